What follows belongs to an exercise in optimizing a design on an open flow for small area; a production flow would make more cautious choices. RTL that was checked went through simulation tests only; none was proved equivalent to the original. Order is by start time. A run may have started before the one above it ended, and the first run may already hold edits. Some runs may be left out. An edit can pass the tests and still lose a function that they never use. Only the layout flow was run in runs 3 to 6, 13 and 14; the RTL was not checked for function there. Power figures rest on the tool's default switching activity, not on a simulated workload.

==> flow/run.sh <==
#!/bin/bash
# synth_recipe.tcl (not shown) runs the flow's synth.tcl, then flattens the netlist and writes it again
# the make line also repeats each setting of config.mk as NAME=value (left out here)
make -C /OpenROAD-flow-scripts/flow DESIGN_CONFIG=/design/flow/config.mk WORK_HOME=/design/flow/orfs CLKGATE_MAP_FILE= SYNTH_SCRIPT=/design/flow/synth_recipe.tcl finish
==> flow/config.mk <==
export PLATFORM = sky130hd
export DESIGN_NAME = cpu
export DESIGN_NICKNAME = cpu
export VERILOG_FILES = /design/flow/design.v
export SDC_FILE = /design/flow/constraint.sdc
export NUM_CORES = 4
export LEC_CHECK = 0
export CAP_MARGIN = 20
export CORE_MARGIN = 2
export CORE_UTILIZATION = 40
export SLEW_MARGIN = 20
==> flow/constraint.sdc <==
create_clock -name core_clock -period 10.0 [get_ports {clk}]
set_input_delay 2.0000 -clock core_clock [delete_from_list [all_inputs] [get_ports {clk}]]
set_output_delay 2.0000 -clock core_clock [all_outputs]
set_load 0.01 [all_outputs]
==> flow/design.v <==
module register #(parameter WIDTH=8) (
  input clk, rst,
  input load,
  input [WIDTH-1:0] in,
  output reg [WIDTH-1:0] out
);
  always @(posedge clk or negedge rst) begin
    if (!rst) out <= {WIDTH{1'b0}};  
    else if (load) out <= in;        
  end
endmodule
module register_reset #(parameter WIDTH=8, parameter RSTVAL=8'b0) (
  input clk, rst,
  input load,
  input [WIDTH-1:0] in,
  output reg [WIDTH-1:0] out
);
  always @(posedge clk or negedge rst) begin
    if (!rst) out <= RSTVAL;   
    else if (load) out <= in;  
  end
endmodule
module stage_reg #(parameter WIDTH=8) (
  input clk, rst,
  input keep,
  input [WIDTH-1:0] in,
  output wire [WIDTH-1:0] out
);
  register #(.WIDTH(WIDTH)) stage_regi (.clk(clk), .rst(rst),
                                        .load(!keep),
                                        .in(in),
                                        .out(out));
endmodule
module flags_reg (
  input clk, rst,
  input enable,
  input sc,
  input zi, ni, ci,
  output wire z, n, c
);
  wire [2:0] flags_out;
  assign {z, n, c} = flags_out;  
  wire [2:0] flags_in;
  assign flags_in = {zi, ni, sc || ci};  
  register #(.WIDTH(3)) flags_regi (.clk(clk), .rst(rst),
                                    .load(enable),
                                    .in(flags_in),
                                    .out(flags_out));
endmodule
module in_reg (
  input clk, rst,
  input [15:0] in_port,
  output wire [15:0] in
);
  register #(.WIDTH(16)) in_regi (.clk(clk), .rst(rst),
                                  .load(1'b1),
                                  .in(in_port),
                                  .out(in));
endmodule
module out_reg (
  input clk, rst,
  input enable,
  input [15:0] out,
  output wire [15:0] out_port
);
  register #(.WIDTH(16)) out_regi (.clk(clk), .rst(rst),
                                   .load(enable),
                                   .in(out),
                                   .out(out_port));
endmodule
module pc_reg (
  input clk, rst,
  input enable,
  input load,
  input [31:0] in,
  output wire [31:0] pc
);
  reg [31:0] pc_in;
  always @(*) begin
    if (load)
      pc_in = in;
    else
      pc_in = pc + 32'd4;
  end
  register #(.WIDTH(32)) pc_regi (.clk(clk), .rst(rst),
                                  .load(enable),
                                  .in(pc_in),
                                  .out(pc));
endmodule
module sp_reg (
  input clk, rst,
  input enable,
  input push, pop,
  output wire [31:0] sp
);
  wire [31:0] sp_out;
  assign sp = pop ? sp_out + 32'd2 : sp_out;  
  wire [31:0] sp_in;
  assign sp_in = push ? sp_out - 32'd2 : sp_out + 32'd2;  
  register_reset #(.WIDTH(32), .RSTVAL({32'hFFFFFFFE})) sp_regi (.clk(clk), .rst(rst),
                                                                 .load(enable && (push || pop)),
                                                                 .in(sp_in),
                                                                 .out(sp_out));
endmodule
module register_file (
  input clk, rst,
  input write,
  input [2:0] wreg, rreg1, rreg2,
  input [15:0] wd,
  output wire [15:0] rd1, rd2
);
  integer i;
  reg [15:0] regfile[0:7];
  assign rd1 = (write && rreg1 == wreg) ? wd : regfile[rreg1];
  assign rd2 = (write && rreg2 == wreg) ? wd : regfile[rreg2];
  always @(posedge clk or negedge rst) begin
    if (!rst) begin
      for (i = 0; i < 8; i = i + 1)
        regfile[i] <= 16'b0;
    end else if (write) begin
      regfile[wreg] <= wd;
    end
  end
endmodule
module rd_wr_unit (
  input clk, rst,
  input dirty, skip,
  input [2:0] wreg, rreg1, rreg2,
  input [15:0] wd,
  output wire [15:0] rd1, rd2
);
  wire write;
  assign write = !dirty && !skip;
  register_file regi_file (.clk(clk), .rst(rst),
                           .write(write),
                           .wreg(wreg), .rreg1(rreg1), .rreg2(rreg2),
                           .wd(wd),
                           .rd1(rd1), .rd2(rd2));
endmodule
module alu (
  input [2:0] func,
  input [15:0] a, b,
  output reg [15:0] r,
  output reg z, n, c
);
  parameter ADD = 3'b000;
  parameter SUB = 3'b001;
  parameter INC = 3'b010;
  parameter SHL = 3'b011;
  parameter SHR = 3'b100;
  parameter AND = 3'b101;
  parameter ORR = 3'b110;
  parameter NOT = 3'b111;
  always @(*) begin
    case (func)
      ADD: {c, r} = a + b;
      SUB: {c, r} = a - b;
      INC: {c, r} = a + 1'b1;
      SHL: {c, r} = {a[15], a << 1'b1};
      SHR: {c, r} = {a[0], a >> 1'b1};
      AND: {c, r} = {1'b0, a & b};
      ORR: {c, r} = {1'b0, a | b};
      NOT: {c, r} = {1'b0, ~a};
    endcase
    z = (r == 16'b0);
    n = r[15];
  end
endmodule
module exec_unit (
  input skip,
  input [2:0] func,
  input [15:0] a, b,
  output wire [15:0] r,
  output wire z, n, c
);
  wire zo, no, co;
  assign z = !skip ? zo : 1'b0;
  assign n = !skip ? no : 1'b0;
  assign c = !skip ? co : 1'b0;
  alu alu (.func(func),
           .a(a), .b(b),
           .r(r),
           .z(zo), .n(no), .c(co));
endmodule
module decode_unit (
  input [31:0] instr,
  output wire [6:0] opcode,
  output wire [2:0] rdst, rsrc1, rsrc2,
  output wire [15:0] imm
);
  assign {opcode, rdst, rsrc1, rsrc2, imm} = instr;
endmodule
module pipe_unit (
  input clk, rst,
  input [4:0] stall,
  input [4:0] flush,
  input [4:0] extend,
  output reg [4:0] keep,
  output reg [4:0] throw,
  output reg [4:0] dirtyNow,
  output wire [4:0] dirty
);
  reg [4:0] bubble;
  reg [4:0] nextBubble;
  always @(posedge clk or negedge rst) begin
    if (!rst) bubble <= 5'b11111;   
    else bubble <= nextBubble;      
  end
  always @(*) begin 
    casez (flush)
      5'b????1: nextBubble = 5'b11111;
      5'b???10: nextBubble = {4'b1111, bubble[0]};
      5'b??100: nextBubble = {3'b111, bubble[1:0]};
      5'b?1000: nextBubble = {2'b11, bubble[2:0]};
      5'b10000: nextBubble = {1'b1, bubble[3:0]};
      5'b00000: nextBubble = bubble[4:0];
      default: nextBubble = bubble[4:0];
    endcase
    casez (stall | extend)
      5'b????1: nextBubble = nextBubble;
      5'b???10: nextBubble = {nextBubble[4:1], 1'b1};
      5'b??100: nextBubble = {nextBubble[4:2], 1'b1, nextBubble[1]};
      5'b?1000: nextBubble = {nextBubble[4:3], 1'b1, nextBubble[2:1]};
      5'b10000: nextBubble = {nextBubble[4], 1'b1, nextBubble[3:1]};
      5'b00000: nextBubble = {1'b0, nextBubble[4:1]};
      default: nextBubble = {1'b0, nextBubble[4:1]};
    endcase
  end
  always @(*) begin
    keep[0] = stall[0] || extend[0];
    keep[1] = |stall[1:0] || |extend[1:0];
    keep[2] = |stall[2:0] || |extend[2:0];
    keep[3] = |stall[3:0] || |extend[3:0];
    keep[4] = |stall[4:0] || |extend[4:0];
  end
  always @(*) begin
    throw[0] = flush[0];
    throw[1] = |flush[1:0];
    throw[2] = |flush[2:0];
    throw[3] = |flush[3:0];
    throw[4] = |flush[4:0];
  end
  always @(*) begin
    dirtyNow[0] = bubble[0] || stall[0];
    dirtyNow[1] = bubble[1] || |stall[1:0] || extend[0];
    dirtyNow[2] = bubble[2] || |stall[2:0] || |extend[1:0];
    dirtyNow[3] = bubble[3] || |stall[3:0] || |extend[2:0];
    dirtyNow[4] = bubble[4] || |stall[4:0] || |extend[3:0];
  end
  assign dirty = dirtyNow | throw;
endmodule
module fetch_control (
  input clk, rst,
  input valid, flush,
  input intr, expt1, expt2,
  output reg extend,
  output reg fetch,
  output reg [1:0] fetchSrc
);
  parameter RSTSRC   = 2'b00;
  parameter EXPT1SRC = 2'b01;
  parameter EXPT2SRC = 2'b10;
  parameter INTSRC   = 2'b11;
  parameter STRT  = 3'b000;
  parameter NORM  = 3'b001;
  parameter RST   = 3'b010;
  parameter INT   = 3'b011;
  parameter EXPT1 = 3'b100;
  parameter EXPT2 = 3'b101;
  reg [2:0] state, nextState;
  always @(posedge clk or negedge rst) begin
    if (!rst) state <= STRT;  
    else state <= nextState;  
  end
  always @(*) begin
    extend = 1'b0;
    fetch = 1'b0;
    fetchSrc = 2'b00;
    if (valid) begin
      case (state)
        RST: begin
          extend = 1'b1;
          fetch = 1'b1;
          fetchSrc = RSTSRC;
        end
        EXPT1: begin
          extend = 1'b1;
          fetch = 1'b1;
          fetchSrc = EXPT1SRC;
        end
        EXPT2: begin
          extend = 1'b1;
          fetch = 1'b1;
          fetchSrc = EXPT2SRC;
        end
        INT: begin
          extend = 1'b1;
          fetch = 1'b1;
          fetchSrc = INTSRC;
        end
      endcase
    end
  end
  always @(*) begin
    if (expt1) nextState = EXPT1;
    else if (expt2) nextState = EXPT2;
    else if (intr) nextState = INT;
    else if (state == STRT) nextState = RST;
    else if (flush) nextState = NORM;
    else if (valid) nextState = NORM;
    else nextState = state;
  end
endmodule
module mem_control (
  input clk, rst,
  input valid, flush,
  input cont,
  output reg extend,
  output reg offset
);
  parameter NORM = 2'b0;
  parameter CONT = 2'b1;
  reg state, nextState;
  always @(posedge clk or negedge rst) begin
    if (!rst) state <= NORM;  
    else state <= nextState;  
  end
  always @(*) begin
    extend = 1'b0;
    offset = 1'b0;
    if (valid) begin
      case (state)
        NORM: begin
          extend = cont;
          offset = 1'b0;
        end
        CONT: begin
          extend = 1'b0;
          offset = 1'b1;
        end
      endcase
    end
  end
  always @(*) begin
    if (flush) nextState = NORM;
    else if (valid) begin
      if (cont && state == NORM) nextState = CONT;
      else nextState = NORM;
    end else nextState = state;
  end
endmodule
module branch_logic (
  input valid,
  input z, n, c,
  input [2:0] branch,
  output reg jump
);
  parameter JMP = 3'b100;
  parameter  JZ = 3'b101;
  parameter  JN = 3'b110;
  parameter  JC = 3'b111;
  always @(*) begin
    jump = 1'b0;
    if (valid) begin
      case (branch)
        JMP: jump = 1'b1;
        JZ: jump = z;
        JN: jump = n;
        JC: jump = c;
      endcase
    end
  end
endmodule
module control_logic (
  input [6:0] opcode,
  output wire hlt,
  output wire call, intr, ret,
  output wire [2:0] branch,
  output wire setC, load,
  output wire in, out,
  output wire imm1, imm2,
  output wire skipE,
  output wire [2:0] func,
  output wire skipM, push, pop, wr,
  output wire skipW
);
  reg [21:0] code;
  assign {hlt,
          call, intr, ret,
          branch, setC, load, in, out,
          imm1, imm2,
          skipE, func,
          skipM, push, pop, wr,
          skipW} = code;
  always @(*) begin
    casez (opcode)
      7'b00000??: code = 22'b0000000000000100010001;  
      7'b00001??: code = 22'b1000000000000100010001;  
      7'b00010??: code = 22'b0000000100000100010001;  
      7'b00011??: code = 22'b0000000001000100010000;  
      7'b00100??: code = 22'b0000000000100100010001;  
      7'b0100101: code = 22'b0000000000000010110000;  
      7'b0100110: code = 22'b0000000000000011010000;  
      7'b0100111: code = 22'b0000000000000011110000;  
      7'b0100000: code = 22'b0000000000000000010000;  
      7'b0101000: code = 22'b0000000000001000010000;  
      7'b0100001: code = 22'b0000000000000000110000;  
      7'b0100010: code = 22'b0000000000000001010000;  
      7'b0100011: code = 22'b0000000000000001110000;  
      7'b0100100: code = 22'b0000000000000010010000;  
      7'b0110???: code = 22'b0000000000000100010000;  
      7'b0111???: code = 22'b0000000000010100010000;  
      7'b1000???: code = 22'b0000000000000100001011;  
      7'b1001???: code = 22'b0000000000000100000100;  
      7'b1010???: code = 22'b0000000010001000000000;  
      7'b1011???: code = 22'b0000000000001000000011;  
      7'b11000??: code = 22'b0000101000000100010001;  
      7'b11001??: code = 22'b0000110000000100010001;  
      7'b11010??: code = 22'b0000111000000100010001;  
      7'b11011??: code = 22'b0000100000000100010001;  
      7'b11100??: code = 22'b0100000000000100001011;  
      7'b11101??: code = 22'b0001000000000100000101;  
      7'b11110??: code = 22'b0010000000010100001011;  
      7'b11111??: code = 22'b0001000000000100000101;  
      default: code = 22'b0000000000000100010001;
    endcase
  end
endmodule
module forward_logic (
  input me_valid, wb_valid,
  input [2:0] rsrc1, rsrc2,
  input [2:0] me_rdst, wb_rdst,
  output reg [1:0] fwd1, fwd2
);
  parameter NOF = 2'b00;
  parameter MEF = 2'b10;
  parameter WBF = 2'b11;
  always @(*) begin
    fwd1 = NOF;
    fwd2 = NOF;
    if (me_valid && rsrc1 == me_rdst)
      fwd1 = MEF;
    else if (wb_valid && rsrc1 == wb_rdst)
      fwd1 = WBF;
    if (me_valid && rsrc2 == me_rdst)
      fwd2 = MEF;
    else if (wb_valid && rsrc2 == wb_rdst)
      fwd2 = WBF;
  end
endmodule
module hazard_logic (
  input ex_valid,
  input ex_load,
  input [6:0] opcode,
  input [2:0] rsrc1, rsrc2,
  input [2:0] ex_rdst,
  output reg stallD
);
  always @(*) begin
    stallD = 1'b0;
    if (ex_valid && ex_load) begin
      if (rsrc1 == ex_rdst && rsrc2 == ex_rdst) begin
        casez (opcode)
          7'b0100101: stallD = 1'b1;  
          7'b0100110: stallD = 1'b1;  
          7'b0100000: stallD = 1'b1;  
          7'b0100001: stallD = 1'b1;  
          7'b1011???: stallD = 1'b1;  
        endcase
      end else if (rsrc1 == ex_rdst) begin
        casez (opcode)
          7'b00100??: stallD = 1'b1;  
          7'b0100111: stallD = 1'b1;  
          7'b0100010: stallD = 1'b1;  
          7'b0100011: stallD = 1'b1;  
          7'b0100100: stallD = 1'b1;  
          7'b0110???: stallD = 1'b1;  
          7'b0101000: stallD = 1'b1;  
          7'b1010???: stallD = 1'b1;  
        endcase
      end else if (rsrc2 == ex_rdst) begin
        casez (opcode)
          7'b1000???: stallD = 1'b1;  
        endcase
      end
    end
  end
endmodule
module cpu (
  input clk, rst, 
  input [15:0] in_port,
  output wire [15:0] out_port,
  output wire [17:0] imem_addr,
  input  [31:0] imem_data,
  output wire [18:0] dmem_addr,
  output wire dmem_we,
  output wire [15:0] dmem_wdata,
  input  [15:0] dmem_rdata
);
  parameter RSTSRC   = 2'b00;
  parameter EXPT1SRC = 2'b01;
  parameter EXPT2SRC = 2'b10;
  parameter INTSRC   = 2'b11;
  parameter MEF = 2'b10;
  parameter WBF = 2'b11;
  wire keepF, keepD, keepE, keepM, keepW;
  wire throwF, throwD, throwE, throwM, throwW;
  wire dirtyNowF, dirtyNowD, dirtyNowE, dirtyNowM, dirtyNowW;
  wire dirtyF, dirtyD, dirtyE, dirtyM, dirtyW;
  wire [31:0] pc;
  wire extendF;
  wire fetch;
  wire [1:0] fetchSrc;
  wire [31:0] instr;
  wire [31:0] id_pc, id_instr;
  wire [15:0] inputData;
  wire [6:0] opcode;
  wire [2:0] rdst, rsrc1, rsrc2;
  wire [15:0] imm;
  wire [15:0] rd1, rd2;
  wire hlt;
  wire call, intr, ret;
  wire [2:0] branch;
  wire setC, load;
  wire in, out;
  wire imm1, imm2;
  wire skipE;
  wire [2:0] func;
  wire skipM, push, pop, wr;
  wire skipW;
  wire stallD;
  wire [31:0] ex_pc;
  wire [2:0] ex_rdst, ex_rsrc1, ex_rsrc2;
  wire [15:0] ex_rd1, ex_rd2, ex_imm, ex_input;
  wire ex_hlt;
  wire ex_call, ex_int, ex_ret;
  wire [2:0] ex_branch;
  wire ex_setC, ex_load;
  wire ex_in, ex_out;
  wire ex_imm1, ex_imm2;
  wire ex_skipE;
  wire [2:0] ex_func;
  wire ex_skipM, ex_push, ex_pop, ex_wr;
  wire ex_skipW;
  wire halted;
  wire stallE;
  wire z, n, c;
  wire [1:0] fwd1, fwd2;
  reg [15:0] s1, s2;
  wire [15:0] r;
  wire zo, no, co;
  wire flushD;
  wire jump;
  wire [31:0] target;
  wire [31:0] me_pc;
  wire [2:0] me_rdst;
  wire [15:0] me_s1, me_r, me_s2;
  wire [31:0] me_target;
  wire me_call, me_int, me_ret;
  wire me_out;
  wire me_skipE;
  wire me_skipM, me_push, me_pop, me_wr;
  wire me_skipW;
  wire extendM;
  wire offset;
  wire [31:0] sp;
  wire [15:0] r_s1;
  wire [15:0] dout;
  wire [31:0] epc;
  wire flushM;
  wire memExpt, memExpt1, memExpt2;
  wire flushE;
  wire memJump, memInt;
  wire [31:0] memTarget;
  wire [31:0] wb_pc;
  wire [2:0] wb_rdst;
  wire [15:0] wb_r_s1, wb_do;
  wire wb_out;
  wire wb_skipM;
  wire wb_skipW;
  wire [15:0] wd;
  reg [31:0] pc_in;
  always @(*) begin
    if (jump) pc_in = target;
    else if (memJump) pc_in = memTarget;
    else if (fetch) pc_in = instr;
    else pc_in = 32'b0;
  end
  pc_reg pc_reg (.clk(clk), .rst(rst),
                 .enable(!keepF || fetch),
                 .load(fetch || jump || memJump),
                 .in(pc_in),
                 .pc(pc));
  reg [31:0] instrAddr;
  always @(*) begin
    if (fetch) begin
      case (fetchSrc)
        RSTSRC:   instrAddr = 32'd0;
        EXPT1SRC: instrAddr = 32'd4;
        EXPT2SRC: instrAddr = 32'd8;
        INTSRC:   instrAddr = 32'd12 + ({16'b0, wb_r_s1} << 2);
      endcase
    end else instrAddr = pc;
  end
  assign imem_addr = instrAddr[19:2];
  assign instr = imem_data;
  fetch_control fetch_control (.clk(clk), .rst(rst),
                               .valid(!dirtyF), .flush(throwF),
                               .intr(memInt), .expt1(memExpt1), .expt2(memExpt2),
                               .extend(extendF),
                               .fetch(fetch),
                               .fetchSrc(fetchSrc));
  wire [63:0] if_id_in, if_id_out;
  assign if_id_in = {instr, pc};
  assign {id_instr, id_pc} = if_id_out;
  stage_reg #(.WIDTH(64)) if_id_reg (.clk(clk), .rst(rst),
                                     .keep(keepD),
                                     .in(if_id_in),
                                     .out(if_id_out));
  decode_unit decode_unit (.instr(id_instr),
                           .opcode(opcode),
                           .rdst(rdst), .rsrc1(rsrc1), .rsrc2(rsrc2),
                           .imm(imm));
  rd_wr_unit rd_wr_unit (.clk(clk), .rst(rst),
                         .dirty(dirtyW), .skip(wb_skipW),
                         .wreg(wb_rdst), .rreg1(rsrc1), .rreg2(rsrc2),
                         .wd(wd),
                         .rd1(rd1), .rd2(rd2));
  in_reg in_reg (.clk(clk), .rst(rst),
                 .in_port(in_port),
                 .in(inputData));
  out_reg out_reg (.clk(clk), .rst(rst),
                   .enable(wb_out && !dirtyW),
                   .out(wd),
                   .out_port(out_port));
  control_logic control_logic (.opcode(opcode),
                               .hlt(hlt),
                               .intr(intr), .call(call), .ret(ret),
                               .branch(branch),
                               .setC(setC), .load(load),
                               .in(in), .out(out),
                               .imm1(imm1), .imm2(imm2),
                               .skipE(skipE),
                               .func(func),
                               .skipM(skipM), .push(push), .pop(pop), .wr(wr),
                               .skipW(skipW));
  hazard_logic hazard_logic (.ex_valid(!dirtyE),
                             .ex_load(ex_load),
                             .opcode(opcode),
                             .rsrc1(rsrc1), .rsrc2(rsrc2),
                             .ex_rdst(ex_rdst),
                             .stallD(stallD));
  wire [126:0] id_ex_in, id_ex_out;
  assign id_ex_in = {hlt, call, intr, ret, branch, setC, load, in, out,
                     imm1, imm2, rsrc1, rsrc2,
                     skipE, func, skipM, push, pop, wr, skipW,
                     inputData, imm, rd2, rd1, rdst, id_pc};
  assign {ex_hlt, ex_call, ex_int, ex_ret, ex_branch, ex_setC, ex_load, ex_in, ex_out,
          ex_imm1, ex_imm2, ex_rsrc1, ex_rsrc2,
          ex_skipE, ex_func, ex_skipM, ex_push, ex_pop, ex_wr, ex_skipW,
          ex_input, ex_imm, ex_rd2, ex_rd1, ex_rdst, ex_pc} = id_ex_out;
  stage_reg #(.WIDTH(127)) id_ex_reg (.clk(clk), .rst(rst),
                                      .keep(keepE),
                                      .in(id_ex_in),
                                      .out(id_ex_out));
  forward_logic forward_logic (.me_valid(!(dirtyM || me_skipW)), .wb_valid(!(dirtyW || wb_skipW)),
                               .rsrc1(ex_rsrc1), .rsrc2(ex_rsrc2),
                               .me_rdst(me_rdst), .wb_rdst(wb_rdst),
                               .fwd1(fwd1), .fwd2(fwd2));
  always @(*) begin
    if (ex_in) s1 = ex_input;
    else if (ex_imm1) s1 = ex_imm;
    else begin
      case (fwd1)
        MEF: s1 = r_s1;
        WBF: s1 = wd;
        default: s1 = ex_rd1;
      endcase
    end
    case (fwd2)
      MEF: s2 = r_s1;
      WBF: s2 = wd;
      default: s2 = ex_rd2;
    endcase
  end
  wire [15:0] a, b;
  assign a = s1;
  assign b = ex_imm2 ? ex_imm : s2;
  exec_unit exec_unit (.skip(ex_skipE),
                       .func(ex_func),
                       .a(a), .b(b),
                       .r(r),
                       .z(zo), .n(no), .c(co));
  register #(.WIDTH(1)) halt_reg (.clk(clk), .rst(rst),
                                  .load(!dirtyE),
                                  .in(ex_hlt),
                                  .out(halted));
  assign stallE = halted;
  flags_reg flags_reg (.clk(clk), .rst(rst),
                       .enable(!dirtyE),
                       .sc(ex_setC),
                       .zi(zo), .ni(no), .ci(co),
                       .z(z), .n(n), .c(c));
  assign target = ex_pc + ({{16{ex_imm[15]}}, ex_imm} << 2);
  branch_logic branch_logic (.valid(!dirtyE),
                             .z(z), .n(n), .c(c),
                             .branch(ex_branch),
                             .jump(jump));
  assign flushD = jump;
  wire [124:0] ex_me_in, ex_me_out;
  assign ex_me_in = {ex_call, ex_int, ex_ret, ex_out,
                     ex_skipE, ex_skipM, ex_push, ex_pop, ex_wr, ex_skipW,
                     target, s2, r, s1, ex_rdst, ex_pc};
  assign {me_call, me_int, me_ret, me_out,
          me_skipE, me_skipM, me_push, me_pop, me_wr, me_skipW,
          me_target, me_s2, me_r, me_s1, me_rdst, me_pc} = ex_me_out;
  stage_reg #(.WIDTH(125)) ex_me_reg (.clk(clk), .rst(rst),
                                     .keep(keepM),
                                     .in(ex_me_in),
                                     .out(ex_me_out));
  wire badPop, badAddr;
  assign badPop = sp == 32'hFFFFFFFE || (me_ret && sp == 32'hFFFFFFFC);
  assign badAddr = me_r >= 16'hFF00;
  assign memExpt1 = !(dirtyNowM || me_skipM) && me_pop && badPop;
  assign memExpt2 = !(dirtyNowM || me_skipM) && !(me_push || me_pop) && badAddr;
  assign memExpt = memExpt1 || memExpt2;
  assign flushM = memExpt;
  register #(.WIDTH(32)) epc_reg (.clk(clk), .rst(rst),
                                  .load(memExpt),
                                  .in(me_pc),
                                  .out(epc));
  sp_reg sp_reg (.clk(clk), .rst(rst),
                 .enable(!(dirtyM || me_skipM)),
                 .push(me_push), .pop(me_pop),
                 .sp(sp));
  wire [31:0] pc_save;
  assign pc_save = me_pc + 32'd4;
  wire [31:0] memAddr;
  wire [15:0] memInput;
  assign memAddr  = (me_push || me_pop) ? sp : {16'b0, me_r};
  assign memInput = (me_call || me_int) ? (offset ? pc_save[31:16] : pc_save[15:0]) : me_s2;
  assign dmem_we = !dirtyM && !me_skipM && me_wr;
  assign dmem_addr = memAddr[19:1];
  assign dmem_wdata = memInput;
  assign dout = dmem_rdata;
  assign r_s1 = me_skipE ? me_s1 : me_r;
  mem_control mem_control (.clk(clk), .rst(rst),
                           .valid(!dirtyM), .flush(throwM),
                           .cont(me_call || me_int || me_ret),
                           .extend(extendM),
                           .offset(offset));
  wire [31:0] pc_load;
  assign pc_load = {wb_do, dout};
  assign memTarget = me_ret ? pc_load : me_target;
  assign memJump = (me_call || me_ret) && offset;
  assign memInt = me_int && offset;
  assign flushE = memJump || memInt || halted;
  wire [69:0] me_wb_in, me_wb_out;
  assign me_wb_in = {me_out, me_skipM, me_skipW,
                     dout, r_s1, me_rdst, me_pc};
  assign {wb_out, wb_skipM, wb_skipW,
          wb_do, wb_r_s1, wb_rdst, wb_pc} = me_wb_out;
  stage_reg #(.WIDTH(70)) me_wb_reg (.clk(clk), .rst(rst),
                                     .keep(keepW),
                                     .in(me_wb_in),
                                     .out(me_wb_out));
  assign wd = wb_skipM ? wb_r_s1 : wb_do;
  pipe_unit pipe_unit (.clk(clk), .rst(rst),
                       .stall({1'b0, stallD, stallE, 1'b0, 1'b0}),
                       .flush({1'b0, flushD, flushE, flushM, 1'b0}),
                       .extend({extendF, 1'b0, 1'b0, extendM, 1'b0}),
                       .keep({keepF, keepD, keepE, keepM, keepW}),
                       .throw({throwF, throwD, throwE, throwM, throwW}),
                       .dirtyNow({dirtyNowF, dirtyNowD, dirtyNowE, dirtyNowM, dirtyNowW}),
                       .dirty({dirtyF, dirtyD, dirtyE, dirtyM, dirtyW}));
endmodule
==> results by group, run 1 <==
Run status
  – Status: finished clean

Synth
  – Cell accounting for the most synthesized area: dfrtp_1
  – Post-synth EDFFs: 0
  – Area contributors post-synth: dfrtp_1 (41%), nand2_1 (11%), o21ai_0 (5.5%), nor2_1 (3.1%), a21oi_1 (2.9%)
  – Number of nets in the synthesized netlist: 4093
  – Async set-reset flop share out of synthesis: 1.00
  – Syn Area/Cell: 8.50 sq um
  – Prevailing post-synth register cell: dfrtp_1
  – Synth top area share: 0.409
  – Share of synthesized area occupied by flip-flops and latches: 0.437
  – Synthesized flop and latch total: 588
  – Gate count of the mapped netlist: 3974
  – Post-synth cell types: 106
  – Mapped cell area: 33800 sq um
  – Yosys warning total: 21

Floorplan
  – Effective utilization at floorplan: 0.404
  – Die Outline Area: 86800 sq um
  – Number of placement rows: 106
  – Number of top-level pins: 136
  – Std-Cell Core Area: 83700 sq um
  – Die X-Extent: 295 microns
  – Height of the die: 295 microns

Power and ir drop
  – Sequential power share: 0.292
  – Share of power burned in the clock network: 0.168
  – Fraction of power spent switching nets: 0.472
  – Peak ir drop on the vdd network: 0.203 mV
  – Standby leakage power: 16.8 nW
  – Proportion of power drawn by combinational gates: 0.540
  – Internal power contribution: 8.54 mW
  – Net Sw Power: 7.65 mW
  – Ratio of total power to cell area: 420 nW/um^2
  – Power consumption: 16.2 mW

STA
  – Post-layout worst setup margin: 1.39 ns
  – Fin crit share: 0.861
  – Tmin final: 8.61 ns
  – Unrepaired setup endpoints after global routing: no
  – Highest clock rate: 116 MHz
  – Hold Violations, Final: 0
  – Max Slew Vio Count: 0
  – Setup total negative slack: 0 ns
  – Worst Max-Slew Pin Slew: 1.22 ns
  – Relative slew slack: 0.164
  – Final setup vio count: 0
  – Final setup skew: 0.0265 ns

Critical path
  – Type of element launching the critical path: register
  – Type of element capturing the critical path: output port
  – Critical Setup Path Class: register to output port
  – Worst endpoint required time: 8.00 ns
  – Crit-path max FO: 15
  – Arrival time of the worst setup path: 6.61 ns

Cells and area
  – Number of flip-flops under the largest register name: 128
  – Non-filler cells in the finished layout: 5152
  – Area delta synth->final: 14.0%
  – Number of nets in the finished design: 4086
  – Leading cell types in the layout, fill and taps excluded: nand2_1 (963), dfrtp_1 (549), o21ai_0 (373), nor2_1 (274), a21oi_1 (192)
  – Most frequent standard cell in the layout excluding fill and tap cells: nand2_1
  – Layout cells sized above 1: 0.0881

Placed design
  – Port Buffer Count: 135
  – Weighted congestion reported at the end of routability-driven placement: 0.979
  – Total placed cells including tap cells: 5030
  – Worst setup slack after placement: 2.23 ns
  – Estimated wirelength of the detail-placed design: 85.4 mm

Clocking
  – Buffers inserted during post-CTS setup optimization: 0
  – Insertion delay of the later-clocked pin in the worst-skew pair: 0.64 ns
  – Clk pin slew, worst setup/hold paths: 0.06 ns
  – Maximum level of the CTS H-tree: 3
  – Number of clock buffers inserted by TritonCTS: 69
  – Num Clock Sinks: 588
  – Maximum root-to-sink buffer count: 3
  – Hold buffer count at CTS: 0
  – Clock tree from TritonCTS: done
  – Resize count post-CTS: 0
  – Root Buffer: clkbuf_16

Flow run
  – Number of max-cap violations: 0

Routing
  – Sum of met3 wire segment lengths after detailed routing: 9.66 mm
  – Detail Route Antenna Nets: 0
  – Highest layer used for signal routing: met4
  – Detail-routed via count per cell: 5.84
  – Iteration count of the initial detailed-routing pass: 5
  – Starting DRT DRC Count: 3375
  – Vias: 30100
  – Remaining design rule violation count: 0
  – Length of routed wiring on met1: 53.7 mm
  – Wire length on met2: 53.0 mm
  – Average routed wire per standard cell: 23.5 microns
  – Routed WL: 121 mm

Global route
  – Wire length of the first global-routing pass: 184 mm
  – All-layer global routing usage: 0.279
  – Via count of the first global-routing pass: 28500
  – Sum of overflow across all layers after global routing: 0
  – Pin count of the biggest net entering global routing: 159
  – Initial antenna violation count: 3

Worst hold path
  – Hold/Removal Path Class: register to register
-- cells in the mapped netlist, types with 25 or more instances --
cell and number:
dfstp_2 36, and3_1 52, mux2i_1 80, nand2_1 965, nor2_1 277, mux2_2 60
nand2b_1 31, inv_1 75, clkbuf_1 243, o22ai_1 33, o21ai_0 373, a21oi_1 193
a31oi_1 32, ha_1 51, o211ai_1 72, nand3_1 82, o21a_1 51, a21o_1 26
nand4_1 25, xnor2_1 105, nor2b_1 25, nor3_1 54, xor2_1 61, dfrtp_1 552
-- critical path, cell delays in order, from the launching register on --
cell and delay, ns:
dfstp_2 0.64, ha_1 0.36, nand3_2 0.24, nor4_1 0.70, a2111oi_0 0.23, o21ai_0 0.33, a211o_1 0.26, o22ai_4 0.16
a21oi_2 0.47, nand2_1 0.29, nor3_2 0.32, nand3_1 0.16, or2_2 0.49, o21ai_0 0.66, clkdlybuf4s50_1 0.67
-- cells by family (layout without fill, tap and decap cells) --
kind of cell    after synthesis  after routing  share of synthesized area
xor+xnor                    166            166                     0.0430
compound gates             1020           1020                      0.192
flops                       588            588                      0.437
other cells                   0              1                          0
fa+ha+maj                    53             53                     0.0201
mux                         163            163                     0.0587
buf+inv                     360            403                     0.0407
simple gates               1624           1624                      0.209
-- routing by layer --
metal | vias up | GRT usage
met2 | 1227 | 0.419
met1 | 14800 | 0.402
met5 | - | 0
li1 | 13900 | -
met4 | 0 | 0.107
met3 | 216 | 0.0456
-- power by group through the flow --
| stage | sequential (mW) | clock, mW | combinational, mW |
|---|---|---|---|
| floorplan | 4.13 | 0 | 6.05 |
| global placement | 4.71 | 0 | 8.51 |
| detailed placement | 4.73 | 0 | 8.58 |
| CTS | 4.70 | 2.75 | 8.63 |
| global route | 4.86 | 2.85 | 9.59 |
| finish | 4.73 | 2.71 | 8.75 |
-- through the flow --
step | area (sq um) | hold WS, ns | util
finish | 38500 | 0.375 | 0.460
global placement | 36100 | 0.359 | 0.431
global route | 38500 | 0.381 | 0.460
detailed placement | 36100 | 0.365 | 0.431
floorplan | 33800 | 0.354 | -
CTS | 38500 | 0.375 | 0.460
-- final timing paths --
check / cells after the start / to / startpoint / slack [ns]
min in group asynchronous: 1 / in_reg.in_regi.out[6]$_DFF_PN0_ / rst / 1.42
hold / removal: 0 / me_wb_reg.stage_regi.out[69]$_DFF_PN0_ / ex_me_reg.stage_regi.out[121]$_DFFE_PN0N_ / 0.38
hold reg to reg: 0 / me_wb_reg.stage_regi.out[69]$_DFF_PN0_ / ex_me_reg.stage_regi.out[121]$_DFFE_PN0N_ / 0.38
max in group asynchronous: 3 / if_id_reg.stage_regi.out[50]$_DFFE_PN0N_ / rst / 6.60
setup reg to reg: 27 / flags_reg.flags_regi.out[2]$_DFFE_PN0N_ / ex_me_reg.stage_regi.out[122]$_DFFE_PN0N_ / 2.33
setup / recovery: 14 / imem_addr[2] / sp_reg.sp_regi.out[2]$_DFFE_PN1P_ / 1.39
-- layout make-up --
class | count | area (sq um)
antenna | 1 | 2.50
clock buffer | 96 | 1970
clock inverter | 25 | 437
fill | 8267 | 45200
inverter | 80 | 300
multi-input combinational | 3026 | 17700
sequential | 588 | 14800
tap | 1134 | 1420
timing repair buffer | 202 | 1900
==> inputs of run 2 (changes only) <==
==> flow/design.v (replaced) <==
module cpu (
  input clk, rst,
  input [15:0] in_port,
  output wire [15:0] out_port,
  output wire [17:0] imem_addr,
  input  [31:0] imem_data,
  output wire [18:0] dmem_addr,
  output wire dmem_we,
  output wire [15:0] dmem_wdata,
  input  [15:0] dmem_rdata
);
  reg [31:0] pc;
  reg [31:1] sp_out;
  reg [15:0] regfile [0:7];
  reg [15:0] out_r;
  reg fz, fn, fc;
  reg halted;
  reg [4:0] bubble;           
  reg [2:0] fstate;
  reg mstate;
  reg [31:0] id_instr;
  reg [31:0] ex_instr;
  reg me_call, me_int, me_ret, me_out, me_skipM, me_push, me_pop, me_wr, me_skipW;
  reg [2:0] me_rdst;
  reg [15:0] me_rs, me_s2;
  reg wb_out, wb_skipW;
  reg [2:0] wb_rdst;
  reg [15:0] wb_wd;
  wire bF = bubble[4], bD = bubble[3], bE = bubble[2], bM = bubble[1], bW = bubble[0];
  wire stallD, stallE, extendM, extendF, flushD, flushE, flushM;
  assign stallE = halted;
  wire dirtyW = bW;
  wire dirtyM = bM | flushM;
  wire dirtyE = bE | stallE | extendM | flushM | flushE;
  wire dirtyF = bF | stallD | stallE | extendM | flushM | flushE | flushD;
  wire keepF  = stallD | stallE | extendM | extendF;
  reg [4:0] nb, nextBubble;
  always @(*) begin
    if (flushM) nb = {4'b1111, bW};
    else if (flushE) nb = {3'b111, bM, bW};
    else if (flushD) nb = {2'b11, bE, bM, bW};
    else nb = bubble;
    if (extendM) nextBubble = {nb[4:1], 1'b1};
    else if (stallE) nextBubble = {nb[4:2], 1'b1, nb[1]};
    else if (stallD) nextBubble = {nb[4:3], 1'b1, nb[2:1]};
    else if (extendF) nextBubble = {nb[4], 1'b1, nb[3:1]};
    else nextBubble = {1'b0, nb[4:1]};
  end
  always @(posedge clk or negedge rst)
    if (!rst) bubble <= 5'b11111;
    else bubble <= nextBubble;
  wire [6:0] id_op = id_instr[31:25];
  wire [2:0] id_rs1 = id_instr[21:19], id_rs2 = id_instr[18:16];
  wire [6:0] ex_op = ex_instr[31:25];
  wire [2:0] ex_rdst = ex_instr[24:22], ex_rs1 = ex_instr[21:19], ex_rs2 = ex_instr[18:16];
  wire [15:0] ex_imm = ex_instr[15:0];
  reg [21:0] code;
  always @(*) begin
    casez (ex_op)
      7'b00000??: code = 22'b0000000000000100010001;  
      7'b00001??: code = 22'b1000000000000100010001;  
      7'b00010??: code = 22'b0000000100000100010001;  
      7'b00011??: code = 22'b0000000001000100010000;  
      7'b00100??: code = 22'b0000000000100100010001;  
      7'b0100101: code = 22'b0000000000000010110000;  
      7'b0100110: code = 22'b0000000000000011010000;  
      7'b0100111: code = 22'b0000000000000011110000;  
      7'b0100000: code = 22'b0000000000000000010000;  
      7'b0101000: code = 22'b0000000000001000010000;  
      7'b0100001: code = 22'b0000000000000000110000;  
      7'b0100010: code = 22'b0000000000000001010000;  
      7'b0100011: code = 22'b0000000000000001110000;  
      7'b0100100: code = 22'b0000000000000010010000;  
      7'b0110???: code = 22'b0000000000000100010000;  
      7'b0111???: code = 22'b0000000000010100010000;  
      7'b1000???: code = 22'b0000000000000100001011;  
      7'b1001???: code = 22'b0000000000000100000100;  
      7'b1010???: code = 22'b0000000010001000000000;  
      7'b1011???: code = 22'b0000000000001000000011;  
      7'b11000??: code = 22'b0000101000000100010001;  
      7'b11001??: code = 22'b0000110000000100010001;  
      7'b11010??: code = 22'b0000111000000100010001;  
      7'b11011??: code = 22'b0000100000000100010001;  
      7'b11100??: code = 22'b0100000000000100001011;  
      7'b11101??: code = 22'b0001000000000100000101;  
      7'b11110??: code = 22'b0010000000010100001011;  
      7'b11111??: code = 22'b0001000000000100000101;  
      default: code = 22'b0000000000000100010001;
    endcase
  end
  wire ex_hlt, ex_call, ex_int, ex_ret, ex_setC, ex_load, ex_in, ex_out, ex_imm1, ex_imm2;
  wire ex_skipE, ex_skipM, ex_push, ex_pop, ex_wr, ex_skipW;
  wire [2:0] ex_branch, ex_func;
  assign {ex_hlt, ex_call, ex_int, ex_ret, ex_branch, ex_setC, ex_load, ex_in, ex_out,
          ex_imm1, ex_imm2, ex_skipE, ex_func, ex_skipM, ex_push, ex_pop, ex_wr, ex_skipW} = code;
  wire ex_valid = !dirtyE;
  wire [15:0] rf1 = regfile[ex_rs1];
  wire [15:0] rf2 = regfile[ex_rs2];
  wire me_fv = !(dirtyM || me_skipW);
  wire wb_fv = !(dirtyW || wb_skipW);
  reg [15:0] s1, s2;
  always @(*) begin
    if (ex_in || ex_imm1 || ex_call) s1 = ex_imm;
    else if (me_fv && ex_rs1 == me_rdst) s1 = me_rs;
    else if (wb_fv && ex_rs1 == wb_rdst) s1 = wb_wd;
    else s1 = rf1;
    if (me_fv && ex_rs2 == me_rdst) s2 = me_rs;
    else if (wb_fv && ex_rs2 == wb_rdst) s2 = wb_wd;
    else s2 = rf2;
  end
  wire [15:0] a = s1;
  wire [15:0] b = ex_imm2 ? ex_imm : s2;
  wire do_sub = (ex_func == 3'b001);
  wire do_inc = (ex_func == 3'b010);
  wire [15:0] addb = do_inc ? 16'd0 : (do_sub ? ~b : b);
  wire [16:0] sum = {1'b0, a} + {1'b0, addb} + {16'd0, do_sub | do_inc};
  reg [15:0] r;
  reg co;
  always @(*) begin
    case (ex_func)
      3'b000, 3'b010: {co, r} = sum;
      3'b001: {co, r} = {!sum[16], sum[15:0]};
      3'b011: {co, r} = {a[15], a[14:0], 1'b0};
      3'b100: {co, r} = {a[0], 1'b0, a[15:1]};
      3'b101: {co, r} = {1'b0, a & b};
      3'b110: {co, r} = {1'b0, a | b};
      default: {co, r} = {1'b0, ~a};
    endcase
  end
  wire zo = (r == 16'd0);
  wire no = r[15];
  always @(posedge clk or negedge rst)
    if (!rst) halted <= 1'b0;
    else if (ex_valid) halted <= ex_hlt;
  always @(posedge clk or negedge rst)
    if (!rst) {fz, fn, fc} <= 3'b000;
    else if (ex_valid) {fz, fn, fc} <= {!ex_skipE & zo, !ex_skipE & no, ex_setC | (!ex_skipE & co)};
  reg jump;
  always @(*) begin
    jump = 1'b0;
    if (ex_valid)
      case (ex_branch)
        3'b100: jump = 1'b1;
        3'b101: jump = fz;
        3'b110: jump = fn;
        3'b111: jump = fc;
        default: jump = 1'b0;
      endcase
  end
  assign flushD = jump;
  reg stallD_r;
  always @(*) begin
    stallD_r = 1'b0;
    if (ex_valid && ex_load) begin
      if (id_rs1 == ex_rdst && id_rs2 == ex_rdst) begin
        casez (id_op)
          7'b0100101, 7'b0100110, 7'b0100000, 7'b0100001, 7'b1011???: stallD_r = 1'b1;
          default: ;
        endcase
      end else if (id_rs1 == ex_rdst) begin
        casez (id_op)
          7'b00100??, 7'b0100111, 7'b0100010, 7'b0100011, 7'b0100100,
          7'b0110???, 7'b0101000, 7'b1010???: stallD_r = 1'b1;
          default: ;
        endcase
      end else if (id_rs2 == ex_rdst) begin
        casez (id_op)
          7'b1000???: stallD_r = 1'b1;
          default: ;
        endcase
      end
    end
  end
  assign stallD = stallD_r;
  wire me_validm = !(bM || me_skipM);
  wire me_stk = me_push || me_pop;
  wire [31:1] sp_ud = me_push ? sp_out - 31'd1 : sp_out + 31'd1;
  wire [31:1] spv = me_pop ? sp_ud : sp_out;
  wire badPop = (sp_out == 31'h7FFFFFFE) || (me_ret && sp_out == 31'h7FFFFFFD);
  wire badAddr = (me_rs[15:8] == 8'hFF);
  wire memExpt1 = me_validm && me_pop && badPop;
  wire memExpt2 = me_validm && !me_stk && badAddr;
  assign flushM = memExpt1 || memExpt2;
  always @(posedge clk or negedge rst)
    if (!rst) sp_out <= 31'h7FFFFFFF;
    else if (!(dirtyM || me_skipM) && me_stk) sp_out <= sp_ud;
  wire mvalid = !dirtyM;
  wire mcont = me_call || me_int || me_ret;
  assign extendM = mvalid && !mstate && mcont;
  wire offset = mvalid && mstate;
  always @(posedge clk or negedge rst)
    if (!rst) mstate <= 1'b0;
    else if (flushM) mstate <= 1'b0;
    else if (mvalid) mstate <= mcont && !mstate;
  wire memJump = (me_call || me_ret) && offset;
  wire memInt = me_int && offset;
  assign flushE = memJump || memInt || halted;
  wire callJ = memJump && me_call;
  wire [15:0] isel = jump ? ex_imm : (callJ ? me_rs : 16'd0);
  wire [16:0] kc = (jump || extendM) ? 17'h1FFFE : (callJ ? 17'h1FFFD : 17'h00001);
  wire [16:0] kt = {isel[15], isel} + kc;
  wire [29:0] pcA = pc[31:2] + {{13{kt[16]}}, kt};
  wire [15:0] pcm8_lo = {pcA[13:0], pc[1:0]};
  assign dmem_we = !dirtyM && !me_skipM && me_wr;
  assign dmem_addr = me_stk ? spv[19:1] : me_rs[15:1];
  assign dmem_wdata = ((me_call || me_int) && !offset) ? pcm8_lo : me_s2;
  reg fetch;
  reg [1:0] fetchSrc;
  reg [2:0] nfstate;
  wire fvalid = !dirtyF;
  wire throwF = flushM | flushE | flushD;
  always @(*) begin
    fetch = 1'b0;
    fetchSrc = 2'b00;
    if (fvalid)
      case (fstate)
        3'b010: begin fetch = 1'b1; fetchSrc = 2'b00; end
        3'b100: begin fetch = 1'b1; fetchSrc = 2'b01; end
        3'b101: begin fetch = 1'b1; fetchSrc = 2'b10; end
        3'b011: begin fetch = 1'b1; fetchSrc = 2'b11; end
        default: ;
      endcase
    if (memExpt1) nfstate = 3'b100;
    else if (memExpt2) nfstate = 3'b101;
    else if (memInt) nfstate = 3'b011;
    else if (fstate == 3'b000) nfstate = 3'b010;
    else if (throwF) nfstate = 3'b001;
    else if (fvalid) nfstate = 3'b001;
    else nfstate = fstate;
  end
  assign extendF = fetch;
  always @(posedge clk or negedge rst)
    if (!rst) fstate <= 3'b000;
    else fstate <= nfstate;
  reg [17:0] iaddr;
  always @(*) begin
    if (fetch)
      case (fetchSrc)
        2'b00: iaddr = 18'd0;
        2'b01: iaddr = 18'd1;
        2'b10: iaddr = 18'd2;
        default: iaddr = {2'b00, wb_wd} + 18'd3;
      endcase
    else iaddr = pc[19:2];
  end
  assign imem_addr = iaddr;
  always @(posedge clk or negedge rst)
    if (!rst) pc <= 32'd0;
    else if (!keepF || fetch)
      pc <= fetch ? imem_data : ((memJump && me_ret) ? {wb_wd, dmem_rdata} : {pcA, pc[1:0]});
  wire f_is_in = (imem_data[31:27] == 5'b00011);
  always @(posedge clk)
    if (!stallD) id_instr <= {imem_data[31:16], f_is_in ? in_port : imem_data[15:0]};
  always @(posedge clk)
    ex_instr <= id_instr;
  always @(posedge clk) begin
    if (!extendM) begin
      {me_call, me_int, me_ret, me_out, me_skipM, me_push, me_pop, me_wr, me_skipW} <=
        {ex_call, ex_int, ex_ret, ex_out, ex_skipM, ex_push, ex_pop, ex_wr, ex_skipW};
      me_rs <= ex_skipE ? s1 : r;
    end
    me_rdst <= ex_rdst;
    me_s2 <= extendM ? pcA[29:14] : s2;
  end
  always @(posedge clk) begin
    wb_out <= me_out;
    wb_skipW <= me_skipW;
    wb_rdst <= me_rdst;
    wb_wd <= (me_skipM || me_int) ? me_rs : dmem_rdata;
  end
  integer i;
  always @(posedge clk or negedge rst)
    if (!rst) begin
      for (i = 0; i < 8; i = i + 1) regfile[i] <= 16'd0;
    end else if (!dirtyW && !wb_skipW)
      regfile[wb_rdst] <= wb_wd;
  always @(posedge clk or negedge rst)
    if (!rst) out_r <= 16'd0;
    else if (wb_out && !dirtyW) out_r <= wb_wd;
  assign out_port = out_r;
endmodule
==> run 2 against run 1 <==
Net effect:
- die area is 31% lower
- largest power group unchanged
- via count down 34%
- maximum frequency fell by 9.2%
- critical path depth up 9
- sequential share of layout area fell by 5.5 points
- still clean
- area after synthesis shrank 32%
- cell count decreased by 36%
- clock power fell by 43%
==> results by group, run 2 <==
Run status
  – Status: finished clean (unchanged)

Worst hold path
  – Worst hold path startpoint: id_instr[22]$_DFFE_PN_ (was ex_me_reg.stage_regi.out[121]$_DFFE_PN0N_)
  – Worst Hold Endpoint: ex_instr[22]$_DFF_P_ (was me_wb_reg.stage_regi.out[69]$_DFF_PN0_)
  – Worst hold path stage count: 0 (unchanged)
  – Hold/Removal Path Class: register to register (unchanged)

Synth
  – Synthesized flop and latch total: 349 (was 588)
  – Synth top area share: 0.200 (was 0.409)
  – Prevailing post-synth register cell: dfrtp_1 (unchanged)
  – Share of synthesized area occupied by flip-flops and latches: 0.378 (was 0.437)
  – Commonest cells in the netlist: nand2_1 (237), mux2_2 (206), dfrtp_1 (184), o21ai_0 (162), nor2_1 (146) (was nand2_1 (965), dfrtp_1 (552), o21ai_0 (373), nor2_1 (277), clkbuf_1 (243))
  – Post-synth cell types: 91 (was 106)
  – Post-synth EDFFs: 57 (was 0)
  – Gate count of the mapped netlist: 2406 (was 3974)
  – Async set-reset flop share out of synthesis: 0.630 (was 1.00)
  – Yosys warning total: 2 (was 21)
  – Syn Area/Cell: 9.58 sq um (was 8.50 sq um)
  – Cell accounting for the most synthesized area: dfrtp_1 (unchanged)
  – Most frequent cell after synthesis: nand2_1 (unchanged)
  – Area contributors post-synth: dfrtp_1 (20%), mux2_2 (10%), edfxtp_1 (7.4%), dfxtp_1 (6.3%), ha_1 (5.0%) (was dfrtp_1 (41%), nand2_1 (11%), o21ai_0 (5.5%), nor2_1 (3.1%), a21oi_1 (2.9%))
  – Number of nets in the synthesized netlist: 2569 (was 4093)
  – Mapped cell area: 23000 sq um (was 33800 sq um)

Cells and area
  – Non-filler cells in the finished layout: 3273 (was 5152)
  – Area delta synth->final: 15.0% (was 14.0%)
  – Number of flip-flops under the largest register name: 128 (unchanged)
  – Leading cell types in the layout, fill and taps excluded: nand2_1 (236), mux2_2 (206), dfrtp_1 (184), o21ai_0 (162), nor2_1 (145) (was nand2_1 (963), dfrtp_1 (549), o21ai_0 (373), nor2_1 (274), a21oi_1 (192))
  – Most frequent standard cell in the layout excluding fill and tap cells: nand2_1 (unchanged)
  – Largest register by flop count: regfile
  – Layout cells sized above 1: 0.159 (was 0.0881)
  – Number of nets in the finished design: 2648 (was 4086)
  – Filler Cell Count: 5320 (was 8267)

Clocking
  – Number of clock buffers inserted by TritonCTS: 42 (was 69)
  – Maximum root-to-sink buffer count: 3 (unchanged)
  – Insertion delay of the later-clocked pin in the worst-skew pair: 0.59 ns (was 0.64 ns)
  – Hold buffer count at CTS: 0 (unchanged)
  – Num Clock Sinks: 349 (was 588)
  – Root Buffer: clkbuf_16 (unchanged)
  – Maximum level of the CTS H-tree: 2 (was 3)
  – Clock tree from TritonCTS: done (unchanged)
  – Clk pin slew, worst setup/hold paths: 0.06 ns (about the same)

Routing
  – Average routed wire per standard cell: 26.5 microns (was 23.5 microns)
  – Vias: 20000 (was 30100)
  – Starting DRT DRC Count: 1867 (was 3375)
  – Detail Route Antenna Nets: 0 (unchanged)
  – Detail-routed via count per cell: 6.11 (was 5.84)
  – Routed WL: 86.8 mm (was 121 mm)
  – Iteration count of the initial detailed-routing pass: 6 (was 5)
  – Remaining design rule violation count: 0 (unchanged)

Critical path
  – Top cell by count, worst path: nand4_1 (was o21ai_0)
  – Arrival time of the worst setup path: 7.48 ns (was 6.61 ns)
  – Crit-path max cell delay: 0.56 ns (was 0.70 ns)
  – Worst-case reg-to-reg path depth: 28 (was 27)
  – Type of element launching the critical path: register (unchanged)
  – R2r endpoint: pc[30]$_DFFE_PN0P_ (was flags_reg.flags_regi.out[2]$_DFFE_PN0N_)
  – R2r setup slk: 1.74 ns (was 2.33 ns)
  – Critical Setup Path Class: register to output port (unchanged)
  – Master of the slowest instance on the critical path: dfstp_2 (was nor4_1)
  – Worst endpoint required time: 8.00 ns (about the same)
  – Crit-path max FO: 17 (was 15)
  – Crit path cell chain: nand4_1 -> nor4_1 -> nand4_1 -> nand2_1 -> nor2_1 -> and3_1 -> nand2b_1 -> ha_1 -> a21oi_1 -> o21bai_1 -> a21oi_1 -> nor2b_1 -> o21a_1 -> o31a_1 -> o41ai_2 -> xnor2_1 -> ha_1 -> nand4_1 -> o32ai_1 -> nor2_1 -> xnor2_1 -> mux2_2 -> clkdlybuf4s50_1 (was ha_1 -> nand3_2 -> nor4_1 -> a2111oi_0 -> o21ai_0 -> a211o_1 -> o22ai_4 -> a21oi_2 -> nand2_1 -> nor3_2 -> nand3_1 -> or2_2 -> o21ai_0 -> clkdlybuf4s50_1)
  – Type of element capturing the critical path: output port (unchanged)
  – Source of the worst register-to-register timing path: sp_out[7]$_DFFE_PN1P_ (was ex_me_reg.stage_regi.out[122]$_DFFE_PN0N_)

STA
  – Final setup skew: 0.0294 ns (was 0.0265 ns)
  – Setup total negative slack: 0 ns (unchanged)
  – Unrepaired setup endpoints after global routing: no (unchanged)
  – Tmin final: 9.48 ns (was 8.61 ns)
  – Highest clock rate: 106 MHz (was 116 MHz)
  – Worst Max-Slew Pin Slew: 1.02 ns (was 1.22 ns)
  – Fin crit share: 0.948 (was 0.861)
  – Max Slew Vio Count: 0 (unchanged)
  – Relative slew slack: 0.317 (was 0.164)
  – Hold Violations, Final: 0 (unchanged)
  – Final setup vio count: 0 (unchanged)

Floorplan
  – Number of placement rows: 87 (was 106)
  – Effective utilization at floorplan: 0.406 (was 0.404)
  – Die X-Extent: 244 microns (was 295 microns)
  – Number of top-level pins: 136 (unchanged)
  – Die Outline Area: 59500 sq um (was 86800 sq um)
  – Std-Cell Core Area: 56700 sq um (was 83700 sq um)
  – Height of the die: 244 microns (was 295 microns)

Global route
  – Pin count of the biggest net entering global routing: 88 (was 159)
  – Initial antenna violation count: 6 (was 3)
  – Via count of the first global-routing pass: 19500 (was 28500)
  – Wire length of the first global-routing pass: 128 mm (was 184 mm)
  – All-layer global routing usage: 0.286 (was 0.279)
  – Sum of overflow across all layers after global routing: 0 (unchanged)

Placed design
  – Port Buffer Count: 135 (unchanged)
  – Estimated wirelength of the detail-placed design: 63.5 mm (was 85.4 mm)
  – Total placed cells including tap cells: 3195 (was 5030)
  – Weighted congestion reported at the end of routability-driven placement: 0.953 (was 0.979)

Power and ir drop
  – Peak ir drop on the vdd network: 0.148 mV (was 0.203 mV)
  – Standby leakage power: 11.5 nW (was 16.8 nW)
  – Ratio of total power to cell area: 294 nW/um^2 (was 420 nW/um^2)
  – Power consumption: 7.78 mW (was 16.2 mW)

Flow run
  – Number of max-cap violations: 0 (unchanged)
## run 2: cell count changes after synthesis, moves of 72 or more
cell,before,now
dfrtp_1,552,184
dfxtp_1,0,72
clkbuf_1,243,103
o21ai_0,373,162
nor2_1,277,146
nand2_1,965,237
mux2_2,60,206
## run 2: power by group
group | total, mW | leakage (nW) | internal, mW | switching [mW]
Combinational | 3.54 | 6.82 | 1.59 | 1.95
Sequential | 2.68 | 4.00 | 2.03 | 0.647
Clock | 1.55 | 0.673 | 0.906 | 0.648
## run 2: kinds of logic (layout without fill, tap and decap cells)
group / Yosys count / in the layout / share of synthesized area
fa+ha+maj: 97 / 97 / 0.0543
xor+xnor: 133 / 133 / 0.0506
mux: 325 / 325 / 0.156
other cells: 0 / 1 / 0
compound gates: 662 / 662 / 0.191
simple gates: 634 / 634 / 0.132
buf+inv: 206 / 316 / 0.0381
flops: 349 / 349 / 0.378
## run 2: metrics by stage
stage | cell area [sq um] | util | worst slack, ns | hold slack [ns]
5_1_grt | 26500 | 0.467 | 0.0645 | 0.344
3_3_place_gp | 25100 | 0.442 | 0.818 | 0.326
2_1_floorplan | 23000 | - | 1.94 | 0.323
6_report | 26500 | 0.467 | 0.524 | 0.340
3_5_place_dp | 25100 | 0.442 | 0.683 | 0.328
4_1_cts | 26500 | 0.466 | 0.0507 | 0.341
## run 2: how the worst max path moves through the flow
stage	slack (ns)	from	to
after floorplan	1.94	me_push$_DFFE_PN_	dmem_wdata[14]
after global placement	0.82	sp_out[9]$_DFFE_PN1P_	dmem_wdata[14]
after detailed placement	0.68	sp_out[7]$_DFFE_PN1P_	dmem_wdata[14]
after CTS	0.05	sp_out[7]$_DFFE_PN1P_	dmem_wdata[14]
after global routing	0.06	sp_out[9]$_DFFE_PN1P_	dmem_wdata[14]
final	0.52	sp_out[7]$_DFFE_PN1P_	dmem_wdata[14]
## run 2: routing by layer
layer / track usage / part of all wire / vias to the layer above
met5: 0 / 0.00025 / -
met4: 0.113 / 0.040 / 4
met3: 0.0452 / 0.074 / 192
met2: 0.460 / 0.46 / 852
met1: 0.384 / 0.43 / 9896
li1: - / - / 9057
## run 2: critical path: cells and delay by family (launching register included)
kind	cells	cell delay (ns)
fa+ha+maj	2	0.80
mux	1	0.18
buf+inv	1	0.55
flops	1	0.56
xor+xnor	2	0.37
compound gates	7	1.91
simple gates	10	2.53
## run 2: layout make-up
class	count	area, sq um	share of cell area
Antenna cell	1	2.50	0.0000945
Clock buffer	61	1220	0.0462
Clock inverter	14	146	0.00553
Inverter	57	214	0.00808
Multi-Input combinational cell	1851	13500	0.510
Sequential cell	349	8710	0.329
Tap cell	756	946	0.0357
Timing Repair Buffer	184	1730	0.0654
## run 2: what timing repair did
item	4_1_cts	5_1_grt
setup endpoints to repair	0	3
resized for setup	0	1
buffers inserted	0	2
==> inputs of run 3 (changes only) <==
--- a/flow/design.v
+++ b/flow/design.v
@@ -9,9 +9,24 @@
   output wire [15:0] dmem_wdata,
   input  [15:0] dmem_rdata
 );
+  function [32:0] radd;
+    input [31:0] x, y;
+    input cin;
+    integer k;
+    reg c;
+    begin
+      c = cin;
+      for (k = 0; k < 32; k = k + 1) begin
+        radd[k] = x[k] ^ y[k] ^ c;
+        c = (x[k] & y[k]) | (c & (x[k] ^ y[k]));
+      end
+      radd[32] = c;
+    end
+  endfunction
   reg [31:0] pc;
   reg [31:1] sp_out;
   reg [15:0] regfile [0:7];
+  reg [7:0] rvalid;
   reg [15:0] out_r;
   reg fz, fn, fc;
   reg halted;
@@ -19,6 +34,7 @@
   reg [2:0] fstate;
   reg mstate;
   reg [31:0] id_instr;
+  reg id_tx, ex_tx, me_tx;
   reg [31:0] ex_instr;
   reg me_call, me_int, me_ret, me_out, me_skipM, me_push, me_pop, me_wr, me_skipW;
   reg [2:0] me_rdst;
@@ -94,9 +110,17 @@
   assign {ex_hlt, ex_call, ex_int, ex_ret, ex_branch, ex_setC, ex_load, ex_in, ex_out,
           ex_imm1, ex_imm2, ex_skipE, ex_func, ex_skipM, ex_push, ex_pop, ex_wr, ex_skipW} = code;
   wire ex_valid = !dirtyE;
-  wire [15:0] rf1 = regfile[ex_rs1];
-  wire [15:0] rf2 = regfile[ex_rs2];
-  wire me_fv = !(dirtyM || me_skipW);
+  reg [15:0] rf1, rf2;
+  integer j;
+  always @(*) begin
+    rf1 = 16'd0;
+    rf2 = 16'd0;
+    for (j = 0; j < 8; j = j + 1) begin
+      rf1 = rf1 | (regfile[j] & {16{rvalid[j] && ex_rs1 == j}});
+      rf2 = rf2 | (regfile[j] & {16{rvalid[j] && ex_rs2 == j}});
+    end
+  end
+  wire me_fv = !(bM || me_skipW);
   wire wb_fv = !(dirtyW || wb_skipW);
   reg [15:0] s1, s2;
   always @(*) begin
@@ -148,6 +172,10 @@
       endcase
   end
   assign flushD = jump;
+  wire mcont = me_call || me_int || me_ret;
+  wire jumpF = !bE && !halted && (bM || !mcont) && (
+                 (ex_branch == 3'b100) || (ex_branch == 3'b101 && fz) ||
+                 (ex_branch == 3'b110 && fn) || (ex_branch == 3'b111 && fc));
   reg stallD_r;
   always @(*) begin
     stallD_r = 1'b0;
@@ -174,7 +202,7 @@
   assign stallD = stallD_r;
   wire me_validm = !(bM || me_skipM);
   wire me_stk = me_push || me_pop;
-  wire [31:1] sp_ud = me_push ? sp_out - 31'd1 : sp_out + 31'd1;
+  wire [31:1] sp_ud = sp_out + {{30{me_push}}, 1'b1};
   wire [31:1] spv = me_pop ? sp_ud : sp_out;
   wire badPop = (sp_out == 31'h7FFFFFFE) || (me_ret && sp_out == 31'h7FFFFFFD);
   wire badAddr = (me_rs[15:8] == 8'hFF);
@@ -185,7 +213,6 @@
     if (!rst) sp_out <= 31'h7FFFFFFF;
     else if (!(dirtyM || me_skipM) && me_stk) sp_out <= sp_ud;
   wire mvalid = !dirtyM;
-  wire mcont = me_call || me_int || me_ret;
   assign extendM = mvalid && !mstate && mcont;
   wire offset = mvalid && mstate;
   always @(posedge clk or negedge rst)
@@ -195,11 +222,12 @@
   wire memJump = (me_call || me_ret) && offset;
   wire memInt = me_int && offset;
   assign flushE = memJump || memInt || halted;
-  wire callJ = memJump && me_call;
-  wire [15:0] isel = jump ? ex_imm : (callJ ? me_rs : 16'd0);
-  wire [16:0] kc = (jump || extendM) ? 17'h1FFFE : (callJ ? 17'h1FFFD : 17'h00001);
-  wire [16:0] kt = {isel[15], isel} + kc;
-  wire [29:0] pcA = pc[31:2] + {{13{kt[16]}}, kt};
+  wire callJ = !bM && mstate && me_call;
+  wire extM = !bM && !mstate && mcont;
+  wire [16:0] isel = ({17{jumpF}} & {ex_tx, ex_imm}) | ({17{callJ}} & {me_tx, me_rs}) |
+                     ({17{extM}} & 17'h1FFFE);
+  wire pcin = !(jumpF || callJ || extM);
+  wire [29:0] pcA = pc[31:2] + {{13{isel[16]}}, isel} + {29'd0, pcin};
   wire [15:0] pcm8_lo = {pcA[13:0], pc[1:0]};
   assign dmem_we = !dirtyM && !me_skipM && me_wr;
   assign dmem_addr = me_stk ? spv[19:1] : me_rs[15:1];
@@ -232,6 +260,8 @@
   always @(posedge clk or negedge rst)
     if (!rst) fstate <= 3'b000;
     else fstate <= nfstate;
+  wire [32:0] iaddr_w = radd({16'd0, wb_wd}, 32'd3, 1'b0);
+  wire [17:0] iaddr_int = iaddr_w[17:0];
   reg [17:0] iaddr;
   always @(*) begin
     if (fetch)
@@ -239,25 +269,35 @@
         2'b00: iaddr = 18'd0;
         2'b01: iaddr = 18'd1;
         2'b10: iaddr = 18'd2;
-        default: iaddr = {2'b00, wb_wd} + 18'd3;
+        default: iaddr = iaddr_int;
       endcase
+    else if (fstate == 3'b000) iaddr = 18'd0;
     else iaddr = pc[19:2];
   end
   assign imem_addr = iaddr;
-  always @(posedge clk or negedge rst)
-    if (!rst) pc <= 32'd0;
-    else if (!keepF || fetch)
+  always @(posedge clk)
+    if (!keepF || fetch)
       pc <= fetch ? imem_data : ((memJump && me_ret) ? {wb_wd, dmem_rdata} : {pcA, pc[1:0]});
   wire f_is_in = (imem_data[31:27] == 5'b00011);
+  wire f_is_br = (imem_data[31:29] == 3'b110);    
+  wire f_is_call = (imem_data[31:27] == 5'b11100);
+  wire [16:0] f_t = {imem_data[15], imem_data[15:0]} + (f_is_call ? 17'h1FFFD : 17'h1FFFE);
   always @(posedge clk)
-    if (!stallD) id_instr <= {imem_data[31:16], f_is_in ? in_port : imem_data[15:0]};
-  always @(posedge clk)
+    if (!stallD) begin
+      id_instr <= {imem_data[31:16], f_is_in ? in_port :
+                                     ((f_is_br || f_is_call) ? f_t[15:0] : imem_data[15:0])};
+      id_tx <= f_t[16];
+    end
+  always @(posedge clk) begin
     ex_instr <= id_instr;
+    ex_tx <= id_tx;
+  end
   always @(posedge clk) begin
     if (!extendM) begin
       {me_call, me_int, me_ret, me_out, me_skipM, me_push, me_pop, me_wr, me_skipW} <=
         {ex_call, ex_int, ex_ret, ex_out, ex_skipM, ex_push, ex_pop, ex_wr, ex_skipW};
       me_rs <= ex_skipE ? s1 : r;
+      me_tx <= ex_tx;
     end
     me_rdst <= ex_rdst;
     me_s2 <= extendM ? pcA[29:14] : s2;
@@ -268,13 +308,14 @@
     wb_rdst <= me_rdst;
     wb_wd <= (me_skipM || me_int) ? me_rs : dmem_rdata;
   end
-  integer i;
-  always @(posedge clk or negedge rst)
-    if (!rst) begin
-      for (i = 0; i < 8; i = i + 1) regfile[i] <= 16'd0;
-    end else if (!dirtyW && !wb_skipW)
+  always @(posedge clk)
+    if (!dirtyW && !wb_skipW)
       regfile[wb_rdst] <= wb_wd;
   always @(posedge clk or negedge rst)
+    if (!rst) rvalid <= 8'd0;
+    else if (!dirtyW && !wb_skipW)
+      rvalid[wb_rdst] <= 1'b1;
+  always @(posedge clk or negedge rst)
     if (!rst) out_r <= 16'd0;
     else if (wb_out && !dirtyW) out_r <= wb_wd;
   assign out_port = out_r;
==> run 3 against run 2 <==
Net effect:
- die area is 5.3% lower
- clock power grew 8%
- cell area fell by 4.0%
- non-clock buffer count rose by 1
- worst setup slack better by 1.7 ns
- core utilization grew 0.53 points
- sequential share of layout area up 5.6 points
- synthesized cell count decreased by 7.7%
- largest power group unchanged
==> results by group, run 3 <==
Clocking
  – Clock tree from TritonCTS: done (unchanged)
  – Number of clock buffers inserted by TritonCTS: 43 (was 42)
  – Hold buffer count at CTS: 0 (unchanged)
  – Resize count post-CTS: 0 (unchanged)
  – Maximum root-to-sink buffer count: 3 (unchanged)
  – Num Clock Sinks: 360 (was 349)
  – Clk pin slew, worst setup/hold paths: 0.06 ns (about the same)
  – Buffers inserted during post-CTS setup optimization: 0 (unchanged)
  – Root Buffer: clkbuf_16 (unchanged)
  – Insertion delay of the later-clocked pin in the worst-skew pair: 0.60 ns (was 0.59 ns)
  – Maximum level of the CTS H-tree: 2 (unchanged)

Global route
  – Via count of the first global-routing pass: 18200 (was 19500)
  – All-layer global routing usage: 0.280 (was 0.286)
  – Wire length of the first global-routing pass: 118 mm (was 128 mm)
  – Pin count of the biggest net entering global routing: 69 (was 88)
  – Initial antenna violation count: 0 (was 6)
  – Sum of overflow across all layers after global routing: 0 (unchanged)

Critical path
  – Crit-path max FO: 28 (was 17)
  – Worst endpoint required time: 8.00 ns (about the same)
  – Type of element capturing the critical path: output port (unchanged)
  – Critical path buffer and inverter count: 2 (was 1)
  – Crit path cell chain: o21ai_0 -> o21ai_0 -> nand4b_1 -> nor2_2 -> nor3_1 -> fa_1 -> inv_1 -> fa_1 -> nor2b_1 -> o31a_1 -> o21ai_1 -> o221ai_1 -> or2_2 -> xor2_1 -> mux2_2 -> clkdlybuf4s50_1 (was nand4_1 -> nor4_1 -> nand4_1 -> nand2_1 -> nor2_1 -> and3_1 -> nand2b_1 -> ha_1 -> a21oi_1 -> o21bai_1 -> a21oi_1 -> nor2b_1 -> o21a_1 -> o31a_1 -> o41ai_2 -> xnor2_1 -> ha_1 -> nand4_1 -> o32ai_1 -> nor2_1 -> xnor2_1 -> mux2_2 -> clkdlybuf4s50_1)
  – Arrival time of the worst setup path: 5.82 ns (was 7.48 ns)
  – Crit-path max cell delay: 0.88 ns (was 0.56 ns)
  – Type of element launching the critical path: register (unchanged)
  – Master of the slowest instance on the critical path: dfxtp_1 (was dfstp_2)
  – Critical Setup Path Class: register to output port (unchanged)
  – Kind of cell adding the most delay to the critical path: simple AND/OR/NAND/NOR gates (unchanged)

Cells and area
  – Layout cells sized above 1: 0.121 (was 0.159)
  – Sequential standard cell area: 9780 sq um (was 8710 sq um)
  – Area occupied by multi-input gates: 11400 sq um (was 13500 sq um)
  – Area delta synth->final: 16.6% (was 15.0%)
  – Number of antenna cells inserted: 0 (was 1)
  – Number of flip-flops under the largest register name: 128 (unchanged)
  – Leading cell types in the layout, fill and taps excluded: nand2_1 (219), edfxtp_1 (219), nor2_1 (191), a21oi_1 (143), clkdlybuf4s50_1 (134) (was nand2_1 (236), mux2_2 (206), dfrtp_1 (184), o21ai_0 (162), nor2_1 (145))
  – Largest register by flop count: regfile (unchanged)
  – Number of nets in the finished design: 2477 (was 2648)
  – Filler Cell Count: 5066 (was 5320)
  – Non-filler cells in the finished layout: 3044 (was 3273)

Routing
  – Detail-routed via count per cell: 6.24 (was 6.11)
  – Remaining design rule violation count: 0 (unchanged)
  – Vias: 19000 (was 20000)
  – Detail Route Antenna Nets: 0 (unchanged)
  – Iteration count of the initial detailed-routing pass: 5 (was 6)
  – Routed WL: 79.9 mm (was 86.8 mm)
  – Average routed wire per standard cell: 26.2 microns (was 26.5 microns)
  – Starting DRT DRC Count: 2004 (was 1867)

STA
  – Max Slew Vio Count: 0 (unchanged)
  – Tmin final: 7.82 ns (was 9.48 ns)
  – Worst Max-Slew Pin Slew: 1.12 ns (was 1.02 ns)
  – Setup total negative slack: 0 ns (unchanged)
  – Final setup vio count: 0 (unchanged)
  – Hold Violations, Final: 0 (unchanged)
  – Highest clock rate: 128 MHz (was 106 MHz)
  – Unrepaired setup endpoints after global routing: no (unchanged)
  – Fin crit share: 0.782 (was 0.948)
  – Relative slew slack: 0.251 (was 0.317)
  – Final setup skew: 0.0190 ns (was 0.0294 ns)

Floorplan
  – Die X-Extent: 237 microns (was 244 microns)
  – Die Outline Area: 56400 sq um (was 59500 sq um)
  – Effective utilization at floorplan: 0.405 (was 0.406)
  – Number of top-level pins: 136 (unchanged)
  – Number of placement rows: 85 (was 87)
  – Height of the die: 237 microns (was 244 microns)
  – Std-Cell Core Area: 53800 sq um (was 56700 sq um)

Synth
  – Number of nets in the synthesized netlist: 2384 (was 2569)
  – Post-synth cell types: 93 (was 91)
  – Synthesized flop and latch total: 360 (was 349)
  – Share of synthesized area occupied by flip-flops and latches: 0.449 (was 0.378)
  – Async set-reset flop share out of synthesis: 0.189 (was 0.630)
  – Post-synth EDFFs: 219 (was 57)
  – Syn Area/Cell: 9.82 sq um (was 9.58 sq um)
  – Commonest cells in the netlist: edfxtp_1 (219), nand2_1 (219), nor2_1 (193), a21oi_1 (144), o21ai_0 (124) (was nand2_1 (237), mux2_2 (206), dfrtp_1 (184), o21ai_0 (162), nor2_1 (146))
  – Gate count of the mapped netlist: 2220 (was 2406)
  – Prevailing post-synth register cell: edfxtp_1 (was dfrtp_1)
  – Synth top area share: 0.302 (was 0.200)
  – Area contributors post-synth: edfxtp_1 (30%), dfxtp_1 (6.7%), ha_1 (5.3%), dfstp_2 (4.3%), nand2_1 (3.8%) (was dfrtp_1 (20%), mux2_2 (10%), edfxtp_1 (7.4%), dfxtp_1 (6.3%), ha_1 (5.0%))
  – Yosys warning total: 1 (was 2)
  – Cell accounting for the most synthesized area: edfxtp_1 (was dfrtp_1)
  – Mapped cell area: 21800 sq um (was 23000 sq um)

Run status
  – Status: finished clean (unchanged)

Worst hold path
  – Hold/Removal Path Class: register to register (unchanged)

Power and ir drop
  – Fraction of power spent switching nets: 0.401 (was 0.418)
  – Internal power contribution: 4.34 mW (was 4.53 mW)
  – Ratio of total power to cell area: 285 nW/um^2 (was 294 nW/um^2)
  – Standby leakage power: 9.76 nW (was 11.5 nW)
  – Share of power burned in the clock network: 0.231 (was 0.200)
  – Proportion of power drawn by combinational gates: 0.412 (was 0.455)
  – Net Sw Power: 2.91 mW (was 3.25 mW)
  – Peak ir drop on the vdd network: 0.172 mV (was 0.148 mV)
  – Sequential power share: 0.357 (was 0.345)

Placed design
  – Port Buffer Count: 135 (unchanged)
  – Estimated wirelength of the detail-placed design: 56.8 mm (was 63.5 mm)
  – Weighted congestion reported at the end of routability-driven placement: 0.962 (was 0.953)
  – Total placed cells including tap cells: 2964 (was 3195)

Flow run
  – Number of max-cap violations: 0 (unchanged)
[run 3: cell types whose count changed after synthesis, moves of 47 or more]
cell / delta
a22oi_1: +85
mux2_2: -142
mux2i_1: -92
nor2_1: +47
dfrtp_1: -152
edfxtp_1: +162
[run 3: path summary, 6_finish.rpt]
kind	startpoint	to	slack (ns)	cells after the start
setup / recovery	ex_instr[27]$_DFF_P_	dmem_wdata[14]	2.18	16
hold / removal	id_instr[7]$_DFFE_PN_	ex_instr[7]$_DFF_P_	0.34	0
setup reg to reg	ex_instr[26]$_DFF_P_	fz$_DFFE_PN0N_	3.75	20
hold reg to reg	id_instr[7]$_DFFE_PN_	ex_instr[7]$_DFF_P_	0.34	0
max in group asynchronous	rst	fstate[2]$_DFFE_PN0P_	7.75	1
min in group asynchronous	rst	rvalid[0]$_DFFE_PN0P_	1.53	1
[run 3: per-stage QoR]
stage | hold slack [ns] | setup WS, ns | cell area, sq um | util | power (mW)
2_1_floorplan | 0.323 | 3.95 | 21800 | - | 4.18
3_3_place_gp | 0.331 | 2.59 | 23900 | 0.444 | 5.49
3_5_place_dp | 0.327 | 2.88 | 23900 | 0.444 | 5.52
4_1_cts | 0.334 | 2.24 | 25400 | 0.472 | 7.22
5_1_grt | 0.341 | 1.81 | 25400 | 0.472 | 7.60
6_report | 0.340 | 2.18 | 25400 | 0.472 | 7.26
[run 3: area by class of cell]
| class | instances | share of cell area |
|---|---|---|
| clock buffers | 47 | 0.0442 |
| well taps | 696 | 0.0343 |
| flip-flops and latches | 360 | 0.385 |
| multi-input cells | 1681 | 0.447 |
| repair buffers | 185 | 0.0678 |
| clock inverters | 33 | 0.0156 |
| inverters | 42 | 0.00620 |
[run 3: cells by family after synthesis]
kind of cell,Yosys count,synth area share
AO/OA/AOI/OAI,660,0.210
buffers and inverters,179,0.0348
AND/OR/NAND/NOR,718,0.158
flip-flops,360,0.449
multiplexers,84,0.0422
XOR/XNOR,120,0.0482
adder cells (fa/ha/maj),99,0.0588
[run 3: metal layers]
| layer | vias to the layer above | share of wire | track usage |
|---|---|---|---|
| li1 | 8565 | - | - |
| met5 | - | 0 | 0 |
| met3 | 163 | 0.084 | 0.0417 |
| met1 | 9273 | 0.44 | 0.397 |
| met2 | 981 | 0.44 | 0.423 |
| met4 | 0 | 0.045 | 0.122 |
[run 3: power by group through the flow]
stage                     registers [mW]  logic (mW)  clock network, mW
final                               2.59        2.99               1.68
after global routing                2.61        3.23               1.76
after CTS                           2.57        2.95               1.70
after detailed placement            2.59        2.93                  0
after global placement              2.58        2.91                  0
after floorplan                     2.34        1.84                  0
==> inputs of run 4 (changes only) <==
--- a/flow/design.v
+++ b/flow/design.v
@@ -202,7 +202,17 @@
   assign stallD = stallD_r;
   wire me_validm = !(bM || me_skipM);
   wire me_stk = me_push || me_pop;
-  wire [31:1] sp_ud = sp_out + {{30{me_push}}, 1'b1};
+  wire sp_en = !(dirtyM || me_skipM) && me_stk;
+  reg [31:1] sp_ud;
+  reg spc;
+  integer q;
+  always @(*) begin
+    spc = sp_en;
+    for (q = 1; q < 32; q = q + 1) begin
+      sp_ud[q] = sp_out[q] ^ spc;
+      spc = spc & (sp_out[q] ^ me_push);
+    end
+  end
   wire [31:1] spv = me_pop ? sp_ud : sp_out;
   wire badPop = (sp_out == 31'h7FFFFFFE) || (me_ret && sp_out == 31'h7FFFFFFD);
   wire badAddr = (me_rs[15:8] == 8'hFF);
@@ -211,7 +221,7 @@
   assign flushM = memExpt1 || memExpt2;
   always @(posedge clk or negedge rst)
     if (!rst) sp_out <= 31'h7FFFFFFF;
-    else if (!(dirtyM || me_skipM) && me_stk) sp_out <= sp_ud;
+    else sp_out <= sp_ud;
   wire mvalid = !dirtyM;
   assign extendM = mvalid && !mstate && mcont;
   wire offset = mvalid && mstate;
--- a/flow/config.mk
+++ b/flow/config.mk
@@ -7,5 +7,7 @@
 export LEC_CHECK = 0
 export CAP_MARGIN = 20
 export CORE_MARGIN = 2
-export CORE_UTILIZATION = 40
+export CORE_UTILIZATION = 60
+export CTS_BUF_LIST = sky130_fd_sc_hd__clkbuf_4
+export GPL_TIMING_DRIVEN = 0
 export SLEW_MARGIN = 20
==> run 4 against run 3 <==
Net effect:
- hold slack worse by 0.0056 ns
- total power decreased by 15%
- area after synthesis shrank 4.0%
- maximum frequency is 7.5% lower
- die area decreased by 35%
- sequential share of layout area up 1.8 points
- worst setup slack got worse by 0.64 ns
- routed wire length down 2.9%
- combinational power down about 20%
- cell count shrank 6.0%
- critical path type unchanged
- clock power down 21%
- core utilization increased by 23 points
- largest cell class unchanged
==> results by group, run 4 <==
Floorplan
  – Number of placement rows: 68 (was 85)
  – Std-Cell Core Area: 34500 sq um (was 53800 sq um)
  – Height of the die: 191 microns (was 237 microns)
  – Die Outline Area: 36400 sq um (was 56400 sq um)
  – Number of top-level pins: 136 (unchanged)
  – Effective utilization at floorplan: 0.607 (was 0.405)
  – Die X-Extent: 191 microns (was 237 microns)

Synth
  – Syn Area/Cell: 10.0 sq um (was 9.82 sq um)
  – Prevailing post-synth register cell: edfxtp_1 (unchanged)
  – Gate count of the mapped netlist: 2085 (was 2220)
  – Yosys warning total: 1 (unchanged)
  – Share of synthesized area occupied by flip-flops and latches: 0.467 (was 0.449)
  – Post-synth cell types: 99 (was 93)
  – Area contributors post-synth: edfxtp_1 (31%), dfxtp_1 (7.0%), dfstp_2 (4.5%), dfrtp_1 (3.8%), ha_1 (3.8%) (was edfxtp_1 (30%), dfxtp_1 (6.7%), ha_1 (5.3%), dfstp_2 (4.3%), nand2_1 (3.8%))
  – Async set-reset flop share out of synthesis: 0.189 (unchanged)
  – Post-synth EDFFs: 219 (unchanged)
  – Synthesized flop and latch total: 360 (unchanged)
  – Commonest cells in the netlist: edfxtp_1 (219), nand2_1 (190), nor2_1 (189), o21ai_0 (114), clkbuf_1 (91) (was edfxtp_1 (219), nand2_1 (219), nor2_1 (193), a21oi_1 (144), o21ai_0 (124))
  – Number of nets in the synthesized netlist: 2219 (was 2384)
  – Cell accounting for the most synthesized area: edfxtp_1 (unchanged)
  – Most frequent cell after synthesis: edfxtp_1
  – Synth top area share: 0.314 (was 0.302)
  – Mapped cell area: 20900 sq um (was 21800 sq um)

Critical path
  – R2r endpoint: fz$_DFFE_PN0N_ (unchanged)
  – Worst endpoint required time: 8.00 ns (about the same)
  – Master of the slowest instance on the critical path: clkdlybuf4s50_1 (was dfxtp_1)
  – Crit-path max cell delay: 0.54 ns (was 0.88 ns)
  – Type of element capturing the critical path: output port (unchanged)
  – R2r setup slk: 3.27 ns (was 3.75 ns)
  – Arrival time of the worst setup path: 6.45 ns (was 5.82 ns)
  – Worst-case reg-to-reg path depth: 22 (was 20)
  – Crit-path max FO: 10 (was 28)
  – Top cell by count, worst path: clkbuf_1
  – Crit path cell chain: clkbuf_1 -> clkbuf_1 -> o21ai_0 -> nor4b_1 -> clkbuf_1 -> clkbuf_1 -> nor3_1 -> fa_1 -> a21o_1 -> a21oi_1 -> nor2b_1 -> o41a_1 -> o221ai_1 -> o21ai_0 -> xor2_1 -> mux2_2 -> clkdlybuf4s50_1 (was o21ai_0 -> o21ai_0 -> nand4b_1 -> nor2_2 -> nor3_1 -> fa_1 -> inv_1 -> fa_1 -> nor2b_1 -> o31a_1 -> o21ai_1 -> o221ai_1 -> or2_2 -> xor2_1 -> mux2_2 -> clkdlybuf4s50_1)
  – Type of element launching the critical path: register (unchanged)
  – Source of the worst register-to-register timing path: ex_instr[16]$_DFF_P_ (was ex_instr[26]$_DFF_P_)
  – Critical Setup Path Class: register to output port (unchanged)

Placed design
  – Weighted congestion reported at the end of routability-driven placement: 1.07 (was 0.962)
  – Port Buffer Count: 135 (unchanged)
  – Estimated wirelength of the detail-placed design: 57.0 mm (was 56.8 mm)
  – Worst setup slack after placement: 2.56 ns (was 2.88 ns)

Power and ir drop
  – Peak ir drop on the vdd network: 0.194 mV (was 0.172 mV)
  – Standby leakage power: 9.26 nW (was 9.76 nW)
  – Ratio of total power to cell area: 255 nW/um^2 (was 285 nW/um^2)

Clocking
  – Resize count post-CTS: 0 (unchanged)
  – Hold buffer count at CTS: 0 (unchanged)
  – Root Buffer: clkbuf_4 (was clkbuf_16)
  – Clock tree from TritonCTS: done (unchanged)
  – Number of clock buffers inserted by TritonCTS: 95 (was 43)
  – Maximum root-to-sink buffer count: 3 (unchanged)
  – Clk pin slew, worst setup/hold paths: 0.07 ns (was 0.06 ns)
  – Buffers inserted during post-CTS setup optimization: 0 (unchanged)
  – Maximum level of the CTS H-tree: 3 (was 2)
  – Insertion delay of the later-clocked pin in the worst-skew pair: 0.82 ns (was 0.60 ns)
  – Num Clock Sinks: 360 (unchanged)

Cells and area
  – Number of nets in the finished design: 2464 (was 2477)
  – Sequential standard cell area: 9780 sq um (unchanged)
  – Filler Cell Count: 2662 (was 5066)
  – Largest register by flop count: regfile (unchanged)
  – Leading cell types in the layout, fill and taps excluded: edfxtp_1 (219), nand2_1 (190), nor2_1 (186), clkbuf_4 (140), clkdlybuf4s50_1 (134) (was nand2_1 (219), edfxtp_1 (219), nor2_1 (191), a21oi_1 (143), clkdlybuf4s50_1 (134))
  – Layout cells sized above 1: 0.140 (was 0.121)
  – Area occupied by multi-input gates: 10400 sq um (was 11400 sq um)
  – Number of flip-flops under the largest register name: 128 (unchanged)
  – Most frequent standard cell in the layout excluding fill and tap cells: edfxtp_1
  – Area delta synth->final: 16.0% (was 16.6%)

Routing
  – Average routed wire per standard cell: 27.1 microns (was 26.2 microns)
  – Iteration count of the initial detailed-routing pass: 28 (was 5)
  – Starting DRT DRC Count: 3155 (was 2004)
  – Detail-routed via count per cell: 6.92 (was 6.24)
  – Remaining design rule violation count: 0 (unchanged)
  – Detail Route Antenna Nets: 0 (unchanged)
  – Vias: 19800 (was 19000)
  – Routed WL: 77.5 mm (was 79.9 mm)

Worst hold path
  – Worst hold path startpoint: id_instr[3]$_DFFE_PN_ (was id_instr[7]$_DFFE_PN_)
  – Worst hold path stage count: 0 (unchanged)
  – Hold/Removal Path Class: register to register (unchanged)
  – Worst Hold Endpoint: ex_instr[3]$_DFF_P_ (was ex_instr[7]$_DFF_P_)

STA
  – Relative slew slack: 0.193 (was 0.251)
  – Unrepaired setup endpoints after global routing: no (unchanged)
  – Worst Max-Slew Pin Slew: 1.21 ns (was 1.12 ns)
  – Tmin final: 8.45 ns (was 7.82 ns)
  – Highest clock rate: 118 MHz (was 128 MHz)
  – Final setup vio count: 0 (unchanged)
  – Post-layout worst setup margin: 1.55 ns (was 2.18 ns)
  – Hold Violations, Final: 0 (unchanged)
  – Final setup skew: 0.0650 ns (was 0.0190 ns)
  – Max Slew Vio Count: 0 (unchanged)
  – Setup total negative slack: 0 ns (unchanged)
  – Fin crit share: 0.845 (was 0.782)

Global route
  – GRT Max-Usage Layer: met2 (unchanged)
  – Met2 track utilization from global routing: 0.619 (was 0.423)
  – Initial antenna violation count: 3 (was 0)
  – Sum of overflow across all layers after global routing: 0 (unchanged)
  – Met3 GRT Util: 0.129 (was 0.0417)
  – Met1 track demand over resource in global routing: 0.554 (was 0.397)
  – Via count of the first global-routing pass: 18800 (was 18200)
  – Wire length of the first global-routing pass: 114 mm (was 118 mm)
  – All-layer global routing usage: 0.425 (was 0.280)
  – Pin count of the biggest net entering global routing: 47 (was 69)

Run status
  – Status: finished clean (unchanged)

Flow run
  – Number of max-cap violations: 0 (unchanged)
run 4: layer usage:
| metal | routed length (microns) | vias to the layer above | part of all wire |
|---|---|---|---|
| met5 | 23 | - | 0.00030 |
| met1 | 28500 | 9305 | 0.37 |
| li1 | - | 8459 | - |
| met3 | 11200 | 354 | 0.14 |
| met4 | 5250 | 2 | 0.068 |
| met2 | 32600 | 1676 | 0.42 |
run 4: logic make-up (layout without fill, tap and decap cells):
group / Yosys count / count (layout) / synth area share
and+or+nand+nor: 707 / 707 / 0.169
AOI/OAI and AO/OA: 568 / 568 / 0.192
DFF: 360 / 360 / 0.467
buffers and inverters: 178 / 496 / 0.0363
xor gates and xnor gates: 133 / 133 / 0.0563
muxes: 71 / 71 / 0.0368
adders and majority gates: 68 / 68 / 0.0424
other: 0 / 2 / 0
run 4: cell type report:
cell class,count,area share
Multi-Input combinational cell,1547,0.430
Clock buffer,140,0.0433
Tap cell,455,0.0235
Antenna cell,2,0.000206
Clock inverter,30,0.00691
Sequential cell,360,0.403
Inverter,38,0.00588
Buffer,140,0.0255
Timing Repair Buffer,148,0.0620
run 4: how the worst max path moves through the flow:
| stage | slack (ns) | end | from | cells after the start |
|---|---|---|---|---|
| finish | 1.55 | dmem_wdata[15] | ex_instr[28]$_DFF_P_ | 17 |
| global route | 1.27 | dmem_wdata[15] | ex_instr[28]$_DFF_P_ | 17 |
| CTS | 1.69 | dmem_wdata[15] | ex_instr[28]$_DFF_P_ | 17 |
| detailed placement | 2.56 | dmem_wdata[15] | ex_instr[28]$_DFF_P_ | 17 |
| global placement | 2.61 | dmem_wdata[15] | ex_instr[28]$_DFF_P_ | 17 |
| floorplan | 4.13 | dmem_wdata[15] | ex_instr[31]$_DFF_P_ | 16 |
run 4: metrics by stage:
stage,cell area [sq um],utilization,hold WS (ns),cells,power [mW]
2_1_floorplan,20900,-,0.323,2085,3.66
3_3_place_gp,22900,0.663,0.324,2675,4.70
3_5_place_dp,23000,0.668,0.327,2688,4.74
4_1_cts,24300,0.704,0.326,2858,6.06
5_1_grt,24300,0.704,0.341,2859,6.40
6_report,24300,0.704,0.335,2860,6.18
run 4: critical path, delay by kind of cell (launching register included):
family	cells	cell delay, ns
buf+inv	5	1.95
fa+ha+maj	1	0.44
flops	1	0.32
simple gates	3	0.63
xor+xnor	1	0.26
mux	1	0.22
compound gates	6	1.81
run 4: report_power, final:
| group | total, mW | internal [mW] | switching, mW |
|---|---|---|---|
| clock network | 1.32 | 0.670 | 0.650 |
| logic | 2.38 | 1.03 | 1.35 |
| registers | 2.47 | 2.00 | 0.475 |
| total | 6.18 | 3.70 | 2.48 |
==> inputs of run 5 (changes only) <==
--- a/flow/config.mk
+++ b/flow/config.mk
@@ -7,7 +7,6 @@
 export LEC_CHECK = 0
 export CAP_MARGIN = 20
 export CORE_MARGIN = 2
-export CORE_UTILIZATION = 60
+export CORE_UTILIZATION = 40
 export CTS_BUF_LIST = sky130_fd_sc_hd__clkbuf_4
-export GPL_TIMING_DRIVEN = 0
 export SLEW_MARGIN = 20
==> run 5 against run 4 <==
Net effect:
- total power grew 1.1%
- hold slack lost 0.0011 ns
- critical path depth shrank 5
- core utilization shrank 23 points
- global-route usage shrank 13 points
- sequential cell count is the same
- cell area grew 0.27%
- sequential power is essentially flat
- register-to-register slack gained 0.44 ns
- via count shrank 5.4%
- critical endpoint is now imem_addr[7]
- largest power group unchanged
- highest routed layer unchanged
==> results by group, run 5 <==
Power and ir drop
  – Proportion of power drawn by combinational gates: 0.386 (about the same)
  – Internal power contribution: 3.76 mW (was 3.70 mW)
  – Net Sw Power: 2.49 mW (was 2.48 mW)
  – Ratio of total power to cell area: 257 nW/um^2 (was 255 nW/um^2)
  – Standby leakage power: 9.23 nW (was 9.26 nW)
  – Power consumption: 6.25 mW (was 6.18 mW)
  – Sequential power share: 0.391 (was 0.401)
  – Fraction of power spent switching nets: 0.398 (was 0.401)
  – Peak ir drop on the vdd network: 0.152 mV (was 0.194 mV)
  – Share of power burned in the clock network: 0.223 (was 0.214)

STA
  – Setup total negative slack: 0 ns (unchanged)
  – Relative slew slack: 0.247 (was 0.193)
  – Final setup skew: 0.0710 ns (was 0.0650 ns)
  – Final setup vio count: 0 (unchanged)
  – Hold Violations, Final: 0 (unchanged)
  – Fin crit share: 0.775 (was 0.845)
  – Tmin final: 7.75 ns (was 8.45 ns)
  – Highest clock rate: 129 MHz (was 118 MHz)
  – Worst Max-Slew Pin Slew: 1.13 ns (was 1.21 ns)
  – Unrepaired setup endpoints after global routing: no (unchanged)
  – Worst hold slack across all endpoints: 0.334 ns (was 0.335 ns)
  – Max Slew Vio Count: 0 (unchanged)

Cells and area
  – Most frequent standard cell in the layout excluding fill and tap cells: edfxtp_1 (unchanged)
  – Largest register by flop count: regfile (unchanged)
  – Number of nets in the finished design: 2364 (was 2464)
  – Non-filler cells in the finished layout: 2991 (was 2860)
  – Filler Cell Count: 4895 (was 2662)
  – Number of flip-flops under the largest register name: 128 (unchanged)
  – Post-route core utilization: 0.472 (was 0.704)
  – Layout cells sized above 1: 0.152 (was 0.140)
  – Leading cell types in the layout, fill and taps excluded: edfxtp_1 (219), nand2_1 (190), nor2_1 (189), clkbuf_4 (147), clkdlybuf4s50_1 (134) (was edfxtp_1 (219), nand2_1 (190), nor2_1 (186), clkbuf_4 (140), clkdlybuf4s50_1 (134))
  – Area delta synth->final: 16.3% (was 16.0%)

Synth
  – Prevailing post-synth register cell: edfxtp_1 (unchanged)
  – Gate count of the mapped netlist: 2085 (unchanged)
  – Synth top area share: 0.314 (unchanged)
  – Yosys warning total: 1 (unchanged)
  – Mapped cell area: 20900 sq um (unchanged)
  – Commonest cells in the netlist: edfxtp_1 (219), nand2_1 (190), nor2_1 (189), o21ai_0 (114), clkbuf_1 (91) (unchanged)
  – Area contributors post-synth: edfxtp_1 (31%), dfxtp_1 (7.0%), dfstp_2 (4.5%), dfrtp_1 (3.8%), ha_1 (3.8%) (unchanged)
  – Most frequent cell after synthesis: edfxtp_1 (unchanged)
  – Syn Area/Cell: 10.0 sq um (unchanged)
  – Async set-reset flop share out of synthesis: 0.189 (unchanged)
  – Dominant combinational cell family by area after synthesis: compound AO/OA/AOI/OAI gates (unchanged)
  – Area fraction in compound gates after synthesis: 0.192 (unchanged)
  – Post-synth cell types: 99 (unchanged)
  – Cell accounting for the most synthesized area: edfxtp_1 (unchanged)
  – Adder-cell share of the synthesized area: 0.0424 (unchanged)
  – Share of synthesized area occupied by flip-flops and latches: 0.467 (unchanged)
  – Post-synthesis xor/xnor area fraction: 0.0563 (unchanged)
  – Synthesized flop and latch total: 360 (unchanged)
  – Number of nets in the synthesized netlist: 2219 (unchanged)
  – Post-synth EDFFs: 219 (unchanged)
  – Simple-gate share of the synthesized area: 0.169 (unchanged)
  – Fraction of synthesized area in multiplexers: 0.0368 (unchanged)

Critical path
  – R2r endpoint: fz$_DFFE_PN0N_ (unchanged)
  – Arrival time of the worst setup path: 5.75 ns (was 6.45 ns)
  – Type of element launching the critical path: register (unchanged)
  – Type of element capturing the critical path: output port (unchanged)
  – Worst-case reg-to-reg path depth: 20 (was 22)
  – Source of the worst register-to-register timing path: ex_instr[29]$_DFF_P_ (was ex_instr[16]$_DFF_P_)
  – Critical Setup Path Class: register to output port (unchanged)
  – Worst endpoint required time: 8.00 ns (about the same)
  – R2r setup slk: 3.71 ns (was 3.27 ns)
  – Crit-path max FO: 45 (was 10)

Routing
  – Detail Route Antenna Nets: 0 (unchanged)
  – Routed WL: 79.9 mm (was 77.5 mm)
  – Iteration count of the initial detailed-routing pass: 10 (was 28)
  – Vias: 18700 (was 19800)
  – Average routed wire per standard cell: 26.7 microns (was 27.1 microns)
  – Detail-routed via count per cell: 6.26 (was 6.92)
  – Starting DRT DRC Count: 2508 (was 3155)
  – Remaining design rule violation count: 0 (unchanged)

Clocking
  – Insertion delay of the later-clocked pin in the worst-skew pair: 0.89 ns (was 0.82 ns)
  – Maximum root-to-sink buffer count: 3 (unchanged)
  – Clk pin slew, worst setup/hold paths: 0.07 ns (about the same)
  – Root Buffer: clkbuf_4 (unchanged)
  – Clock tree from TritonCTS: done (unchanged)
  – Hold buffer count at CTS: 0 (unchanged)
  – Num Clock Sinks: 360 (unchanged)
  – Number of clock buffers inserted by TritonCTS: 96 (was 95)
  – Resize count post-CTS: 0 (unchanged)
  – Buffers inserted during post-CTS setup optimization: 0 (unchanged)
  – Maximum level of the CTS H-tree: 3 (unchanged)

Global route
  – Sum of overflow across all layers after global routing: 0 (unchanged)
  – Via count of the first global-routing pass: 18200 (was 18800)
  – Wire length of the first global-routing pass: 116 mm (was 114 mm)
  – Pin count of the biggest net entering global routing: 60 (was 47)
  – Initial antenna violation count: 3 (unchanged)
  – All-layer global routing usage: 0.291 (was 0.425)

Worst hold path
  – Worst hold path startpoint: id_instr[24]$_DFFE_PN_ (was id_instr[3]$_DFFE_PN_)
  – Hold/Removal Path Class: register to register (unchanged)
  – Worst hold path stage count: 0 (unchanged)
  – Worst Hold Endpoint: ex_instr[24]$_DFF_P_ (was ex_instr[3]$_DFF_P_)

Floorplan
  – Die Outline Area: 54200 sq um (was 36400 sq um)
  – Number of placement rows: 83 (was 68)
  – Number of top-level pins: 136 (unchanged)
  – Height of the die: 233 microns (was 191 microns)
  – Effective utilization at floorplan: 0.406 (was 0.607)
  – Std-Cell Core Area: 51500 sq um (was 34500 sq um)
  – Die X-Extent: 233 microns (was 191 microns)

Placed design
  – Port Buffer Count: 135 (unchanged)
  – Estimated wirelength of the detail-placed design: 56.1 mm (was 57.0 mm)
  – Total placed cells including tap cells: 2811 (was 2688)
  – Weighted congestion reported at the end of routability-driven placement: 0.960 (was 1.07)

Flow run
  – Number of max-cap violations: 0 (unchanged)

Run status
  – Status: finished clean (unchanged)
## run 5: changes by cell type in the layout (fill, tap and decap cells not counted), sizes merged
cell / delta
bufinv: +1
clkbuf: -85
clkinv: -2
buf: -9
inv: +2
diode: -1
## run 5: worst max-delay path by stage
stage / to / slack (ns) / startpoint
floorplan: dmem_wdata[15] / 4.13 / ex_instr[31]$_DFF_P_
global placement: imem_addr[17] / 3.38 / me_pop$_DFFE_PN_
detailed placement: imem_addr[17] / 3.28 / me_pop$_DFFE_PN_
CTS: imem_addr[7] / 2.26 / me_pop$_DFFE_PN_
global route: imem_addr[16] / 1.99 / me_pop$_DFFE_PN_
finish: imem_addr[7] / 2.25 / me_pop$_DFFE_PN_
## run 5: power by group through the flow
stage          clock network (mW)  registers (mW)  logic, mW
4_1_cts                      1.43            2.41       2.37
5_1_grt                      1.50            2.45       2.57
3_3_place_gp                    0            2.44       2.35
6_report                     1.39            2.44       2.41
2_1_floorplan                   0            2.21       1.45
3_5_place_dp                    0            2.44       2.35
## run 5: final cells by class
type | instances | area [sq um] | share of cell area
clock buffer | 147 | 1100 | 0.0453
inverter | 38 | 143 | 0.00586
tap | 680 | 851 | 0.0350
timing repair buffer | 187 | 1750 | 0.0721
multi-input combinational | 1547 | 10500 | 0.431
antenna | 1 | 2.50 | 0.000103
clock inverter | 31 | 204 | 0.00838
sequential | 360 | 9780 | 0.402
## run 5: logic make-up after synthesis
| kind of cell | count (synthesis) |
|---|---|
| mux | 71 |
| simple gates | 707 |
| compound gates | 568 |
| xor+xnor | 133 |
| fa+ha+maj | 68 |
| buf+inv | 178 |
| flops | 360 |
## run 5: layer usage
| metal | track usage | part of all wire | up-vias |
|---|---|---|---|
| met2 | 0.450 | 0.45 | 1209 |
| li1 | - | - | 8255 |
| met5 | 0 | 0.00016 | - |
| met1 | 0.371 | 0.39 | 9020 |
| met4 | 0.176 | 0.058 | 2 |
| met3 | 0.0663 | 0.11 | 232 |
## run 5: through the flow
step | setup WS (ns) | cell area [sq um]
2_1_floorplan | 4.13 | 20900
3_3_place_gp | 3.38 | 23000
3_5_place_dp | 3.28 | 23000
4_1_cts | 2.26 | 24300
5_1_grt | 1.99 | 24300
6_report | 2.25 | 24300
## run 5: critical path, cell delays in order, from the launching register on
cell             delay [ns]
edfxtp_1               0.46
buf_4                  0.35
nand4_1                0.19
nor4_1                 0.38
nand4_1                0.36
nand3b_1               0.39
a2111oi_0              0.16
or3_1                  0.50
or4_2                  0.97
buf_4                  0.39
nand3_1                0.15
nand2_1                0.08
clkdlybuf4s50_1        0.47
==> inputs of run 6 (changes only) <==
--- a/flow/design.v
+++ b/flow/design.v
@@ -136,7 +136,7 @@
   wire [15:0] b = ex_imm2 ? ex_imm : s2;
   wire do_sub = (ex_func == 3'b001);
   wire do_inc = (ex_func == 3'b010);
-  wire [15:0] addb = do_inc ? 16'd0 : (do_sub ? ~b : b);
+  wire [15:0] addb = (do_inc || ex_skipE) ? 16'd0 : (do_sub ? ~b : b);
   wire [16:0] sum = {1'b0, a} + {1'b0, addb} + {16'd0, do_sub | do_inc};
   reg [15:0] r;
   reg co;
@@ -306,7 +306,7 @@
     if (!extendM) begin
       {me_call, me_int, me_ret, me_out, me_skipM, me_push, me_pop, me_wr, me_skipW} <=
         {ex_call, ex_int, ex_ret, ex_out, ex_skipM, ex_push, ex_pop, ex_wr, ex_skipW};
-      me_rs <= ex_skipE ? s1 : r;
+      me_rs <= r;
       me_tx <= ex_tx;
     end
     me_rdst <= ex_rdst;
==> flow/flow/run.sh (new file) <==
#!/bin/bash
# The standard layout (standard.sh: standard synthesis, floorplan,
# placement, CTS, routing), with one change: the port buffers that
# buffer_ports inserts use the smallest buffer cell (buf_1) instead of the
# resizer's default pick (clkdlybuf4s50_1). Every port still gets its buffer;
# repair_design resizes any that need more drive.
export BUFFER_PORTS_ARGS="-buffer_cell sky130_fd_sc_hd__buf_1"
bash standard.sh > standard.log 2>&1
==> flow/standard.sh (new file) <==
#!/bin/bash
# synth_recipe.tcl (not shown) runs the flow's synth.tcl, then flattens the netlist and writes it again
# the make line also repeats each setting of config.mk as NAME=value (left out here)
make -C /OpenROAD-flow-scripts/flow DESIGN_CONFIG=/design/flow/config.mk WORK_HOME=/design/flow/orfs CLKGATE_MAP_FILE= SYNTH_SCRIPT=/design/flow/synth_recipe.tcl "${@:-finish}"
removed: flow/run.sh
==> run 6 against run 5 <==
Net effect:
- synthesized cell count increased by 0.34%
- clock skew increased by 0.011 ns
- cell area decreased by 3.1%
- clock power increased by 3%
- via count increased by 0.78%
- count of clock-buffer cells in the layout decreased by 9
- register-to-register slack got worse by 0.55 ns
- sequential power about the same
- first-iteration DRC count decreased by 5.3%
- routed wire length decreased by 1.0%
- total power decreased by 3.8%
- largest power group unchanged
==> results by group, run 6 <==
Clocking
  – Root Buffer: clkbuf_4 (unchanged)
  – Number of clock buffers inserted by TritonCTS: 98 (was 96)
  – Clock tree from TritonCTS: done (unchanged)
  – Resize count post-CTS: 0 (unchanged)
  – Maximum root-to-sink buffer count: 3 (unchanged)
  – Hold buffer count at CTS: 0 (unchanged)
  – Buffers inserted during post-CTS setup optimization: 0 (unchanged)
  – Insertion delay of the later-clocked pin in the worst-skew pair: 0.92 ns (was 0.89 ns)
  – Clk pin slew, worst setup/hold paths: 0.06 ns (was 0.07 ns)
  – Num Clock Sinks: 360 (unchanged)
  – Maximum level of the CTS H-tree: 3 (unchanged)

Global route
  – All-layer global routing usage: 0.288 (was 0.291)
  – Via count of the first global-routing pass: 17700 (was 18200)
  – Sum of overflow across all layers after global routing: 0 (unchanged)
  – Initial antenna violation count: 3 (unchanged)
  – Pin count of the biggest net entering global routing: 60 (unchanged)
  – Wire length of the first global-routing pass: 115 mm (was 116 mm)

Flow run
  – Number of max-cap violations: 0 (unchanged)

Routing
  – Routed WL: 79.1 mm (was 79.9 mm)
  – Vias: 18900 (was 18700)
  – Detail Route Antenna Nets: 0 (unchanged)
  – Starting DRT DRC Count: 2374 (was 2508)
  – Iteration count of the initial detailed-routing pass: 7 (was 10)
  – Detail-routed via count per cell: 6.25 (was 6.26)
  – Remaining design rule violation count: 0 (unchanged)
  – Average routed wire per standard cell: 26.2 microns (was 26.7 microns)

Synth
  – Async set-reset flop share out of synthesis: 0.189 (unchanged)
  – Share of synthesized area occupied by flip-flops and latches: 0.468 (was 0.467)
  – Area contributors post-synth: edfxtp_1 (31%), dfxtp_1 (7.0%), dfstp_2 (4.5%), nand2_1 (3.9%), dfrtp_1 (3.8%) (was edfxtp_1 (31%), dfxtp_1 (7.0%), dfstp_2 (4.5%), dfrtp_1 (3.8%), ha_1 (3.8%))
  – Number of nets in the synthesized netlist: 2226 (was 2219)
  – Cell accounting for the most synthesized area: edfxtp_1 (unchanged)
  – Post-synth EDFFs: 219 (unchanged)
  – Yosys warning total: 1 (unchanged)
  – Mapped cell area: 20900 sq um (about the same)
  – Post-synth cell types: 102 (was 99)
  – Synthesized flop and latch total: 360 (unchanged)
  – Syn Area/Cell: 9.99 sq um (was 10.0 sq um)
  – Commonest cells in the netlist: edfxtp_1 (219), nand2_1 (219), nor2_1 (175), a21oi_1 (103), clkbuf_1 (99) (was edfxtp_1 (219), nand2_1 (190), nor2_1 (189), o21ai_0 (114), clkbuf_1 (91))
  – Prevailing post-synth register cell: edfxtp_1 (unchanged)
  – Gate count of the mapped netlist: 2092 (was 2085)
  – Synth top area share: 0.315 (was 0.314)

STA
  – Relative slew slack: 0.222 (was 0.247)
  – Worst hold slack across all endpoints: 0.340 ns (was 0.334 ns)
  – Worst Max-Slew Pin Slew: 1.15 ns (was 1.13 ns)
  – Post-layout worst setup margin: 2.44 ns (was 2.25 ns)
  – Final setup skew: 0.0821 ns (was 0.0710 ns)
  – Highest clock rate: 132 MHz (was 129 MHz)
  – Hold Violations, Final: 0 (unchanged)
  – Tmin final: 7.56 ns (was 7.75 ns)
  – Max Slew Vio Count: 0 (unchanged)
  – Final setup vio count: 0 (unchanged)
  – Unrepaired setup endpoints after global routing: no (unchanged)
  – Fin crit share: 0.756 (was 0.775)
  – Setup total negative slack: 0 ns (unchanged)

Floorplan
  – Number of top-level pins: 136 (unchanged)
  – Effective utilization at floorplan: 0.406 (about the same)
  – Height of the die: 233 microns (about the same)
  – Die X-Extent: 233 microns (about the same)
  – Number of placement rows: 83 (unchanged)
  – Std-Cell Core Area: 51500 sq um (unchanged)
  – Die Outline Area: 54100 sq um (was 54200 sq um)

Critical path
  – Worst endpoint required time: 8.00 ns (about the same)
  – Type of element launching the critical path: register (unchanged)
  – Arrival time of the worst setup path: 5.56 ns (was 5.75 ns)
  – Crit-path max FO: 18 (was 45)
  – Type of element capturing the critical path: output port (unchanged)
  – Critical Setup Path Class: register to output port (unchanged)

Run status
  – Status: finished clean (unchanged)

Power and ir drop
  – Ratio of total power to cell area: 255 nW/um^2 (was 257 nW/um^2)
  – Peak ir drop on the vdd network: 0.150 mV (was 0.152 mV)
  – Standby leakage power: 8.94 nW (was 9.23 nW)

Placed design
  – Weighted congestion reported at the end of routability-driven placement: 0.983 (was 0.960)
  – Port Buffer Count: 135 (unchanged)
  – Estimated wirelength of the detail-placed design: 55.3 mm (was 56.1 mm)
  – Total placed cells including tap cells: 2826 (was 2811)
  – Worst setup slack after placement: 3.26 ns (was 3.28 ns)

Cells and area
  – Number of nets in the finished design: 2381 (was 2364)
  – Leading cell types in the layout, fill and taps excluded: nand2_1 (219), edfxtp_1 (219), nor2_1 (175), clkbuf_4 (139), buf_1 (134) (was edfxtp_1 (219), nand2_1 (190), nor2_1 (189), clkbuf_4 (147), clkdlybuf4s50_1 (134))
  – Number of flip-flops under the largest register name: 128 (unchanged)
  – Non-filler cells in the finished layout: 3016 (was 2991)
  – Largest register by flop count: regfile (unchanged)
  – Area delta synth->final: 12.9% (was 16.3%)
  – Layout cells sized above 1: 0.150 (was 0.152)

Worst hold path
  – Hold/Removal Path Class: register to register (unchanged)
-- run 6: changes by cell type after synthesis, moves of 11 or more --
cell      before  now
a222oi_1      32    0
nand2_1      190  219
nor2_1       189  175
nand4_1       18   31
and3_1        13   24
xnor2_1       83   65
a22o_1        12   36
nand3_1       78   55
a21oi_1       85  103
o21ai_0      114   97
a221oi_1       8   35
nor3_1        42   53
or3_1         24   13
-- run 6: cell type report --
type	count	area, sq um
Multi-Input combinational cell	1549	10500
Tap cell	680	851
Sequential cell	360	9780
Clock buffer	138	1040
Timing Repair Buffer	193	966
Fill cell	5025	27900
Antenna cell	3	7.51
Clock inverter	48	307
Inverter	45	169
-- run 6: kinds of logic (layout without fill, tap and decap cells) --
| kind of cell | after synthesis | after routing | synth area share |
|---|---|---|---|
| multiplexers | 70 | 70 | 0.0369 |
| other | 0 | 3 | 0 |
| buffers and inverters | 183 | 424 | 0.0362 |
| XOR/XNOR | 119 | 119 | 0.0520 |
| AND/OR/NAND/NOR | 703 | 703 | 0.164 |
| flip-flops | 360 | 360 | 0.468 |
| adder cells (fa/ha/maj) | 69 | 69 | 0.0430 |
| AO/OA/AOI/OAI | 588 | 588 | 0.200 |
-- run 6: worst paths after layout --
kind | start | to | slack, ns | depth (start not counted)
worst max-delay path | ex_instr[30]$_DFF_P_ | dmem_wdata[12] | 2.44 | 19
worst min register to register | id_instr[11]$_DFFE_PN_ | ex_instr[11]$_DFF_P_ | 0.34 | 0
worst min-delay path | id_instr[11]$_DFFE_PN_ | ex_instr[11]$_DFF_P_ | 0.34 | 0
worst max register to register | ex_instr[17]$_DFF_P_ | fz$_DFFE_PN0N_ | 3.16 | 21
min in group asynchronous | rst | rvalid[6]$_DFFE_PN0P_ | 1.05 | 1
max in group asynchronous | rst | bubble[3]$_DFF_PN1_ | 7.92 | 2
-- run 6: stage by stage --
step,total power [mW],util,area (sq um)
CTS,5.95,0.457,23600
floorplan,3.59,-,20900
global placement,4.48,0.431,22200
detailed placement,4.50,0.431,22200
finish,6.01,0.458,23600
global route,6.28,0.458,23600
-- run 6: layer usage --
metal | wire length [microns] | GRT usage
met1 | 32300 | 0.392
met2 | 33800 | 0.417
met3 | 8680 | 0.0737
met4 | 4330 | 0.153
met5 | 29 | 0
-- run 6: where the power goes --
| part | switching, mW | internal [mW] |
|---|---|---|
| Combinational | 1.32 | 0.801 |
| Sequential | 0.442 | 2.01 |
| Clock | 0.706 | 0.729 |
| Total | 2.47 | 3.54 |
-- run 6: critical path, stage by stage, from the launching register on --
cell	delay, ns
dfxtp_1	0.52
nor2b_1	0.49
nand3_1	0.21
nor4_2	0.28
buf_4	0.28
nor3_1	0.10
fa_1	0.46
inv_1	0.10
fa_1	0.21
nor2b_1	0.05
o21ai_0	0.23
a21boi_0	0.24
o31a_1	0.33
o21a_1	0.19
o21a_1	0.18
o21ai_0	0.14
nand2_1	0.08
xor2_1	0.15
mux2_2	0.29
buf_1	0.13
==> inputs of run 7 (changes only) <==
--- a/flow/design.v
+++ b/flow/design.v
@@ -1,3 +1,4 @@
+`default_nettype none
 module cpu (
   input clk, rst,
   input [15:0] in_port,
@@ -39,8 +40,7 @@
   reg me_call, me_int, me_ret, me_out, me_skipM, me_push, me_pop, me_wr, me_skipW;
   reg [2:0] me_rdst;
   reg [15:0] me_rs, me_s2;
-  reg wb_out, wb_skipW;
-  reg [2:0] wb_rdst;
+  reg wb_out;
   reg [15:0] wb_wd;
   wire bF = bubble[4], bD = bubble[3], bE = bubble[2], bM = bubble[1], bW = bubble[0];
   wire stallD, stallE, extendM, extendF, flushD, flushE, flushM;
@@ -121,15 +121,12 @@
     end
   end
   wire me_fv = !(bM || me_skipW);
-  wire wb_fv = !(dirtyW || wb_skipW);
   reg [15:0] s1, s2;
   always @(*) begin
     if (ex_in || ex_imm1 || ex_call) s1 = ex_imm;
     else if (me_fv && ex_rs1 == me_rdst) s1 = me_rs;
-    else if (wb_fv && ex_rs1 == wb_rdst) s1 = wb_wd;
     else s1 = rf1;
     if (me_fv && ex_rs2 == me_rdst) s2 = me_rs;
-    else if (wb_fv && ex_rs2 == wb_rdst) s2 = wb_wd;
     else s2 = rf2;
   end
   wire [15:0] a = s1;
@@ -146,8 +143,8 @@
       3'b001: {co, r} = {!sum[16], sum[15:0]};
       3'b011: {co, r} = {a[15], a[14:0], 1'b0};
       3'b100: {co, r} = {a[0], 1'b0, a[15:1]};
-      3'b101: {co, r} = {1'b0, a & b};
-      3'b110: {co, r} = {1'b0, a | b};
+      3'b101: {co, r} = {1'b0, a & addb};    
+      3'b110: {co, r} = {1'b0, a | addb};
       default: {co, r} = {1'b0, ~a};
     endcase
   end
@@ -238,6 +235,8 @@
                      ({17{extM}} & 17'h1FFFE);
   wire pcin = !(jumpF || callJ || extM);
   wire [29:0] pcA = pc[31:2] + {{13{isel[16]}}, isel} + {29'd0, pcin};
+  wire [15:0] me_wd = (me_skipM || me_int) ? me_rs : dmem_rdata;
+  wire rf_we = !dirtyM && !me_skipW;
   wire [15:0] pcm8_lo = {pcA[13:0], pc[1:0]};
   assign dmem_we = !dirtyM && !me_skipM && me_wr;
   assign dmem_addr = me_stk ? spv[19:1] : me_rs[15:1];
@@ -314,19 +313,18 @@
   end
   always @(posedge clk) begin
     wb_out <= me_out;
-    wb_skipW <= me_skipW;
-    wb_rdst <= me_rdst;
-    wb_wd <= (me_skipM || me_int) ? me_rs : dmem_rdata;
+    wb_wd <= me_wd;
   end
   always @(posedge clk)
-    if (!dirtyW && !wb_skipW)
-      regfile[wb_rdst] <= wb_wd;
+    if (rf_we)
+      regfile[me_rdst] <= me_wd;
   always @(posedge clk or negedge rst)
     if (!rst) rvalid <= 8'd0;
-    else if (!dirtyW && !wb_skipW)
-      rvalid[wb_rdst] <= 1'b1;
+    else if (rf_we)
+      rvalid[me_rdst] <= 1'b1;
   always @(posedge clk or negedge rst)
     if (!rst) out_r <= 16'd0;
     else if (wb_out && !dirtyW) out_r <= wb_wd;
   assign out_port = out_r;
 endmodule
+`default_nettype wire
==> run 7 against run 6 <==
Net effect:
- combinational power decreased by 5%
- clock power is 8% lower
- still clean on timing, DRC and antenna
- largest cell class unchanged
- cell count shrank 2.1%
- critical endpoint is now dmem_wdata[15]
- global-route usage up 0.33 points
- critical path depth shrank 7
- routed wire length fell by 0.80%
- synthesized cell count decreased by 2.6%
==> results by group, run 7 <==
Synth
  – Post-synth cell types: 89 (was 102)
  – Gate count of the mapped netlist: 2037 (was 2092)
  – Synthesized flop and latch total: 356 (was 360)
  – Yosys warning total: 1 (unchanged)
  – Commonest cells in the netlist: edfxtp_1 (219), nand2_1 (208), o21ai_0 (155), nor2_1 (141), a22oi_1 (87) (was edfxtp_1 (219), nand2_1 (219), nor2_1 (175), a21oi_1 (103), clkbuf_1 (99))
  – Async set-reset flop share out of synthesis: 0.191 (was 0.189)
  – Post-synth EDFFs: 219 (unchanged)
  – Area contributors post-synth: edfxtp_1 (32%), dfxtp_1 (6.7%), ha_1 (4.9%), dfstp_2 (4.6%), dfrtp_1 (3.9%) (was edfxtp_1 (31%), dfxtp_1 (7.0%), dfstp_2 (4.5%), nand2_1 (3.9%), dfrtp_1 (3.8%))
  – Cell accounting for the most synthesized area: edfxtp_1 (unchanged)
  – Prevailing post-synth register cell: edfxtp_1 (unchanged)
  – Syn Area/Cell: 10.1 sq um (was 9.99 sq um)
  – Mapped cell area: 20500 sq um (was 20900 sq um)
  – Synth top area share: 0.320 (was 0.315)
  – Most frequent cell after synthesis: edfxtp_1
  – Share of synthesized area occupied by flip-flops and latches: 0.472 (was 0.468)
  – Number of nets in the synthesized netlist: 2188 (was 2226)

Floorplan
  – Number of placement rows: 83 (unchanged)
  – Die X-Extent: 231 microns (was 233 microns)
  – Effective utilization at floorplan: 0.403 (was 0.406)
  – Height of the die: 231 microns (was 233 microns)
  – Number of top-level pins: 136 (unchanged)
  – Die Outline Area: 53200 sq um (was 54100 sq um)
  – Std-Cell Core Area: 51000 sq um (was 51500 sq um)

Global route
  – Initial antenna violation count: 3 (unchanged)
  – Via count of the first global-routing pass: 17200 (was 17700)
  – All-layer global routing usage: 0.291 (was 0.288)
  – Wire length of the first global-routing pass: 114 mm (was 115 mm)
  – Sum of overflow across all layers after global routing: 0 (unchanged)
  – Pin count of the biggest net entering global routing: 69 (was 60)

Placed design
  – Port Buffer Count: 135 (unchanged)
  – Estimated wirelength of the detail-placed design: 56.2 mm (was 55.3 mm)
  – Total placed cells including tap cells: 2780 (was 2826)
  – Weighted congestion reported at the end of routability-driven placement: 0.978 (was 0.983)

Routing
  – Vias: 18300 (was 18900)
  – Iteration count of the initial detailed-routing pass: 6 (was 7)
  – Detail-routed via count per cell: 6.19 (was 6.25)
  – Average routed wire per standard cell: 26.6 microns (was 26.2 microns)
  – Routed WL: 78.5 mm (was 79.1 mm)
  – Remaining design rule violation count: 0 (unchanged)
  – Starting DRT DRC Count: 2215 (was 2374)
  – Detail Route Antenna Nets: 0 (unchanged)

Clocking
  – Num Clock Sinks: 356 (was 360)
  – Buffers inserted during post-CTS setup optimization: 0 (unchanged)
  – Resize count post-CTS: 0 (unchanged)
  – Maximum root-to-sink buffer count: 3 (unchanged)
  – Hold buffer count at CTS: 0 (unchanged)
  – Maximum level of the CTS H-tree: 3 (unchanged)
  – Insertion delay of the later-clocked pin in the worst-skew pair: 0.88 ns (was 0.92 ns)
  – Number of clock buffers inserted by TritonCTS: 96 (was 98)
  – Clk pin slew, worst setup/hold paths: 0.09 ns (was 0.06 ns)
  – Root Buffer: clkbuf_4 (unchanged)
  – Clock tree from TritonCTS: done (unchanged)

Flow run
  – Number of max-cap violations: 0 (unchanged)

Cells and area
  – Largest register by flop count: regfile (unchanged)
  – Leading cell types in the layout, fill and taps excluded: edfxtp_1 (219), nand2_1 (208), o21ai_0 (154), nor2_1 (139), clkbuf_4 (139) (was nand2_1 (219), edfxtp_1 (219), nor2_1 (175), clkbuf_4 (139), buf_1 (134))
  – Post-route core utilization: 0.453 (was 0.458)
  – Layout cells sized above 1: 0.149 (was 0.150)
  – Non-filler cells in the finished layout: 2952 (was 3016)
  – Number of nets in the finished design: 2349 (was 2381)
  – Most frequent standard cell in the layout excluding fill and tap cells: edfxtp_1
  – Area delta synth->final: 12.5% (was 12.9%)
  – Number of flip-flops under the largest register name: 128 (unchanged)
  – Filler Cell Count: 4909 (was 5025)

Power and ir drop
  – Ratio of total power to cell area: 243 nW/um^2 (was 255 nW/um^2)
  – Peak ir drop on the vdd network: 0.180 mV (was 0.150 mV)
  – Standby leakage power: 8.82 nW (was 8.94 nW)

Critical path
  – Crit-path max FO: 19 (was 18)
  – Worst endpoint required time: 8.00 ns (about the same)
  – Type of element launching the critical path: register (unchanged)
  – Type of element capturing the critical path: output port (unchanged)
  – Arrival time of the worst setup path: 5.65 ns (was 5.56 ns)
  – Critical Setup Path Class: register to output port (unchanged)

STA
  – Unrepaired setup endpoints after global routing: no (unchanged)
  – Highest clock rate: 131 MHz (was 132 MHz)
  – Relative slew slack: 0.177 (was 0.222)
  – Worst Max-Slew Pin Slew: 1.22 ns (was 1.15 ns)
  – Final setup vio count: 0 (unchanged)
  – Setup total negative slack: 0 ns (unchanged)
  – Tmin final: 7.65 ns (was 7.56 ns)
  – Max Slew Vio Count: 0 (unchanged)
  – Final setup skew: 0.0859 ns (was 0.0821 ns)
  – Hold Violations, Final: 0 (unchanged)
  – Fin crit share: 0.765 (was 0.756)

Worst hold path
  – Hold/Removal Path Class: register to register (unchanged)

Run status
  – Status: finished clean (unchanged)
## run 7: per-stage QoR
step                hold WS (ns)  setup WS (ns)  total power, mW  area [sq um]
finish                     0.316           2.35             5.62         23100
global route               0.334           1.87             5.90         23100
CTS                        0.324           2.47             5.60         23100
detailed placement         0.328           3.41             4.27         21900
global placement           0.324           3.52             4.26         21900
floorplan                  0.323           3.95             3.39         20500
## run 7: area by class of cell
cell class	instances	area, sq um	area share
multi-input combinational	1497	10200	0.442
sequential	356	9700	0.420
clock buffer	138	1040	0.0448
timing repair buffer	184	876	0.0379
tap	680	851	0.0368
inverter	63	236	0.0102
clock inverter	33	183	0.00791
antenna	1	2.50	0.000108
## run 7: cell families after synthesis
kind of cell	synth area share
DFF	0.472
and+or+nand+nor	0.152
buffers and inverters	0.0358
xor gates and xnor gates	0.0490
muxes	0.0404
AOI/OAI and AO/OA	0.196
adders and majority gates	0.0541
## run 7: worst max-delay path: stages, from the launching register on
cell and delay [ns]:
edfxtp_1 0.44, nor3_1 0.40, nor2_1 0.19, nor4_4 0.93, nor3_1 0.19, fa_1 0.49
a211oi_1 0.36, o21ai_0 0.28, a311oi_1 0.53, o21ai_0 0.25, xor2_1 0.36, mux2_2 0.26
buf_1 0.16
## run 7: path summary, 6_finish.rpt
check	startpoint	endpoint	slack, ns	cells past startpoint
setup / recovery	me_ret$_DFFE_PN_	dmem_wdata[15]	2.35	12
hold / removal	id_instr[5]$_DFFE_PN_	ex_instr[5]$_DFF_P_	0.32	0
setup reg to reg	ex_instr[26]$_DFF_P_	fz$_DFFE_PN0N_	4.00	20
hold reg to reg	id_instr[5]$_DFFE_PN_	ex_instr[5]$_DFF_P_	0.32	0
max in group asynchronous	rst	rvalid[4]$_DFFE_PN0P_	7.90	2
min in group asynchronous	rst	out_r[3]$_DFFE_PN0P_	1.43	2
## run 7: layer usage
metal  GRT usage  vias up  share of wire
li1            -     8047              -
met1       0.392     8924           0.41
met2       0.445     1116           0.44
met3      0.0736      178           0.11
met4       0.123        0          0.041
met5           0        -              0
## run 7: where the power goes
| part | internal [mW] | total [mW] | switching, mW |
|---|---|---|---|
| registers | 1.97 | 2.30 | 0.328 |
| clock network | 0.664 | 1.32 | 0.653 |
| logic | 0.714 | 2.01 | 1.30 |
| total | 3.35 | 5.62 | 2.28 |
==> inputs of run 8 (changes only) <==
==> flow/flow/run.sh (replaced) <==
#!/bin/bash
# The standard layout (standard.sh: standard synthesis, floorplan,
# placement, CTS, routing), with two changes:
#  - the port buffers that buffer_ports inserts use the smallest buffer cell
#    (buf_1) instead of the resizer's default pick (clkdlybuf4s50_1); every
#    port still gets its buffer, and repair_design resizes any that need it;
#  - clock tree: clkbuf_8 buffers, sink clusters of up to 16 flip-flops within
#    80 um, no dummy loads.
export BUFFER_PORTS_ARGS="-buffer_cell sky130_fd_sc_hd__buf_1"
export CTS_ARGS="-sink_clustering_enable -repair_clock_nets -dont_use_dummy_load -buf_list sky130_fd_sc_hd__clkbuf_8 -sink_clustering_size 16 -sink_clustering_max_diameter 80"
bash standard.sh > standard.log 2>&1
--- a/flow/config.mk
+++ b/flow/config.mk
@@ -5,6 +5,7 @@
 export SDC_FILE = /design/flow/constraint.sdc
 export NUM_CORES = 4
 export LEC_CHECK = 0
+export ABC_AREA = 1
 export CAP_MARGIN = 20
 export CORE_MARGIN = 2
 export CORE_UTILIZATION = 40
==> run 8 against run 7 <==
Net effect:
- first-iteration DRC count shrank 2.8%
- core utilization is 1.1 points lower
- count of clock-buffer cells in the layout shrank 110
- total power is 6.6% lower
- cell count up 6.7%
- global-route usage shrank 1.7 points
- non-clock buffer count is 13 lower
- maximum frequency rose by 2.6%
- sequential share of layout area up 1.6 points
- area after synthesis down 0.41%
==> results by group, run 8 <==
Run status
  – Status: finished clean (unchanged)

Critical path
  – Kind of cell adding the most delay to the critical path: simple AND/OR/NAND/NOR gates (unchanged)
  – Master of the slowest instance on the critical path: inv_2 (was nor4_4)
  – Type of element launching the critical path: register (unchanged)
  – Type of element capturing the critical path: output port (unchanged)
  – Top cell by count, worst path: nand2_1
  – Crit-path max FO: 41 (was 19)
  – Crit path cell chain: nand2_1 -> nor3_1 -> nand3_1 -> nand2_1 -> nor2_1 -> inv_2 -> nand2_1 -> a21oi_4 -> buf_4 -> nand2_1 -> nor2_2 -> nand2_1 -> nand2_1 -> buf_1 (was nor3_1 -> nor2_1 -> nor4_4 -> nor3_1 -> fa_1 -> a211oi_1 -> o21ai_0 -> a311oi_1 -> o21ai_0 -> xor2_1 -> mux2_2 -> buf_1)
  – Source of the worst register-to-register timing path: ex_instr[30]$_DFF_P_ (was ex_instr[26]$_DFF_P_)
  – Critical Setup Path Class: register to output port (unchanged)
  – Worst-case reg-to-reg path depth: 37 (was 20)
  – Crit-path max cell delay: 0.82 ns (was 0.93 ns)
  – R2r setup slk: 3.26 ns (was 4.00 ns)
  – Critical path buffer and inverter count: 3 (was 1)
  – Arrival time of the worst setup path: 5.45 ns (was 5.65 ns)
  – R2r endpoint: fc$_DFFE_PN0N_ (was fz$_DFFE_PN0N_)
  – Worst endpoint required time: 8.00 ns (about the same)

Power and ir drop
  – Peak ir drop on the vdd network: 0.143 mV (was 0.180 mV)
  – Ratio of total power to cell area: 236 nW/um^2 (was 243 nW/um^2)
  – Standby leakage power: 9.38 nW (was 8.82 nW)

STA
  – Fin crit share: 0.745 (was 0.765)
  – Unrepaired setup endpoints after global routing: no (unchanged)
  – Post-layout worst setup margin: 2.55 ns (was 2.35 ns)
  – Setup total negative slack: 0 ns (unchanged)
  – Final setup vio count: 0 (unchanged)
  – Relative slew slack: 0.309 (was 0.177)
  – Highest clock rate: 134 MHz (was 131 MHz)
  – Tmin final: 7.45 ns (was 7.65 ns)
  – Hold Violations, Final: 0 (unchanged)
  – Max Slew Vio Count: 0 (unchanged)
  – Worst Max-Slew Pin Slew: 1.03 ns (was 1.22 ns)
  – Final setup skew: 0.0609 ns (was 0.0859 ns)

Placed design
  – Worst setup slack after placement: 2.96 ns (was 3.41 ns)
  – Weighted congestion reported at the end of routability-driven placement: 1.08 (was 0.978)
  – Total placed cells including tap cells: 3118 (was 2780)
  – Estimated wirelength of the detail-placed design: 56.0 mm (was 56.2 mm)
  – Post-detailed-placement cell area: 21800 sq um (was 21900 sq um)
  – Port Buffer Count: 135 (unchanged)

Synth
  – Mapped cell area: 20500 sq um (about the same)
  – Simple-gate share of the synthesized area: 0.182 (was 0.152)
  – Yosys warning total: 1 (unchanged)
  – Fraction of synthesized area in multiplexers: 0.0141 (was 0.0404)
  – Async set-reset flop share out of synthesis: 0.191 (unchanged)
  – Post-synth EDFFs: 219 (unchanged)
  – Post-synthesis xor/xnor area fraction: 0.0428 (was 0.0490)
  – Dominant combinational cell family by area after synthesis: simple AND/OR/NAND/NOR gates (was compound AO/OA/AOI/OAI gates)
  – Gate count of the mapped netlist: 2351 (was 2037)
  – Commonest cells in the netlist: nand2_1 (444), inv_1 (303), nor2_1 (234), edfxtp_1 (219), o21ai_0 (111) (was edfxtp_1 (219), nand2_1 (208), o21ai_0 (155), nor2_1 (141), a22oi_1 (87))
  – Syn Area/Cell: 8.70 sq um (was 10.1 sq um)
  – Adder-cell share of the synthesized area: 0.0538 (was 0.0541)
  – Synthesized flop and latch total: 356 (unchanged)
  – Number of nets in the synthesized netlist: 2502 (was 2188)
  – Area fraction in compound gates after synthesis: 0.157 (was 0.196)
  – Area contributors post-synth: edfxtp_1 (32%), nand2_1 (8.1%), dfxtp_1 (6.8%), inv_1 (5.6%), ha_1 (4.9%) (was edfxtp_1 (32%), dfxtp_1 (6.7%), ha_1 (4.9%), dfstp_2 (4.6%), dfrtp_1 (3.9%))
  – Cell accounting for the most synthesized area: edfxtp_1 (unchanged)
  – Most frequent cell after synthesis: nand2_1 (was edfxtp_1)
  – Synth top area share: 0.321 (was 0.320)
  – Prevailing post-synth register cell: edfxtp_1 (unchanged)
  – Share of synthesized area occupied by flip-flops and latches: 0.474 (was 0.472)
  – Post-synth cell types: 64 (was 89)

Routing
  – Starting DRT DRC Count: 2154 (was 2215)
  – Routed WL: 74.3 mm (was 78.5 mm)
  – Detail-routed via count per cell: 5.82 (was 6.19)
  – Iteration count of the initial detailed-routing pass: 6 (unchanged)
  – Detail Route Antenna Nets: 0 (unchanged)
  – Remaining design rule violation count: 0 (unchanged)
  – Vias: 18300 (about the same)
  – Average routed wire per standard cell: 23.6 microns (was 26.6 microns)

Clocking
  – Maximum root-to-sink buffer count: 3 (unchanged)
  – Num Clock Sinks: 356 (unchanged)
  – Insertion delay of the later-clocked pin in the worst-skew pair: 0.66 ns (was 0.88 ns)
  – Root Buffer: clkbuf_8 (was clkbuf_4)
  – Number of clock buffers inserted by TritonCTS: 28 (was 96)
  – Clock tree from TritonCTS: done (unchanged)
  – Hold buffer count at CTS: 0 (unchanged)
  – Clk pin slew, worst setup/hold paths: 0.12 ns (was 0.09 ns)
  – Maximum level of the CTS H-tree: 1 (was 3)
  – Buffers inserted during post-CTS setup optimization: 0 (unchanged)
  – Resize count post-CTS: 0 (unchanged)

Cells and area
  – Non-filler cells in the finished layout: 3149 (was 2952)
  – Leading cell types in the layout, fill and taps excluded: nand2_1 (444), inv_1 (303), nor2_1 (230), edfxtp_1 (219), buf_1 (134) (was edfxtp_1 (219), nand2_1 (208), o21ai_0 (154), nor2_1 (139), clkbuf_4 (139))
  – Area delta synth->final: 8.74% (was 12.5%)
  – Most frequent standard cell in the layout excluding fill and tap cells: nand2_1 (was edfxtp_1)
  – Largest register by flop count: regfile (unchanged)
  – Sequential standard cell area: 9700 sq um (unchanged)
  – Area occupied by multi-input gates: 9270 sq um (was 10200 sq um)
  – Number of flip-flops under the largest register name: 128 (unchanged)
  – Final instance area: 22200 sq um (was 23100 sq um)
  – Number of nets in the finished design: 2629 (was 2349)
  – Layout cells sized above 1: 0.0800 (was 0.149)
  – Filler Cell Count: 4947 (was 4909)

Floorplan
  – Height of the die: 230 microns (was 231 microns)
  – Number of placement rows: 82 (was 83)
  – Effective utilization at floorplan: 0.407 (was 0.403)
  – Std-Cell Core Area: 50300 sq um (was 51000 sq um)
  – Die Outline Area: 53000 sq um (was 53200 sq um)
  – Die X-Extent: 230 microns (was 231 microns)
  – Number of top-level pins: 136 (unchanged)

Worst hold path
  – Hold/Removal Path Class: register to register (unchanged)
  – Worst hold path startpoint: me_out$_DFFE_PN_ (was id_instr[5]$_DFFE_PN_)
  – Worst hold path stage count: 0 (unchanged)
  – Worst Hold Endpoint: wb_out$_DFF_P_ (was ex_instr[5]$_DFF_P_)

Global route
  – Initial antenna violation count: 4 (was 3)
  – Sum of overflow across all layers after global routing: 0 (unchanged)
  – All-layer global routing usage: 0.274 (was 0.291)
  – Pin count of the biggest net entering global routing: 69 (unchanged)
  – Wire length of the first global-routing pass: 109 mm (was 114 mm)
  – Via count of the first global-routing pass: 17300 (was 17200)

Flow run
  – Number of max-cap violations: 0 (unchanged)
run 8: report_power, final:
| group | switching [mW] | total, mW | internal [mW] |
|---|---|---|---|
| Clock | 0.480 | 0.729 | 0.250 |
| Combinational | 1.63 | 2.32 | 0.688 |
| Sequential | 0.246 | 2.21 | 1.96 |
run 8: how the worst max path moves through the flow:
stage	depth (start not counted)	to	startpoint	slack, ns
after floorplan	19	imem_addr[10]	sp_out[2]$_DFF_PN1_	4.40
after CTS	14	imem_addr[2]	me_pop$_DFFE_PN_	2.24
after global placement	17	imem_addr[4]	me_pop$_DFFE_PN_	3.19
after global routing	14	imem_addr[4]	me_pop$_DFFE_PN_	2.18
final	14	imem_addr[2]	me_pop$_DFFE_PN_	2.55
after detailed placement	14	imem_addr[2]	me_pop$_DFFE_PN_	2.96
run 8: cells by family (layout without fill, tap and decap cells):
family / after synthesis / count (layout)
AO/OA/AOI/OAI: 511 / 511
XOR/XNOR: 100 / 100
adder cells (fa/ha/maj): 85 / 85
buffers and inverters: 403 / 528
flip-flops: 356 / 356
multiplexers: 27 / 27
other: 0 / 1
AND/OR/NAND/NOR: 869 / 869
run 8: area by class of cell:
cell class | count | share of cell area
antenna | 1 | 0.000112
clock buffer | 28 | 0.0173
inverter | 329 | 0.0556
multi-input combinational | 1592 | 0.417
tap | 672 | 0.0378
sequential | 356 | 0.436
timing repair buffer | 171 | 0.0362
run 8: per-stage QoR:
| stage | hold slack (ns) | total power, mW | utilization |
|---|---|---|---|
| 3_3_place_gp | 0.326 | 4.46 | 0.434 |
| 3_5_place_dp | 0.327 | 4.48 | 0.434 |
| 6_report | 0.347 | 5.26 | 0.442 |
| 4_1_cts | 0.350 | 5.20 | 0.441 |
| 2_1_floorplan | 0.323 | 3.52 | - |
| 5_1_grt | 0.353 | 5.51 | 0.442 |
run 8: metal layers:
metal	GRT usage	up-vias	share of wire
met3	0.0511	201	0.095
met4	0.134	2	0.055
met5	0	-	0.00011
met2	0.430	1056	0.45
met1	0.363	8758	0.40
li1	-	8319	-
==> inputs of run 9 (changes only) <==
==> flow/flow/run.sh (replaced) <==
#!/bin/bash
# The standard layout (standard.sh: standard synthesis, floorplan,
# placement, CTS, routing), with two changes:
#  - the port buffers that buffer_ports inserts use the smallest buffer cell
#    (buf_1) instead of the resizer's default pick (clkdlybuf4s50_1); every
#    port still gets its buffer, and repair_design resizes any that need it;
#  - clock tree: clkbuf_16 buffers, sink clusters of up to 24 flip-flops within
#    100 um, no dummy loads.
export BUFFER_PORTS_ARGS="-buffer_cell sky130_fd_sc_hd__buf_1"
export CTS_ARGS="-sink_clustering_enable -repair_clock_nets -dont_use_dummy_load -buf_list sky130_fd_sc_hd__clkbuf_16 -sink_clustering_size 24 -sink_clustering_max_diameter 100"
bash standard.sh > standard.log 2>&1
==> run 9 against run 8 <==
Net effect:
- area after synthesis stayed put
- die area unchanged
- sequential share of layout area decreased by 0.15 points
- maximum frequency grew 1.5%
- cell count decreased by 0.32%
- count of clock-buffer cells in the layout shrank 9
- clock skew increased by 0.0066 ns
- global-route usage is 0.076 points lower
- critical path type unchanged
- largest power group unchanged
==> results by group, run 9 <==
Worst hold path
  – Worst hold path startpoint: id_instr[14]$_DFFE_PN_ (was me_out$_DFFE_PN_)
  – Worst Hold Endpoint: ex_instr[14]$_DFF_P_ (was wb_out$_DFF_P_)
  – Hold/Removal Path Class: register to register (unchanged)
  – Worst hold path stage count: 0 (unchanged)

Global route
  – Met1 track demand over resource in global routing: 0.363 (about the same)
  – Sum of overflow across all layers after global routing: 0 (unchanged)
  – Via count of the first global-routing pass: 17200 (was 17300)
  – Wire length of the first global-routing pass: 109 mm (about the same)
  – All-layer global routing usage: 0.273 (was 0.274)
  – Initial antenna violation count: 2 (was 4)
  – GRT Max-Usage Layer: met2 (unchanged)
  – Met3 GRT Util: 0.0491 (was 0.0511)
  – Pin count of the biggest net entering global routing: 69 (unchanged)
  – Met2 track utilization from global routing: 0.429 (was 0.430)

Synth
  – Most frequent cell after synthesis: nand2_1 (unchanged)
  – Syn Area/Cell: 8.70 sq um (unchanged)
  – Share of synthesized area occupied by flip-flops and latches: 0.474 (unchanged)
  – Async set-reset flop share out of synthesis: 0.191 (unchanged)
  – Synth top area share: 0.321 (unchanged)
  – Area contributors post-synth: edfxtp_1 (32%), nand2_1 (8.1%), dfxtp_1 (6.8%), inv_1 (5.6%), ha_1 (4.9%) (unchanged)
  – Synthesized flop and latch total: 356 (unchanged)
  – Mapped cell area: 20500 sq um (unchanged)
  – Number of nets in the synthesized netlist: 2502 (unchanged)
  – Post-synth EDFFs: 219 (unchanged)
  – Cell accounting for the most synthesized area: edfxtp_1 (unchanged)
  – Post-synth cell types: 64 (unchanged)
  – Yosys warning total: 1 (unchanged)
  – Commonest cells in the netlist: nand2_1 (444), inv_1 (303), nor2_1 (234), edfxtp_1 (219), o21ai_0 (111) (unchanged)
  – Gate count of the mapped netlist: 2351 (unchanged)
  – Prevailing post-synth register cell: edfxtp_1 (unchanged)

Cells and area
  – Number of flip-flops under the largest register name: 128 (unchanged)
  – Largest register by flop count: regfile (unchanged)
  – Non-filler cells in the finished layout: 3139 (was 3149)
  – Post-route core utilization: 0.444 (was 0.442)
  – Final instance area: 22300 sq um (was 22200 sq um)
  – Leading cell types in the layout, fill and taps excluded: nand2_1 (444), inv_1 (303), nor2_1 (230), edfxtp_1 (219), buf_1 (134) (unchanged)
  – Most frequent standard cell in the layout excluding fill and tap cells: nand2_1 (unchanged)
  – Number of antenna cells inserted: 0 (was 1)
  – Area delta synth->final: 9.11% (was 8.74%)
  – Number of nets in the finished design: 2620 (was 2629)
  – Layout cells sized above 1: 0.0766 (was 0.0800)

Routing
  – Average routed wire per standard cell: 23.6 microns (about the same)
  – Starting DRT DRC Count: 2177 (was 2154)
  – Remaining design rule violation count: 0 (unchanged)
  – Vias: 18200 (was 18300)
  – Detail Route Antenna Nets: 0 (unchanged)
  – Routed WL: 73.9 mm (was 74.3 mm)
  – Detail-routed via count per cell: 5.79 (was 5.82)
  – Iteration count of the initial detailed-routing pass: 6 (unchanged)

Critical path
  – R2r endpoint: fz$_DFFE_PN0N_ (was fc$_DFFE_PN0N_)
  – Arrival time of the worst setup path: 5.34 ns (was 5.45 ns)
  – Master of the slowest instance on the critical path: inv_2 (unchanged)
  – R2r setup slk: 3.30 ns (was 3.26 ns)
  – Crit-path max cell delay: 0.84 ns (was 0.82 ns)
  – Worst-case reg-to-reg path depth: 39 (was 37)
  – Top cell by count, worst path: nand2_1 (unchanged)
  – Type of element launching the critical path: register (unchanged)
  – Crit-path max FO: 41 (unchanged)
  – Crit path cell chain: nor2_1 -> a21oi_1 -> nand2_1 -> nor2_1 -> inv_2 -> nand2_1 -> a21oi_4 -> buf_4 -> nand2_1 -> nor2_2 -> nand2_1 -> nand2_1 -> buf_1 (was nand2_1 -> nor3_1 -> nand3_1 -> nand2_1 -> nor2_1 -> inv_2 -> nand2_1 -> a21oi_4 -> buf_4 -> nand2_1 -> nor2_2 -> nand2_1 -> nand2_1 -> buf_1)
  – Critical Setup Path Class: register to output port (unchanged)
  – Source of the worst register-to-register timing path: ex_instr[30]$_DFF_P_ (unchanged)
  – Start point of the critical path: me_int$_DFFE_PN_ (was me_pop$_DFFE_PN_)
  – Worst endpoint required time: 8.00 ns (about the same)
  – Type of element capturing the critical path: output port (unchanged)

Floorplan
  – Die Outline Area: 53000 sq um (unchanged)
  – Effective utilization at floorplan: 0.407 (unchanged)
  – Number of top-level pins: 136 (unchanged)
  – Height of the die: 230 microns (unchanged)
  – Std-Cell Core Area: 50300 sq um (unchanged)
  – Die X-Extent: 230 microns (unchanged)
  – Number of placement rows: 82 (unchanged)

Clocking
  – Clock tree from TritonCTS: done (unchanged)
  – Hold buffer count at CTS: 0 (unchanged)
  – Resize count post-CTS: 0 (unchanged)
  – Number of clock buffers inserted by TritonCTS: 19 (was 28)
  – Buffers inserted during post-CTS setup optimization: 0 (unchanged)
  – Clk pin slew, worst setup/hold paths: 0.09 ns (was 0.12 ns)
  – Maximum level of the CTS H-tree: 1 (unchanged)
  – Num Clock Sinks: 356 (unchanged)
  – Insertion delay of the later-clocked pin in the worst-skew pair: 0.57 ns (was 0.66 ns)
  – Root Buffer: clkbuf_16 (was clkbuf_8)
  – Maximum root-to-sink buffer count: 3 (unchanged)

STA
  – Worst Max-Slew Pin Slew: 1.13 ns (was 1.03 ns)
  – Hold Violations, Final: 0 (unchanged)
  – Post-layout worst setup margin: 2.66 ns (was 2.55 ns)
  – Setup total negative slack: 0 ns (unchanged)
  – Final setup skew: 0.0675 ns (was 0.0609 ns)
  – Max Slew Vio Count: 0 (unchanged)
  – Final setup vio count: 0 (unchanged)
  – Relative slew slack: 0.242 (was 0.309)
  – Fin crit share: 0.734 (was 0.745)
  – Unrepaired setup endpoints after global routing: no (unchanged)
  – Worst hold slack across all endpoints: 0.348 ns (was 0.347 ns)
  – Tmin final: 7.34 ns (was 7.45 ns)
  – Highest clock rate: 136 MHz (was 134 MHz)

Placed design
  – Worst setup slack after placement: 2.96 ns (unchanged)
  – Port Buffer Count: 135 (unchanged)
  – Total placed cells including tap cells: 3118 (unchanged)
  – Estimated wirelength of the detail-placed design: 56.0 mm (unchanged)
  – Post-detailed-placement cell area: 21800 sq um (unchanged)
  – Weighted congestion reported at the end of routability-driven placement: 1.08 (unchanged)

Power and ir drop
  – Peak ir drop on the vdd network: 0.145 mV (was 0.143 mV)
  – Ratio of total power to cell area: 239 nW/um^2 (was 236 nW/um^2)
  – Standby leakage power: 9.41 nW (was 9.38 nW)
  – Power consumption: 5.33 mW (was 5.26 mW)

Flow run
  – Number of max-cap violations: 0 (unchanged)

Run status
  – Status: finished clean (unchanged)
-- run 9: kinds of logic (layout without fill, tap and decap cells) --
group | after synthesis | count (layout) | synth area share
buffers and inverters | 403 | 519 | 0.0758
adders and majority gates | 85 | 85 | 0.0538
DFF | 356 | 356 | 0.474
and+or+nand+nor | 869 | 869 | 0.182
AOI/OAI and AO/OA | 511 | 511 | 0.157
muxes | 27 | 27 | 0.0141
xor gates and xnor gates | 100 | 100 | 0.0428
-- run 9: layout make-up --
cell class              instances  area (sq um)
clock buffers                  19           475
flip-flops and latches        356          9700
repair buffers                171           792
well taps                     672           841
inverters                     329          1240
fillers                      4949         28000
multi-input cells            1592          9270
-- run 9: power breakdown --
group | internal (mW) | switching [mW]
Sequential | 1.96 | 0.247
Combinational | 0.686 | 1.63
Clock | 0.341 | 0.470
-- run 9: how the worst max path moves through the flow --
stage | endpoint | slack (ns) | cells after the start
floorplan | imem_addr[10] | 4.40 | 19
global placement | imem_addr[4] | 3.19 | 17
detailed placement | imem_addr[2] | 2.96 | 14
CTS | imem_addr[2] | 2.36 | 14
global route | imem_addr[4] | 2.35 | 14
finish | imem_addr[2] | 2.66 | 13
-- run 9: critical path: cells and delay by family (launching register included) --
| family | cells | cell delay, ns |
|---|---|---|
| AOI/OAI and AO/OA | 2 | 0.32 |
| buffers and inverters | 3 | 1.46 |
| and+or+nand+nor | 8 | 2.55 |
| DFF | 1 | 0.47 |
-- run 9: routing by layer --
metal  routed length, microns  vias up  share of wire
li1                         -     8321              -
met1                    29500     8660           0.40
met2                    33100      998           0.45
met3                     7250      189          0.098
met4                     4120        2          0.056
met5                        8        -        0.00011
==> inputs of run 10 (changes only) <==
--- a/flow/design.v
+++ b/flow/design.v
@@ -35,7 +35,7 @@
   reg [2:0] fstate;
   reg mstate;
   reg [31:0] id_instr;
-  reg id_tx, ex_tx, me_tx;
+  reg id_tx, ex_tx, me_tx, wb_tx;
   reg [31:0] ex_instr;
   reg me_call, me_int, me_ret, me_out, me_skipM, me_push, me_pop, me_wr, me_skipW;
   reg [2:0] me_rdst;
@@ -133,7 +133,7 @@
   wire [15:0] b = ex_imm2 ? ex_imm : s2;
   wire do_sub = (ex_func == 3'b001);
   wire do_inc = (ex_func == 3'b010);
-  wire [15:0] addb = (do_inc || ex_skipE) ? 16'd0 : (do_sub ? ~b : b);
+  wire [15:0] addb = (do_inc || ex_skipE) ? {14'd0, ex_int, ex_int} : (do_sub ? ~b : b);
   wire [16:0] sum = {1'b0, a} + {1'b0, addb} + {16'd0, do_sub | do_inc};
   reg [15:0] r;
   reg co;
@@ -234,7 +234,23 @@
   wire [16:0] isel = ({17{jumpF}} & {ex_tx, ex_imm}) | ({17{callJ}} & {me_tx, me_rs}) |
                      ({17{extM}} & 17'h1FFFE);
   wire pcin = !(jumpF || callJ || extM);
-  wire [29:0] pcA = pc[31:2] + {{13{isel[16]}}, isel} + {29'd0, pcin};
+  wire [9:0] lo9 = {1'b0, pc[10:2]} + {1'b0, isel[8:0]} + {9'd0, pcin};
+  wire [8:0] up0 = {1'b0, pc[18:11]} + {1'b0, isel[16:9]};
+  wire [8:0] up1 = {1'b0, pc[18:11]} + {1'b0, isel[16:9]} + 9'd1;
+  wire [8:0] up = lo9[9] ? up1 : up0;
+  wire [17:0] pcLo = {up, lo9[8:0]};
+  wire hi_en = pcLo[17] ^ isel[16];
+  reg [12:0] pcHi;
+  reg hc;
+  integer h;
+  always @(*) begin
+    hc = hi_en;
+    for (h = 0; h < 13; h = h + 1) begin
+      pcHi[h] = pc[19 + h] ^ hc;
+      hc = hc & (pc[19 + h] ^ isel[16]);
+    end
+  end
+  wire [29:0] pcA = {pcHi, pcLo[16:0]};
   wire [15:0] me_wd = (me_skipM || me_int) ? me_rs : dmem_rdata;
   wire rf_we = !dirtyM && !me_skipW;
   wire [15:0] pcm8_lo = {pcA[13:0], pc[1:0]};
@@ -269,8 +285,7 @@
   always @(posedge clk or negedge rst)
     if (!rst) fstate <= 3'b000;
     else fstate <= nfstate;
-  wire [32:0] iaddr_w = radd({16'd0, wb_wd}, 32'd3, 1'b0);
-  wire [17:0] iaddr_int = iaddr_w[17:0];
+  wire [17:0] iaddr_int = {1'b0, wb_tx, wb_wd};    
   reg [17:0] iaddr;
   always @(*) begin
     if (fetch)
@@ -306,7 +321,7 @@
       {me_call, me_int, me_ret, me_out, me_skipM, me_push, me_pop, me_wr, me_skipW} <=
         {ex_call, ex_int, ex_ret, ex_out, ex_skipM, ex_push, ex_pop, ex_wr, ex_skipW};
       me_rs <= r;
-      me_tx <= ex_tx;
+      me_tx <= ex_int ? sum[16] : ex_tx;
     end
     me_rdst <= ex_rdst;
     me_s2 <= extendM ? pcA[29:14] : s2;
@@ -314,6 +329,7 @@
   always @(posedge clk) begin
     wb_out <= me_out;
     wb_wd <= me_wd;
+    wb_tx <= me_tx;
   end
   always @(posedge clk)
     if (rf_we)
==> flow/flow/run.sh (replaced) <==
#!/bin/bash
# The standard layout (standard.sh: standard synthesis, floorplan,
# placement, CTS, routing), with two changes:
#  - the port buffers that buffer_ports inserts use the smallest buffer cell
#    (buf_1) instead of the resizer's default pick (clkdlybuf4s50_1); every
#    port still gets its buffer, and repair_design resizes any that need it;
#  - clock tree: clkbuf_8 buffers, sink clusters of up to 12 flip-flops within
#    60 um, no dummy loads.
export BUFFER_PORTS_ARGS="-buffer_cell sky130_fd_sc_hd__buf_1"
export CTS_ARGS="-sink_clustering_enable -repair_clock_nets -dont_use_dummy_load -buf_list sky130_fd_sc_hd__clkbuf_8 -sink_clustering_size 12 -sink_clustering_max_diameter 60"
bash standard.sh > standard.log 2>&1
==> run 10 against run 9 <==
Net effect:
- still clean on timing, DRC and antenna
- count of clock-buffer cells in the layout up 18
- core utilization is 0.21 points lower
- sequential share of layout area rose by 0.38 points
- clock skew rose by 0.0039 ns
- via count increased by 0.40%
- cell count rose by 1.4%
- global-route usage about the same
- cell area down 0.67%
- register-to-register slack improved by 0.17 ns
- largest cell class unchanged
- highest routed layer unchanged
==> results by group, run 10 <==
Clocking
  – Number of clock buffers inserted by TritonCTS: 37 (was 19)
  – Resize count post-CTS: 0 (unchanged)
  – Root Buffer: clkbuf_8 (was clkbuf_16)
  – Clk pin slew, worst setup/hold paths: 0.08 ns (was 0.09 ns)
  – Num Clock Sinks: 357 (was 356)
  – Insertion delay of the later-clocked pin in the worst-skew pair: 0.64 ns (was 0.57 ns)
  – Hold buffer count at CTS: 0 (unchanged)
  – Clock tree from TritonCTS: done (unchanged)
  – Maximum level of the CTS H-tree: 2 (was 1)
  – Buffers inserted during post-CTS setup optimization: 0 (unchanged)
  – Maximum root-to-sink buffer count: 3 (unchanged)

Cells and area
  – Sequential standard cell area: 9720 sq um (was 9700 sq um)
  – Filler Cell Count: 4933 (was 4949)
  – Area occupied by multi-input gates: 8910 sq um (was 9270 sq um)
  – Largest register by flop count: regfile (unchanged)
  – Most frequent standard cell in the layout excluding fill and tap cells: nand2_1 (unchanged)
  – Layout cells sized above 1: 0.0754 (was 0.0766)
  – Leading cell types in the layout, fill and taps excluded: nand2_1 (433), inv_1 (345), nor2_1 (245), edfxtp_1 (219), buf_1 (134) (was nand2_1 (444), inv_1 (303), nor2_1 (230), edfxtp_1 (219), buf_1 (134))
  – Number of flip-flops under the largest register name: 128 (unchanged)
  – Area delta synth->final: 8.97% (was 9.11%)
  – Number of nets in the finished design: 2636 (was 2620)

STA
  – Relative slew slack: 0.155 (was 0.242)
  – Max Slew Vio Count: 0 (unchanged)
  – Unrepaired setup endpoints after global routing: no (unchanged)
  – Final setup vio count: 0 (unchanged)
  – Highest clock rate: 112 MHz (was 136 MHz)
  – Worst Max-Slew Pin Slew: 1.25 ns (was 1.13 ns)
  – Tmin final: 8.91 ns (was 7.34 ns)
  – Worst hold slack across all endpoints: 0.334 ns (was 0.348 ns)
  – Hold Violations, Final: 0 (unchanged)
  – Setup total negative slack: 0 ns (unchanged)
  – Fin crit share: 0.891 (was 0.734)
  – Final setup skew: 0.0714 ns (was 0.0675 ns)

Synth
  – Commonest cells in the netlist: nand2_1 (433), inv_1 (345), nor2_1 (247), edfxtp_1 (219), o21ai_0 (137) (was nand2_1 (444), inv_1 (303), nor2_1 (234), edfxtp_1 (219), o21ai_0 (111))
  – Synthesized flop and latch total: 357 (was 356)
  – Async set-reset flop share out of synthesis: 0.190 (was 0.191)
  – Post-synth EDFFs: 219 (unchanged)
  – Prevailing post-synth register cell: edfxtp_1 (unchanged)
  – Simple-gate share of the synthesized area: 0.195 (was 0.182)
  – Synth top area share: 0.323 (was 0.321)
  – Area fraction in compound gates after synthesis: 0.154 (was 0.157)
  – Area contributors post-synth: edfxtp_1 (32%), nand2_1 (8.0%), dfxtp_1 (6.9%), inv_1 (6.4%), dfstp_2 (4.6%) (was edfxtp_1 (32%), nand2_1 (8.1%), dfxtp_1 (6.8%), inv_1 (5.6%), ha_1 (4.9%))
  – Adder-cell share of the synthesized area: 0.0397 (was 0.0538)
  – Share of synthesized area occupied by flip-flops and latches: 0.478 (was 0.474)
  – Post-synth cell types: 69 (was 64)
  – Syn Area/Cell: 8.54 sq um (was 8.70 sq um)
  – Fraction of synthesized area in multiplexers: 0.00603 (was 0.0141)
  – Most frequent cell after synthesis: nand2_1 (unchanged)
  – Cell accounting for the most synthesized area: edfxtp_1 (unchanged)
  – Gate count of the mapped netlist: 2382 (was 2351)
  – Number of nets in the synthesized netlist: 2509 (was 2502)
  – Mapped cell area: 20300 sq um (was 20500 sq um)
  – Post-synthesis xor/xnor area fraction: 0.0422 (was 0.0428)
  – Yosys warning total: 1 (unchanged)
  – Dominant combinational cell family by area after synthesis: simple AND/OR/NAND/NOR gates (unchanged)

Floorplan
  – Number of placement rows: 82 (unchanged)
  – Die Outline Area: 52700 sq um (was 53000 sq um)
  – Std-Cell Core Area: 50200 sq um (was 50300 sq um)
  – Effective utilization at floorplan: 0.405 (was 0.407)
  – Die X-Extent: 230 microns (about the same)
  – Height of the die: 230 microns (about the same)
  – Number of top-level pins: 136 (unchanged)

Placed design
  – Estimated wirelength of the detail-placed design: 54.8 mm (was 56.0 mm)
  – Port Buffer Count: 135 (unchanged)
  – Weighted congestion reported at the end of routability-driven placement: 0.997 (was 1.08)

Critical path
  – Worst-case reg-to-reg path depth: 28 (was 39)
  – Master of the slowest instance on the critical path: nand3_4 (was inv_2)
  – Crit path cell chain: buf_4 -> inv_2 -> nand2_4 -> nor3_2 -> nand3_2 -> nand2_1 -> nor2_1 -> inv_2 -> nor2_2 -> inv_2 -> nor2_4 -> inv_4 -> o2111ai_2 -> nor2_1 -> nand3_2 -> inv_2 -> nand2_1 -> buf_4 -> nand3_2 -> inv_2 -> nand3_4 -> o31ai_1 -> buf_1 (was nor2_1 -> a21oi_1 -> nand2_1 -> nor2_1 -> inv_2 -> nand2_1 -> a21oi_4 -> buf_4 -> nand2_1 -> nor2_2 -> nand2_1 -> nand2_1 -> buf_1)
  – Critical path buffer and inverter count: 9 (was 3)
  – Type of element launching the critical path: register (unchanged)
  – Kind of cell adding the most delay to the critical path: simple AND/OR/NAND/NOR gates (unchanged)
  – Crit-path max FO: 73 (was 41)
  – Start point of the critical path: me_push$_DFFE_PN_ (was me_int$_DFFE_PN_)
  – Crit-path max cell delay: 0.78 ns (was 0.84 ns)
  – Type of element capturing the critical path: output port (unchanged)
  – Top cell by count, worst path: inv_2 (was nand2_1)
  – Critical Setup Path Class: register to output port (unchanged)
  – End of the critical path: imem_addr[13] (was imem_addr[2])
  – Count of cell instances traversed by the critical path: 23 (was 13)
  – Source of the worst register-to-register timing path: ex_instr[18]$_DFF_P_ (was ex_instr[30]$_DFF_P_)
  – Worst endpoint required time: 8.00 ns (about the same)
  – R2r setup slk: 3.47 ns (was 3.30 ns)
  – Arrival time of the worst setup path: 6.91 ns (was 5.34 ns)
  – R2r endpoint: fz$_DFFE_PN0N_ (unchanged)

Routing
  – Vias: 18200 (about the same)
  – Detail Route Antenna Nets: 0 (unchanged)
  – Remaining design rule violation count: 0 (unchanged)
  – Detail-routed via count per cell: 5.73 (was 5.79)
  – Iteration count of the initial detailed-routing pass: 9 (was 6)
  – Starting DRT DRC Count: 2350 (was 2177)
  – Average routed wire per standard cell: 23.0 microns (was 23.6 microns)
  – Routed WL: 73.4 mm (was 73.9 mm)

Run status
  – Status: finished clean (unchanged)

Power and ir drop
  – Peak ir drop on the vdd network: 0.132 mV (was 0.145 mV)
  – Ratio of total power to cell area: 234 nW/um^2 (was 239 nW/um^2)
  – Standby leakage power: 9.26 nW (was 9.41 nW)

Global route
  – Initial antenna violation count: 5 (was 2)
  – Wire length of the first global-routing pass: 108 mm (was 109 mm)
  – Pin count of the biggest net entering global routing: 74 (was 69)
  – All-layer global routing usage: 0.273 (about the same)
  – Sum of overflow across all layers after global routing: 0 (unchanged)
  – Via count of the first global-routing pass: 17100 (was 17200)

Flow run
  – Number of max-cap violations: 0 (unchanged)

Worst hold path
  – Worst hold path startpoint: id_instr[14]$_DFFE_PN_ (unchanged)
  – Hold/Removal Path Class: register to register (unchanged)
==> run 10: cell types whose count changed in the layout (fill, tap and decap cells not counted), moves of 10 or more <==
cell       previous run  this run
a21oi_1             105        78
clkbuf_16            19         0
clkbuf_8              0        37
ha_1                 80        55
inv_1               303       345
mux2_2               15         2
nand2_1             444       433
nand3_1              93       112
nor2_1              230       245
o21ai_0             104       132
o21ai_1              43        25
o22ai_1              78        88
o31ai_1               4        17
==> run 10: power by group <==
part / switching [mW] / total [mW] / internal, mW / leakage [nW]
Sequential: 0.221 / 2.18 / 1.96 / 3.50
Clock: 0.504 / 0.835 / 0.331 / 0.266
Combinational: 1.54 / 2.16 / 0.621 / 5.50
==> run 10: worst register-to-register path: cells and delay by family, from the launching register on <==
| kind | cells | cell delay, ns |
|---|---|---|
| compound gates | 9 | 2.88 |
| fa+ha+maj | 1 | 0.46 |
| buf+inv | 3 | 0.65 |
| flops | 1 | 0.50 |
| simple gates | 15 | 1.95 |
==> run 10: cell type report <==
| class | count | area share |
|---|---|---|
| sequential | 357 | 0.439 |
| multi-input combinational | 1575 | 0.402 |
| inverter | 365 | 0.0620 |
| tap | 672 | 0.0379 |
| timing repair buffer | 173 | 0.0359 |
| clock buffer | 37 | 0.0230 |
| antenna | 4 | 0.000452 |
==> run 10: worst min-delay path by stage <==
stage | endpoint | slack, ns | depth (start not counted)
global route | ex_instr[14]$_DFF_P_ | 0.35 | 0
detailed placement | ex_instr[7]$_DFF_P_ | 0.33 | 0
finish | ex_instr[14]$_DFF_P_ | 0.33 | 0
floorplan | ex_instr[0]$_DFF_P_ | 0.32 | 0
CTS | ex_instr[14]$_DFF_P_ | 0.34 | 0
global placement | ex_instr[22]$_DFF_P_ | 0.33 | 0
==> run 10: kinds of logic after synthesis <==
logic type / after synthesis
buf+inv: 450
mux: 12
xor+xnor: 98
simple gates: 906
fa+ha+maj: 61
flops: 357
compound gates: 498
==> run 10: routing by layer <==
layer | share of wire | routed length (microns) | track usage
met1 | 0.41 | 30400 | 0.372
met2 | 0.44 | 32100 | 0.421
met3 | 0.10 | 7650 | 0.0605
met4 | 0.043 | 3160 | 0.111
met5 | 0.00018 | 13 | 0
==> run 10: metrics by stage <==
step / util / setup WS, ns / cells / total power, mW / area, sq um
floorplan: - / 4.03 / 2382 / 3.45 / 20300
global placement: 0.431 / 2.00 / 3141 / 4.28 / 21600
detailed placement: 0.431 / 1.84 / 3141 / 4.30 / 21600
CTS: 0.441 / 1.18 / 3178 / 5.13 / 22100
global route: 0.442 / 0.569 / 3179 / 5.43 / 22200
finish: 0.442 / 1.09 / 3183 / 5.18 / 22200
==> inputs of run 11 (changes only) <==
==> flow/flow/run.sh (replaced) <==
#!/bin/bash
# The standard layout (standard.sh: standard synthesis, floorplan,
# placement, CTS, routing), with two changes:
#  - the port buffers that buffer_ports inserts use the smallest buffer cell
#    (buf_1) instead of the resizer's default pick (clkdlybuf4s50_1); every
#    port still gets its buffer, and repair_design resizes any that need it;
#  - clock tree: clkbuf_16 buffers, sink clusters of up to 24 flip-flops within
#    100 um, no dummy loads.
export BUFFER_PORTS_ARGS="-buffer_cell sky130_fd_sc_hd__buf_1"
export CTS_ARGS="-sink_clustering_enable -repair_clock_nets -dont_use_dummy_load -buf_list sky130_fd_sc_hd__clkbuf_16 -sink_clustering_size 24 -sink_clustering_max_diameter 100"
bash standard.sh > standard.log 2>&1
--- a/flow/config.mk
+++ b/flow/config.mk
@@ -6,8 +6,8 @@
 export NUM_CORES = 4
 export LEC_CHECK = 0
 export ABC_AREA = 1
-export CAP_MARGIN = 20
+export CAP_MARGIN = 10
 export CORE_MARGIN = 2
 export CORE_UTILIZATION = 40
 export CTS_BUF_LIST = sky130_fd_sc_hd__clkbuf_4
-export SLEW_MARGIN = 20
+export SLEW_MARGIN = 10
==> run 11 against run 10 <==
Net effect:
- first-iteration DRC count fell by 2.4%
- register-to-register slack lost 0.43 ns
- cell count down 0.69%
- highest routed layer unchanged
==> results by group, run 11 <==
Routing
  – Starting DRT DRC Count: 2293 (was 2350)
  – Average routed wire per standard cell: 23.0 microns (about the same)
  – Remaining design rule violation count: 0 (unchanged)
  – Detail-routed via count per cell: 5.73 (about the same)
  – Iteration count of the initial detailed-routing pass: 6 (was 9)
  – Routed WL: 72.8 mm (was 73.4 mm)
  – Detail Route Antenna Nets: 0 (unchanged)
  – Vias: 18100 (was 18200)

Critical path
  – R2r setup slk: 3.04 ns (was 3.47 ns)
  – Worst endpoint required time: 8.00 ns (about the same)
  – Type of element launching the critical path: register (unchanged)
  – R2r endpoint: fz$_DFFE_PN0N_ (unchanged)
  – Type of element capturing the critical path: output port (unchanged)
  – Worst-case reg-to-reg path depth: 34 (was 28)
  – Crit-path max FO: 73 (unchanged)
  – Critical Setup Path Class: register to output port (unchanged)
  – Arrival time of the worst setup path: 6.86 ns (was 6.91 ns)
  – Source of the worst register-to-register timing path: ex_instr[30]$_DFF_P_ (was ex_instr[18]$_DFF_P_)

Global route
  – Initial antenna violation count: 4 (was 5)
  – Met2 track utilization from global routing: 0.418 (was 0.421)
  – Via count of the first global-routing pass: 17100 (about the same)
  – GRT Max-Usage Layer: met2 (unchanged)
  – Sum of overflow across all layers after global routing: 0 (unchanged)
  – Met1 track demand over resource in global routing: 0.370 (was 0.372)
  – Met3 GRT Util: 0.0542 (was 0.0605)
  – All-layer global routing usage: 0.270 (was 0.273)
  – Pin count of the biggest net entering global routing: 74 (unchanged)
  – Wire length of the first global-routing pass: 107 mm (was 108 mm)

Worst hold path
  – Worst hold path startpoint: id_instr[14]$_DFFE_PN_ (unchanged)
  – Worst Hold Endpoint: ex_instr[14]$_DFF_P_ (unchanged)
  – Hold/Removal Path Class: register to register (unchanged)
  – Worst hold path stage count: 0 (unchanged)

Clocking
  – Resize count post-CTS: 0 (unchanged)
  – Maximum root-to-sink buffer count: 3 (unchanged)
  – Insertion delay of the later-clocked pin in the worst-skew pair: 0.55 ns (was 0.64 ns)
  – Clk pin slew, worst setup/hold paths: 0.11 ns (was 0.08 ns)
  – Buffers inserted during post-CTS setup optimization: 0 (unchanged)
  – Hold buffer count at CTS: 0 (unchanged)
  – Clock tree from TritonCTS: done (unchanged)
  – Maximum level of the CTS H-tree: 1 (was 2)
  – Number of clock buffers inserted by TritonCTS: 18 (was 37)
  – Num Clock Sinks: 357 (unchanged)
  – Root Buffer: clkbuf_16 (was clkbuf_8)

STA
  – Relative slew slack: 0.153 (was 0.155)
  – Final setup skew: 0.0219 ns (was 0.0714 ns)
  – Setup total negative slack: 0 ns (unchanged)
  – Worst hold slack across all endpoints: 0.325 ns (was 0.334 ns)
  – Final setup vio count: 0 (unchanged)
  – Unrepaired setup endpoints after global routing: no (unchanged)
  – Fin crit share: 0.886 (was 0.891)
  – Hold Violations, Final: 0 (unchanged)
  – Max Slew Vio Count: 0 (unchanged)
  – Highest clock rate: 113 MHz (was 112 MHz)
  – Post-layout worst setup margin: 1.14 ns (was 1.09 ns)
  – Tmin final: 8.86 ns (was 8.91 ns)
  – Worst Max-Slew Pin Slew: 1.26 ns (was 1.25 ns)

Floorplan
  – Die Outline Area: 52700 sq um (unchanged)
  – Height of the die: 230 microns (unchanged)
  – Die X-Extent: 230 microns (unchanged)
  – Effective utilization at floorplan: 0.405 (unchanged)
  – Number of placement rows: 82 (unchanged)
  – Number of top-level pins: 136 (unchanged)
  – Std-Cell Core Area: 50200 sq um (unchanged)

Synth
  – Synth top area share: 0.323 (unchanged)
  – Area contributors post-synth: edfxtp_1 (32%), nand2_1 (8.0%), dfxtp_1 (6.9%), inv_1 (6.4%), dfstp_2 (4.6%) (unchanged)
  – Synthesized flop and latch total: 357 (unchanged)
  – Post-synth EDFFs: 219 (unchanged)
  – Async set-reset flop share out of synthesis: 0.190 (unchanged)
  – Mapped cell area: 20300 sq um (unchanged)
  – Most frequent cell after synthesis: nand2_1 (unchanged)
  – Cell accounting for the most synthesized area: edfxtp_1 (unchanged)
  – Yosys warning total: 1 (unchanged)
  – Syn Area/Cell: 8.54 sq um (unchanged)
  – Number of nets in the synthesized netlist: 2509 (unchanged)
  – Post-synth cell types: 69 (unchanged)
  – Commonest cells in the netlist: nand2_1 (433), inv_1 (345), nor2_1 (247), edfxtp_1 (219), o21ai_0 (137) (unchanged)
  – Prevailing post-synth register cell: edfxtp_1 (unchanged)
  – Gate count of the mapped netlist: 2382 (unchanged)
  – Share of synthesized area occupied by flip-flops and latches: 0.478 (unchanged)

Cells and area
  – Largest register by flop count: regfile (unchanged)
  – Most frequent standard cell in the layout excluding fill and tap cells: nand2_1 (unchanged)
  – Number of nets in the finished design: 2616 (was 2636)
  – Post-route core utilization: 0.440 (was 0.442)
  – Area delta synth->final: 8.57% (was 8.97%)
  – Layout cells sized above 1: 0.0667 (was 0.0754)
  – Non-filler cells in the finished layout: 3161 (was 3183)
  – Leading cell types in the layout, fill and taps excluded: nand2_1 (433), inv_1 (345), nor2_1 (246), edfxtp_1 (219) (was nand2_1 (433), inv_1 (345), nor2_1 (245), edfxtp_1 (219), buf_1 (134))
  – Number of flip-flops under the largest register name: 128 (unchanged)

Run status
  – Status: finished clean (unchanged)

Placed design
  – Weighted congestion reported at the end of routability-driven placement: 0.997 (unchanged)
  – Port Buffer Count: 135 (unchanged)
  – Total placed cells including tap cells: 3141 (unchanged)
  – Estimated wirelength of the detail-placed design: 54.8 mm (unchanged)
  – Worst setup slack after placement: 1.84 ns (unchanged)

Power and ir drop
  – Standby leakage power: 9.21 nW (was 9.26 nW)
  – Peak ir drop on the vdd network: 0.124 mV (was 0.132 mV)
  – Ratio of total power to cell area: 233 nW/um^2 (was 234 nW/um^2)

Flow run
  – Number of max-cap violations: 0 (unchanged)
==> run 11: cell type report <==
type | instances | area [sq um]
Antenna cell | 2 | 5.00
Clock buffer | 18 | 450
Fill cell | 4941 | 28100
Inverter | 365 | 1380
Multi-Input combinational cell | 1575 | 8900
Sequential cell | 357 | 9720
Tap cell | 672 | 841
Timing Repair Buffer | 172 | 788
==> run 11: worst max path at each step <==
stage / from / to / cells past startpoint
floorplan: bubble[1]$_DFF_PN1_ / imem_addr[10] / 23
CTS: me_push$_DFFE_PN_ / imem_addr[13] / 23
global placement: me_push$_DFFE_PN_ / imem_addr[6] / 23
global route: me_push$_DFFE_PN_ / imem_addr[7] / 23
finish: me_push$_DFFE_PN_ / imem_addr[13] / 23
detailed placement: me_push$_DFFE_PN_ / imem_addr[13] / 23
==> run 11: per-stage QoR <==
| stage | power [mW] | area, sq um |
|---|---|---|
| 4_1_cts | 5.09 | 22100 |
| 6_report | 5.14 | 22100 |
| 5_1_grt | 5.38 | 22100 |
| 2_1_floorplan | 3.45 | 20300 |
| 3_5_place_dp | 4.30 | 21600 |
| 3_3_place_gp | 4.28 | 21600 |
==> run 11: cell families after synthesis <==
family,Yosys count,synth area share
and+or+nand+nor,906,0.195
AOI/OAI and AO/OA,498,0.154
buffers and inverters,450,0.0850
DFF,357,0.478
xor gates and xnor gates,98,0.0422
adders and majority gates,61,0.0397
muxes,12,0.00603
==> run 11: where the power goes <==
part / internal (mW) / total (mW) / switching, mW / leakage, nW
sequential: 1.96 / 2.19 / 0.222 / 3.50
combinational: 0.620 / 2.15 / 1.53 / 5.49
clock: 0.325 / 0.797 / 0.473 / 0.222
==> run 11: worst max-delay path, stage by stage, from the launching register on <==
cell	delay [ns]
edfxtp_1	0.34
buf_4	0.40
inv_2	0.26
nand2_4	0.27
nor3_2	0.07
nand3_2	0.17
nand2_1	0.13
nor2_1	0.17
inv_2	0.05
nor2_2	0.11
inv_2	0.07
nor2_4	0.52
inv_4	0.33
o2111ai_2	0.18
nor2_1	0.11
nand3_2	0.12
inv_2	0.08
nand2_1	0.06
buf_4	0.40
nand3_2	0.17
inv_2	0.62
nand3_4	0.79
o31ai_1	0.53
buf_1	0.19
==> run 11: metal layers <==
metal | routed length (microns) | vias up | share of wire
li1 | - | 8310 | -
met1 | 30000 | 8619 | 0.41
met2 | 31700 | 1038 | 0.44
met3 | 7770 | 148 | 0.11
met4 | 3280 | 4 | 0.045
met5 | 23 | - | 0.00032
==> inputs of run 12 (changes only) <==
==> flow/flow/run.sh (replaced) <==
#!/bin/bash
# The standard layout (standard.sh), with three changes:
#  - synthesis: the standard flow's own synthesis script (synth_recipe.tcl, i.e. ORFS
#    synthesis without fsm/share, flattened, function nets renamed), except
#    that ABC maps the combinational logic with flow/abc.script (area-oriented
#    &nf mapping) instead of ORFS's abc script. Flip-flops are mapped before
#    ABC runs, so the registers are exactly the standard synthesis's.
#  - the port buffers that buffer_ports inserts use the smallest buffer cell
#    (buf_1) instead of the resizer's default pick (clkdlybuf4s50_1); every
#    port still gets its buffer, and repair_design resizes any that need it;
#  - clock tree: clkbuf_16 buffers, sink clusters of up to 24 flip-flops
#    within 100 um, no dummy loads.
# Each tool's output goes to a log file in this folder (and ORFS's logs).
set -euo pipefail
W=$(pwd)
export BUFFER_PORTS_ARGS="-buffer_cell sky130_fd_sc_hd__buf_1"
export CTS_ARGS="-sink_clustering_enable -repair_clock_nets -dont_use_dummy_load -buf_list sky130_fd_sc_hd__clkbuf_16 -sink_clustering_size 24 -sink_clustering_max_diameter 100"
export FLOW_ABC_SCRIPT="$W/flow/abc.script"
# ORFS synth.tcl with only the abc call's script replaced
sed 's|^  log_cmd abc {\*}\$abc_args$|  log_cmd abc -script $::env(FLOW_ABC_SCRIPT) {*}[lrange $abc_args 2 end]|' \
  "$FLOW_HOME/scripts/synth.tcl" > "$W/flow_synth_orfs.tcl"
grep -q 'FLOW_ABC_SCRIPT' "$W/flow_synth_orfs.tcl"
sed "s|source \$::env(SCRIPTS_DIR)/synth.tcl|source $W/flow_synth_orfs.tcl|" \
  "$W/synth_recipe.tcl" > "$W/flow_synth.tcl"
grep -q 'flow_synth_orfs.tcl' "$W/flow_synth.tcl"
bash standard.sh SYNTH_SCRIPT="$W/flow_synth.tcl" synth > synth.log 2>&1
bash standard.sh > standard.log 2>&1
==> flow/flow/abc.script (new file) <==
strash
&get -n
&st
&dch
&nf -R 1000
&put
topo
--- a/flow/config.mk
+++ b/flow/config.mk
@@ -6,8 +6,8 @@
 export NUM_CORES = 4
 export LEC_CHECK = 0
 export ABC_AREA = 1
-export CAP_MARGIN = 10
+export CAP_MARGIN = 20
 export CORE_MARGIN = 2
 export CORE_UTILIZATION = 40
 export CTS_BUF_LIST = sky130_fd_sc_hd__clkbuf_4
-export SLEW_MARGIN = 10
+export SLEW_MARGIN = 20
==> run 12 against run 11 <==
Net effect:
- total power down 2.7%
- combinational power down 11%
- hold slack worse by 0.018 ns
- area after synthesis down 8.7%
- register-to-register slack worse by 0.73 ns
- cell count down 19%
==> results by group, run 12 <==
Routing
  – Routed WL: 65.7 mm (was 72.8 mm)
  – Remaining design rule violation count: 0 (unchanged)
  – Vias: 15600 (was 18100)
  – Detail Route Antenna Nets: 0 (unchanged)
  – Average routed wire per standard cell: 25.8 microns (was 23.0 microns)
  – Iteration count of the initial detailed-routing pass: 6 (unchanged)
  – Detail-routed via count per cell: 6.12 (was 5.73)
  – Starting DRT DRC Count: 2353 (was 2293)

Synth
  – Synthesized flop and latch total: 357 (unchanged)
  – Area contributors post-synth: edfxtp_1 (35%), dfxtp_1 (7.5%), dfstp_2 (5.1%), nand2_1 (4.8%), dfrtp_1 (4.3%) (was edfxtp_1 (32%), nand2_1 (8.0%), dfxtp_1 (6.9%), inv_1 (6.4%), dfstp_2 (4.6%))
  – Most frequent cell after synthesis: nand2_1 (unchanged)
  – Prevailing post-synth register cell: edfxtp_1 (unchanged)
  – Post-synth cell types: 57 (was 69)
  – Cell accounting for the most synthesized area: edfxtp_1 (unchanged)
  – Mapped cell area: 18600 sq um (was 20300 sq um)
  – Gate count of the mapped netlist: 1751 (was 2382)
  – Yosys warning total: 1 (unchanged)
  – Async set-reset flop share out of synthesis: 0.190 (unchanged)
  – Synth top area share: 0.354 (was 0.323)
  – Post-synth EDFFs: 219 (unchanged)
  – Number of nets in the synthesized netlist: 1878 (was 2509)
  – Share of synthesized area occupied by flip-flops and latches: 0.524 (was 0.478)
  – Commonest cells in the netlist: nand2_1 (236), edfxtp_1 (219), o21ai_0 (160), nor2_1 (142), a21oi_1 (97) (was nand2_1 (433), inv_1 (345), nor2_1 (247), edfxtp_1 (219), o21ai_0 (137))
  – Syn Area/Cell: 10.6 sq um (was 8.54 sq um)

Cells and area
  – Most frequent standard cell in the layout excluding fill and tap cells: nand2_1 (unchanged)
  – Area occupied by multi-input gates: 8750 sq um (was 8900 sq um)
  – Largest register by flop count: regfile (unchanged)
  – Number of flip-flops under the largest register name: 128 (unchanged)
  – Sequential standard cell area: 9720 sq um (unchanged)
  – Number of antenna cells inserted: 0 (was 2)
  – Layout cells sized above 1: 0.0647 (was 0.0667)
  – Leading cell types in the layout, fill and taps excluded: nand2_1 (236), edfxtp_1 (219), o21ai_0 (160), nor2_1 (138), buf_1 (134) (was nand2_1 (433), inv_1 (345), nor2_1 (246), edfxtp_1 (219))
  – Area delta synth->final: 11.9% (was 8.57%)
  – Number of nets in the finished design: 2076 (was 2616)
  – Final instance area: 20800 sq um (was 22100 sq um)
  – Filler Cell Count: 4254 (was 4941)

STA
  – Tmin final: 8.39 ns (was 8.86 ns)
  – Setup total negative slack: 0 ns (unchanged)
  – Post-layout worst setup margin: 1.61 ns (was 1.14 ns)
  – Final setup vio count: 0 (unchanged)
  – Final setup skew: 0.0733 ns (was 0.0219 ns)
  – Highest clock rate: 119 MHz (was 113 MHz)
  – Worst hold slack across all endpoints: 0.306 ns (was 0.325 ns)
  – Max Slew Vio Count: 0 (unchanged)
  – Fin crit share: 0.839 (was 0.886)
  – Unrepaired setup endpoints after global routing: no (unchanged)
  – Relative slew slack: 0.230 (was 0.153)
  – Worst Max-Slew Pin Slew: 1.16 ns (was 1.26 ns)
  – Hold Violations, Final: 0 (unchanged)

Clocking
  – Clk pin slew, worst setup/hold paths: 0.11 ns (about the same)
  – Hold buffer count at CTS: 0 (unchanged)
  – Maximum level of the CTS H-tree: 1 (unchanged)
  – Clock tree from TritonCTS: done (unchanged)
  – Resize count post-CTS: 0 (unchanged)
  – Insertion delay of the later-clocked pin in the worst-skew pair: 0.57 ns (was 0.55 ns)
  – Number of clock buffers inserted by TritonCTS: 19 (was 18)
  – Buffers inserted during post-CTS setup optimization: 0 (unchanged)
  – Root Buffer: clkbuf_16 (unchanged)
  – Num Clock Sinks: 357 (unchanged)
  – Maximum root-to-sink buffer count: 3 (unchanged)

Global route
  – Sum of overflow across all layers after global routing: 0 (unchanged)
  – Wire length of the first global-routing pass: 96.2 mm (was 107 mm)
  – Initial antenna violation count: 0 (was 4)
  – Pin count of the biggest net entering global routing: 69 (was 74)
  – All-layer global routing usage: 0.269 (was 0.270)
  – Via count of the first global-routing pass: 14900 (was 17100)

Critical path
  – Worst endpoint required time: 8.00 ns (about the same)
  – Crit-path max FO: 6 (was 73)
  – Critical Setup Path Class: register to output port (unchanged)
  – Arrival time of the worst setup path: 6.39 ns (was 6.86 ns)
  – Type of element launching the critical path: register (unchanged)
  – Type of element capturing the critical path: output port (unchanged)

Placed design
  – Port Buffer Count: 135 (unchanged)
  – Estimated wirelength of the detail-placed design: 46.2 mm (was 54.8 mm)
  – Worst setup slack after placement: 1.56 ns (was 1.84 ns)
  – Weighted congestion reported at the end of routability-driven placement: 0.942 (was 0.997)
  – Post-detailed-placement cell area: 20300 sq um (was 21600 sq um)

Floorplan
  – Die Outline Area: 48200 sq um (was 52700 sq um)
  – Height of the die: 219 microns (was 230 microns)
  – Die X-Extent: 219 microns (was 230 microns)
  – Effective utilization at floorplan: 0.407 (was 0.405)
  – Number of top-level pins: 136 (unchanged)
  – Number of placement rows: 78 (was 82)
  – Std-Cell Core Area: 45600 sq um (was 50200 sq um)

Flow run
  – Number of max-cap violations: 0 (unchanged)

Power and ir drop
  – Ratio of total power to cell area: 241 nW/um^2 (was 233 nW/um^2)
  – Peak ir drop on the vdd network: 0.136 mV (was 0.124 mV)
  – Standby leakage power: 7.54 nW (was 9.21 nW)

Worst hold path
  – Hold/Removal Path Class: register to register (unchanged)

Run status
  – Status: finished clean (unchanged)
==> run 12: changes by cell type after synthesis, moves of 61 or more <==
| cell | previous run | this run |
|---|---|---|
| clkbuf_1 | 61 | 0 |
| clkinv_1 | 2 | 63 |
| inv_1 | 345 | 0 |
| nand2_1 | 433 | 236 |
| nand3_1 | 113 | 43 |
| nor2_1 | 247 | 142 |
| o22ai_1 | 88 | 9 |
==> run 12: path summary, 6_finish.rpt <==
kind / from / to / slack, ns / cells past startpoint
setup / recovery: sp_out[2]$_DFF_PN1_ / dmem_addr[18] / 1.61 / 26
hold / removal: id_instr[10]$_DFFE_PN_ / ex_instr[10]$_DFF_P_ / 0.31 / 0
setup reg to reg: ex_instr[27]$_DFF_P_ / pc[31]$_DFFE_PP_ / 2.31 / 32
hold reg to reg: id_instr[10]$_DFFE_PN_ / ex_instr[10]$_DFF_P_ / 0.31 / 0
max in group asynchronous: rst / out_r[0]$_DFFE_PN0P_ / 7.86 / 2
min in group asynchronous: rst / rvalid[4]$_DFFE_PN0P_ / 1.59 / 2
==> run 12: final cells by class <==
cell class,instances,share of cell area
Sequential cell,357,0.468
Tap cell,600,0.0361
Timing Repair Buffer,177,0.0403
Inverter,63,0.0114
Multi-Input combinational cell,1331,0.421
Clock buffer,19,0.0229
==> run 12: per-layer routing <==
metal	GRT usage	vias up	part of all wire
met2	0.412	850	0.44
met1	0.381	7586	0.43
met5	0	-	0
met4	0.129	0	0.051
met3	0.0313	142	0.086
li1	-	7017	-
==> run 12: logic make-up after synthesis <==
group	Yosys count	share of synthesized area
flip-flops	357	0.524
XOR/XNOR	149	0.0703
adder cells (fa/ha/maj)	61	0.0435
AO/OA/AOI/OAI	465	0.167
AND/OR/NAND/NOR	600	0.150
multiplexers	56	0.0326
buffers and inverters	63	0.0127
==> run 12: stage by stage <==
stage / utilization / power (mW) / std cells
2_1_floorplan: - / 3.36 / 1751
3_3_place_gp: 0.445 / 4.14 / 2527
3_5_place_dp: 0.445 / 4.17 / 2527
4_1_cts: 0.455 / 4.98 / 2546
5_1_grt: 0.456 / 5.24 / 2547
6_report: 0.456 / 5.00 / 2547
==> run 12: power breakdown <==
part           internal, mW  total, mW  leakage [nW]  switching [mW]
Sequential             1.98       2.27          3.50           0.290
Combinational         0.657       1.92          3.81            1.26
Clock                 0.341      0.812         0.234           0.471
Total                  2.97       5.00          7.54            2.03
==> run 12: critical path: stages (launching register included) <==
cell and delay, ns:
dfstp_2 0.58, nand4b_1 0.13, nor2_1 0.06, nand4_1 0.09, a21oi_1 0.12, or3_1 0.44
nor2_1 0.19, o21ai_0 0.16, a21oi_1 0.16, o21ai_0 0.15, nor2_1 0.21, nand2_1 0.10
nor2_1 0.24, nand4_1 0.17, nand2b_1 0.23, nor4_1 0.52, nand2_1 0.16, nor2_1 0.22
nand3_1 0.17, nor4_1 0.48, and3b_1 0.27, nand3_1 0.12, nor3b_1 0.40, xor2_1 0.21
nand2_1 0.07, o21ai_0 0.07, buf_1 0.18
==> inputs of run 13 (changes only) <==
--- a/flow/design.v
+++ b/flow/design.v
@@ -48,7 +48,6 @@
   wire dirtyW = bW;
   wire dirtyM = bM | flushM;
   wire dirtyE = bE | stallE | extendM | flushM | flushE;
-  wire dirtyF = bF | stallD | stallE | extendM | flushM | flushE | flushD;
   wire keepF  = stallD | stallE | extendM | extendF;
   reg [4:0] nb, nextBubble;
   always @(*) begin
@@ -260,8 +259,7 @@
   reg fetch;
   reg [1:0] fetchSrc;
   reg [2:0] nfstate;
-  wire fvalid = !dirtyF;
-  wire throwF = flushM | flushE | flushD;
+  wire fvalid = !bF;
   always @(*) begin
     fetch = 1'b0;
     fetchSrc = 2'b00;
@@ -277,7 +275,6 @@
     else if (memExpt2) nfstate = 3'b101;
     else if (memInt) nfstate = 3'b011;
     else if (fstate == 3'b000) nfstate = 3'b010;
-    else if (throwF) nfstate = 3'b001;
     else if (fvalid) nfstate = 3'b001;
     else nfstate = fstate;
   end
==> flow/flow/abc.script (replaced) <==
strash
dch -f
&get -n
&st
&dch
&nf -R 1000
&put
topo
==> run 13 against run 12 <==
Net effect:
- core utilization down 0.34 points
- sequential cell count unchanged
- worst setup slack worse by 0.17 ns
- critical path depth rose by 1
- synthesized cell count is 0.57% higher
- register-to-register slack got worse by 0.29 ns
- critical path type unchanged
==> results by group, run 13 <==
Cells and area
  – Filler Cell Count: 4360 (was 4254)
  – Number of antenna cells inserted: 0 (unchanged)
  – Most frequent standard cell in the layout excluding fill and tap cells: nand2_1 (unchanged)
  – Number of flip-flops under the largest register name: 128 (unchanged)
  – Largest register by flop count: regfile (unchanged)
  – Non-filler cells in the finished layout: 2570 (was 2547)
  – Area delta synth->final: 12.4% (was 11.9%)
  – Layout cells sized above 1: 0.0667 (was 0.0647)
  – Leading cell types in the layout, fill and taps excluded: nand2_1 (222), edfxtp_1 (219), o21ai_0 (149), buf_1 (134), nor2_1 (127) (was nand2_1 (236), edfxtp_1 (219), o21ai_0 (160), nor2_1 (138), buf_1 (134))
  – Number of nets in the finished design: 2092 (was 2076)

Worst hold path
  – Hold/Removal Path Class: register to register (unchanged)
  – Worst hold path stage count: 0 (unchanged)

Critical path
  – Type of element launching the critical path: register (unchanged)
  – Worst-case reg-to-reg path depth: 36 (was 32)
  – Crit-path max FO: 28 (was 6)
  – Worst endpoint required time: 8.00 ns (about the same)
  – Master of the slowest instance on the critical path: edfxtp_1 (was dfstp_2)
  – Type of element capturing the critical path: output port (unchanged)
  – Arrival time of the worst setup path: 6.56 ns (was 6.39 ns)
  – Top cell by count, worst path: nand2_1 (was nor2_1)
  – Crit-path max cell delay: 0.61 ns (was 0.58 ns)
  – Critical Setup Path Class: register to output port (unchanged)

Global route
  – Pin count of the biggest net entering global routing: 69 (unchanged)
  – Wire length of the first global-routing pass: 96.7 mm (was 96.2 mm)
  – Initial antenna violation count: 1 (was 0)
  – Via count of the first global-routing pass: 14800 (was 14900)
  – All-layer global routing usage: 0.271 (was 0.269)
  – Sum of overflow across all layers after global routing: 0 (unchanged)

Synth
  – Mapped cell area: 18600 sq um (about the same)
  – Commonest cells in the netlist: nand2_1 (223), edfxtp_1 (219), o21ai_0 (151), nor2_1 (133), a21oi_1 (108) (was nand2_1 (236), edfxtp_1 (219), o21ai_0 (160), nor2_1 (142), a21oi_1 (97))
  – Share of synthesized area occupied by flip-flops and latches: 0.522 (was 0.524)
  – Number of nets in the synthesized netlist: 1888 (was 1878)
  – Syn Area/Cell: 10.6 sq um (about the same)
  – Area contributors post-synth: edfxtp_1 (35%), dfxtp_1 (7.5%), dfstp_2 (5.1%), nand2_1 (4.5%), dfrtp_1 (4.3%) (was edfxtp_1 (35%), dfxtp_1 (7.5%), dfstp_2 (5.1%), nand2_1 (4.8%), dfrtp_1 (4.3%))
  – Yosys warning total: 1 (unchanged)
  – Async set-reset flop share out of synthesis: 0.190 (unchanged)
  – Post-synth cell types: 58 (was 57)
  – Synthesized flop and latch total: 357 (unchanged)
  – Gate count of the mapped netlist: 1761 (was 1751)
  – Cell accounting for the most synthesized area: edfxtp_1 (unchanged)
  – Post-synth EDFFs: 219 (unchanged)
  – Prevailing post-synth register cell: edfxtp_1 (unchanged)
  – Most frequent cell after synthesis: nand2_1 (unchanged)
  – Synth top area share: 0.353 (was 0.354)

Placed design
  – Port Buffer Count: 135 (unchanged)
  – Estimated wirelength of the detail-placed design: 45.9 mm (was 46.2 mm)
  – Weighted congestion reported at the end of routability-driven placement: 0.942 (about the same)
  – Total placed cells including tap cells: 2547 (was 2527)

STA
  – Fin crit share: 0.856 (was 0.839)
  – Setup total negative slack: 0 ns (unchanged)
  – Highest clock rate: 117 MHz (was 119 MHz)
  – Tmin final: 8.56 ns (was 8.39 ns)
  – Final setup skew: 0.0595 ns (was 0.0733 ns)
  – Max Slew Vio Count: 0 (unchanged)
  – Unrepaired setup endpoints after global routing: no (unchanged)
  – Final setup vio count: 0 (unchanged)
  – Worst Max-Slew Pin Slew: 1.25 ns (was 1.16 ns)
  – Hold Violations, Final: 0 (unchanged)
  – Relative slew slack: 0.162 (was 0.230)

Floorplan
  – Die X-Extent: 220 microns (was 219 microns)
  – Number of placement rows: 79 (was 78)
  – Die Outline Area: 48300 sq um (was 48200 sq um)
  – Height of the die: 220 microns (was 219 microns)
  – Number of top-level pins: 136 (unchanged)
  – Std-Cell Core Area: 46300 sq um (was 45600 sq um)
  – Effective utilization at floorplan: 0.402 (was 0.407)

Clocking
  – Insertion delay of the later-clocked pin in the worst-skew pair: 0.56 ns (was 0.57 ns)
  – Root Buffer: clkbuf_16 (unchanged)
  – Num Clock Sinks: 357 (unchanged)
  – Number of clock buffers inserted by TritonCTS: 19 (unchanged)
  – Maximum level of the CTS H-tree: 1 (unchanged)
  – Clk pin slew, worst setup/hold paths: 0.10 ns (was 0.11 ns)
  – Buffers inserted during post-CTS setup optimization: 0 (unchanged)
  – Hold buffer count at CTS: 0 (unchanged)
  – Clock tree from TritonCTS: done (unchanged)
  – Maximum root-to-sink buffer count: 3 (unchanged)
  – Resize count post-CTS: 0 (unchanged)

Routing
  – Vias: 15900 (was 15600)
  – Remaining design rule violation count: 0 (unchanged)
  – Iteration count of the initial detailed-routing pass: 12 (was 6)
  – Detail Route Antenna Nets: 0 (unchanged)
  – Routed WL: 66.6 mm (was 65.7 mm)
  – Average routed wire per standard cell: 25.9 microns (was 25.8 microns)
  – Detail-routed via count per cell: 6.17 (was 6.12)
  – Starting DRT DRC Count: 2349 (was 2353)

Flow run
  – Number of max-cap violations: 0 (unchanged)

Run status
  – Status: finished clean (unchanged)

Power and ir drop
  – Peak ir drop on the vdd network: 0.107 mV (was 0.136 mV)
  – Ratio of total power to cell area: 229 nW/um^2 (was 241 nW/um^2)
  – Standby leakage power: 7.57 nW (was 7.54 nW)
## run 13: final cells by class
cell class	instances	area, sq um	share of cell area
Multi-Input combinational cell	1331	8790	0.420
Tap cell	607	759	0.0363
Inverter	73	274	0.0131
Sequential cell	357	9720	0.465
Timing Repair Buffer	183	913	0.0436
Clock buffer	19	475	0.0227
## run 13: path summary, 6_finish.rpt
check	start	to	slack, ns
setup / recovery	me_pop$_DFFE_PN_	dmem_addr[18]	1.44
hold / removal	id_instr[8]$_DFFE_PN_	ex_instr[8]$_DFF_P_	0.33
setup reg to reg	ex_instr[27]$_DFF_P_	pc[31]$_DFFE_PP_	2.02
hold reg to reg	id_instr[8]$_DFFE_PN_	ex_instr[8]$_DFF_P_	0.33
max in group asynchronous	rst	fc$_DFFE_PN0N_	7.78
min in group asynchronous	rst	rvalid[7]$_DFFE_PN0P_	1.60
## run 13: logic make-up after synthesis
logic type	share of synthesized area
compound gates	0.171
xor+xnor	0.0616
fa+ha+maj	0.0434
buf+inv	0.0147
flops	0.522
mux	0.0375
simple gates	0.149
## run 13: where the power goes
group          switching (mW)  internal [mW]  total (mW)
combinational            1.16          0.581        1.74
clock                   0.461          0.341       0.803
sequential              0.287           1.96        2.25
total                    1.91           2.88        4.79
## run 13: metal layers
layer | GRT usage | up-vias | wire length (microns)
li1 | - | 7097 | -
met1 | 0.385 | 7658 | 27500
met2 | 0.417 | 984 | 29300
met3 | 0.0316 | 118 | 6600
met4 | 0.119 | 0 | 3080
met5 | 0 | - | 0
## run 13: through the flow
| step | instance area, sq um | power, mW | utilization | hold WS (ns) | setup WS [ns] |
|---|---|---|---|---|---|
| final | 20900 | 4.79 | 0.453 | 0.333 | 1.44 |
| after global routing | 20900 | 5.03 | 0.453 | 0.340 | 0.701 |
| after CTS | 20900 | 4.77 | 0.451 | 0.339 | 1.11 |
| after detailed placement | 20400 | 3.96 | 0.441 | 0.327 | 1.71 |
| after global placement | 20400 | 3.94 | 0.441 | 0.324 | 1.81 |
| after floorplan | 18600 | 3.21 | - | 0.323 | 2.07 |
## run 13: worst max-delay path: cells and delay by family, from the launching register on
family          cells  cell delay, ns
flops               1            0.61
xor+xnor            1            0.19
compound gates      5            0.56
buf+inv             3            0.56
simple gates       18            4.10
==> inputs of run 14 (changes only) <==
--- a/flow/design.v
+++ b/flow/design.v
@@ -109,25 +109,22 @@
   assign {ex_hlt, ex_call, ex_int, ex_ret, ex_branch, ex_setC, ex_load, ex_in, ex_out,
           ex_imm1, ex_imm2, ex_skipE, ex_func, ex_skipM, ex_push, ex_pop, ex_wr, ex_skipW} = code;
   wire ex_valid = !dirtyE;
-  reg [15:0] rf1, rf2;
+  wire me_fv = !(bM || me_skipW);
+  wire s1_imm = ex_in || ex_imm1 || ex_call;
+  wire s1_me = !s1_imm && me_fv && ex_rs1 == me_rdst;
+  wire s1_rf = !(s1_imm || s1_me);
+  wire s2_me = me_fv && ex_rs2 == me_rdst;
+  wire s2_rf = !s2_me;
+  reg [15:0] s1, s2;
   integer j;
   always @(*) begin
-    rf1 = 16'd0;
-    rf2 = 16'd0;
+    s1 = ({16{s1_imm}} & ex_imm) | ({16{s1_me}} & me_rs);
+    s2 = {16{s2_me}} & me_rs;
     for (j = 0; j < 8; j = j + 1) begin
-      rf1 = rf1 | (regfile[j] & {16{rvalid[j] && ex_rs1 == j}});
-      rf2 = rf2 | (regfile[j] & {16{rvalid[j] && ex_rs2 == j}});
+      s1 = s1 | (regfile[j] & {16{s1_rf && rvalid[j] && ex_rs1 == j}});
+      s2 = s2 | (regfile[j] & {16{s2_rf && rvalid[j] && ex_rs2 == j}});
     end
   end
-  wire me_fv = !(bM || me_skipW);
-  reg [15:0] s1, s2;
-  always @(*) begin
-    if (ex_in || ex_imm1 || ex_call) s1 = ex_imm;
-    else if (me_fv && ex_rs1 == me_rdst) s1 = me_rs;
-    else s1 = rf1;
-    if (me_fv && ex_rs2 == me_rdst) s2 = me_rs;
-    else s2 = rf2;
-  end
   wire [15:0] a = s1;
   wire [15:0] b = ex_imm2 ? ex_imm : s2;
   wire do_sub = (ex_func == 3'b001);
@@ -230,7 +227,7 @@
   assign flushE = memJump || memInt || halted;
   wire callJ = !bM && mstate && me_call;
   wire extM = !bM && !mstate && mcont;
-  wire [16:0] isel = ({17{jumpF}} & {ex_tx, ex_imm}) | ({17{callJ}} & {me_tx, me_rs}) |
+  wire [16:0] isel = ({17{jumpF}} & {ex_tx, ex_imm}) | ({17{callJ}} & {wb_tx, wb_wd}) |
                      ({17{extM}} & 17'h1FFFE);
   wire pcin = !(jumpF || callJ || extM);
   wire [9:0] lo9 = {1'b0, pc[10:2]} + {1'b0, isel[8:0]} + {9'd0, pcin};
@@ -250,7 +247,7 @@
     end
   end
   wire [29:0] pcA = {pcHi, pcLo[16:0]};
-  wire [15:0] me_wd = (me_skipM || me_int) ? me_rs : dmem_rdata;
+  wire [15:0] me_wd = (me_skipM || me_int || me_call) ? me_rs : dmem_rdata;
   wire rf_we = !dirtyM && !me_skipW;
   wire [15:0] pcm8_lo = {pcA[13:0], pc[1:0]};
   assign dmem_we = !dirtyM && !me_skipM && me_wr;
@@ -282,7 +279,7 @@
   always @(posedge clk or negedge rst)
     if (!rst) fstate <= 3'b000;
     else fstate <= nfstate;
-  wire [17:0] iaddr_int = {1'b0, wb_tx, wb_wd};    
+  wire intJ = !bM && mstate && me_int;
   reg [17:0] iaddr;
   always @(*) begin
     if (fetch)
@@ -290,7 +287,7 @@
         2'b00: iaddr = 18'd0;
         2'b01: iaddr = 18'd1;
         2'b10: iaddr = 18'd2;
-        default: iaddr = iaddr_int;
+        default: iaddr = pc[19:2];    
       endcase
     else if (fstate == 3'b000) iaddr = 18'd0;
     else iaddr = pc[19:2];
@@ -298,7 +295,8 @@
   assign imem_addr = iaddr;
   always @(posedge clk)
     if (!keepF || fetch)
-      pc <= fetch ? imem_data : ((memJump && me_ret) ? {wb_wd, dmem_rdata} : {pcA, pc[1:0]});
+      pc <= fetch ? imem_data : ((memJump && me_ret) ? {wb_wd, dmem_rdata} :
+                                 (intJ ? {pcA[29:18], 1'b0, wb_tx, wb_wd, pc[1:0]} : {pcA, pc[1:0]}));
   wire f_is_in = (imem_data[31:27] == 5'b00011);
   wire f_is_br = (imem_data[31:29] == 3'b110);    
   wire f_is_call = (imem_data[31:27] == 5'b11100);
@@ -314,12 +312,11 @@
     ex_tx <= id_tx;
   end
   always @(posedge clk) begin
-    if (!extendM) begin
+    if (!extendM)
       {me_call, me_int, me_ret, me_out, me_skipM, me_push, me_pop, me_wr, me_skipW} <=
         {ex_call, ex_int, ex_ret, ex_out, ex_skipM, ex_push, ex_pop, ex_wr, ex_skipW};
-      me_rs <= r;
-      me_tx <= ex_int ? sum[16] : ex_tx;
-    end
+    me_rs <= r;
+    me_tx <= ex_int ? sum[16] : ex_tx;
     me_rdst <= ex_rdst;
     me_s2 <= extendM ? pcA[29:14] : s2;
   end
==> flow/flow/abc.script (replaced) <==
strash
balance
rewrite
refactor
balance
rewrite
rewrite -z
balance
refactor -z
rewrite -z
balance
dch -f
&get -n
&st
&dch
&nf -R 1000
&put
topo
==> run 14 against run 13 <==
Net effect:
- highest routed layer unchanged
- via count is 2.0% lower
- hold slack better by 0.0068 ns
- count of clock-buffer cells in the layout stayed put
- routed wire length is 2.3% lower
- maximum frequency is 5.8% higher
- sequential share of layout area is 0.34 points higher
- register-to-register slack worse by 0.09 ns
- largest power group unchanged
==> results by group, run 14 <==
STA
  – Fin crit share: 0.809 (was 0.856)
  – Tmin final: 8.09 ns (was 8.56 ns)
  – Hold Violations, Final: 0 (unchanged)
  – Setup total negative slack: 0 ns (unchanged)
  – Max Slew Vio Count: 0 (unchanged)
  – Worst hold slack across all endpoints: 0.340 ns (was 0.333 ns)
  – Unrepaired setup endpoints after global routing: no (unchanged)
  – Final setup skew: 0.0578 ns (was 0.0595 ns)
  – Final setup vio count: 0 (unchanged)
  – Highest clock rate: 124 MHz (was 117 MHz)
  – Relative slew slack: 0.254 (was 0.162)
  – Worst Max-Slew Pin Slew: 1.12 ns (was 1.25 ns)

Clocking
  – Hold buffer count at CTS: 0 (unchanged)
  – Number of clock buffers inserted by TritonCTS: 19 (unchanged)
  – Clk pin slew, worst setup/hold paths: 0.10 ns (about the same)
  – Clock tree from TritonCTS: done (unchanged)
  – Buffers inserted during post-CTS setup optimization: 0 (unchanged)
  – Resize count post-CTS: 0 (unchanged)
  – Maximum root-to-sink buffer count: 3 (unchanged)
  – Num Clock Sinks: 357 (unchanged)
  – Maximum level of the CTS H-tree: 1 (unchanged)
  – Insertion delay of the later-clocked pin in the worst-skew pair: 0.56 ns (about the same)
  – Root Buffer: clkbuf_16 (unchanged)

Power and ir drop
  – Ratio of total power to cell area: 234 nW/um^2 (was 229 nW/um^2)
  – Peak ir drop on the vdd network: 0.153 mV (was 0.107 mV)
  – Standby leakage power: 7.34 nW (was 7.57 nW)

Floorplan
  – Effective utilization at floorplan: 0.403 (was 0.402)
  – Height of the die: 217 microns (was 220 microns)
  – Die Outline Area: 47200 sq um (was 48300 sq um)
  – Die X-Extent: 217 microns (was 220 microns)
  – Std-Cell Core Area: 45100 sq um (was 46300 sq um)
  – Number of top-level pins: 136 (unchanged)
  – Number of placement rows: 78 (was 79)

Global route
  – Wire length of the first global-routing pass: 95.5 mm (was 96.7 mm)
  – All-layer global routing usage: 0.269 (was 0.271)
  – Pin count of the biggest net entering global routing: 61 (was 69)
  – Sum of overflow across all layers after global routing: 0 (unchanged)
  – Via count of the first global-routing pass: 14900 (was 14800)
  – Initial antenna violation count: 0 (was 1)

Synth
  – Synth top area share: 0.333 (was 0.353)
  – Synthesized flop and latch total: 357 (unchanged)
  – Mapped cell area: 18200 sq um (was 18600 sq um)
  – Cell accounting for the most synthesized area: edfxtp_1 (unchanged)
  – Syn Area/Cell: 10.8 sq um (was 10.6 sq um)
  – Post-synth EDFFs: 202 (was 219)
  – Prevailing post-synth register cell: edfxtp_1 (unchanged)
  – Post-synth cell types: 58 (unchanged)
  – Gate count of the mapped netlist: 1687 (was 1761)
  – Async set-reset flop share out of synthesis: 0.190 (unchanged)
  – Commonest cells in the netlist: edfxtp_1 (202), nor2_1 (178), nand2_1 (148), a21oi_1 (128), o21ai_0 (96) (was nand2_1 (223), edfxtp_1 (219), o21ai_0 (151), nor2_1 (133), a21oi_1 (108))
  – Area contributors post-synth: edfxtp_1 (33%), dfxtp_1 (9.6%), dfstp_2 (5.2%), dfrtp_1 (4.4%), a222oi_1 (4.3%) (was edfxtp_1 (35%), dfxtp_1 (7.5%), dfstp_2 (5.1%), nand2_1 (4.5%), dfrtp_1 (4.3%))
  – Number of nets in the synthesized netlist: 1814 (was 1888)
  – Yosys warning total: 1 (unchanged)
  – Share of synthesized area occupied by flip-flops and latches: 0.525 (was 0.522)
  – Most frequent cell after synthesis: edfxtp_1 (was nand2_1)

Critical path
  – Worst endpoint required time: 8.00 ns (about the same)
  – Master of the slowest instance on the critical path: buf_4 (was edfxtp_1)
  – Count of cell instances traversed by the critical path: 26 (was 27)
  – Source of the worst register-to-register timing path: ex_instr[27]$_DFF_P_ (unchanged)
  – R2r setup slk: 1.93 ns (was 2.02 ns)
  – Crit-path max FO: 54 (was 28)
  – R2r endpoint: pc[31]$_DFFE_PP_ (unchanged)
  – Type of element capturing the critical path: output port (unchanged)
  – Top cell by count, worst path: nand2_1 (unchanged)
  – Critical Setup Path Class: register to output port (unchanged)
  – Worst-case reg-to-reg path depth: 38 (was 36)
  – Critical path buffer and inverter count: 2 (was 3)
  – Crit-path max cell delay: 0.49 ns (was 0.61 ns)
  – End of the critical path: dmem_addr[18] (unchanged)
  – Kind of cell adding the most delay to the critical path: compound AO/OA/AOI/OAI gates (was simple AND/OR/NAND/NOR gates)
  – Start point of the critical path: me_push$_DFFE_PN_ (was me_pop$_DFFE_PN_)
  – Type of element launching the critical path: register (unchanged)
  – Arrival time of the worst setup path: 6.09 ns (was 6.56 ns)

Placed design
  – Estimated wirelength of the detail-placed design: 46.5 mm (was 45.9 mm)
  – Weighted congestion reported at the end of routability-driven placement: 0.940 (was 0.942)
  – Port Buffer Count: 135 (unchanged)

Routing
  – Starting DRT DRC Count: 2872 (was 2349)
  – Detail-routed via count per cell: 6.25 (was 6.17)
  – Remaining design rule violation count: 0 (unchanged)
  – Vias: 15500 (was 15900)
  – Routed WL: 65.1 mm (was 66.6 mm)
  – Detail Route Antenna Nets: 0 (unchanged)
  – Average routed wire per standard cell: 26.2 microns (was 25.9 microns)
  – Iteration count of the initial detailed-routing pass: 13 (was 12)

Cells and area
  – Area delta synth->final: 12.3% (was 12.4%)
  – Number of flip-flops under the largest register name: 128 (unchanged)
  – Layout cells sized above 1: 0.0674 (was 0.0667)
  – Leading cell types in the layout, fill and taps excluded: edfxtp_1 (202), nor2_1 (171), nand2_1 (148), buf_1 (134), a21oi_1 (128) (was nand2_1 (222), edfxtp_1 (219), o21ai_0 (149), buf_1 (134), nor2_1 (127))
  – Number of nets in the finished design: 2014 (was 2092)
  – Post-route core utilization: 0.453 (about the same)
  – Most frequent standard cell in the layout excluding fill and tap cells: edfxtp_1 (was nand2_1)
  – Largest register by flop count: regfile (unchanged)
  – Number of antenna cells inserted: 0 (unchanged)

Flow run
  – Number of max-cap violations: 0 (unchanged)

Worst hold path
  – Hold/Removal Path Class: register to register (unchanged)

Run status
  – Status: finished clean (unchanged)
run 14: cell count changes in the layout (fill, tap and decap cells not counted), moves of 16 or more:
cell	previous run	this run
nand4_1	28	12
a222oi_1	48	79
o22ai_1	2	18
o21ai_0	149	93
dfxtp_1	70	87
and3_1	6	53
edfxtp_1	219	202
nor2_1	127	171
nor3_1	37	21
nand2_1	222	148
nand3_1	70	21
a21oi_1	108	128
run 14: worst reg2reg max path: cells and delay by family, from the launching register on:
family	cells	cell delay, ns
DFF	1	0.50
adders and majority gates	1	0.47
AOI/OAI and AO/OA	12	2.53
xor gates and xnor gates	2	0.40
and+or+nand+nor	20	3.33
buffers and inverters	3	0.69
run 14: per-layer routing:
layer	routed length, microns	global-route usage	vias to the layer above
li1	-	-	6873
met3	6870	0.0581	191
met5	0	0	-
met1	25700	0.357	7499
met2	29600	0.430	977
met4	2850	0.107	0
run 14: final cells by class:
type	count	area (sq um)
Sequential cell	357	9550
Fill cell	4256	24700
Clock buffer	19	475
Inverter	66	248
Tap cell	600	751
Timing Repair Buffer	179	856
Multi-Input combinational cell	1264	8530
run 14: kinds of logic after synthesis:
logic type | synth area share
compound gates | 0.184
simple gates | 0.139
flops | 0.525
fa+ha+maj | 0.0444
mux | 0.0347
xor+xnor | 0.0592
buf+inv | 0.0136
run 14: worst min path at each step:
stage,cells after the start,slack [ns],startpoint,endpoint
2_1_floorplan,0,0.31,me_tx$_DFF_P_,wb_tx$_DFF_P_
3_3_place_gp,0,0.32,me_tx$_DFF_P_,wb_tx$_DFF_P_
3_5_place_dp,0,0.33,id_instr[12]$_DFFE_PN_,ex_instr[12]$_DFF_P_
4_1_cts,0,0.34,me_tx$_DFF_P_,wb_tx$_DFF_P_
5_1_grt,0,0.36,id_instr[2]$_DFFE_PN_,ex_instr[2]$_DFF_P_
6_report,0,0.34,me_tx$_DFF_P_,wb_tx$_DFF_P_
run 14: power breakdown:
part	total (mW)	switching (mW)	leakage, nW	internal [mW]
registers	2.26	0.305	3.43	1.96
clock network	0.813	0.471	0.234	0.342
logic	1.70	1.09	3.68	0.612
run 14: through the flow:
step / setup WS, ns / instances / cell area (sq um) / total power [mW]
3_3_place_gp: 2.23 / 2464 / 19900 / 3.92
5_1_grt: 1.16 / 2485 / 20400 / 5.00
2_1_floorplan: 2.57 / 1687 / 18200 / 3.21
4_1_cts: 1.90 / 2484 / 20400 / 4.75
6_report: 1.91 / 2485 / 20400 / 4.78
3_5_place_dp: 2.02 / 2465 / 19900 / 3.95
==> inputs of run 15 (changes only) <==
--- a/flow/design.v
+++ b/flow/design.v
@@ -10,20 +10,6 @@
   output wire [15:0] dmem_wdata,
   input  [15:0] dmem_rdata
 );
-  function [32:0] radd;
-    input [31:0] x, y;
-    input cin;
-    integer k;
-    reg c;
-    begin
-      c = cin;
-      for (k = 0; k < 32; k = k + 1) begin
-        radd[k] = x[k] ^ y[k] ^ c;
-        c = (x[k] & y[k]) | (c & (x[k] ^ y[k]));
-      end
-      radd[32] = c;
-    end
-  endfunction
   reg [31:0] pc;
   reg [31:1] sp_out;
   reg [15:0] regfile [0:7];
==> run 15 against run 14 <==
Net effect:
- still clean on timing, DRC and antenna
- clock skew did not move
- non-clock buffer count did not move
- worst setup slack did not move
- combinational power barely moved
- cell count did not move
- total power did not move
- synthesized cell count did not move
- register-to-register slack barely moved
- maximum frequency did not move
- count of clock-buffer cells in the layout did not move
- critical endpoint unchanged
- largest cell class unchanged
==> results by group, run 15 <==
Floorplan
  – Std-Cell Core Area: 45100 sq um (unchanged)
  – Effective utilization at floorplan: 0.403 (unchanged)
  – Die Outline Area: 47200 sq um (unchanged)
  – Height of the die: 217 microns (unchanged)
  – Number of top-level pins: 136 (unchanged)
  – Number of placement rows: 78 (unchanged)
  – Die X-Extent: 217 microns (unchanged)

Clocking
  – Resize count post-CTS: 0 (unchanged)
  – Hold buffer count at CTS: 0 (unchanged)
  – Number of clock buffers inserted by TritonCTS: 19 (unchanged)
  – Maximum root-to-sink buffer count: 3 (unchanged)
  – Clk pin slew, worst setup/hold paths: 0.10 ns (about the same)
  – Insertion delay of the later-clocked pin in the worst-skew pair: 0.56 ns (about the same)
  – Maximum level of the CTS H-tree: 1 (unchanged)
  – Clock tree from TritonCTS: done (unchanged)
  – Num Clock Sinks: 357 (unchanged)
  – Root Buffer: clkbuf_16 (unchanged)
  – Buffers inserted during post-CTS setup optimization: 0 (unchanged)

Routing
  – Detail-routed via count per cell: 6.25 (unchanged)
  – Detail Route Antenna Nets: 0 (unchanged)
  – Remaining design rule violation count: 0 (unchanged)
  – Iteration count of the initial detailed-routing pass: 13 (unchanged)
  – Vias: 15500 (unchanged)
  – Average routed wire per standard cell: 26.2 microns (unchanged)
  – Starting DRT DRC Count: 2872 (unchanged)
  – Routed WL: 65.1 mm (unchanged)

STA
  – Final setup vio count: 0 (unchanged)
  – Highest clock rate: 124 MHz (unchanged)
  – Setup total negative slack: 0 ns (unchanged)
  – Max Slew Vio Count: 0 (unchanged)
  – Tmin final: 8.09 ns (unchanged)
  – Fin crit share: 0.809 (unchanged)
  – Final setup skew: 0.0578 ns (unchanged)
  – Worst hold slack across all endpoints: 0.340 ns (unchanged)
  – Hold Violations, Final: 0 (unchanged)
  – Unrepaired setup endpoints after global routing: no (unchanged)
  – Post-layout worst setup margin: 1.91 ns (unchanged)
  – Relative slew slack: 0.254 (unchanged)
  – Worst Max-Slew Pin Slew: 1.12 ns (unchanged)

Synth
  – Commonest cells in the netlist: edfxtp_1 (202), nor2_1 (178), nand2_1 (148), a21oi_1 (128), o21ai_0 (96) (unchanged)
  – Share of synthesized area occupied by flip-flops and latches: 0.525 (unchanged)
  – Mapped cell area: 18200 sq um (unchanged)
  – Post-synth cell types: 58 (unchanged)
  – Area contributors post-synth: edfxtp_1 (33%), dfxtp_1 (9.6%), dfstp_2 (5.2%), dfrtp_1 (4.4%), a222oi_1 (4.3%) (unchanged)
  – Synth top area share: 0.333 (unchanged)
  – Cell accounting for the most synthesized area: edfxtp_1 (unchanged)
  – Yosys warning total: 1 (unchanged)
  – Synthesized flop and latch total: 357 (unchanged)
  – Post-synth EDFFs: 202 (unchanged)
  – Gate count of the mapped netlist: 1687 (unchanged)
  – Most frequent cell after synthesis: edfxtp_1 (unchanged)
  – Async set-reset flop share out of synthesis: 0.190 (unchanged)
  – Syn Area/Cell: 10.8 sq um (unchanged)
  – Prevailing post-synth register cell: edfxtp_1 (unchanged)
  – Number of nets in the synthesized netlist: 1814 (unchanged)

Global route
  – Initial antenna violation count: 0 (unchanged)
  – All-layer global routing usage: 0.269 (unchanged)
  – Sum of overflow across all layers after global routing: 0 (unchanged)
  – Pin count of the biggest net entering global routing: 61 (unchanged)
  – Via count of the first global-routing pass: 14900 (unchanged)
  – Wire length of the first global-routing pass: 95.5 mm (unchanged)

Cells and area
  – Area occupied by multi-input gates: 8530 sq um (unchanged)
  – Filler Cell Count: 4256 (unchanged)
  – Leading cell types in the layout, fill and taps excluded: edfxtp_1 (202), nor2_1 (171), nand2_1 (148), buf_1 (134), a21oi_1 (128) (unchanged)
  – Largest register by flop count: regfile (unchanged)
  – Layout cells sized above 1: 0.0674 (unchanged)
  – Number of nets in the finished design: 2014 (unchanged)
  – Number of flip-flops under the largest register name: 128 (unchanged)
  – Sequential standard cell area: 9550 sq um (unchanged)
  – Final instance area: 20400 sq um (unchanged)
  – Number of antenna cells inserted: 0 (unchanged)
  – Non-filler cells in the finished layout: 2485 (unchanged)
  – Post-route core utilization: 0.453 (unchanged)
  – Area delta synth->final: 12.3% (unchanged)
  – Most frequent standard cell in the layout excluding fill and tap cells: edfxtp_1 (unchanged)

Critical path
  – Critical path buffer and inverter count: 2 (unchanged)
  – Worst endpoint required time: 8.00 ns (about the same)
  – Arrival time of the worst setup path: 6.09 ns (about the same)
  – Type of element launching the critical path: register (unchanged)
  – R2r setup slk: 1.93 ns (about the same)
  – Master of the slowest instance on the critical path: buf_4 (unchanged)
  – Kind of cell adding the most delay to the critical path: compound AO/OA/AOI/OAI gates (unchanged)
  – Crit-path max FO: 54 (unchanged)
  – Crit-path max cell delay: 0.49 ns (about the same)
  – Type of element capturing the critical path: output port (unchanged)
  – Top cell by count, worst path: nand2_1 (unchanged)
  – Critical Setup Path Class: register to output port (unchanged)

Power and ir drop
  – Proportion of power drawn by combinational gates: 0.356 (about the same)
  – Standby leakage power: 7.34 nW (unchanged)
  – Net Sw Power: 1.87 mW (unchanged)
  – Internal power contribution: 2.91 mW (unchanged)
  – Peak ir drop on the vdd network: 0.153 mV (unchanged)
  – Share of power burned in the clock network: 0.170 (about the same)
  – Ratio of total power to cell area: 234 nW/um^2 (unchanged)
  – Fraction of power spent switching nets: 0.391 (unchanged)
  – Power consumption: 4.78 mW (unchanged)
  – Sequential power share: 0.473 (about the same)

Placed design
  – Port Buffer Count: 135 (unchanged)
  – Post-detailed-placement cell area: 19900 sq um (unchanged)
  – Weighted congestion reported at the end of routability-driven placement: 0.940 (unchanged)
  – Estimated wirelength of the detail-placed design: 46.5 mm (unchanged)
  – Worst setup slack after placement: 2.02 ns (unchanged)
  – Total placed cells including tap cells: 2465 (unchanged)

Flow run
  – Number of max-cap violations: 0 (unchanged)

Worst hold path
  – Hold/Removal Path Class: register to register (unchanged)

Run status
  – Status: finished clean (unchanged)
-- run 15: cell counts in the layout (fill, tap and decap cells not counted) --
No cell type changed its count.
-- run 15: final cells by class --
class | instances | share of cell area
sequential | 357 | 0.468
clock buffer | 19 | 0.0233
inverter | 66 | 0.0121
timing repair buffer | 179 | 0.0419
tap | 600 | 0.0368
multi-input combinational | 1264 | 0.418
-- run 15: worst reg2reg max path: cells and delay by family, from the launching register on --
family | cells | cell delay [ns]
compound gates | 12 | 2.53
simple gates | 20 | 3.33
flops | 1 | 0.50
xor+xnor | 2 | 0.40
fa+ha+maj | 1 | 0.47
buf+inv | 3 | 0.69
-- run 15: cell families after synthesis --
| family | count (synthesis) | share of synthesized area |
|---|---|---|
| AOI/OAI and AO/OA | 482 | 0.184 |
| xor gates and xnor gates | 123 | 0.0592 |
| adders and majority gates | 61 | 0.0444 |
| buffers and inverters | 66 | 0.0136 |
| DFF | 357 | 0.525 |
| muxes | 58 | 0.0347 |
| and+or+nand+nor | 540 | 0.139 |
-- run 15: power by group through the flow --
| stage | clock network (mW) | logic, mW | registers, mW |
|---|---|---|---|
| floorplan | 0 | 1.05 | 2.16 |
| global placement | 0 | 1.64 | 2.28 |
| detailed placement | 0 | 1.67 | 2.28 |
| CTS | 0.825 | 1.68 | 2.25 |
| global route | 0.865 | 1.85 | 2.28 |
| finish | 0.813 | 1.70 | 2.26 |
-- run 15: final timing paths --
check | startpoint | end | depth (start not counted)
max | me_push$_DFFE_PN_ | dmem_addr[18] | 26
min | me_tx$_DFF_P_ | wb_tx$_DFF_P_ | 0
max reg2reg | ex_instr[27]$_DFF_P_ | pc[31]$_DFFE_PP_ | 38
min reg2reg | me_tx$_DFF_P_ | wb_tx$_DFF_P_ | 0
max in group asynchronous | rst | out_r[5]$_DFFE_PN0P_ | 2
min in group asynchronous | rst | rvalid[6]$_DFFE_PN0P_ | 1
-- run 15: routing by layer --
metal | routed length (microns) | global-route usage
met5 | 0 | 0
met3 | 6870 | 0.0581
met4 | 2850 | 0.107
met2 | 29600 | 0.430
met1 | 25700 | 0.357
==> inputs of run 16 (changes only) <==
--- a/flow/config.mk
+++ b/flow/config.mk
@@ -8,6 +8,6 @@
 export ABC_AREA = 1
 export CAP_MARGIN = 20
 export CORE_MARGIN = 2
-export CORE_UTILIZATION = 40
+export CORE_UTILIZATION = 50
 export CTS_BUF_LIST = sky130_fd_sc_hd__clkbuf_4
 export SLEW_MARGIN = 20
==> run 16 against run 15 <==
Net effect:
- via count is 1.4% lower
- synthesized cell count is the same
- sequential share of layout area grew 0.60 points
- clock power fell by 0.6%
- area after synthesis unchanged
- count of clock-buffer cells in the layout is the same
- cell area decreased by 1.3%
- global-route usage up 5.9 points
- critical endpoint unchanged
==> results by group, run 16 <==
Synth
  – Async set-reset flop share out of synthesis: 0.190 (unchanged)
  – Gate count of the mapped netlist: 1687 (unchanged)
  – Syn Area/Cell: 10.8 sq um (unchanged)
  – Prevailing post-synth register cell: edfxtp_1 (unchanged)
  – Most frequent cell after synthesis: edfxtp_1 (unchanged)
  – Share of synthesized area occupied by flip-flops and latches: 0.525 (unchanged)
  – Synthesized flop and latch total: 357 (unchanged)
  – Post-synth cell types: 58 (unchanged)
  – Post-synth EDFFs: 202 (unchanged)
  – Cell accounting for the most synthesized area: edfxtp_1 (unchanged)
  – Number of nets in the synthesized netlist: 1814 (unchanged)
  – Commonest cells in the netlist: edfxtp_1 (202), nor2_1 (178), nand2_1 (148), a21oi_1 (128), o21ai_0 (96) (unchanged)
  – Yosys warning total: 1 (unchanged)
  – Mapped cell area: 18200 sq um (unchanged)
  – Synth top area share: 0.333 (unchanged)
  – Area contributors post-synth: edfxtp_1 (33%), dfxtp_1 (9.6%), dfstp_2 (5.2%), dfrtp_1 (4.4%), a222oi_1 (4.3%) (unchanged)

Critical path
  – Critical Setup Path Class: register to output port (unchanged)
  – Crit-path max FO: 8 (was 54)
  – Type of element launching the critical path: register (unchanged)
  – Crit-path max cell delay: 0.64 ns (was 0.49 ns)
  – Worst endpoint required time: 8.00 ns (about the same)
  – Arrival time of the worst setup path: 6.54 ns (was 6.09 ns)
  – Critical path buffer and inverter count: 1 (was 2)
  – Kind of cell adding the most delay to the critical path: compound AO/OA/AOI/OAI gates (unchanged)
  – Type of element capturing the critical path: output port (unchanged)
  – Master of the slowest instance on the critical path: dfstp_2 (was buf_4)

Clocking
  – Hold buffer count at CTS: 0 (unchanged)
  – Number of clock buffers inserted by TritonCTS: 19 (unchanged)
  – Buffers inserted during post-CTS setup optimization: 0 (unchanged)
  – Resize count post-CTS: 0 (unchanged)
  – Clock tree from TritonCTS: done (unchanged)
  – Maximum level of the CTS H-tree: 1 (unchanged)
  – Clk pin slew, worst setup/hold paths: 0.10 ns (about the same)
  – Maximum root-to-sink buffer count: 3 (unchanged)
  – Root Buffer: clkbuf_16 (unchanged)
  – Insertion delay of the later-clocked pin in the worst-skew pair: 0.56 ns (about the same)
  – Num Clock Sinks: 357 (unchanged)

Floorplan
  – Die X-Extent: 195 microns (was 217 microns)
  – Number of placement rows: 69 (was 78)
  – Std-Cell Core Area: 35700 sq um (was 45100 sq um)
  – Die Outline Area: 37900 sq um (was 47200 sq um)
  – Effective utilization at floorplan: 0.510 (was 0.403)
  – Height of the die: 195 microns (was 217 microns)
  – Number of top-level pins: 136 (unchanged)

STA
  – Max Slew Vio Count: 0 (unchanged)
  – Relative slew slack: 0.211 (was 0.254)
  – Highest clock rate: 117 MHz (was 124 MHz)
  – Final setup vio count: 0 (unchanged)
  – Worst hold slack across all endpoints: 0.346 ns (was 0.340 ns)
  – Unrepaired setup endpoints after global routing: no (unchanged)
  – Setup total negative slack: 0 ns (unchanged)
  – Tmin final: 8.54 ns (was 8.09 ns)
  – Fin crit share: 0.854 (was 0.809)
  – Worst Max-Slew Pin Slew: 1.18 ns (was 1.12 ns)
  – Final setup skew: 0.0537 ns (was 0.0578 ns)
  – Hold Violations, Final: 0 (unchanged)

Power and ir drop
  – Net Sw Power: 1.81 mW (was 1.87 mW)
  – Fraction of power spent switching nets: 0.384 (was 0.391)
  – Internal power contribution: 2.90 mW (was 2.91 mW)
  – Peak ir drop on the vdd network: 0.182 mV (was 0.153 mV)
  – Share of power burned in the clock network: 0.172 (was 0.170)
  – Proportion of power drawn by combinational gates: 0.344 (was 0.356)
  – Standby leakage power: 7.28 nW (was 7.34 nW)
  – Ratio of total power to cell area: 233 nW/um^2 (was 234 nW/um^2)
  – Power consumption: 4.70 mW (was 4.78 mW)
  – Sequential power share: 0.484 (was 0.473)

Routing
  – Starting DRT DRC Count: 2271 (was 2872)
  – Iteration count of the initial detailed-routing pass: 7 (was 13)
  – Vias: 15300 (was 15500)
  – Average routed wire per standard cell: 27.1 microns (was 26.2 microns)
  – Remaining design rule violation count: 0 (unchanged)
  – Detail-routed via count per cell: 6.57 (was 6.25)
  – Routed WL: 63.4 mm (was 65.1 mm)
  – Detail Route Antenna Nets: 0 (unchanged)

Cells and area
  – Area delta synth->final: 10.8% (was 12.3%)
  – Number of antenna cells inserted: 0 (unchanged)
  – Post-route core utilization: 0.565 (was 0.453)
  – Filler Cell Count: 3150 (was 4256)
  – Most frequent standard cell in the layout excluding fill and tap cells: edfxtp_1 (unchanged)
  – Non-filler cells in the finished layout: 2335 (was 2485)
  – Leading cell types in the layout, fill and taps excluded: edfxtp_1 (202), nor2_1 (170), nand2_1 (148), buf_1 (134), a21oi_1 (128) (was edfxtp_1 (202), nor2_1 (171), nand2_1 (148), buf_1 (134), a21oi_1 (128))
  – Number of nets in the finished design: 2003 (was 2014)
  – Largest register by flop count: regfile (unchanged)
  – Layout cells sized above 1: 0.0624 (was 0.0674)
  – Number of flip-flops under the largest register name: 128 (unchanged)

Run status
  – Status: finished clean (unchanged)

Placed design
  – Weighted congestion reported at the end of routability-driven placement: 0.939 (was 0.940)
  – Estimated wirelength of the detail-placed design: 45.3 mm (was 46.5 mm)
  – Total placed cells including tap cells: 2316 (was 2465)
  – Port Buffer Count: 135 (unchanged)

Global route
  – Wire length of the first global-routing pass: 93.3 mm (was 95.5 mm)
  – Initial antenna violation count: 0 (unchanged)
  – Sum of overflow across all layers after global routing: 0 (unchanged)
  – Pin count of the biggest net entering global routing: 55 (was 61)
  – All-layer global routing usage: 0.329 (was 0.269)
  – Via count of the first global-routing pass: 14700 (was 14900)

Flow run
  – Number of max-cap violations: 0 (unchanged)

Worst hold path
  – Hold/Removal Path Class: register to register (unchanged)
## run 16: stage by stage
| stage | setup slack [ns] | cell area (sq um) |
|---|---|---|
| final | 1.46 | 20200 |
| after global routing | 0.849 | 20200 |
| after CTS | 1.43 | 20200 |
| after detailed placement | 2.02 | 19700 |
| after global placement | 2.06 | 19700 |
| after floorplan | 2.57 | 18200 |
## run 16: metal layers
metal / global-route usage / vias to the layer above / wire length [microns]
met2: 0.517 / 899 / 28500
met4: 0.131 / 0 / 2680
met5: 0 / - / 0
met1: 0.449 / 7425 / 26100
met3: 0.0645 / 152 / 6090
li1: - / 6854 / -
## run 16: cell type report
| type | instances | area (sq um) | share of cell area |
|---|---|---|---|
| clock buffers | 19 | 475 | 0.0236 |
| inverters | 66 | 248 | 0.0123 |
| multi-input cells | 1264 | 8550 | 0.424 |
| flip-flops and latches | 357 | 9550 | 0.474 |
| well taps | 461 | 577 | 0.0286 |
| repair buffers | 168 | 758 | 0.0376 |
## run 16: final timing paths
| check | start | endpoint | slack, ns | cells past startpoint |
|---|---|---|---|---|
| max | bubble[1]$_DFF_PN1_ | dmem_addr[18] | 1.46 | 27 |
| min in group asynchronous | rst | rvalid[0]$_DFFE_PN0P_ | 1.31 | 1 |
| min | id_instr[14]$_DFFE_PN_ | ex_instr[14]$_DFF_P_ | 0.35 | 0 |
| max reg2reg | ex_instr[27]$_DFF_P_ | pc[31]$_DFFE_PP_ | 1.89 | 38 |
| min reg2reg | id_instr[14]$_DFFE_PN_ | ex_instr[14]$_DFF_P_ | 0.35 | 0 |
| max in group asynchronous | rst | out_r[14]$_DFFE_PN0P_ | 7.63 | 2 |
## run 16: kinds of logic (layout without fill, tap and decap cells)
logic type | Yosys count | count (layout) | synth area share
adders and majority gates | 61 | 61 | 0.0444
xor gates and xnor gates | 123 | 123 | 0.0592
and+or+nand+nor | 540 | 540 | 0.139
muxes | 58 | 58 | 0.0347
DFF | 357 | 357 | 0.525
AOI/OAI and AO/OA | 482 | 482 | 0.184
buffers and inverters | 66 | 253 | 0.0136
## run 16: power groups by stage
| stage | sequential [mW] | clock (mW) | combinational [mW] |
|---|---|---|---|
| final | 2.28 | 0.808 | 1.62 |
| after global routing | 2.30 | 0.868 | 1.77 |
| after CTS | 2.26 | 0.820 | 1.60 |
| after detailed placement | 2.29 | 0 | 1.59 |
| after global placement | 2.29 | 0 | 1.57 |
| after floorplan | 2.16 | 0 | 1.05 |
## run 16: worst reg2reg max path, delay by kind of cell, from the launching register on
kind / cells / cell delay [ns]
AND/OR/NAND/NOR: 20 / 3.39
AO/OA/AOI/OAI: 12 / 2.52
adder cells (fa/ha/maj): 1 / 0.46
flip-flops: 1 / 0.56
buffers and inverters: 3 / 0.70
XOR/XNOR: 2 / 0.39

-- static timing again, ports no longer ideal --
No port has a modelled driver above. Below, the same layouts with a new extraction and two added sets of constraints.
Step 1 sets driving cells, clkbuf_16 on the clock port and buf_2 on the other inputs (assumed; they add their load-dependent delay and slew).
Step 2 moves the port delays by t, midway between the first and last clock arrival at a register: inputs arrive t later, outputs are due t later. That takes back most of the time a late clock gives input paths.
Slacks: no drivers / after step 1 / after step 2; pairs: no drivers / after step 1.
run	t, ns	slack for setup (ns)	latest minus earliest clock arrival (ns)	slew at the worst register clock pin (ns)	worst slew at a driven data input, ns
run 1	0.688	1.395 / 1.330 / 2.018	0.028 / 0.028	0.07 / 0.07	0.05
run 2	0.627	0.524 / 0.467 / 1.095	0.029 / 0.029	0.07 / 0.07	0.06
run 3	0.651	2.184 / 2.121 / 2.772	0.019 / 0.019	0.07 / 0.07	0.08
run 4	0.843	1.546 / 1.491 / 2.334	0.065 / 0.065	0.09 / 0.09	0.04
run 5	0.915	2.255 / 2.199 / 3.114	0.072 / 0.072	0.08 / 0.08	0.05
run 6	0.935	2.440 / 2.385 / 3.162	0.087 / 0.087	0.08 / 0.08	0.04
run 7	0.892	2.354 / 2.300 / 3.192	0.086 / 0.086	0.09 / 0.09	0.05
run 8	0.681	2.545 / 2.489 / 3.171	0.061 / 0.061	0.12 / 0.12	0.06
run 9	0.597	2.658 / 2.599 / 3.197	0.067 / 0.067	0.11 / 0.11	0.06
run 10	0.658	1.094 / 1.040 / 1.698	0.072 / 0.072	0.09 / 0.09	0.05
run 11	0.594	1.139 / 1.082 / 1.676	0.022 / 0.022	0.11 / 0.11	0.05
run 12	0.587	1.613 / 1.563 / 2.149	0.073 / 0.073	0.11 / 0.11	0.04
run 13	0.584	1.440 / 1.385 / 1.969	0.060 / 0.060	0.10 / 0.10	0.04
run 14	0.587	1.912 / 1.857 / 1.930	0.058 / 0.058	0.10 / 0.10	0.04
run 15	0.587	1.912 / 1.857 / 1.930	0.058 / 0.058	0.10 / 0.10	0.04
run 16	0.594	1.459 / 1.401 / 1.888	0.059 / 0.058	0.10 / 0.10	0.04
After both steps setup and hold are still met in every run listed.
